From an optimization exercise on the open Yosys and OpenROAD flow, aimed at small area; shortcuts taken in it are not production practice. In this exercise RTL edits were held to simulation tests only and were not proved equivalent to the original. Order is by start time. A run may have started before the one above it ended, and the first run may already hold edits. Not every run is shown, and edits may drop behaviour that the tests do not exercise. The flow treats the clock pin as an ideal source, which a real chip does not have. Power and IR drop assume default switching activity.

### flow/run.sh
#!/bin/bash
# synth_recipe.tcl (not shown) runs the flow's synth.tcl, then flattens the netlist and writes it again
# the make line also repeats each setting of config.mk as NAME=value (left out here)
make -C /OpenROAD-flow-scripts/flow DESIGN_CONFIG=/design/flow/config.mk WORK_HOME=/design/flow/orfs CLKGATE_MAP_FILE= SYNTH_SCRIPT=/design/flow/synth_recipe.tcl finish
### flow/config.mk
export PLATFORM = sky130hd
export DESIGN_NAME = poker_board
export DESIGN_NICKNAME = poker_board
export VERILOG_FILES = /design/flow/design.v
export SDC_FILE = /design/flow/constraint.sdc
export NUM_CORES = 4
export LEC_CHECK = 0
export CAP_MARGIN = 20
export CORE_MARGIN = 2
export CORE_UTILIZATION = 40
export SLEW_MARGIN = 20
### flow/constraint.sdc
create_clock -name core_clock -period 20.0 [get_ports {Clk}]
set_input_delay 4.0000 -clock core_clock [delete_from_list [all_inputs] [get_ports {Clk}]]
set_output_delay 4.0000 -clock core_clock [all_outputs]
set_load 0.01 [all_outputs]
### flow/design.v
module poker (	Switches, Ack,
					Check, Bet, Call, Fold,
					Clk, Reset,  SCEN,
					Card1, Card2, Card3, Card4, Card5,
					Player1card1, Player1card2, Player2card1, Player2card2,
					Player1balance, Player2balance,
					PlayerTurn, DispCards, Winner, Gameover,
					Player1state, Player2state, Betting);
input Ack, Clk, Reset, Check, Bet, Call, Fold;
input [7:0] Switches;
input SCEN;
output [3:0] Card1, Card2, Card3, Card4, Card5, Player1card1, Player1card2, Player2card1, Player2card2;
output [7:0] Player1balance, Player2balance;
output PlayerTurn;
output DispCards;
output Winner;
output Gameover;
output [5:0] Player1state;
output [5:0] Player2state;
output Betting;
reg [5:0] state;
reg [3:0] card1, card2, card3, card4, card5, player1card1, player1card2, player2card1, player2card2;
reg playerTurn;
reg dispCards;
reg gameover;
reg winner;
reg betting;
reg [7:0] player1balance, player2balance, betLimit, bet, pot;
reg [5:0] player1state;
reg [5:0] player2state;
reg flag;
reg [3:0] player1_data [0:6];
reg [3:0] player2_data [0:6];
reg [3:0] player1highcard;
reg [3:0] player2highcard;
reg [2:0] player1hand;
reg [2:0] player2hand;
reg player1sorted;
reg player2sorted;
reg player1High;
reg player2High;
reg [9:0] randomNum;
reg [9:0] rnd;
reg [3:0] srt [0:6];
reg [3:0] tmp;
reg [2:0] numpairs;
reg [2:0] hand_t;
reg [3:0] high_t;
integer i, j;
localparam
START   = 6'b000001,
HAND	= 6'b000010,
THREE	= 6'b000100,
FOUR    = 6'b001000,
FIVE    = 6'b010000,
WINNER  = 6'b100000,
NOMOVE  =   6'b000001,
CHECK   =   6'b000010,
BET	    =   6'b000100,
CALL    =   6'b001000,
FOLD    =   6'b010000,
IN 		=	6'b100000,
HIGHCARD    =   3'b000,
PAIR        =   3'b001,
TWOPAIR     =   3'b010,
TRIPLE      =   3'b011,
STRAIGHT    =   3'b100,
FULLHOUSE   =   3'b101,
QUAD        =   3'b110;
function [9:0] shift;
	input [9:0] v;
	shift = {v[8:0], v[9] ^ v[6]};
endfunction
function [3:0] draw;
	input [9:0] v;
	draw = v % 13 + 2;
endfunction
task rank;
	input [3:0] d0, d1, d2, d3, d4, d5, d6;
	output [2:0] hnd;
	output [3:0] hc;
	integer k;
	reg [3:0] d [0:6];
	begin
		d[0] = d0; d[1] = d1; d[2] = d2; d[3] = d3; d[4] = d4; d[5] = d5; d[6] = d6;
		if(d[0] == d[3] || d[1] == d[4] || d[2] == d[5] || d[3] == d[6])
		begin
			hnd = QUAD;
			hc = d[6];
		end
		else if((d[6] == d[4] && (d[3] == d[2] || d[2] == d[1] || d[1] == d[0]))
		|| (d[5] == d[3] && (d[2] == d[1] || d[1] == d[0])))
		begin
			hnd = FULLHOUSE;
			hc = d[6];
		end
		else if((d[4] == d[2] && (d[6] == d[5] || d[1] == d[0]))
		|| (d[3] == d[1] && (d[6] == d[5] || d[5] == d[4]))
		|| (d[2] == d[0] && (d[6] == d[5] || d[5] == d[4] || d[4] == d[3])))
		begin
			hnd = FULLHOUSE;
			if(d[6] == d[5])
				hc = d[6];
			else if(d[5] == d[4])
				hc = d[5];
			else
				hc = d[4];
		end
		else if(d[5] + 4'd1 == d[6] && d[4] + 4'd1 == d[5] && d[2] + 4'd1 == d[3] && d[3] + 4'd1 == d[4])
		begin
			hnd = STRAIGHT;
			hc = d[6];
		end
		else if(d[4] + 4'd1 == d[5] && d[1] + 4'd1 == d[2] && d[2] + 4'd1 == d[3] && d[3] + 4'd1 == d[4])
		begin
			hnd = STRAIGHT;
			hc = d[5];
		end
		else if(d[0] + 4'd1 == d[1] && d[1] + 4'd1 == d[2] && d[2] + 4'd1 == d[3] && d[3] + 4'd1 == d[4])
		begin
			hnd = STRAIGHT;
			hc = d[4];
		end
		else if(d[0] == d[2] || d[1] == d[3] || d[2] == d[4] || d[3] == d[5] || d[4] == d[6])
		begin
			hnd = TRIPLE;
			hc = d[6];
		end
		else if(d[0] == d[1] || d[1] == d[2] || d[2] == d[3] || d[3] == d[4] || d[4] == d[5] || d[6] == d[5])
		begin
			numpairs = 0;
			for (k = 1; k < 7; k = k + 1)
				if(d[k] == d[k-1])
					numpairs = numpairs + 1;
			hnd = (numpairs > 1) ? TWOPAIR : PAIR;
			hc = d[6];
		end
		else
		begin
			hnd = HIGHCARD;
			hc = d[6];
		end
	end
endtask
wire NEXT_TURN = player1state == CALL || player2state == CALL || (player1state == CHECK && player2state == CHECK);
wire END_GAME = player1state == FOLD || player2state == FOLD;
task betting_round;
	begin
		if(playerTurn == 0)
		begin
			if(player1state == BET)
			begin
				bet <= Switches;
				if(Bet && SCEN)
				begin
					player1state <= NOMOVE;	 
					betting <= 0;
				end
				else if(bet <= player1balance && bet > betLimit && Ack  && SCEN)  
				begin
					playerTurn <= 1;
					player1balance <= player1balance - bet;
					pot <= pot + bet;
					player1state <= IN;
					betLimit <= bet;
					betting <= 0;
				end
			end
			else
			begin
				if(Ack && SCEN)  
					dispCards <= !dispCards;
				if(player2state != NOMOVE && player2state != CHECK && Call && SCEN)
				begin
					playerTurn <= 1;
					dispCards <= 0;
					pot 			<= 	(player1balance > betLimit)	? pot + betLimit : pot + player1balance;
					player1balance 	<= 	(player1balance > betLimit)	? player1balance - betLimit : 0;
					player1state <= CALL;  
				end
				if(player1state != IN && Bet && SCEN)
				begin
					dispCards <= 0;
					player1state <= BET;  
					betting <= 1;
				end
				if((player2state == NOMOVE || player2state == CHECK) && player1state == NOMOVE && Check && SCEN)
				begin
					playerTurn <= 1;
					dispCards <= 0;
					player1state <= CHECK;  
				end
				if(Fold && SCEN)
				begin
					playerTurn <= 1;
					dispCards <= 0;
					player1state <= FOLD;  
				end
			end
		end
		else
		begin
			if(player2state == BET)
			begin
				bet <= Switches;
				if(Bet && SCEN)
				begin
					player2state <= NOMOVE;	 
					betting <= 0;
				end
				else if(bet <= player2balance && bet > betLimit && Ack && SCEN)  
				begin
					playerTurn <= 0;
					player2balance <= player2balance - bet;
					pot <= pot + bet;
					player2state <= IN;
					betLimit <= bet;
					betting <= 0;
				end
			end
			else
			begin
				if(Ack && SCEN)  
					dispCards <= !dispCards;
				if(player1state != NOMOVE && player1state != CHECK && Call && SCEN)  
				begin
					playerTurn <= 0;
					dispCards <= 0;
					pot 			<= 	(player2balance > betLimit)	? pot + betLimit : pot + player2balance;
					player2balance 	<= 	(player2balance > betLimit)	? player2balance - betLimit : 0;
					player2state <= CALL;  
				end
				if(player2state != IN && Bet && SCEN)  
				begin
					dispCards <= 0;
					player2state <= BET;  
					betting <= 1;
				end
				if((player1state == NOMOVE || player1state == CHECK) && player2state == NOMOVE && Check && SCEN)  
				begin
					playerTurn <= 0;
					dispCards <= 0;
					player2state <= CHECK;  
				end
				if(Fold && SCEN)  
				begin
					playerTurn <= 0;
					dispCards <= 0;
					player2state <= FOLD;  
				end
			end
		end
	end
endtask
always @(posedge Clk, posedge Reset)
  begin  : CU_n_DU
    if (Reset)
       begin
           state <= START;
           playerTurn <= 0;
           card1 <= 0;
           card2 <= 0;
           card3 <= 0;
           card4 <= 0;
           card5 <= 0;
           player1card1 <= 0;
           player1card2 <= 0;
           player2card1 <= 0;
           player2card2 <= 0;
           player1state <= NOMOVE;
           player2state <= NOMOVE;
           flag <= 0;
           dispCards <= 0;
           player1sorted <= 0;
           player2sorted <= 0;
           player1High <= 0;
           player2High <= 0;
           gameover <= 0;
           winner <= 0;
           betting <= 0;
           for (i = 0; i < 7; i = i + 1)
           begin
               player1_data[i] <= 0;
               player2_data[i] <= 0;
           end
           player1hand <= 0;
           player2hand <= 0;
           player1highcard <= 0;
           player2highcard <= 0;
			player1balance 		<= 		255;  
			player2balance 		<= 		255;
			betLimit 			<= 		8'b00000000;
			bet 				<= 		8'b00000000;
			pot 				<= 		8'b00000000;
            randomNum           <=      10'b1010110101;
       end
    else
       begin
         rnd = shift(randomNum);
         case (state)
            START :
              begin
                  rnd = shift(shift(rnd));
                  if (SCEN && Ack)
                     state <= HAND;
                    playerTurn <= 0;
                    card1 <= 0;
                    card2 <= 0;
                    card3 <= 0;
                    card4 <= 0;
                    card5 <= 0;
                    player1card1 <= 0;
                    player1card2 <= 0;
                    player2card1 <= 0;
                    player2card2 <= 0;
                    player1state <= NOMOVE;
                    player2state <= NOMOVE;
                    flag <= 0;
                    dispCards <= 0;
                    player1sorted <= 0;
                    player2sorted <= 0;
                    player1High <= 0;
                    player2High <= 0;
                    gameover <= 0;
                    betting <= 0;
                    for (i = 0; i < 7; i = i + 1)
                    begin
                        player1_data[i] <= 0;
                        player2_data[i] <= 0;
                    end
					pot 		<= 8'b00000000;
					betLimit 	<= 8'b00000000;
            end
            HAND, THREE, FOUR, FIVE :
            begin
			if(flag == 0)
			begin
				flag <= 1;
				if (state == HAND)
				begin
					player1card1 <= draw(rnd);
					rnd = shift(rnd);
					player1card2 <= draw(rnd);
					rnd = shift(rnd);
					player2card1 <= draw(rnd);
					rnd = shift(rnd);
					player2card2 <= draw(rnd);
				end
				else if (state == THREE)
				begin
					card1 <= draw(rnd);
					rnd = shift(rnd);
					card2 <= draw(rnd);
					rnd = shift(rnd);
					card3 <= draw(rnd);
					rnd = shift(rnd);
				end
				else if (state == FOUR)
				begin
					card4 <= draw(rnd);
					rnd = shift(rnd);
				end
				else
				begin
					card5 <= draw(rnd);
					rnd = shift(rnd);
				end
			end
			else if (NEXT_TURN)
			begin
				state <= (state == HAND) ? THREE : (state == THREE) ? FOUR : (state == FOUR) ? FIVE : WINNER;
				flag <= 0;
				player1state <= NOMOVE;
				player2state <= NOMOVE;
				betLimit <= 0;
				playerTurn <= 0;
			end
			else if(END_GAME)
			begin
				state <= WINNER;
				flag <= 0;
				betLimit <= 0;
				if (state == HAND)
					betting <= 0;
			end
			else
				betting_round;
            end
            WINNER :
            begin
                if(SCEN && Ack && gameover == 1)
                begin
					if(player1balance != 0 && player2balance != 0)	 
					begin
                        player1state <= NOMOVE;
                        player2state <= NOMOVE;
						state <= START;
					end
                end
                if(flag == 0)
                begin
                    flag <= 1;
                    player1_data[0] <= card1;
                    player1_data[1] <= card2;
                    player1_data[2] <= card3;
                    player1_data[3] <= card4;
                    player1_data[4] <= card5;
                    player1_data[5] <= player1card1;
                    player1_data[6] <= player1card2;
                    player2_data[0] <= card1;
                    player2_data[1] <= card2;
                    player2_data[2] <= card3;
                    player2_data[3] <= card4;
                    player2_data[4] <= card5;
                    player2_data[5] <= player2card1;
                    player2_data[6] <= player2card2;
                end
                if(player1state == FOLD)
                begin
					player2balance <= player2balance + pot;
					pot <= 0;
					winner <= 1;
					gameover <= 1;
                end
                else if(player2state == FOLD)
                begin
					player1balance <= player1balance + pot;
					pot <= 0;
					winner <= 0;
					gameover <= 1;
				end
                else if (player1sorted == 0)
                begin
                    srt[0] = card1; srt[1] = card2; srt[2] = card3; srt[3] = card4;
                    srt[4] = card5; srt[5] = player1card1; srt[6] = player1card2;
                    for (i = 0; i < 6; i = i + 1)
                        for (j = 0; j < 6 - i; j = j + 1)
                            if (srt[j] > srt[j + 1])
                            begin
                                tmp = srt[j];
                                srt[j] = srt[j + 1];
                                srt[j + 1] = tmp;
                            end
                    for (i = 0; i < 7; i = i + 1)
                        player1_data[i] <= srt[i];
                    player1sorted <= 1;
                end
                else if (player2sorted == 0)
                begin
                    for (i = 0; i < 7; i = i + 1)
                        srt[i] = player2_data[i];
                    for (i = 0; i < 6; i = i + 1)
                        for (j = 0; j < 6 - i; j = j + 1)
                            if (srt[j] > srt[j + 1])
                            begin
                                tmp = srt[j];
                                srt[j] = srt[j + 1];
                                srt[j + 1] = tmp;
                            end
                    for (i = 0; i < 7; i = i + 1)
                        player2_data[i] <= srt[i];
                    player2sorted <= 1;
                end
                else if(player1High == 0)
                begin
                    rank(player1_data[0], player1_data[1], player1_data[2], player1_data[3],
                         player1_data[4], player1_data[5], player1_data[6], hand_t, high_t);
                    player1hand <= hand_t;
                    player1highcard <= high_t;
                    player1High <= 1;
                end
                else if(player2High == 0)
                begin
                    rank(player2_data[0], player2_data[1], player2_data[2], player2_data[3],
                         player2_data[4], player2_data[5], player2_data[6], hand_t, high_t);
                    player2hand <= hand_t;
                    player2highcard <= high_t;
                    player2High <= 1;
                end
              else
              begin
                  gameover <= 1;
                  if(player1hand > player2hand || (player1hand == player2hand && player1highcard >= player2highcard))
                  begin
                    winner <= 0;  
					player1balance <= player1balance + pot;
					pot <= 0;
                  end
                  else
                  begin
                    winner <= 1;  
					player2balance <= player2balance + pot;
					pot <= 0;
                  end
              end
            end
            default : ;
        endcase
        randomNum <= rnd;
    end
  end
assign Card1 = card1;
assign Card2 = card2;
assign Card3 = card3;
assign Card4 = card4;
assign Card5 = card5;
assign Player1card1 = player1card1;
assign Player1card2 = player1card2;
assign Player2card1 = player2card1;
assign Player2card2 = player2card2;
assign Player1balance = player1balance;
assign Player2balance = player2balance;
assign PlayerTurn = playerTurn;
assign DispCards = dispCards;
assign Winner = winner;
assign Gameover = gameover;
assign Player1state = player1state;
assign Player2state = player2state;
assign Betting = betting;
endmodule   
module poker_board (
	input        Clk,
	input        Reset,
	input  [7:0] Switches,
	input        SCEN,
	input        Ack,
	input        Check,
	input        Bet,
	input        Call,
	input        Fold,
	output [3:0] Card1, Card2, Card3, Card4, Card5,
	output [3:0] Player1card1, Player1card2, Player2card1, Player2card2,
	output [7:0] Player1balance, Player2balance,
	output       PlayerTurn,
	output       DispCards,
	output       Winner,
	output       Gameover,
	output [5:0] Player1state,
	output [5:0] Player2state,
	output       Betting,
	output [31:0] Digits
);
	poker poker (   .Switches(Switches),
						.Ack(Ack),
						.Check(Check), .Bet(Bet), .Call(Call), .Fold(Fold),
						.Clk(Clk), .Reset(Reset), .SCEN(SCEN),
						.Card1(Card1), .Card2(Card2), .Card3(Card3), .Card4(Card4), .Card5(Card5),
						.Player1card1(Player1card1), .Player1card2(Player1card2), .Player2card1(Player2card1),
						.Player2card2(Player2card2), .Player1balance(Player1balance), .Player2balance(Player2balance),
						.PlayerTurn(PlayerTurn), .DispCards(DispCards), .Winner(Winner), .Gameover(Gameover),
						.Player1state(Player1state), .Player2state(Player2state), .Betting(Betting));
	function [3:0] dig;
		input [7:0] v;
		dig = (v % 10 == 0) ? 4'b1010 : v % 10;
	endfunction
	reg [3:0] SSD7, SSD6, SSD5, SSD4, SSD3, SSD2, SSD1, SSD0;
	reg [7:0] tempBal, tempSwitches;
	always @ *
	begin
		tempBal = 8'd0;
		tempSwitches = 8'd0;
		if(Betting == 0 && Gameover == 0 )
		begin
			SSD7 = (PlayerTurn == 0) ? 4'b0001 : 4'b0010;  
			SSD6 = Card5;
			SSD5 = Card4;
			SSD4 = Card3;
			SSD3 = Card2;
			SSD2 = Card1;
			SSD1 = (DispCards == 0) ? 4'b0000 : (PlayerTurn == 0) ? Player1card2 : Player2card2;  
			SSD0 = (DispCards == 0) ? 4'b0000 : (PlayerTurn == 0) ? Player1card1 : Player2card1;  
		end
		else if ( Betting == 1 )
		begin
			tempBal = (Player1state == 6'b000100)? Player1balance : Player2balance;
			tempSwitches = Switches;
			SSD4 = dig(tempBal);
			tempBal = tempBal / 10;
			SSD5 = dig(tempBal);
			tempBal = tempBal / 10;
			SSD6 = dig(tempBal);
			tempBal = tempBal / 10;
			SSD7 = dig(tempBal);
			SSD0 = dig(tempSwitches);
			tempSwitches = tempSwitches / 10;
			SSD1 = dig(tempSwitches);
			tempSwitches = tempSwitches / 10;
			SSD2 = dig(tempSwitches);
			tempSwitches = tempSwitches / 10;
			SSD3 = dig(tempSwitches);
		end
		else	 
		begin
			SSD7 = 4'b1111;
			SSD6 = (Winner == 0) ? 4'b0001 : 4'b0010;
			SSD5 = 4'b0000;
			SSD4 = 4'b0000;
			tempBal = (Winner == 0) ? Player1balance : Player2balance;
			SSD0 = dig(tempBal);
			tempBal = tempBal / 10;
			SSD1 = dig(tempBal);
			tempBal = tempBal / 10;
			SSD2 = dig(tempBal);
			tempBal = tempBal / 10;
			SSD3 = dig(tempBal);
		end
	end
	assign Digits = {SSD7, SSD6, SSD5, SSD4, SSD3, SSD2, SSD1, SSD0};
endmodule
==> results.toml, run 1 <==
[route]
vias_per_cell = 5.97
vias = 31700
wl_um = 106000
drtIter0Drc = 2803
ant_nets = 0
drc = 0
wl_per_cell_um = 20.0
firstDrtPassIters = 6

[clock_network]
cts.sinks = 184
htree_levels = 4
cts_hold_buffers = 0
root_buffer = "clkbuf_16"
clkTransAtPathRegs_ns = 0.08
insertion_delay_ns = 0.51
cts_buffers = 17
cts_tree = "done"
cts_buffer_depth = 2

[critical_path]
cp.required_ns = 20.34
crit_top_cell = "ha_1"
crit_fanout = 11
crit_buf_inv = 7
cp-end-kind = "flip-flop"
cp_top_family = "compound AO/OA/AOI/OAI gates"
cp.arrival_ns = 18.75
worstSetupPathType = "flip-flop to flip-flop"
start_kind = "flip-flop"
cp_slowest_cell = "dfrtp_1"
max_stage_delay_ns = 0.58

[power]
power_density_mw_per_mm2 = 23.9
netSwitchingPower_mw = 0.242
pwr-share-comb_pct = 9.6
pwr-share-clk_pct = 44.6
seqPwrFrac_pct = 45.8
peakVddDrop_uv = 70.0
switching_share_pct = 29.8
intPower_mw = 0.571
p_leak_nw = 15.0

[yosys]
synth_most_common_cell = "nand2_1"
synth_seq_area_share_pct = 14.8
yosys.cell_types.count = 115
yosysTopAreaCell = "dfrtp_1"
synth_area_per_cell_sq_um = 7.27
async_flop_share_pct = 100
synthesis.area_sq_mm = 0.0313
ys_ff_latch = 184
synth.net_count = 4631
synth_top_cell_area_share_pct = 12.7
synth.top_cells.by_count = "nand2_1 (452), a21oi_1 (367), o21ai_0 (352), nor2_1 (346), ha_1 (296)"
ys.flop_type = "dfrtp_1"
synth_edf_count = 0
synthTopCellsByArea = "dfrtp_1 (13%), ha_1 (12%), mux2i_1 (6.7%)"
synth_cells = 4311
synth.yosys.warnings = 7

[die]
rows = 102
die-area_sq_mm = 0.0806
ioPinCount = 117
die_w_um = 284
core_sq_mm = 0.0775
initial_core_util_pct = 40.4
fp.dieH_um = 284

[timing]
holdWs_ns = 0.492
min_period_over_period_pct = 92.1
hold_viol = 0
worst_pin_slew_ns = 1.02
setup_ws_ns = 1.59
fin_crit_ns = 18.41
setup_tns_ns = 0
setup_viol = 0
max_slew_margin_pct = 31.2
fin_skew_ns = 0.0270
max_freq_mhz = 54.3
drv_slew = 0

[global_route]
grt_max_degree = 66
grt_pass1_vias = 28400
grt_antenna_before_repair = 2
grt_usage_pct = 25.4
grt.overflow.total = 0
grt_pass1_wl_um = 165000

[layout]
drive_gt1_share_pct = 6.42
diodes = 0
seqCellArea_sq_mm = 0.00464
nets = 4578
area_growth_pct = 8.49
nFillCells = 7940
multi_input_area_sq_mm = 0.0247
final_util_pct = 43.9

[place]
port_buffers = 116
dp_slack_ns = 0.741
dp_hpwl_um = 82200
place_congestion = 0.939

[job]
cap_viol_max_count = 0

[status]
status = "complete, no violations"

[worst_hold_path]
holdCritPathClass = "flip-flop to flip-flop"
## repair_timing
action | CTS | global route
setup buffers | 0 | 0
endpoints found under the setup margin | 0 | 16
resized for setup | 0 | 14
## state kept, by name, summed over array words and instances, names as in the netlist, 6 cells and up
register	flops
poker.bet	8
poker.betLimit	8
poker.player1_data	28
poker.player1balance	8
poker.player1state	6
poker.player2_data	28
poker.player2balance	8
poker.player2state	6
poker.pot	8
poker.randomNum	10
poker.state	6
## metal layers
metal	track usage, %	vias up	routed length (um)
met1	36.0	15000	49500
met2	39.4	1024	46200
met3	4.05	140	7440
li1	-	15500	-
met4	7.53	4	2920
met5	0	-	27
## cell usage in the layout (no fill, tap or decap), types with 39 or more instances in the layout
master / netlist / routed
a21o_1: 54 / 54
a31oi_1: 46 / 45
a21oi_1: 367 / 366
o22ai_1: 42 / 42
o211ai_1: 46 / 46
buf_4: 2 / 58
nand4_1: 46 / 46
xnor2_1: 218 / 218
nand2_1: 452 / 452
nor2b_1: 68 / 68
mux2i_1: 211 / 211
ha_1: 296 / 296
nand3_1: 92 / 91
dfrtp_1: 159 / 157
nand2b_1: 60 / 60
nor2_1: 346 / 342
o31ai_1: 43 / 43
mux2_2: 60 / 60
inv_1: 279 / 278
xor2_1: 109 / 108
o21ai_0: 352 / 350
clkdlybuf4s50_1: 0 / 116
nor3_1: 64 / 63
a211oi_1: 39 / 39
## metrics by stage
step | power [mW] | instances | cell area [sq um]
global placement | 0.457 | 5279 | 33300
CTS | 0.824 | 5311 | 33900
global route | 0.845 | 5311 | 34000
floorplan | 0.438 | 4311 | 31300
finish | 0.814 | 5311 | 34000
detailed placement | 0.457 | 5279 | 33300
## logic make-up (layout without fill, tap and decap cells)
group	Yosys count	after routing	share of synthesized area, %
xor+xnor	327	327	9.14
mux	275	275	9.06
flops	184	184	14.8
buf+inv	536	496	6.52
fa+ha+maj	318	318	12.8
simple gates	1330	1330	20.2
compound gates	1341	1341	27.5
## power groups by stage
| stage | Clock [mW] | Combinational, mW | Sequential (mW) |
|---|---|---|---|
| final | 0.363 | 0.0781 | 0.372 |
| after floorplan | 0 | 0.0582 | 0.379 |
| after detailed placement | 0 | 0.0769 | 0.380 |
| after global placement | 0 | 0.0775 | 0.380 |
| after global routing | 0.386 | 0.0865 | 0.373 |
| after CTS | 0.375 | 0.0774 | 0.372 |
## cell type report
class	instances	area share (%)
Multi-Input combinational cell	3591	72.8
Clock inverter	15	0.563
Clock buffer	17	1.25
Inverter	290	3.23
Tap cell	1040	3.83
Timing Repair Buffer	174	4.70
Sequential cell	184	13.6
## tightest hold or removal path, stage by stage (launching register included)
cell and delay, ns:
dfrtp_1 0.35, nand2_1 0.04, o21ai_0 0.06
## final timing paths
path / from / depth (start not counted) / to / slack, ns
setup / recovery: poker.player2_data[0][1] / 83 / poker.player2_data[1][3] / 1.59
hold / removal: poker.player2highcard[1] / 2 / poker.player2highcard[1] / 0.49
setup reg to reg: poker.player2_data[0][1] / 83 / poker.player2_data[1][3] / 1.59
hold reg to reg: poker.player2highcard[1] / 2 / poker.player2highcard[1] / 0.49
max in group asynchronous: Reset / 3 / poker.flag / 14.77
min in group asynchronous: Reset / 2 / poker.player2_data[6][1] / 3.94
==> run 2, diff against run 1 <==
==> flow/design.v (replaced) <==
module poker (
	input            Clk,
	input            Reset,
	input      [7:0] Switches,
	input            SCEN,
	input            Ack,
	input            Check,
	input            Bet,
	input            Call,
	input            Fold,
	output reg [3:0] Card1, Card2, Card3, Card4, Card5,
	output reg [3:0] Player1card1, Player1card2, Player2card1, Player2card2,
	output reg [7:0] Player1balance, Player2balance,
	output reg       PlayerTurn,
	output reg       DispCards,
	output reg       Winner,
	output reg       Gameover,
	output reg [5:0] Player1state,
	output reg [5:0] Player2state,
	output reg       Betting
);
localparam
NOMOVE  = 6'b000001,
CHECK   = 6'b000010,
BET     = 6'b000100,
CALL    = 6'b001000,
FOLD    = 6'b010000,
IN      = 6'b100000;
localparam
S_START  = 3'b000,
S_WINNER = 3'b001,
S_HAND   = 3'b100,
S_THREE  = 3'b101,
S_FOUR   = 3'b110,
S_FIVE   = 3'b111;
reg [2:0] st;
reg [2:0] cnt;
reg [7:0] betLimit, bet;
reg [9:0] rnd;      
reg [3:0] rmod;     
reg [6:0] p1rank;   
function [9:0] shift;
	input [9:0] v;
	shift = {v[8:0], v[9] ^ v[6]};
endfunction
function [3:0] mstep;
	input [3:0] u;
	input b, f;
	reg [4:0] t;
	begin
		t = {u, 1'b0} + {3'b000, b, b} + {4'b0000, f} - 5'd2;   
		mstep = (t >= 5'd28) ? t - 5'd26 : (t >= 5'd15) ? t - 5'd13 : t;
	end
endfunction
wire [9:0] r1 = shift(rnd);
wire [9:0] r2 = shift(r1);
wire [9:0] r3 = shift(r2);
wire [9:0] r4 = shift(r3);
wire [3:0] u1 = mstep(rmod, rnd[9], r1[0]);
wire [3:0] u2 = mstep(u1, r1[9], r2[0]);
wire [3:0] u3 = mstep(u2, r2[9], r3[0]);
wire [3:0] u4 = mstep(u3, r3[9], r4[0]);
wire [6:0] rk;
poker_rank rank (.c0(Card1), .c1(Card2), .c2(Card3), .c3(Card4), .c4(Card5),
	.c5(cnt[2] ? Player2card1 : Player1card1),
	.c6(cnt[2] ? Player2card2 : Player1card2), .rk(rk));
wire p1wins = p1rank >= rk;
wire [5:0] meS = PlayerTurn ? Player2state : Player1state;
wire [5:0] otS = PlayerTurn ? Player1state : Player2state;
wire [7:0] meB = PlayerTurn ? Player2balance : Player1balance;
wire       inBet = meS == BET;
wire [7:0] subB = inBet ? bet : betLimit;
wire [8:0] diff = {1'b0, meB} - {1'b0, subB};
wire [7:0] newB = diff[8] ? 8'd0 : diff[7:0];
wire sAck = SCEN & Ack, sBet = SCEN & Bet, sCall = SCEN & Call, sCheck = SCEN & Check, sFold = SCEN & Fold;
wire NEXT_TURN = Player1state == CALL || Player2state == CALL || (Player1state == CHECK && Player2state == CHECK);
wire END_GAME = Player1state == FOLD || Player2state == FOLD;
wire act     = st[2] & cnt[0] & ~NEXT_TURN & ~END_GAME;
wire bCancel = inBet & sBet;
wire bSubmit = inBet & ~sBet & ~diff[8] & (bet > betLimit) & sAck;
wire mCall   = ~inBet & otS != NOMOVE & otS != CHECK & sCall;
wire mBet    = ~inBet & meS != IN & sBet;
wire mCheck  = ~inBet & (otS == NOMOVE || otS == CHECK) & meS == NOMOVE & sCheck;
wire mFold   = ~inBet & sFold;
wire mSwap   = bSubmit | mCall | mCheck | mFold;
wire newBal  = act & (bSubmit | mCall);
wire [5:0] newS = mFold ? FOLD : mCheck ? CHECK : mBet ? BET : mCall ? CALL :
                  bSubmit ? IN : bCancel ? NOMOVE : meS;
always @(posedge Clk, posedge Reset)
begin
	if (Reset)
	begin
		st <= S_START;
		cnt <= 0;
		PlayerTurn <= 0;
		Card1 <= 0; Card2 <= 0; Card3 <= 0; Card4 <= 0; Card5 <= 0;
		Player1card1 <= 0; Player1card2 <= 0; Player2card1 <= 0; Player2card2 <= 0;
		Player1state <= NOMOVE;
		Player2state <= NOMOVE;
		DispCards <= 0;
		Gameover <= 0;
		Winner <= 0;
		Betting <= 0;
		Player1balance <= 255;
		Player2balance <= 255;
		betLimit <= 0;
		bet <= 0;
		rnd <= 10'b1010110101;
		rmod <= 4'd6;    
	end
	else
	begin
		rnd <= r1;
		rmod <= u1;
		case (st)
		S_START:
		begin
			rnd <= r3;
			rmod <= u3;
			if (sAck)
				st <= S_HAND;
			cnt <= 0;
			PlayerTurn <= 0;
			Card1 <= 0; Card2 <= 0; Card3 <= 0; Card4 <= 0; Card5 <= 0;
			Player1card1 <= 0; Player1card2 <= 0; Player2card1 <= 0; Player2card2 <= 0;
			Player1state <= NOMOVE;
			Player2state <= NOMOVE;
			DispCards <= 0;
			Gameover <= 0;
			Betting <= 0;
			betLimit <= 0;
		end
		S_WINNER:
		begin
			if (sAck && Gameover && Player1balance != 0 && Player2balance != 0)
			begin
				Player1state <= NOMOVE;
				Player2state <= NOMOVE;
				st <= S_START;
			end
			if (!cnt[2])
				cnt <= cnt + 3'd1;
			if (Player1state == FOLD)
			begin
				Player2balance <= ~Player1balance - 8'd1;
				Winner <= 1;
				Gameover <= 1;
			end
			else if (Player2state == FOLD)
			begin
				Player1balance <= ~Player2balance - 8'd1;
				Winner <= 0;
				Gameover <= 1;
			end
			else if (cnt[2])
			begin
				Gameover <= 1;
				Winner <= !p1wins;
				if (p1wins)
					Player1balance <= ~Player2balance - 8'd1;
				else
					Player2balance <= ~Player1balance - 8'd1;
			end
		end
		default:	 
		begin
			if (!cnt[0])
			begin
				cnt <= 1;
				case (st[1:0])
				2'b00: begin
					Player1card1 <= u1; Player1card2 <= u2; Player2card1 <= u3; Player2card2 <= u4;
					rnd <= r4; rmod <= u4;
				end
				2'b01: begin
					Card1 <= u1; Card2 <= u2; Card3 <= u3;
					rnd <= r4; rmod <= u4;
				end
				2'b10: begin
					Card4 <= u1;
					rnd <= r2; rmod <= u2;
				end
				default: begin
					Card5 <= u1;
					rnd <= r2; rmod <= u2;
				end
				endcase
			end
			else if (NEXT_TURN)
			begin
				st <= (st == S_FIVE) ? S_WINNER : st + 3'd1;
				cnt <= 0;
				Player1state <= NOMOVE;
				Player2state <= NOMOVE;
				betLimit <= 0;
				PlayerTurn <= 0;
			end
			else if (END_GAME)
			begin
				st <= S_WINNER;
				cnt <= 0;
				betLimit <= 0;
				if (st == S_HAND)
					Betting <= 0;
			end
			else
			begin
				if (inBet)
				begin
					bet <= Switches;
					if (bCancel)
						Betting <= 0;
					else if (bSubmit)
					begin
						betLimit <= bet;
						Betting <= 0;
					end
				end
				else
				begin
					if (mBet)
						Betting <= 1;
					if (mCall | mBet | mCheck | mFold)
						DispCards <= 0;
					else if (sAck)
						DispCards <= !DispCards;
				end
				if (mSwap)
					PlayerTurn <= !PlayerTurn;
				if (PlayerTurn)
				begin
					Player2state <= newS;
					if (newBal)
						Player2balance <= newB;
				end
				else
				begin
					Player1state <= newS;
					if (newBal)
						Player1balance <= newB;
				end
			end
		end
		endcase
	end
end
always @(posedge Clk)
	if (!cnt[2])
		p1rank <= rk;
endmodule
module poker_rank (
	input  [3:0] c0, c1, c2, c3, c4, c5, c6,
	output reg [6:0] rk
);
function [7:0] cx;
	input [3:0] a, b;
	cx = (a > b) ? {b, a} : {a, b};
endfunction
reg [3:0] d0, d1, d2, d3, d4, d5, d6;
reg [2:0] hnd;
reg [3:0] hc;
always @*
begin
	d0 = c0; d1 = c1; d2 = c2; d3 = c3; d4 = c4; d5 = c5; d6 = c6;
	{d0, d6} = cx(d0, d6);
	{d2, d3} = cx(d2, d3);
	{d4, d5} = cx(d4, d5);
	{d0, d2} = cx(d0, d2);
	{d1, d4} = cx(d1, d4);
	{d3, d6} = cx(d3, d6);
	{d0, d1} = cx(d0, d1);
	{d2, d5} = cx(d2, d5);
	{d3, d4} = cx(d3, d4);
	{d1, d2} = cx(d1, d2);
	{d4, d6} = cx(d4, d6);
	{d2, d3} = cx(d2, d3);
	{d4, d5} = cx(d4, d5);
	{d1, d2} = cx(d1, d2);
	{d3, d4} = cx(d3, d4);
	{d5, d6} = cx(d5, d6);
	hc = d6;
	if (d0 == d3 || d1 == d4 || d2 == d5 || d3 == d6)
		hnd = 3'd6;
	else if ((d6 == d4 && (d3 == d2 || d2 == d1 || d1 == d0))
	      || (d5 == d3 && (d2 == d1 || d1 == d0)))
		hnd = 3'd5;
	else if ((d4 == d2 && (d6 == d5 || d1 == d0))
	      || (d3 == d1 && (d6 == d5 || d5 == d4))
	      || (d2 == d0 && (d6 == d5 || d5 == d4 || d4 == d3)))
	begin
		hnd = 3'd5;
		if (d6 == d5)
			hc = d6;
		else if (d5 == d4)
			hc = d5;
		else
			hc = d4;
	end
	else if (d5 + 4'd1 == d6 && d4 + 4'd1 == d5 && d2 + 4'd1 == d3 && d3 + 4'd1 == d4)
		hnd = 3'd4;
	else if (d4 + 4'd1 == d5 && d1 + 4'd1 == d2 && d2 + 4'd1 == d3 && d3 + 4'd1 == d4)
	begin
		hnd = 3'd4;
		hc = d5;
	end
	else if (d0 + 4'd1 == d1 && d1 + 4'd1 == d2 && d2 + 4'd1 == d3 && d3 + 4'd1 == d4)
	begin
		hnd = 3'd4;
		hc = d4;
	end
	else if (d0 == d2 || d1 == d3 || d2 == d4 || d3 == d5 || d4 == d6)
		hnd = 3'd3;
	else if ((d0 == d1) + (d1 == d2) + (d2 == d3) + (d3 == d4) + (d4 == d5) + (d5 == d6) > 1)
		hnd = 3'd2;
	else if (d0 == d1 || d1 == d2 || d2 == d3 || d3 == d4 || d4 == d5 || d5 == d6)
		hnd = 3'd1;
	else
		hnd = 3'd0;
	rk = {hnd, hc};
end
endmodule
module poker_board (
	input        Clk,
	input        Reset,
	input  [7:0] Switches,
	input        SCEN,
	input        Ack,
	input        Check,
	input        Bet,
	input        Call,
	input        Fold,
	output [3:0] Card1, Card2, Card3, Card4, Card5,
	output [3:0] Player1card1, Player1card2, Player2card1, Player2card2,
	output [7:0] Player1balance, Player2balance,
	output       PlayerTurn,
	output       DispCards,
	output       Winner,
	output       Gameover,
	output [5:0] Player1state,
	output [5:0] Player2state,
	output       Betting,
	output [31:0] Digits
);
	poker poker (.Switches(Switches), .Ack(Ack),
		.Check(Check), .Bet(Bet), .Call(Call), .Fold(Fold),
		.Clk(Clk), .Reset(Reset), .SCEN(SCEN),
		.Card1(Card1), .Card2(Card2), .Card3(Card3), .Card4(Card4), .Card5(Card5),
		.Player1card1(Player1card1), .Player1card2(Player1card2), .Player2card1(Player2card1),
		.Player2card2(Player2card2), .Player1balance(Player1balance), .Player2balance(Player2balance),
		.PlayerTurn(PlayerTurn), .DispCards(DispCards), .Winner(Winner), .Gameover(Gameover),
		.Player1state(Player1state), .Player2state(Player2state), .Betting(Betting));
	function [11:0] dec3;
		input [7:0] v;
		reg [7:0] h, t, o;
		begin
			h = v / 100;
			t = (v / 10) % 10;
			o = v % 10;
			dec3[11:8] = (h == 0) ? 4'd10 : h[3:0];
			dec3[7:4]  = (t == 0) ? 4'd10 : t[3:0];
			dec3[3:0]  = (o == 0) ? 4'd10 : o[3:0];
		end
	endfunction
	wire [7:0] balA = Betting ? ((Player1state == 6'b000100) ? Player1balance : Player2balance)
	                          : (Winner ? Player2balance : Player1balance);
	wire [11:0] decA = dec3(balA);
	wire [11:0] decS = dec3(Switches);
	reg [3:0] SSD7, SSD6, SSD5, SSD4, SSD3, SSD2, SSD1, SSD0;
	always @ *
	begin
		if (Betting)
		begin
			SSD7 = 4'd10;
			{SSD6, SSD5, SSD4} = decA;
			SSD3 = 4'd10;
			{SSD2, SSD1, SSD0} = decS;
		end
		else if (Gameover)
		begin
			SSD7 = 4'b1111;
			SSD6 = Winner ? 4'd2 : 4'd1;
			SSD5 = 4'd0;
			SSD4 = 4'd0;
			SSD3 = 4'd10;
			{SSD2, SSD1, SSD0} = decA;
		end
		else
		begin
			SSD7 = PlayerTurn ? 4'd2 : 4'd1;
			SSD6 = Card5;
			SSD5 = Card4;
			SSD4 = Card3;
			SSD3 = Card2;
			SSD2 = Card1;
			SSD1 = DispCards ? (PlayerTurn ? Player2card2 : Player1card2) : 4'd0;
			SSD0 = DispCards ? (PlayerTurn ? Player2card1 : Player1card1) : 4'd0;
		end
	end
	assign Digits = {SSD7, SSD6, SSD5, SSD4, SSD3, SSD2, SSD1, SSD0};
endmodule
--- a/flow/config.mk
+++ b/flow/config.mk
@@ -5,6 +5,7 @@
 export SDC_FILE = /design/flow/constraint.sdc
 export NUM_CORES = 4
 export LEC_CHECK = 0
+export ABC_AREA = 1
 export CAP_MARGIN = 20
 export CORE_MARGIN = 2
 export CORE_UTILIZATION = 40
==> run 2 against run 1 <==
Effect of this change: routed wire length fell by 54%; area after synthesis is 51% lower; first-iteration DRC count fell by 54%; setup slack gained 2.1 ns; critical path type unchanged; count of clock-buffer cells in the layout decreased by 8; flip-flop and latch count is 72 lower; cell count shrank 44%; maximum frequency up 13%; sequential share of layout area increased by 2.9 points; register-to-register slack better by 2.1 ns; critical path depth down 18; utilization is 2.0 points higher.
==> results.toml, run 2 <==
[status]
status = "complete, no violations"

[yosys]
synthTopCellsByArea = "nand2_1 (15%), ha_1 (13%), dfrtp_1 (13%)"
yosysTopAreaCell = "nand2_1"
synthSimpleGateAreaFrac_pct = 29.8
synth_seq_area_share_pct = 18.6
yosys.cell_types.count = 67
synth_most_common_cell = "nand2_1"
synth_edf_count = 7
synth_top_family_by_area = "simple AND/OR/NAND/NOR gates"
synth_top_cell_area_share_pct = 14.8
synth-compound-area-share_pct = 20.8
synthAdderAreaFrac_pct = 14.1
ys_ff_latch = 112
synth_area_per_cell_sq_um = 6.52
synth.area.mux_share_pct = 0.203
synth.yosys.warnings = 3
synthesis.area_sq_mm = 0.0154
synth.net_count = 2552
synth_xor_area_share_pct = 6.07
async_flop_share_pct = 93.8
synth_cells = 2367
ys.flop_type = "dfrtp_1"
synth.top_cells.by_count = "nand2_1 (608), inv_1 (328), o21ai_0 (232), ha_1 (161), nor2_1 (130)"

[die]
initial_core_util_pct = 40.8
rows = 71
die_w_um = 200
ioPinCount = 117
core_sq_mm = 0.0378
fp.dieH_um = 200
die-area_sq_mm = 0.0402

[layout]
drive_gt1_share_pct = 8.89
area_growth_pct = 12.5
nets = 2633
final_common_cell = "nand2_1"
most-common-layout-cells = "nand2_1 (608), inv_1 (327), o21ai_0 (232), ha_1 (161), nor2_1 (130)"
top_register = "poker.rnd"
largest_reg_flops = 10
diodes = 0

[place]
place_congestion = 0.909
dp_hpwl_um = 39600
port_buffers = 116

[global_route]
grt.overflow.total = 0
grt_max_degree = 59
grt_pass1_wl_um = 78500
grt_pass1_vias = 14700
grt_usage_pct = 23.9
grt_antenna_before_repair = 0

[worst_hold_path]
min_from = "poker.cnt[1]"
holdCritPathClass = "flip-flop to flip-flop"

[timing]
max_slew_margin_pct = 29.5
fin_skew_ns = 0.00963
setup_viol = 0
worst_pin_slew_ns = 1.03
setup_tns_ns = 0
max_freq_mhz = 61.2
rsz0062_at_grt = "false"
drv_slew = 0
hold_viol = 0
fin_crit_ns = 16.34
min_period_over_period_pct = 81.7

[critical_path]
cp-end-kind = "flip-flop"
crit_fanout = 16
max_stage_delay_ns = 0.88
cp.required_ns = 20.30
crit_top_cell = "nand2_1"
cp_slowest_cell = "a2111oi_0"
worstSetupPathType = "flip-flop to flip-flop"
cp.arrival_ns = 16.64
r2r_start = "poker.cnt[2]"
start_kind = "flip-flop"
cp-startpoint = "poker.cnt[2]"

[route]
wl_per_cell_um = 16.5
drtIter0Drc = 1276
vias = 15900
wl_um = 49000
vias_per_cell = 5.35
drc = 0
ant_nets = 0
firstDrtPassIters = 6

[job]
cap_viol_max_count = 0

[clock_network]
insertion_delay_ns = 0.37
cts_buffer_depth = 2
cts_setup_buffers = 0
cts_hold_buffers = 0
cts_tree = "done"
cts_buffers = 9
root_buffer = "clkbuf_16"
clkTransAtPathRegs_ns = 0.09
htree_levels = 3
cts.sinks = 112
cts-resized-gates = 0
run 2: cell count changes after synthesis, moves of 49 or more:
cell,before,now
a21oi_1,367,91
nor2_1,346,130
mux2i_1,211,2
xnor2_1,218,36
clkbuf_1,207,37
nand2_1,452,608
ha_1,296,161
o21ai_0,352,232
dfrtp_1,159,79
nor2b_1,68,0
nand2b_1,60,0
mux2_2,60,1
a21o_1,54,2
inv_1,279,328
run 2: area by class of cell:
class	count	area, sq um
tap	511	639
fill	3993	20500
sequential	112	2870
inverter	363	1370
timing repair buffer	126	1230
clock buffer	9	225
multi-input combinational	1836	10900
clock inverter	7	70.1
run 2: critical path, delay by kind of cell (launching register included):
family                   cells  cell delay, ns
buffers and inverters       14            2.46
XOR/XNOR                     1            0.15
flip-flops                   1            0.58
AO/OA/AOI/OAI               25            7.46
AND/OR/NAND/NOR             15            1.76
adder cells (fa/ha/maj)     10            3.83
run 2: path summary, 6_finish.rpt:
check,end,slack [ns],cells after the start
setup / recovery,poker.Player2balance[2],3.66,65
hold reg to reg,poker.cnt[1],0.51,1
setup reg to reg,poker.Player2balance[2],3.66,65
max in group asynchronous,poker.betLimit[5],14.72,3
min in group asynchronous,poker.rnd[3],4.04,2
hold / removal,poker.cnt[1],0.51,1
run 2: per-layer routing:
| layer | GRT usage [%] | routed length (um) |
|---|---|---|
| met2 | 40.1 | 22700 |
| met5 | 0 | 0 |
| met4 | 6.24 | 1100 |
| met1 | 32.9 | 22800 |
| met3 | 2.26 | 2410 |
run 2: stage by stage:
step | setup slack (ns) | area, sq um | hold WS, ns | util [%] | instances
global placement | 4.36 | 17000 | 0.479 | 45.0 | 2946
finish | 3.66 | 17400 | 0.512 | 45.9 | 2964
global route | 2.17 | 17400 | 0.552 | 45.9 | 2964
detailed placement | 3.67 | 17000 | 0.491 | 45.0 | 2946
floorplan | 6.88 | 15400 | 0.470 | - | 2367
CTS | 3.61 | 17300 | 0.511 | 45.8 | 2962
run 2: cell families (layout without fill, tap and decap cells):
group                      Yosys count  count (layout)
buffers and inverters              419             505
AOI/OAI and AO/OA                  539             539
xor gates and xnor gates           107             107
adders and majority gates          169             169
muxes                                3               3
DFF                                112             112
and+or+nand+nor                   1018            1018
Power of run 2 is not shown: default switching activity piles up to over one toggle a cycle in this logic, so the estimate is an artifact.
==> run 3, diff against run 2 <==
--- a/flow/design.v
+++ b/flow/design.v
@@ -250,15 +250,28 @@
 endmodule
 module poker_rank (
 	input  [3:0] c0, c1, c2, c3, c4, c5, c6,
-	output reg [6:0] rk
+	output [6:0] rk
 );
 function [7:0] cx;
 	input [3:0] a, b;
-	cx = (a > b) ? {b, a} : {a, b};
+	reg [3:0] gt, ge;
+	reg g;
+	begin
+		gt = a & ~b;
+		ge = a | ~b;
+		g = gt[3] | ge[3] & (gt[2] | ge[2] & (gt[1] | ge[1] & gt[0]));
+		cx = g ? {b, a} : {a, b};
+	end
+endfunction
+function succ;
+	input [3:0] a, b;
+	reg [3:0] a1;
+	begin
+		a1 = a + 4'd1;
+		succ = a1 == b;
+	end
 endfunction
 reg [3:0] d0, d1, d2, d3, d4, d5, d6;
-reg [2:0] hnd;
-reg [3:0] hc;
 always @*
 begin
 	d0 = c0; d1 = c1; d2 = c2; d3 = c3; d4 = c4; d5 = c5; d6 = c6;
@@ -278,46 +291,45 @@
 	{d1, d2} = cx(d1, d2);
 	{d3, d4} = cx(d3, d4);
 	{d5, d6} = cx(d5, d6);
-	hc = d6;
-	if (d0 == d3 || d1 == d4 || d2 == d5 || d3 == d6)
-		hnd = 3'd6;
-	else if ((d6 == d4 && (d3 == d2 || d2 == d1 || d1 == d0))
-	      || (d5 == d3 && (d2 == d1 || d1 == d0)))
-		hnd = 3'd5;
-	else if ((d4 == d2 && (d6 == d5 || d1 == d0))
-	      || (d3 == d1 && (d6 == d5 || d5 == d4))
-	      || (d2 == d0 && (d6 == d5 || d5 == d4 || d4 == d3)))
+end
+wire e0 = d0 == d1, e1 = d1 == d2, e2 = d2 == d3, e3 = d3 == d4, e4 = d4 == d5, e5 = d5 == d6;
+wire s0 = succ(d0, d1), s1 = succ(d1, d2), s2 = succ(d2, d3), s3 = succ(d3, d4), s4 = succ(d4, d5), s5 = succ(d5, d6);
+wire quad  = e0 & e1 & e2 | e1 & e2 & e3 | e2 & e3 & e4 | e3 & e4 & e5;
+wire full1 = e4 & e5 & (e2 | e1 | e0) | e3 & e4 & (e1 | e0);
+wire full2 = e2 & e3 & (e5 | e0) | e1 & e2 & (e5 | e4) | e0 & e1 & (e5 | e4 | e3);
+wire str1  = s2 & s3 & s4 & s5;
+wire str2  = s1 & s2 & s3 & s4;
+wire str3  = s0 & s1 & s2 & s3;
+wire trip  = e0 & e1 | e1 & e2 | e2 & e3 | e3 & e4 | e4 & e5;
+wire pair  = e0 | e1 | e2 | e3 | e4 | e5;
+wire pair2 = e0 & (e1 | e2 | e3 | e4 | e5) | e1 & (e2 | e3 | e4 | e5) | e2 & (e3 | e4 | e5) | e3 & (e4 | e5) | e4 & e5;
+reg [2:0] hnd;
+reg [1:0] hsel;   
+always @*
+begin
+	hsel = 2'd0;
+	if (quad | full1)
+		hnd = 3'd6 - {2'b00, ~quad};
+	else if (full2)
 	begin
 		hnd = 3'd5;
-		if (d6 == d5)
-			hc = d6;
-		else if (d5 == d4)
-			hc = d5;
-		else
-			hc = d4;
+		hsel = e5 ? 2'd0 : e4 ? 2'd1 : 2'd2;
 	end
-	else if (d5 + 4'd1 == d6 && d4 + 4'd1 == d5 && d2 + 4'd1 == d3 && d3 + 4'd1 == d4)
-		hnd = 3'd4;
-	else if (d4 + 4'd1 == d5 && d1 + 4'd1 == d2 && d2 + 4'd1 == d3 && d3 + 4'd1 == d4)
+	else if (str1 | str2 | str3)
 	begin
 		hnd = 3'd4;
-		hc = d5;
+		hsel = str1 ? 2'd0 : str2 ? 2'd1 : 2'd2;
 	end
-	else if (d0 + 4'd1 == d1 && d1 + 4'd1 == d2 && d2 + 4'd1 == d3 && d3 + 4'd1 == d4)
-	begin
-		hnd = 3'd4;
-		hc = d4;
-	end
-	else if (d0 == d2 || d1 == d3 || d2 == d4 || d3 == d5 || d4 == d6)
+	else if (trip)
 		hnd = 3'd3;
-	else if ((d0 == d1) + (d1 == d2) + (d2 == d3) + (d3 == d4) + (d4 == d5) + (d5 == d6) > 1)
+	else if (pair2)
 		hnd = 3'd2;
-	else if (d0 == d1 || d1 == d2 || d2 == d3 || d3 == d4 || d4 == d5 || d5 == d6)
+	else if (pair)
 		hnd = 3'd1;
 	else
 		hnd = 3'd0;
-	rk = {hnd, hc};
 end
+assign rk = {hnd, hsel[1] ? d4 : hsel[0] ? d5 : d6};
 endmodule
 module poker_board (
 	input        Clk,
@@ -349,16 +361,33 @@
 		.Player2card2(Player2card2), .Player1balance(Player1balance), .Player2balance(Player2balance),
 		.PlayerTurn(PlayerTurn), .DispCards(DispCards), .Winner(Winner), .Gameover(Gameover),
 		.Player1state(Player1state), .Player2state(Player2state), .Betting(Betting));
+	function [3:0] add3;
+		input [3:0] x;
+		begin
+			add3[3] = x[3] | x[2] & (x[1] | x[0]);
+			add3[2] = x[2] & ~x[1] & ~x[0] | x[3] & x[0];
+			add3[1] = ~x[2] & x[1] | x[1] & x[0] | x[3] & ~x[0];
+			add3[0] = ~x[3] & ~x[2] & x[0] | x[2] & x[1] & ~x[0] | x[3] & ~x[0];
+		end
+	endfunction
 	function [11:0] dec3;
 		input [7:0] v;
-		reg [7:0] h, t, o;
+		reg [3:0] c1, c2, c3, c4, c5, c6, c7;
+		reg [3:0] h, t, o;
 		begin
-			h = v / 100;
-			t = (v / 10) % 10;
-			o = v % 10;
-			dec3[11:8] = (h == 0) ? 4'd10 : h[3:0];
-			dec3[7:4]  = (t == 0) ? 4'd10 : t[3:0];
-			dec3[3:0]  = (o == 0) ? 4'd10 : o[3:0];
+			c1 = add3({1'b0, v[7:5]});
+			c2 = add3({c1[2:0], v[4]});
+			c3 = add3({c2[2:0], v[3]});
+			c4 = add3({1'b0, c1[3], c2[3], c3[3]});
+			c5 = add3({c3[2:0], v[2]});
+			c6 = add3({c4[2:0], c5[3]});
+			c7 = add3({c5[2:0], v[1]});
+			h = {2'b00, c4[3], c6[3]};
+			t = {c6[2:0], c7[3]};
+			o = {c7[2:0], v[0]};
+			dec3[11:8] = (h == 0) ? 4'd10 : h;
+			dec3[7:4]  = (t == 0) ? 4'd10 : t;
+			dec3[3:0]  = (o == 0) ? 4'd10 : o;
 		end
 	endfunction
 	wire [7:0] balA = Betting ? ((Player1state == 6'b000100) ? Player1balance : Player2balance)
==> run 3 against run 2 <==
Effect of this change: cell count down 0.34%; synthesized cell count increased by 1.2%; maximum frequency up 39%; area after synthesis is 5.4% lower; count of clock-buffer cells in the layout increased by 1; highest routed layer unchanged.
==> results.toml, run 3 <==
[route]
ant_nets = 0
vias_per_cell = 5.33
wl_per_cell_um = 16.3
drtIter0Drc = 1305
vias = 15800
firstDrtPassIters = 5
wl_um = 48100
drc = 0

[critical_path]
crit_top_cell = "inv_1"
worst-r2r-cell-count = 72
start_kind = "input pin"
max_stage_delay_ns = 0.59
crit_buf_inv = 8
r2r_start = "poker.cnt[2]"
cp-startpoint = "Switches[7]"
cp_slowest_cell = "clkdlybuf4s50_1"
path_cells = "clkdlybuf4s50_1 -> inv_1 -> nor2_1 -> inv_1 -> nor2_1 -> inv_1 -> nor2_1 -> inv_1 -> o21ai_0 -> nor3_1 -> nor3_1 -> inv_1 -> o21ai_0 -> nand2_1 -> nor2_1 -> inv_1 -> o21ai_0 -> nand4_1 -> o221ai_1 -> clkdlybuf4s50_1"
r2r-end = "poker.Player1balance[2]"
crit_fanout = 5
cp-end-kind = "primary output"
cp.required_ns = 16.00
cp_top_family = "buffers and inverters"
reg2reg_slack_ns = 9.77
worstSetupPathType = "input pin to primary output"
cp.arrival_ns = 7.74

[die]
core_sq_mm = 0.0357
initial_core_util_pct = 40.9
fp.dieH_um = 195
die_w_um = 195
ioPinCount = 117
rows = 69
die-area_sq_mm = 0.0380

[yosys]
ys_ff_latch = 112
synth_seq_area_share_pct = 19.7
synthesis.area_sq_mm = 0.0146
synth_cells = 2395
synth.top_cells.by_count = "nand2_1 (636), inv_1 (405), nand3_1 (239), o21ai_0 (217), nor2_1 (172)"
yosysTopAreaCell = "nand2_1"
synth.yosys.warnings = 3
synth_most_common_cell = "nand2_1"
synth_edf_count = 7
ys.flop_type = "dfrtp_1"
synth_top_cell_area_share_pct = 16.3
synth.net_count = 2521
yosys.cell_types.count = 61
synthTopCellsByArea = "nand2_1 (16%), dfrtp_1 (14%), inv_1 (10%)"
async_flop_share_pct = 93.8
synth_area_per_cell_sq_um = 6.10

[global_route]
grt.overflow.total = 0
grt_pass1_vias = 14700
grt_max_degree = 66
grt_pass1_wl_um = 77300
grt_usage_pct = 25.1
grt_antenna_before_repair = 0

[timing]
hold_viol = 0
drv_slew = 0
worst_pin_slew_ns = 0.947
max_freq_mhz = 85.2
setup_tns_ns = 0
rsz0062_at_grt = "false"
holdWs_ns = 0.517
fin_skew_ns = 0.0213
setup_viol = 0
max_slew_margin_pct = 36.7
min_period_over_period_pct = 58.7
fin_crit_ns = 11.74

[layout]
largest_reg_flops = 10
nets = 2614
diodes = 0
final_area_sq_mm = 0.0165
area_growth_pct = 13.0
drive_gt1_share_pct = 8.74
seqCellArea_sq_mm = 0.00287
final_common_cell = "nand2_1"
most-common-layout-cells = "nand2_1 (636), inv_1 (404), nand3_1 (239), o21ai_0 (217), nor2_1 (172)"
nFillCells = 3804
top_register = "poker.rnd"
multi_input_area_sq_mm = 0.00986

[status]
status = "complete, no violations"

[place]
port_buffers = 116
place_congestion = 0.940
postPlaceCellArea_sq_mm = 0.0162
dp_hpwl_um = 38800

[clock_network]
cts-resized-gates = 0
cts_buffer_depth = 2
clkTransAtPathRegs_ns = 0.10
htree_levels = 3
cts_buffers = 9
cts.sinks = 112
cts_setup_buffers = 0
root_buffer = "clkbuf_16"
insertion_delay_ns = 0.38
cts_tree = "done"
cts_hold_buffers = 0

[worst_hold_path]
holdCritPathClass = "flip-flop to flip-flop"
hold_end = "poker.Player1state[0]"
hold_path_depth = 2
min_from = "poker.Player1state[0]"

[job]
cap_viol_max_count = 0
==> run 3: layout make-up <==
type | count | area share [%]
Tap cell | 461 | 3.50
Timing Repair Buffer | 128 | 7.59
Clock inverter | 6 | 0.372
Inverter | 431 | 9.88
Multi-Input combinational cell | 1806 | 59.8
Clock buffer | 10 | 1.45
Sequential cell | 112 | 17.4
==> run 3: metrics by stage <==
step	cells	worst slack [ns]	utilization, %
global route	2954	7.91	46.1
floorplan	2395	9.78	-
CTS	2952	8.32	46.1
global placement	2936	8.49	45.3
detailed placement	2936	8.33	45.3
finish	2954	8.26	46.1
==> run 3: kinds of logic after synthesis <==
family / Yosys count / synth area share, %
compound gates: 406 / 15.8
xor+xnor: 40 / 2.40
fa+ha+maj: 110 / 9.68
buf+inv: 477 / 12.8
flops: 112 / 19.7
mux: 1 / 0.0686
simple gates: 1249 / 39.6
==> run 3: per-layer routing <==
layer | global-route usage [%] | routed length, um
met5 | 0 | 0
met2 | 39.6 | 20800
met3 | 2.59 | 2580
met1 | 36.3 | 23600
met4 | 6.79 | 1130
==> run 3: how the worst max path moves through the flow <==
stage                             to  slack (ns)  cells after the start
after floorplan            Digits[3]        9.78                     22
after global placement     Digits[3]        8.49                     24
after detailed placement  Digits[11]        8.33                     20
after CTS                 Digits[11]        8.32                     20
after global routing       Digits[7]        7.91                     20
final                     Digits[11]        8.26                     20
==> run 3: worst register-to-register path: cells and delay by family, from the launching register on <==
family	cells	cell delay, ns
adder cells (fa/ha/maj)	3	0.68
buffers and inverters	8	1.44
flip-flops	1	0.86
AO/OA/AOI/OAI	6	1.42
AND/OR/NAND/NOR	55	5.73
Power of run 3 is left out for the same reason.
==> run 4, diff against run 3 <==
==> flow/flow/run.sh (new file) <==
#!/bin/bash
# Own layout flow: the standard synthesis, then its combinational logic
# re-mapped by ABC for area (every register instance is kept as it is), then
# the standard layout from floorplan to finish.
set -euo pipefail
W=$(pwd)
R=$W/orfs/results/$FLOW_PLATFORM/poker_board/base
LIB=$FLOW_HOME/platforms/$FLOW_PLATFORM/lib/sky130_fd_sc_hd__tt_025C_1v80.lib

bash standard.sh synth > $W/log_1_synth.txt 2>&1
cp $R/1_2_yosys.v $W/std_1_2_yosys.v

DONT_USE=$(sed -n '/^export DONT_USE_CELLS += /,/^$/p' $FLOW_HOME/platforms/$FLOW_PLATFORM/config.mk \
	| grep -o 'sky130_fd_sc_hd__[a-z0-9_]*' | sed 's/^/-dont_use /' | tr '\n' ' ')

yosys -p "
read_liberty -ignore_miss_func $LIB
read_verilog $W/std_1_2_yosys.v
hierarchy -check -top $FLOW_TOP
setattr -mod -set keep_hierarchy 1 sky130_fd_sc_hd__df* sky130_fd_sc_hd__edf* sky130_fd_sc_hd__conb_1
flatten
rename -hide w:*.*
opt -purge
abc -liberty $LIB -script $W/flow/area.abc $DONT_USE $FLOW_TOP
opt_clean -purge
select $FLOW_TOP
write_verilog -noattr -nohex -nodec -selected $W/abc_1_2_yosys.v
" > $W/log_2_resyn.txt 2>&1

yosys -p "
read_liberty -lib $LIB
read_verilog $W/abc_1_2_yosys.v
hierarchy -check -top $FLOW_TOP
hilomap -singleton -hicell sky130_fd_sc_hd__conb_1 HI -locell sky130_fd_sc_hd__conb_1 LO
splitnets
opt_clean -purge
insbuf -buf sky130_fd_sc_hd__buf_4 A X
check -assert
tee -o $W/resyn_stat.txt stat -liberty $LIB
write_verilog -noattr -nohex -nodec $W/resyn_1_2_yosys.v
" > $W/log_3_resyn_check.txt 2>&1

cp $W/resyn_1_2_yosys.v $R/1_2_yosys.v
rm -f $R/1_synth.odb
bash standard.sh BUFFER_PORTS_ARGS="-buffer_cell sky130_fd_sc_hd__buf_1" finish > $W/log_4_layout.txt 2>&1
==> flow/flow/area.abc (new file) <==
strash
&get -n
&dch -f
&nf -R 1000
&put
==> flow/standard.sh (new file) <==
#!/bin/bash
# synth_recipe.tcl (not shown) runs the flow's synth.tcl, then flattens the netlist and writes it again
# the make line also repeats each setting of config.mk as NAME=value (left out here)
make -C /OpenROAD-flow-scripts/flow DESIGN_CONFIG=/design/flow/config.mk WORK_HOME=/design/flow/orfs CLKGATE_MAP_FILE= SYNTH_SCRIPT=/design/flow/synth_recipe.tcl "${@:-finish}"
removed: flow/run.sh
==> run 4 against run 3 <==
Effect of this change: sequential share of layout area is 7.2 points higher; critical path depth up 35; worst hold slack worse by 0.0058 ns; count of clock-buffer cells in the layout up 1; first-iteration DRC count is 30% lower; cell count shrank 36%; die area shrank 28%; maximum frequency shrank 13%; register-to-register slack got worse by 3.3 ns; final area is 29% lower; area after synthesis fell by 28%; global-route usage fell by 0.22 points; critical path type is now flip-flop to flip-flop.
==> results.toml, run 4 <==
[clock_network]
insertion_delay_ns = 0.37
clkTransAtPathRegs_ns = 0.08
htree_levels = 3
cts_hold_buffers = 0
cts_buffer_depth = 2
cts-resized-gates = 0
cts_buffers = 9
cts_setup_buffers = 0
cts.sinks = 112
root_buffer = "clkbuf_16"
cts_tree = "done"

[job]
cap_viol_max_count = 0

[layout]
area_growth_pct = 11.8
seqCellArea_sq_mm = 0.00287
largest_reg_flops = 10
top_register = "poker.rnd"
nFillCells = 2656
nets = 1573
final_util_pct = 45.2
diodes = 0
most-common-layout-cells = "nand2_1 (225), o21ai_0 (176), nor2_1 (173), a21oi_1 (138), buf_1 (116)"
multi_input_area_sq_mm = 0.00734
final_common_cell = "nand2_1"
drive_gt1_share_pct = 3.46

[critical_path]
cp-end-kind = "flip-flop"
max_stage_delay_ns = 0.83
start_kind = "flip-flop"
crit_top_cell = "a21oi_1"
cp.arrival_ns = 13.80
crit_fanout = 16
cp_slowest_cell = "dfrtp_1"
reg2reg_slack_ns = 6.48
cp.required_ns = 20.29
worstSetupPathType = "flip-flop to flip-flop"

[timing]
rsz0062_at_grt = "false"
hold_viol = 0
drv_slew = 0
holdWs_ns = 0.511
min_period_over_period_pct = 67.6
worst_pin_slew_ns = 1.11
max_freq_mhz = 74.0
max_slew_margin_pct = 25.1
setup_tns_ns = 0
fin_crit_ns = 13.52
setup_viol = 0
fin_skew_ns = 0.0155

[die]
die_w_um = 166
initial_core_util_pct = 40.4
die-area_sq_mm = 0.0274
rows = 59
fp.dieH_um = 166
ioPinCount = 117
core_sq_mm = 0.0258

[status]
status = "complete, no violations"

[global_route]
grt_pass1_vias = 10300
grt_usage_pct = 24.9
grt_max_degree = 57
grt.overflow.total = 0
grt_pass1_wl_um = 55900
grt_antenna_before_repair = 0

[place]
place_congestion = 0.950
dp_hpwl_um = 27200
port_buffers = 116

[route]
vias_per_cell = 5.91
firstDrtPassIters = 6
drtIter0Drc = 918
ant_nets = 0
drc = 0
vias = 11200
wl_um = 35100
wl_per_cell_um = 18.5

[worst_hold_path]
holdCritPathClass = "flip-flop to flip-flop"

[yosys]
synth_area_per_cell_sq_um = 7.36
synth.net_count = 1436
synth_cells = 1420
synth.yosys.warnings = 3
synthesis.area_sq_mm = 0.0104
## run 4: cell type report
class	instances	share of cell area, %
Inverter	62	2.01
Sequential cell	112	24.6
Timing Repair Buffer	128	4.50
Multi-Input combinational cell	1244	62.8
Clock inverter	5	0.546
Clock buffer	11	1.99
Tap cell	335	3.59
## run 4: path summary, 6_finish.rpt
check                             start                      end  cells past startpoint
max in group asynchronous         Reset           poker.Card1[0]                      3
min in group asynchronous         Reset    poker.Player2state[4]                      2
min reg2reg                poker.cnt[1]             poker.cnt[1]                      2
min                        poker.cnt[1]             poker.cnt[1]                      2
max                        poker.cnt[2]  poker.Player1balance[1]                     55
max reg2reg                poker.cnt[2]  poker.Player1balance[1]                     55
## run 4: metrics by stage
stage | cells | setup slack (ns) | cell area [sq um]
finish | 1897 | 6.48 | 11700
global route | 1897 | 5.04 | 11700
CTS | 1897 | 6.63 | 11700
detailed placement | 1881 | 6.71 | 11400
global placement | 1881 | 7.20 | 11400
floorplan | 1420 | 8.30 | 10400
## run 4: metal layers
layer  vias to the layer above  global-route usage [%]  part of all wire, %
li1                       5459                       -                    -
met2                       370                    39.8                   45
met4                         0                    6.81                  2.2
met1                      5332                    35.4                   46
met3                        43                    3.23                  6.3
met5                         -                       0                    0
## run 4: worst max-delay path, delay by kind of cell (launching register included)
| kind | cells | cell delay (ns) |
|---|---|---|
| AOI/OAI and AO/OA | 29 | 6.68 |
| buffers and inverters | 2 | 0.34 |
| and+or+nand+nor | 15 | 2.46 |
| xor gates and xnor gates | 1 | 0.15 |
| DFF | 1 | 0.83 |
| muxes | 6 | 2.12 |
| adders and majority gates | 2 | 0.84 |
Power of run 4 is left out for the same reason.
==> run 5, diff against run 4 <==
--- a/flow/design.v
+++ b/flow/design.v
@@ -39,6 +39,58 @@
 reg [9:0] rnd;      
 reg [3:0] rmod;     
 reg [6:0] p1rank;   
+function gt8;
+	input [7:0] a, b;
+	integer i;
+	reg g;
+	begin
+		g = 1'b0;
+		for (i = 0; i < 8; i = i + 1)
+			g = a[i] & ~b[i] | (a[i] | ~b[i]) & g;
+		gt8 = g;
+	end
+endfunction
+function [8:0] sub8;
+	input [7:0] a, b;
+	integer i;
+	reg br;
+	reg [7:0] d;
+	begin
+		br = 1'b0;
+		for (i = 0; i < 8; i = i + 1)
+		begin
+			d[i] = a[i] ^ b[i] ^ br;
+			br = ~a[i] & b[i] | ~(a[i] ^ b[i]) & br;
+		end
+		sub8 = {br, d};
+	end
+endfunction
+function [7:0] pay;
+	input [7:0] v;
+	integer i;
+	reg br;
+	reg [7:0] d;
+	begin
+		br = 1'b1;
+		for (i = 0; i < 8; i = i + 1)
+		begin
+			d[i] = ~v[i] ^ br;
+			br = v[i] & br;
+		end
+		pay = d;
+	end
+endfunction
+function ge7;
+	input [6:0] a, b;
+	integer i;
+	reg g;
+	begin
+		g = 1'b1;
+		for (i = 0; i < 7; i = i + 1)
+			g = a[i] & ~b[i] | (a[i] | ~b[i]) & g;
+		ge7 = g;
+	end
+endfunction
 function [9:0] shift;
 	input [9:0] v;
 	shift = {v[8:0], v[9] ^ v[6]};
@@ -64,20 +116,20 @@
 poker_rank rank (.c0(Card1), .c1(Card2), .c2(Card3), .c3(Card4), .c4(Card5),
 	.c5(cnt[2] ? Player2card1 : Player1card1),
 	.c6(cnt[2] ? Player2card2 : Player1card2), .rk(rk));
-wire p1wins = p1rank >= rk;
+wire p1wins = ge7(p1rank, rk);
 wire [5:0] meS = PlayerTurn ? Player2state : Player1state;
 wire [5:0] otS = PlayerTurn ? Player1state : Player2state;
 wire [7:0] meB = PlayerTurn ? Player2balance : Player1balance;
 wire       inBet = meS == BET;
 wire [7:0] subB = inBet ? bet : betLimit;
-wire [8:0] diff = {1'b0, meB} - {1'b0, subB};
+wire [8:0] diff = sub8(meB, subB);
 wire [7:0] newB = diff[8] ? 8'd0 : diff[7:0];
 wire sAck = SCEN & Ack, sBet = SCEN & Bet, sCall = SCEN & Call, sCheck = SCEN & Check, sFold = SCEN & Fold;
 wire NEXT_TURN = Player1state == CALL || Player2state == CALL || (Player1state == CHECK && Player2state == CHECK);
 wire END_GAME = Player1state == FOLD || Player2state == FOLD;
 wire act     = st[2] & cnt[0] & ~NEXT_TURN & ~END_GAME;
 wire bCancel = inBet & sBet;
-wire bSubmit = inBet & ~sBet & ~diff[8] & (bet > betLimit) & sAck;
+wire bSubmit = inBet & ~sBet & ~diff[8] & gt8(bet, betLimit) & sAck;
 wire mCall   = ~inBet & otS != NOMOVE & otS != CHECK & sCall;
 wire mBet    = ~inBet & meS != IN & sBet;
 wire mCheck  = ~inBet & (otS == NOMOVE || otS == CHECK) & meS == NOMOVE & sCheck;
@@ -142,13 +194,13 @@
 				cnt <= cnt + 3'd1;
 			if (Player1state == FOLD)
 			begin
-				Player2balance <= ~Player1balance - 8'd1;
+				Player2balance <= pay(Player1balance);
 				Winner <= 1;
 				Gameover <= 1;
 			end
 			else if (Player2state == FOLD)
 			begin
-				Player1balance <= ~Player2balance - 8'd1;
+				Player1balance <= pay(Player2balance);
 				Winner <= 0;
 				Gameover <= 1;
 			end
@@ -157,9 +209,9 @@
 				Gameover <= 1;
 				Winner <= !p1wins;
 				if (p1wins)
-					Player1balance <= ~Player2balance - 8'd1;
+					Player1balance <= pay(Player2balance);
 				else
-					Player2balance <= ~Player1balance - 8'd1;
+					Player2balance <= pay(Player1balance);
 			end
 		end
 		default:	 
@@ -263,13 +315,9 @@
 		cx = g ? {b, a} : {a, b};
 	end
 endfunction
-function succ;
+function plus4;
 	input [3:0] a, b;
-	reg [3:0] a1;
-	begin
-		a1 = a + 4'd1;
-		succ = a1 == b;
-	end
+	plus4 = b[1:0] == a[1:0] && b[3:2] == a[3:2] + 2'd1;
 endfunction
 reg [3:0] d0, d1, d2, d3, d4, d5, d6;
 always @*
@@ -293,13 +341,12 @@
 	{d5, d6} = cx(d5, d6);
 end
 wire e0 = d0 == d1, e1 = d1 == d2, e2 = d2 == d3, e3 = d3 == d4, e4 = d4 == d5, e5 = d5 == d6;
-wire s0 = succ(d0, d1), s1 = succ(d1, d2), s2 = succ(d2, d3), s3 = succ(d3, d4), s4 = succ(d4, d5), s5 = succ(d5, d6);
 wire quad  = e0 & e1 & e2 | e1 & e2 & e3 | e2 & e3 & e4 | e3 & e4 & e5;
 wire full1 = e4 & e5 & (e2 | e1 | e0) | e3 & e4 & (e1 | e0);
 wire full2 = e2 & e3 & (e5 | e0) | e1 & e2 & (e5 | e4) | e0 & e1 & (e5 | e4 | e3);
-wire str1  = s2 & s3 & s4 & s5;
-wire str2  = s1 & s2 & s3 & s4;
-wire str3  = s0 & s1 & s2 & s3;
+wire str1  = ~(e2 | e3 | e4 | e5) & plus4(d2, d6);
+wire str2  = ~(e1 | e2 | e3 | e4) & plus4(d1, d5);
+wire str3  = ~(e0 | e1 | e2 | e3) & plus4(d0, d4);
 wire trip  = e0 & e1 | e1 & e2 | e2 & e3 | e3 & e4 | e4 & e5;
 wire pair  = e0 | e1 | e2 | e3 | e4 | e5;
 wire pair2 = e0 & (e1 | e2 | e3 | e4 | e5) | e1 & (e2 | e3 | e4 | e5) | e2 & (e3 | e4 | e5) | e3 & (e4 | e5) | e4 & e5;
==> run 5 against run 4 <==
Effect of this change: still clean; final area down 1.6%; die area shrank 2.0%; global-route usage is 0.78 points higher; via count is 0.20% lower; flip-flop and latch count did not move; synthesized cell count shrank 0.77%; critical path depth down 3; non-clock buffer count up 1; cell count is 0.69% lower; maximum frequency increased by 2.4%; largest cell class unchanged; highest routed layer unchanged.
==> results.toml, run 5 <==
[yosys]
synth_area_per_cell_sq_um = 7.27
synth_cells = 1409
synth.yosys.warnings = 3
synth.net_count = 1425
synthesis.area_sq_mm = 0.0102

[layout]
nets = 1565
drive_gt1_share_pct = 3.80
diodes = 0
final_common_cell = "nand2_1"
final_util_pct = 45.6
area_growth_pct = 12.3
top_register = "poker.rnd"
nFillCells = 2596
most-common-layout-cells = "nand2_1 (225), nor2_1 (183), o21ai_0 (169), a21oi_1 (150), buf_1 (116)"
largest_reg_flops = 10

[clock_network]
cts-resized-gates = 0
root_buffer = "clkbuf_16"
cts_buffer_depth = 2
cts_tree = "done"
cts_buffers = 9
htree_levels = 3
cts.sinks = 112
cts_setup_buffers = 0
clkTransAtPathRegs_ns = 0.08
cts_hold_buffers = 0
insertion_delay_ns = 0.37

[global_route]
grt_usage_pct = 25.6
grt_antenna_before_repair = 0
grt_max_degree = 61
grt.overflow.total = 0
grt_pass1_vias = 10000
grt_pass1_wl_um = 54400

[place]
place_congestion = 0.946
dp_hpwl_um = 26600
port_buffers = 116

[critical_path]
crit_fanout = 16
cp_slowest_cell = "o21ai_0"
worst-r2r-cell-count = 52
worstSetupPathType = "flip-flop to flip-flop"
cp.required_ns = 20.30
max_stage_delay_ns = 0.80
start_kind = "flip-flop"
cp-end-kind = "flip-flop"
crit_top_cell = "a21oi_1"
cp.arrival_ns = 13.50

[status]
status = "complete, no violations"

[die]
die-area_sq_mm = 0.0269
ioPinCount = 117
core_sq_mm = 0.0252
rows = 58
initial_core_util_pct = 40.7
fp.dieH_um = 164
die_w_um = 164

[timing]
rsz0062_at_grt = "false"
setup_viol = 0
fin_crit_ns = 13.20
max_slew_margin_pct = 29.1
worst_pin_slew_ns = 1.05
max_freq_mhz = 75.7
min_period_over_period_pct = 66.0
hold_viol = 0
fin_skew_ns = 0.0154
drv_slew = 0
setup_tns_ns = 0

[job]
cap_viol_max_count = 0

[route]
vias_per_cell = 5.94
wl_um = 34800
drc = 0
vias = 11200
drtIter0Drc = 963
ant_nets = 0
wl_per_cell_um = 18.5
firstDrtPassIters = 6

[worst_hold_path]
hold_path_depth = 2
holdCritPathClass = "flip-flop to flip-flop"
[run 5: critical path, delay by kind of cell (launching register included)]
kind                     cells  cell delay, ns
AND/OR/NAND/NOR              7            0.82
XOR/XNOR                     1            0.16
buffers and inverters        2            0.36
multiplexers                 5            1.78
adder cells (fa/ha/maj)      1            0.35
AO/OA/AOI/OAI               36            8.91
flip-flops                   1            0.79
[run 5: metal layers]
metal	part of all wire (%)	wire [um]	global-route usage, %	up-vias
met4	2.3	786	7.22	0
met3	6.9	2390	4.52	51
met5	0	0	0	-
met1	47	16200	36.6	5304
met2	44	15300	39.7	401
li1	-	-	-	5426
[run 5: final timing paths]
| check | from | end | slack (ns) |
|---|---|---|---|
| setup / recovery | poker.cnt[2] | poker.Player2balance[0] | 6.80 |
| hold / removal | poker.betLimit[4] | poker.betLimit[4] | 0.50 |
| min in group asynchronous | Reset | poker.rnd[1] | 3.70 |
| max in group asynchronous | Reset | poker.bet[3] | 15.06 |
| setup reg to reg | poker.cnt[2] | poker.Player2balance[0] | 6.80 |
| hold reg to reg | poker.betLimit[4] | poker.betLimit[4] | 0.50 |
[run 5: per-stage QoR]
| stage | std cells | hold WS (ns) | worst slack (ns) | instance area, sq um |
|---|---|---|---|---|
| after floorplan | 1409 | 0.458 | 7.97 | 10200 |
| after global placement | 1868 | 0.481 | 7.45 | 11200 |
| after detailed placement | 1868 | 0.494 | 7.00 | 11200 |
| after CTS | 1884 | 0.513 | 6.98 | 11500 |
| after global routing | 1884 | 0.535 | 5.05 | 11500 |
| final | 1884 | 0.504 | 6.80 | 11500 |
[run 5: cell type report]
type	instances	area (sq um)	area share [%]
timing repair buffer	129	533	4.64
multi-input combinational	1231	7150	62.2
sequential	112	2870	25.0
tap	330	413	3.59
inverter	66	250	2.18
clock inverter	7	55.1	0.479
clock buffer	9	225	1.96
Power of run 5 is not shown: the default activity estimate is doubtful for this run.
==> run 6, diff against run 5 <==
--- a/flow/flow/run.sh
+++ b/flow/flow/run.sh
@@ -1,7 +1,8 @@
 #!/bin/bash
 # Own layout flow: the standard synthesis, then its combinational logic
 # re-mapped by ABC for area (every register instance is kept as it is), then
-# the standard layout from floorplan to finish.
+# the standard layout from floorplan to finish, with the smallest buffer
+# on the ports and no dummy loads in the clock tree.
 set -euo pipefail
 W=$(pwd)
 R=$W/orfs/results/$FLOW_PLATFORM/poker_board/base
@@ -42,4 +43,5 @@
 
 cp $W/resyn_1_2_yosys.v $R/1_2_yosys.v
 rm -f $R/1_synth.odb
-bash standard.sh BUFFER_PORTS_ARGS="-buffer_cell sky130_fd_sc_hd__buf_1" finish > $W/log_4_layout.txt 2>&1
+bash standard.sh BUFFER_PORTS_ARGS="-buffer_cell sky130_fd_sc_hd__buf_1" \
+	CTS_ARGS="-sink_clustering_enable -repair_clock_nets -dont_use_dummy_load" finish > $W/log_4_layout.txt 2>&1
==> flow/flow/area.abc (replaced) <==
strash
&get -n
&dch -f
&nf -R 1000
&put
mfs2 -a
strash
&get -n
&dch -f
&nf -R 1000
&put
mfs2 -a
strash
&get -n
&dch -f
&nf -R 1000
&put
mfs2 -a
strash
&get -n
&dch -f
&nf -R 1000
&put
mfs2 -a
strash
&get -n
&dch -f
&nf -R 1000
&put
mfs2 -a
strash
&get -n
&dch -f
&nf -R 1000
&put
mfs2 -a
strash
&get -n
&dch -f
&nf -R 1000
&put
mfs2 -a
strash
&get -n
&dch -f
&nf -R 1000
&put
mfs2 -a
strash
&get -n
&dch -f
&nf -R 1000
&put
mfs2 -a
strash
&get -n
&dch -f
&nf -R 1000
&put
mfs2 -a
strash
&get -n
&dch -f
&nf -R 1000
&put
mfs2 -a
strash
&get -n
&dch -f
&nf -R 1000
&put
mfs2 -a
strash
&get -n
&dch -f
&nf -R 1000
&put
mfs2 -a
strash
&get -n
&dch -f
&nf -R 1000
&put
mfs2 -a
strash
&get -n
&dch -f
&nf -R 1000
&put
mfs2 -a
strash
&get -n
&dch -f
&nf -R 1000
&put
mfs2 -a
strash
&get -n
&dch -f
&nf -R 1000
&put
mfs2 -a
strash
&get -n
&dch -f
&nf -R 1000
&put
mfs2 -a
strash
&get -n
&dch -f
&nf -R 1000
&put
mfs2 -a
strash
&get -n
&dch -f
&nf -R 1000
&put
mfs2 -a
strash
&get -n
&dch -f
&nf -R 1000
&put
mfs2 -a
strash
&get -n
&dch -f
&nf -R 1000
&put
mfs2 -a
strash
&get -n
&dch -f
&nf -R 1000
&put
mfs2 -a
strash
&get -n
&dch -f
&nf -R 1000
&put
mfs2 -a
strash
&get -n
&dch -f
&nf -R 1000
&put
mfs2 -a
strash
&get -n
&dch -f
&nf -R 1000
&put
mfs2 -a
strash
&get -n
&dch -f
&nf -R 1000
&put
mfs2 -a
strash
&get -n
&dch -f
&nf -R 1000
&put
mfs2 -a
strash
&get -n
&dch -f
&nf -R 1000
&put
mfs2 -a
strash
&get -n
&dch -f
&nf -R 1000
&put
mfs2 -a
strash
&get -n
&dch -f
&nf -R 1000
&put
mfs2 -a
strash
&get -n
&dch -f
&nf -R 1000
&put
mfs2 -a
strash
&get -n
&dch -f
&nf -R 1000
&put
mfs2 -a
strash
&get -n
&dch -f
&nf -R 1000
&put
mfs2 -a
strash
&get -n
&dch -f
&nf -R 1000
&put
mfs2 -a
strash
&get -n
&dch -f
&nf -R 1000
&put
mfs2 -a
strash
&get -n
&dch -f
&nf -R 1000
&put
mfs2 -a
strash
&get -n
&dch -f
&nf -R 1000
&put
mfs2 -a
strash
&get -n
&dch -f
&nf -R 1000
&put
mfs2 -a
strash
&get -n
&dch -f
&nf -R 1000
&put
mfs2 -a
strash
&get -n
&dch -f
&nf -R 1000
&put
==> run 6 against run 5 <==
Effect of this change: synthesized cell count decreased by 6.3%; die area decreased by 3.6%; global-route usage increased by 0.57 points; flip-flop and latch count unchanged.
==> results.toml, run 6 <==
[layout]
diodes = 0
drive_gt1_share_pct = 3.43
largest_reg_flops = 10
most-common-layout-cells = "nand2_1 (184), nor2_1 (168), o21ai_0 (158), a21oi_1 (126), buf_1 (116)"
nets = 1476
top_register = "poker.rnd"
area_growth_pct = 11.9
final_common_cell = "nand2_1"

[global_route]
grt.overflow.total = 0
grt_usage_pct = 26.2
grt_antenna_before_repair = 0
grt_max_degree = 63
grt_pass1_wl_um = 54200
grt_pass1_vias = 9608

[clock_network]
cts-resized-gates = 0
htree_levels = 3
cts_buffer_depth = 2
cts_tree = "done"
cts_hold_buffers = 0
root_buffer = "clkbuf_16"
insertion_delay_ns = 0.36
cts.sinks = 112
cts_setup_buffers = 0
clkTransAtPathRegs_ns = 0.07
cts_buffers = 9

[place]
dp_hpwl_um = 26300
port_buffers = 116
place_congestion = 0.932

[timing]
setup_viol = 0
hold_viol = 0
max_freq_mhz = 73.9
worst_pin_slew_ns = 1.04
setup_tns_ns = 0
min_period_over_period_pct = 67.7
fin_crit_ns = 13.53
max_slew_margin_pct = 29.9
fin_skew_ns = 0.0333
rsz0062_at_grt = "false"
drv_slew = 0

[route]
vias = 10500
ant_nets = 0
wl_per_cell_um = 19.1
vias_per_cell = 5.88
drtIter0Drc = 1096
drc = 0
wl_um = 34000
firstDrtPassIters = 5

[critical_path]
crit_top_cell = "o21ai_0"
cp_slowest_cell = "dfrtp_1"
crit_buf_inv = 3
worstSetupPathType = "flip-flop to flip-flop"
cp-end-kind = "flip-flop"
reg2reg_slack_ns = 6.47
cp_top_family = "compound AO/OA/AOI/OAI gates"
start_kind = "flip-flop"
cp.arrival_ns = 13.81
max_stage_delay_ns = 0.67
cp.required_ns = 20.28
crit_fanout = 16

[status]
status = "complete, no violations"

[yosys]
synth.yosys.warnings = 3
synthesis.area_sq_mm = 0.00986
synth_area_per_cell_sq_um = 7.47
synth_cells = 1320
synth.net_count = 1336

[die]
die-area_sq_mm = 0.0259
initial_core_util_pct = 40.7
ioPinCount = 117
rows = 57
fp.dieH_um = 161
die_w_um = 161
core_sq_mm = 0.0242

[worst_hold_path]
holdCritPathClass = "flip-flop to flip-flop"

[job]
cap_viol_max_count = 0
run 6: layout make-up:
cell class | count | area (sq um)
clock buffers | 9 | 225
flip-flops and latches | 112 | 2870
well taps | 324 | 405
fillers | 2480 | 13200
repair buffers | 129 | 533
inverters | 53 | 201
multi-input cells | 1155 | 6790
run 6: metal layers:
metal  GRT usage (%)  share of wire, %  up-vias
met3            4.60               6.7       45
met2            38.0                42      383
met5               0                 0        -
met4            7.10               2.4        0
li1                -                 -     5118
met1            39.9                49     4939
run 6: path summary, 6_finish.rpt:
check / from / endpoint / depth (start not counted)
max: poker.cnt[2] / poker.Player2balance[4] / 53
min: poker.betLimit[4] / poker.betLimit[4] / 2
max reg2reg: poker.cnt[2] / poker.Player2balance[4] / 53
min reg2reg: poker.betLimit[4] / poker.betLimit[4] / 2
max in group asynchronous: Reset / poker.cnt[0] / 3
min in group asynchronous: Reset / poker.DispCards / 2
run 6: tightest hold or removal path: cells and delay by family (launching register included):
kind / cells / cell delay (ns)
flip-flops: 1 / 0.37
AND/OR/NAND/NOR: 1 / 0.05
AO/OA/AOI/OAI: 1 / 0.06
run 6: metrics by stage:
step,hold WS [ns],util (%),setup slack [ns],area (sq um),instances
after global routing,0.529,45.5,5.04,11000,1782
after floorplan,0.462,-,8.04,9860,1320
after global placement,0.491,44.5,6.50,10800,1773
after CTS,0.518,45.5,6.35,11000,1782
final,0.512,45.5,6.47,11000,1782
after detailed placement,0.503,44.5,6.37,10800,1773
Power of run 6 is left out: the tool's default activity adds up to more than one toggle a clock period on the data nets, which glitch-free logic cannot reach.
==> run 7, diff against run 6 <==
--- a/flow/design.v
+++ b/flow/design.v
@@ -15,17 +15,21 @@
 	output reg       DispCards,
 	output reg       Winner,
 	output reg       Gameover,
-	output reg [5:0] Player1state,
-	output reg [5:0] Player2state,
+	output     [5:0] Player1state,
+	output     [5:0] Player2state,
 	output reg       Betting
 );
 localparam
-NOMOVE  = 6'b000001,
-CHECK   = 6'b000010,
-BET     = 6'b000100,
-CALL    = 6'b001000,
-FOLD    = 6'b010000,
-IN      = 6'b100000;
+NOMOVE  = 3'b000,
+CHECK   = 3'b001,
+BET     = 3'b010,
+IN      = 3'b110,
+CALL    = 3'b100,
+FOLD    = 3'b101;
+function [5:0] onehot;
+	input [2:0] e;
+	onehot = {e == IN, e == FOLD, e == CALL, e == BET, e == CHECK, e == NOMOVE};
+endfunction
 localparam
 S_START  = 3'b000,
 S_WINNER = 3'b001,
@@ -39,6 +43,9 @@
 reg [9:0] rnd;      
 reg [3:0] rmod;     
 reg [6:0] p1rank;   
+reg [2:0] p1e, p2e;   
+assign Player1state = onehot(p1e);
+assign Player2state = onehot(p2e);
 function gt8;
 	input [7:0] a, b;
 	integer i;
@@ -117,16 +124,16 @@
 	.c5(cnt[2] ? Player2card1 : Player1card1),
 	.c6(cnt[2] ? Player2card2 : Player1card2), .rk(rk));
 wire p1wins = ge7(p1rank, rk);
-wire [5:0] meS = PlayerTurn ? Player2state : Player1state;
-wire [5:0] otS = PlayerTurn ? Player1state : Player2state;
+wire [2:0] meS = PlayerTurn ? p2e : p1e;
+wire [2:0] otS = PlayerTurn ? p1e : p2e;
 wire [7:0] meB = PlayerTurn ? Player2balance : Player1balance;
 wire       inBet = meS == BET;
 wire [7:0] subB = inBet ? bet : betLimit;
 wire [8:0] diff = sub8(meB, subB);
 wire [7:0] newB = diff[8] ? 8'd0 : diff[7:0];
 wire sAck = SCEN & Ack, sBet = SCEN & Bet, sCall = SCEN & Call, sCheck = SCEN & Check, sFold = SCEN & Fold;
-wire NEXT_TURN = Player1state == CALL || Player2state == CALL || (Player1state == CHECK && Player2state == CHECK);
-wire END_GAME = Player1state == FOLD || Player2state == FOLD;
+wire NEXT_TURN = p1e == CALL || p2e == CALL || (p1e == CHECK && p2e == CHECK);
+wire END_GAME = p1e == FOLD || p2e == FOLD;
 wire act     = st[2] & cnt[0] & ~NEXT_TURN & ~END_GAME;
 wire bCancel = inBet & sBet;
 wire bSubmit = inBet & ~sBet & ~diff[8] & gt8(bet, betLimit) & sAck;
@@ -136,7 +143,7 @@
 wire mFold   = ~inBet & sFold;
 wire mSwap   = bSubmit | mCall | mCheck | mFold;
 wire newBal  = act & (bSubmit | mCall);
-wire [5:0] newS = mFold ? FOLD : mCheck ? CHECK : mBet ? BET : mCall ? CALL :
+wire [2:0] newS = mFold ? FOLD : mCheck ? CHECK : mBet ? BET : mCall ? CALL :
                   bSubmit ? IN : bCancel ? NOMOVE : meS;
 always @(posedge Clk, posedge Reset)
 begin
@@ -147,8 +154,8 @@
 		PlayerTurn <= 0;
 		Card1 <= 0; Card2 <= 0; Card3 <= 0; Card4 <= 0; Card5 <= 0;
 		Player1card1 <= 0; Player1card2 <= 0; Player2card1 <= 0; Player2card2 <= 0;
-		Player1state <= NOMOVE;
-		Player2state <= NOMOVE;
+		p1e <= NOMOVE;
+		p2e <= NOMOVE;
 		DispCards <= 0;
 		Gameover <= 0;
 		Winner <= 0;
@@ -175,8 +182,8 @@
 			PlayerTurn <= 0;
 			Card1 <= 0; Card2 <= 0; Card3 <= 0; Card4 <= 0; Card5 <= 0;
 			Player1card1 <= 0; Player1card2 <= 0; Player2card1 <= 0; Player2card2 <= 0;
-			Player1state <= NOMOVE;
-			Player2state <= NOMOVE;
+			p1e <= NOMOVE;
+			p2e <= NOMOVE;
 			DispCards <= 0;
 			Gameover <= 0;
 			Betting <= 0;
@@ -186,25 +193,25 @@
 		begin
 			if (sAck && Gameover && Player1balance != 0 && Player2balance != 0)
 			begin
-				Player1state <= NOMOVE;
-				Player2state <= NOMOVE;
+				p1e <= NOMOVE;
+				p2e <= NOMOVE;
 				st <= S_START;
 			end
-			if (!cnt[2])
+			if (!(cnt[2] & cnt[0]))
 				cnt <= cnt + 3'd1;
-			if (Player1state == FOLD)
+			if (p1e == FOLD)
 			begin
 				Player2balance <= pay(Player1balance);
 				Winner <= 1;
 				Gameover <= 1;
 			end
-			else if (Player2state == FOLD)
+			else if (p2e == FOLD)
 			begin
 				Player1balance <= pay(Player2balance);
 				Winner <= 0;
 				Gameover <= 1;
 			end
-			else if (cnt[2])
+			else if (cnt[2] & ~cnt[0])
 			begin
 				Gameover <= 1;
 				Winner <= !p1wins;
@@ -242,8 +249,8 @@
 			begin
 				st <= (st == S_FIVE) ? S_WINNER : st + 3'd1;
 				cnt <= 0;
-				Player1state <= NOMOVE;
-				Player2state <= NOMOVE;
+				p1e <= NOMOVE;
+				p2e <= NOMOVE;
 				betLimit <= 0;
 				PlayerTurn <= 0;
 			end
@@ -281,13 +288,13 @@
 					PlayerTurn <= !PlayerTurn;
 				if (PlayerTurn)
 				begin
-					Player2state <= newS;
+					p2e <= newS;
 					if (newBal)
 						Player2balance <= newB;
 				end
 				else
 				begin
-					Player1state <= newS;
+					p1e <= newS;
 					if (newBal)
 						Player1balance <= newB;
 				end
@@ -297,8 +304,7 @@
 	end
 end
 always @(posedge Clk)
-	if (!cnt[2])
-		p1rank <= rk;
+	p1rank <= rk;
 endmodule
 module poker_rank (
 	input  [3:0] c0, c1, c2, c3, c4, c5, c6,
@@ -437,28 +443,29 @@
 			dec3[3:0]  = (o == 0) ? 4'd10 : o;
 		end
 	endfunction
-	wire [7:0] balA = Betting ? ((Player1state == 6'b000100) ? Player1balance : Player2balance)
-	                          : (Winner ? Player2balance : Player1balance);
-	wire [11:0] decA = dec3(balA);
-	wire [11:0] decS = dec3(Switches);
+	wire [7:0] balB = (Player1state == 6'b000100) ? Player1balance : Player2balance;
+	wire [7:0] balL = Betting ? Switches : Winner ? Player2balance : Player1balance;
+	wire [11:0] decA = dec3(balB);
+	wire [11:0] decL = dec3(balL);
 	reg [3:0] SSD7, SSD6, SSD5, SSD4, SSD3, SSD2, SSD1, SSD0;
 	always @ *
 	begin
-		if (Betting)
+		if (Betting | Gameover)
 		begin
-			SSD7 = 4'd10;
-			{SSD6, SSD5, SSD4} = decA;
 			SSD3 = 4'd10;
-			{SSD2, SSD1, SSD0} = decS;
-		end
-		else if (Gameover)
-		begin
-			SSD7 = 4'b1111;
-			SSD6 = Winner ? 4'd2 : 4'd1;
-			SSD5 = 4'd0;
-			SSD4 = 4'd0;
-			SSD3 = 4'd10;
-			{SSD2, SSD1, SSD0} = decA;
+			{SSD2, SSD1, SSD0} = decL;
+			if (Betting)
+			begin
+				SSD7 = 4'd10;
+				{SSD6, SSD5, SSD4} = decA;
+			end
+			else
+			begin
+				SSD7 = 4'b1111;
+				SSD6 = Winner ? 4'd2 : 4'd1;
+				SSD5 = 4'd0;
+				SSD4 = 4'd0;
+			end
 		end
 		else
 		begin
==> run 7 against run 6 <==
Effect of this change: flip-flop and latch count down 6; sequential share of layout area down 0.66 points; still clean on timing, DRC and antenna; setup slack better by 0.55 ns; maximum frequency up 4.2%; count of clock-buffer cells in the layout unchanged; first-iteration DRC count down 9.9%.
==> results.toml, run 7 <==
[die]
rows = 55
ioPinCount = 117
core_sq_mm = 0.0227
fp.dieH_um = 156
initial_core_util_pct = 41.0
die_w_um = 156
die-area_sq_mm = 0.0245

[critical_path]
start_kind = "flip-flop"
crit_top_cell = "o21ai_0"
r2r_start = "poker.cnt[2]"
cp.arrival_ns = 13.27
r2r-end = "poker.Player2balance[5]"
worstSetupPathType = "flip-flop to flip-flop"
worst-r2r-cell-count = 55
max_stage_delay_ns = 0.68
cp_slowest_cell = "dfrtp_1"
cp-end-kind = "flip-flop"
cp.required_ns = 20.28
crit_fanout = 16
reg2reg_slack_ns = 7.01

[layout]
nets = 1407
diodes = 0
most-common-layout-cells = "nand2_1 (201), nor2_1 (162), a21oi_1 (119), buf_1 (116), o21ai_0 (110)"
final_common_cell = "nand2_1"
final_area_sq_mm = 0.0104
drive_gt1_share_pct = 3.67
top_register = "poker.rnd"
largest_reg_flops = 10
area_growth_pct = 12.2

[route]
drtIter0Drc = 988
drc = 0
wl_um = 31200
firstDrtPassIters = 5
wl_per_cell_um = 18.7
vias_per_cell = 5.95
vias = 9959
ant_nets = 0

[clock_network]
cts_buffers = 9
cts_setup_buffers = 0
cts_buffer_depth = 2
cts_hold_buffers = 0
insertion_delay_ns = 0.36
clkTransAtPathRegs_ns = 0.07
cts-resized-gates = 0
cts_tree = "done"
root_buffer = "clkbuf_16"
htree_levels = 3
cts.sinks = 106

[worst_hold_path]
hold_end = "poker.rnd[4]"
min_from = "poker.rnd[0]"
holdCritPathClass = "flip-flop to flip-flop"
hold_path_depth = 2

[job]
cap_viol_max_count = 0

[place]
dp_hpwl_um = 24000
place_congestion = 0.912
port_buffers = 116
postPlaceCellArea_sq_mm = 0.0102

[yosys]
synthesis.area_sq_mm = 0.00930
synth.yosys.warnings = 3
synth_cells = 1251
synth_area_per_cell_sq_um = 7.44
synth.net_count = 1267

[status]
status = "complete, no violations"

[timing]
min_period_over_period_pct = 64.9
max_slew_margin_pct = 30.8
fin_skew_ns = 0.0184
fin_crit_ns = 12.99
drv_slew = 0
worst_pin_slew_ns = 1.03
setup_tns_ns = 0
max_freq_mhz = 77.0
hold_viol = 0
holdWs_ns = 0.489
rsz0062_at_grt = "false"
setup_viol = 0

[global_route]
grt_antenna_before_repair = 0
grt.overflow.total = 0
grt_pass1_wl_um = 49300
grt_pass1_vias = 8999
grt_max_degree = 63
grt_usage_pct = 25.5
## run 7: cell types whose count changed in the layout (fill, tap and decap cells not counted), sizes merged, moves of 8 or more
cell / previous run / this run
nand3: 31 / 23
a22oi: 33 / 22
o22ai: 23 / 31
o21ai: 161 / 111
nand2: 184 / 201
xnor2: 38 / 30
xor2: 18 / 29
a222oi: 3 / 12
## run 7: worst max-delay path: cells and delay by family (launching register included)
family / cells / cell delay [ns]
fa+ha+maj: 2 / 0.85
flops: 1 / 0.68
simple gates: 13 / 1.63
buf+inv: 3 / 0.54
mux: 4 / 1.17
compound gates: 33 / 8.04
## run 7: per-layer routing
metal	GRT usage, %	wire (um)	vias to the layer above	share of wire, %
li1	-	-	4879	-
met1	35.9	14400	4760	46
met5	0	0	-	0
met3	3.05	1520	46	4.9
met2	41.2	14500	274	47
met4	7.43	758	0	2.4
## run 7: how the worst max path moves through the flow
| stage | from | end | slack, ns | depth (start not counted) |
|---|---|---|---|---|
| after global placement | poker.cnt[2] | poker.Player2balance[3] | 7.42 | 49 |
| after detailed placement | poker.cnt[2] | poker.Player2balance[2] | 7.29 | 55 |
| after global routing | poker.cnt[2] | poker.Player2balance[5] | 5.45 | 57 |
| after CTS | poker.cnt[2] | poker.Player2balance[5] | 7.23 | 55 |
| final | poker.cnt[2] | poker.Player2balance[5] | 7.01 | 55 |
| after floorplan | Switches[7] | Digits[7] | 8.30 | 18 |
## run 7: area by class of cell
class | instances | area, sq um
fillers | 2361 | 12300
flip-flops and latches | 106 | 2650
repair buffers | 129 | 533
inverters | 47 | 179
multi-input cells | 1098 | 6500
clock buffers | 9 | 225
well taps | 285 | 357
## run 7: stage by stage
step                setup slack [ns]  util (%)  std cells
finish                          7.01      46.0       1674
CTS                             7.23      45.9       1674
global placement                7.42      44.9       1665
global route                    5.45      46.0       1674
detailed placement              7.29      44.9       1665
floorplan                       8.30         -       1251
Power of run 7 is left out for the same reason.
==> run 8, diff against run 7 <==
==> flow/design.v: back to that of run 5 <==
--- a/flow/flow/run.sh
+++ b/flow/flow/run.sh
@@ -44,4 +44,4 @@
 cp $W/resyn_1_2_yosys.v $R/1_2_yosys.v
 rm -f $R/1_synth.odb
 bash standard.sh BUFFER_PORTS_ARGS="-buffer_cell sky130_fd_sc_hd__buf_1" \
-	CTS_ARGS="-sink_clustering_enable -repair_clock_nets -dont_use_dummy_load" finish > $W/log_4_layout.txt 2>&1
+	CTS_ARGS="-sink_clustering_enable -repair_clock_nets -dont_use_dummy_load -buf_list sky130_fd_sc_hd__clkbuf_8 -sink_clustering_size 10" finish > $W/log_4_layout.txt 2>&1
==> run 8 against run 7 <==
Effect of this change: still clean; global-route usage up 0.64 points; maximum frequency decreased by 4.3%; first-iteration DRC count grew 9.3%; synthesized cell count is 5.5% higher; count of clock-buffer cells in the layout is the same; flip-flop and latch count grew 6; largest cell class unchanged.
==> results.toml, run 8 <==
[route]
wl_met1_um = 16300
wl_um = 34000
firstDrtPassIters = 6
vias_per_cell = 5.97
met3_length_um = 2430
top_layer = "met4"
wl_met2_um = 14300
wl_per_cell_um = 19.1
drtIter0Drc = 1080
vias = 10600
drc = 0
ant_nets = 0

[timing]
fin_skew_ns = 0.0517
rsz0062_at_grt = "false"
setup_tns_ns = 0
max_slew_margin_pct = 32.4
fin_crit_ns = 13.57
max_freq_mhz = 73.7
worst_pin_slew_ns = 1.00
drv_slew = 0
hold_viol = 0
min_period_over_period_pct = 67.8
setup_viol = 0

[clock_network]
root_buffer = "clkbuf_8"
htree_levels = 3
cts_buffers = 9
cts_hold_buffers = 0
cts_setup_buffers = 0
clkTransAtPathRegs_ns = 0.10
cts_buffer_depth = 2
cts-resized-gates = 0
insertion_delay_ns = 0.40
cts_tree = "done"
cts.sinks = 112

[critical_path]
crit_buf_inv = 3
cp.arrival_ns = 13.88
max_stage_delay_ns = 0.67
cp-end-kind = "flip-flop"
start_kind = "flip-flop"
cp.required_ns = 20.31
worstSetupPathType = "flip-flop to flip-flop"
cp_slowest_cell = "dfrtp_1"
crit_fanout = 16
cp_top_family = "compound AO/OA/AOI/OAI gates"
crit_top_cell = "o21ai_0"

[global_route]
grt_pass1_wl_um = 54100
grt_max_degree = 63
grt.overflow.total = 0
grt_pass1_vias = 9586
grt_usage_pct = 26.1
grt_antenna_before_repair = 0

[yosys]
synth.net_count = 1336
synth.yosys.warnings = 3
synth_area_per_cell_sq_um = 7.47
synthesis.area_sq_mm = 0.00986
synth_cells = 1320

[place]
port_buffers = 116
place_congestion = 0.932
dp_hpwl_um = 26300

[layout]
top_register = "poker.rnd"
final_common_cell = "nand2_1"
drive_gt1_share_pct = 3.43
nets = 1476
most-common-layout-cells = "nand2_1 (184), nor2_1 (168), o21ai_0 (158), a21oi_1 (126), buf_1 (116)"
diodes = 0
largest_reg_flops = 10
nFillCells = 2496
area_growth_pct = 10.8

[worst_hold_path]
holdCritPathClass = "flip-flop to flip-flop"

[die]
rows = 57
die_w_um = 161
die-area_sq_mm = 0.0259
initial_core_util_pct = 40.7
fp.dieH_um = 161
core_sq_mm = 0.0242
ioPinCount = 117

[job]
cap_viol_max_count = 0

[status]
status = "complete, no violations"
==> run 8: worst paths after layout <==
check / startpoint / cells after the start / end / slack (ns)
hold reg to reg: poker.betLimit[4] / 2 / poker.betLimit[4] / 0.52
min in group asynchronous: Reset / 2 / poker.DispCards / 3.67
hold / removal: poker.betLimit[4] / 2 / poker.betLimit[4] / 0.52
max in group asynchronous: Reset / 3 / poker.cnt[0] / 15.10
setup reg to reg: poker.cnt[2] / 53 / poker.Player2balance[4] / 6.43
setup / recovery: poker.cnt[2] / 53 / poker.Player2balance[4] / 6.43
==> run 8: tightest hold or removal path: cells and delay by family (launching register included) <==
family | cells | cell delay, ns
flip-flops | 1 | 0.38
AO/OA/AOI/OAI | 1 | 0.06
AND/OR/NAND/NOR | 1 | 0.05
==> run 8: cell type report <==
class / instances / area (sq um) / share of cell area, %
Sequential cell: 112 / 2870 / 26.3
Clock buffer: 9 / 124 / 1.13
Timing Repair Buffer: 129 / 533 / 4.88
Multi-Input combinational cell: 1155 / 6790 / 62.2
Tap cell: 324 / 405 / 3.71
Inverter: 53 / 201 / 1.84
==> run 8: metal layers <==
metal / vias to the layer above / GRT usage [%]
met5: - / 0
li1: 5107 / -
met3: 53 / 4.52
met4: 0 / 7.26
met1: 5052 / 39.9
met2: 418 / 37.7
==> run 8: through the flow <==
stage / cells / utilization, % / cell area (sq um) / worst slack (ns) / hold slack, ns
2_1_floorplan: 1320 / - / 9860 / 8.04 / 0.462
5_1_grt: 1782 / 45.1 / 10900 / 5.04 / 0.535
3_5_place_dp: 1773 / 44.5 / 10800 / 6.37 / 0.503
4_1_cts: 1782 / 45.1 / 10900 / 6.36 / 0.523
6_report: 1782 / 45.1 / 10900 / 6.43 / 0.518
3_3_place_gp: 1773 / 44.5 / 10800 / 6.50 / 0.491
Power of run 8 is left out for the same reason.
==> run 9, diff against run 8 <==
--- a/flow/flow/run.sh
+++ b/flow/flow/run.sh
@@ -44,4 +44,4 @@
 cp $W/resyn_1_2_yosys.v $R/1_2_yosys.v
 rm -f $R/1_synth.odb
 bash standard.sh BUFFER_PORTS_ARGS="-buffer_cell sky130_fd_sc_hd__buf_1" \
-	CTS_ARGS="-sink_clustering_enable -repair_clock_nets -dont_use_dummy_load -buf_list sky130_fd_sc_hd__clkbuf_8 -sink_clustering_size 10" finish > $W/log_4_layout.txt 2>&1
+	CTS_ARGS="-sink_clustering_enable -repair_clock_nets -dont_use_dummy_load -buf_list sky130_fd_sc_hd__clkbuf_8 -sink_clustering_size 8" finish > $W/log_4_layout.txt 2>&1
==> run 9 against run 8 <==
Effect of this change: still clean; critical path depth unchanged; global-route usage unchanged; worst hold slack unchanged; maximum frequency unchanged; clock skew unchanged; critical endpoint unchanged; largest cell class unchanged.
==> results.toml, run 9 <==
[die]
core_sq_mm = 0.0242
initial_core_util_pct = 40.7
fp.dieH_um = 161
die-area_sq_mm = 0.0259
rows = 57
ioPinCount = 117
die_w_um = 161

[clock_network]
cts_buffers = 9
cts_tree = "done"
insertion_delay_ns = 0.40
cts_hold_buffers = 0
root_buffer = "clkbuf_8"
cts-resized-gates = 0
htree_levels = 3
cts.sinks = 112
clkTransAtPathRegs_ns = 0.10
cts_setup_buffers = 0
cts_buffer_depth = 2

[timing]
fin_skew_ns = 0.0517
setup_viol = 0
min_period_over_period_pct = 67.8
rsz0062_at_grt = "false"
fin_crit_ns = 13.57
setup_tns_ns = 0
max_slew_margin_pct = 32.4
worst_pin_slew_ns = 1.00
hold_viol = 0
drv_slew = 0
max_freq_mhz = 73.7

[layout]
multi_input_area_sq_mm = 0.00679
largest_reg_flops = 10
final_common_cell = "nand2_1"
top_register = "poker.rnd"
diodes = 0
area_growth_pct = 10.8
drive_gt1_share_pct = 3.43
most-common-layout-cells = "nand2_1 (184), nor2_1 (168), o21ai_0 (158), a21oi_1 (126), buf_1 (116)"
nets = 1476
nFillCells = 2496
seqCellArea_sq_mm = 0.00287

[yosys]
synthesis.area_sq_mm = 0.00986
synth.net_count = 1336
synth_cells = 1320
synth_area_per_cell_sq_um = 7.47
synth.yosys.warnings = 3

[global_route]
grt_pass1_wl_um = 54100
grt.overflow.total = 0
grt_usage_pct = 26.1
grt_max_degree = 63
grt_antenna_before_repair = 0
grt_pass1_vias = 9586

[critical_path]
crit_buf_inv = 3
cp_top_family = "compound AO/OA/AOI/OAI gates"
crit_fanout = 16
worstSetupPathType = "flip-flop to flip-flop"
cp_slowest_cell = "dfrtp_1"
crit_top_cell = "o21ai_0"
cp.arrival_ns = 13.88
max_stage_delay_ns = 0.67
cp-end-kind = "flip-flop"
start_kind = "flip-flop"
cp.required_ns = 20.31

[worst_hold_path]
holdCritPathClass = "flip-flop to flip-flop"

[route]
wl_um = 34000
drc = 0
wl_per_cell_um = 19.1
drtIter0Drc = 1080
firstDrtPassIters = 6
ant_nets = 0
vias = 10600
vias_per_cell = 5.97

[status]
status = "complete, no violations"

[place]
dp_hpwl_um = 26300
place_congestion = 0.932
port_buffers = 116

[job]
cap_viol_max_count = 0
==> run 9: worst register-to-register path: cells and delay by family (launching register included) <==
kind / cells / cell delay (ns)
AOI/OAI and AO/OA: 31 / 8.04
muxes: 5 / 1.84
and+or+nand+nor: 12 / 1.77
adders and majority gates: 2 / 0.70
DFF: 1 / 0.67
buffers and inverters: 3 / 0.51
==> run 9: path summary, 6_finish.rpt <==
| check | slack [ns] | end | startpoint | depth (start not counted) |
|---|---|---|---|---|
| min in group asynchronous | 3.67 | poker.DispCards | Reset | 2 |
| worst min-delay path | 0.52 | poker.betLimit[4] | poker.betLimit[4] | 2 |
| max in group asynchronous | 15.10 | poker.cnt[0] | Reset | 3 |
| worst max register to register | 6.43 | poker.Player2balance[4] | poker.cnt[2] | 53 |
| worst min register to register | 0.52 | poker.betLimit[4] | poker.betLimit[4] | 2 |
| worst max-delay path | 6.43 | poker.Player2balance[4] | poker.cnt[2] | 53 |
==> run 9: layout make-up <==
type	count	share of cell area (%)
tap	324	3.71
multi-input combinational	1155	62.2
inverter	53	1.84
timing repair buffer	129	4.88
clock buffer	9	1.13
sequential	112	26.3
==> run 9: metrics by stage <==
stage / setup slack [ns] / hold WS, ns / instances / utilization [%] / instance area (sq um)
after global routing: 5.04 / 0.535 / 1782 / 45.1 / 10900
after CTS: 6.36 / 0.523 / 1782 / 45.1 / 10900
after global placement: 6.50 / 0.491 / 1773 / 44.5 / 10800
after detailed placement: 6.37 / 0.503 / 1773 / 44.5 / 10800
after floorplan: 8.04 / 0.462 / 1320 / - / 9860
final: 6.43 / 0.518 / 1782 / 45.1 / 10900
==> run 9: layer usage <==
| layer | track usage [%] | share of wire (%) |
|---|---|---|
| met1 | 39.9 | 48 |
| met2 | 37.7 | 42 |
| met3 | 4.52 | 7.2 |
| met4 | 7.26 | 2.6 |
| met5 | 0 | 0 |
Power of run 9 is left out for the same reason.
==> run 10, diff against run 9 <==
--- a/flow/design.v
+++ b/flow/design.v
@@ -15,17 +15,21 @@
 	output reg       DispCards,
 	output reg       Winner,
 	output reg       Gameover,
-	output reg [5:0] Player1state,
-	output reg [5:0] Player2state,
+	output     [5:0] Player1state,
+	output     [5:0] Player2state,
 	output reg       Betting
 );
 localparam
-NOMOVE  = 6'b000001,
-CHECK   = 6'b000010,
-BET     = 6'b000100,
-CALL    = 6'b001000,
-FOLD    = 6'b010000,
-IN      = 6'b100000;
+NOMOVE  = 3'b000,
+CHECK   = 3'b001,
+BET     = 3'b010,
+IN      = 3'b110,
+CALL    = 3'b100,
+FOLD    = 3'b101;
+function [5:0] onehot;
+	input [2:0] e;
+	onehot = {e == IN, e == FOLD, e == CALL, e == BET, e == CHECK, e == NOMOVE};
+endfunction
 localparam
 S_START  = 3'b000,
 S_WINNER = 3'b001,
@@ -39,6 +43,9 @@
 reg [9:0] rnd;      
 reg [3:0] rmod;     
 reg [6:0] p1rank;   
+reg [2:0] p1e, p2e;   
+assign Player1state = onehot(p1e);
+assign Player2state = onehot(p2e);
 function gt8;
 	input [7:0] a, b;
 	integer i;
@@ -65,21 +72,6 @@
 		sub8 = {br, d};
 	end
 endfunction
-function [7:0] pay;
-	input [7:0] v;
-	integer i;
-	reg br;
-	reg [7:0] d;
-	begin
-		br = 1'b1;
-		for (i = 0; i < 8; i = i + 1)
-		begin
-			d[i] = ~v[i] ^ br;
-			br = v[i] & br;
-		end
-		pay = d;
-	end
-endfunction
 function ge7;
 	input [6:0] a, b;
 	integer i;
@@ -117,16 +109,20 @@
 	.c5(cnt[2] ? Player2card1 : Player1card1),
 	.c6(cnt[2] ? Player2card2 : Player1card2), .rk(rk));
 wire p1wins = ge7(p1rank, rk);
-wire [5:0] meS = PlayerTurn ? Player2state : Player1state;
-wire [5:0] otS = PlayerTurn ? Player1state : Player2state;
-wire [7:0] meB = PlayerTurn ? Player2balance : Player1balance;
+wire [2:0] meS = PlayerTurn ? p2e : p1e;
+wire [2:0] otS = PlayerTurn ? p1e : p2e;
+wire inWin   = st == S_WINNER;
+wire p1Fold  = p1e == FOLD;
+wire p2Fold  = p2e == FOLD;
+wire payNow  = inWin & (p1Fold | p2Fold | cnt[2] & ~cnt[0]);
+wire lose2   = p1Fold ? 1'b0 : p2Fold ? 1'b1 : p1wins;
+wire [7:0] meB = (inWin ? lose2 : PlayerTurn) ? Player2balance : Player1balance;
 wire       inBet = meS == BET;
-wire [7:0] subB = inBet ? bet : betLimit;
-wire [8:0] diff = sub8(meB, subB);
-wire [7:0] newB = diff[8] ? 8'd0 : diff[7:0];
+wire [8:0] diff = sub8(payNow ? 8'd254 : meB, payNow ? meB : inBet ? bet : betLimit);
+wire [7:0] newB = (diff[8] & ~payNow) ? 8'd0 : diff[7:0];
 wire sAck = SCEN & Ack, sBet = SCEN & Bet, sCall = SCEN & Call, sCheck = SCEN & Check, sFold = SCEN & Fold;
-wire NEXT_TURN = Player1state == CALL || Player2state == CALL || (Player1state == CHECK && Player2state == CHECK);
-wire END_GAME = Player1state == FOLD || Player2state == FOLD;
+wire NEXT_TURN = p1e == CALL || p2e == CALL || (p1e == CHECK && p2e == CHECK);
+wire END_GAME = p1e == FOLD || p2e == FOLD;
 wire act     = st[2] & cnt[0] & ~NEXT_TURN & ~END_GAME;
 wire bCancel = inBet & sBet;
 wire bSubmit = inBet & ~sBet & ~diff[8] & gt8(bet, betLimit) & sAck;
@@ -136,7 +132,7 @@
 wire mFold   = ~inBet & sFold;
 wire mSwap   = bSubmit | mCall | mCheck | mFold;
 wire newBal  = act & (bSubmit | mCall);
-wire [5:0] newS = mFold ? FOLD : mCheck ? CHECK : mBet ? BET : mCall ? CALL :
+wire [2:0] newS = mFold ? FOLD : mCheck ? CHECK : mBet ? BET : mCall ? CALL :
                   bSubmit ? IN : bCancel ? NOMOVE : meS;
 always @(posedge Clk, posedge Reset)
 begin
@@ -147,8 +143,8 @@
 		PlayerTurn <= 0;
 		Card1 <= 0; Card2 <= 0; Card3 <= 0; Card4 <= 0; Card5 <= 0;
 		Player1card1 <= 0; Player1card2 <= 0; Player2card1 <= 0; Player2card2 <= 0;
-		Player1state <= NOMOVE;
-		Player2state <= NOMOVE;
+		p1e <= NOMOVE;
+		p2e <= NOMOVE;
 		DispCards <= 0;
 		Gameover <= 0;
 		Winner <= 0;
@@ -175,8 +171,8 @@
 			PlayerTurn <= 0;
 			Card1 <= 0; Card2 <= 0; Card3 <= 0; Card4 <= 0; Card5 <= 0;
 			Player1card1 <= 0; Player1card2 <= 0; Player2card1 <= 0; Player2card2 <= 0;
-			Player1state <= NOMOVE;
-			Player2state <= NOMOVE;
+			p1e <= NOMOVE;
+			p2e <= NOMOVE;
 			DispCards <= 0;
 			Gameover <= 0;
 			Betting <= 0;
@@ -186,32 +182,32 @@
 		begin
 			if (sAck && Gameover && Player1balance != 0 && Player2balance != 0)
 			begin
-				Player1state <= NOMOVE;
-				Player2state <= NOMOVE;
+				p1e <= NOMOVE;
+				p2e <= NOMOVE;
 				st <= S_START;
 			end
-			if (!cnt[2])
+			if (!(cnt[2] & cnt[0]))
 				cnt <= cnt + 3'd1;
-			if (Player1state == FOLD)
+			if (p1e == FOLD)
 			begin
-				Player2balance <= pay(Player1balance);
+				Player2balance <= newB;
 				Winner <= 1;
 				Gameover <= 1;
 			end
-			else if (Player2state == FOLD)
+			else if (p2e == FOLD)
 			begin
-				Player1balance <= pay(Player2balance);
+				Player1balance <= newB;
 				Winner <= 0;
 				Gameover <= 1;
 			end
-			else if (cnt[2])
+			else if (cnt[2] & ~cnt[0])
 			begin
 				Gameover <= 1;
 				Winner <= !p1wins;
 				if (p1wins)
-					Player1balance <= pay(Player2balance);
+					Player1balance <= newB;
 				else
-					Player2balance <= pay(Player1balance);
+					Player2balance <= newB;
 			end
 		end
 		default:	 
@@ -242,8 +238,8 @@
 			begin
 				st <= (st == S_FIVE) ? S_WINNER : st + 3'd1;
 				cnt <= 0;
-				Player1state <= NOMOVE;
-				Player2state <= NOMOVE;
+				p1e <= NOMOVE;
+				p2e <= NOMOVE;
 				betLimit <= 0;
 				PlayerTurn <= 0;
 			end
@@ -281,13 +277,13 @@
 					PlayerTurn <= !PlayerTurn;
 				if (PlayerTurn)
 				begin
-					Player2state <= newS;
+					p2e <= newS;
 					if (newBal)
 						Player2balance <= newB;
 				end
 				else
 				begin
-					Player1state <= newS;
+					p1e <= newS;
 					if (newBal)
 						Player1balance <= newB;
 				end
@@ -297,8 +293,7 @@
 	end
 end
 always @(posedge Clk)
-	if (!cnt[2])
-		p1rank <= rk;
+	p1rank <= rk;
 endmodule
 module poker_rank (
 	input  [3:0] c0, c1, c2, c3, c4, c5, c6,
@@ -437,28 +432,29 @@
 			dec3[3:0]  = (o == 0) ? 4'd10 : o;
 		end
 	endfunction
-	wire [7:0] balA = Betting ? ((Player1state == 6'b000100) ? Player1balance : Player2balance)
-	                          : (Winner ? Player2balance : Player1balance);
-	wire [11:0] decA = dec3(balA);
-	wire [11:0] decS = dec3(Switches);
+	wire [7:0] balB = (Player1state == 6'b000100) ? Player1balance : Player2balance;
+	wire [7:0] balL = Betting ? Switches : Winner ? Player2balance : Player1balance;
+	wire [11:0] decA = dec3(balB);
+	wire [11:0] decL = dec3(balL);
 	reg [3:0] SSD7, SSD6, SSD5, SSD4, SSD3, SSD2, SSD1, SSD0;
 	always @ *
 	begin
-		if (Betting)
+		if (Betting | Gameover)
 		begin
-			SSD7 = 4'd10;
-			{SSD6, SSD5, SSD4} = decA;
 			SSD3 = 4'd10;
-			{SSD2, SSD1, SSD0} = decS;
-		end
-		else if (Gameover)
-		begin
-			SSD7 = 4'b1111;
-			SSD6 = Winner ? 4'd2 : 4'd1;
-			SSD5 = 4'd0;
-			SSD4 = 4'd0;
-			SSD3 = 4'd10;
-			{SSD2, SSD1, SSD0} = decA;
+			{SSD2, SSD1, SSD0} = decL;
+			if (Betting)
+			begin
+				SSD7 = 4'd10;
+				{SSD6, SSD5, SSD4} = decA;
+			end
+			else
+			begin
+				SSD7 = 4'b1111;
+				SSD6 = Winner ? 4'd2 : 4'd1;
+				SSD5 = 4'd0;
+				SSD4 = 4'd0;
+			end
 		end
 		else
 		begin
--- a/flow/flow/run.sh
+++ b/flow/flow/run.sh
@@ -44,4 +44,4 @@
 cp $W/resyn_1_2_yosys.v $R/1_2_yosys.v
 rm -f $R/1_synth.odb
 bash standard.sh BUFFER_PORTS_ARGS="-buffer_cell sky130_fd_sc_hd__buf_1" \
-	CTS_ARGS="-sink_clustering_enable -repair_clock_nets -dont_use_dummy_load -buf_list sky130_fd_sc_hd__clkbuf_8 -sink_clustering_size 8" finish > $W/log_4_layout.txt 2>&1
+	CTS_ARGS="-sink_clustering_enable -repair_clock_nets -dont_use_dummy_load" finish > $W/log_4_layout.txt 2>&1
==> run 10 against run 9 <==
Effect of this change: critical path type unchanged; register-to-register slack got worse by 2.7 ns; count of clock-buffer cells in the layout did not move; largest cell class unchanged; maximum frequency fell by 17%; still clean; first-iteration DRC count fell by 34%; via count fell by 6.3%; critical path depth rose by 15; final area fell by 4.2%; utilization rose by 0.88 points; non-clock buffer count fell by 4; critical endpoint is now poker.Player1balance[1]; global-route usage fell by 0.37 points.
==> results.toml, run 10 <==
[timing]
fin_crit_ns = 16.31
rsz0062_at_grt = "false"
max_slew_margin_pct = 29.1
setup_viol = 0
fin_skew_ns = 0.0347
drv_slew = 0
min_period_over_period_pct = 81.6
setup_tns_ns = 0
max_freq_mhz = 61.3
hold_viol = 0
worst_pin_slew_ns = 1.05

[clock_network]
cts_hold_buffers = 0
root_buffer = "clkbuf_16"
htree_levels = 3
cts_buffer_depth = 2
clkTransAtPathRegs_ns = 0.07
insertion_delay_ns = 0.37
cts_tree = "done"
cts_buffers = 9
cts-resized-gates = 0
cts.sinks = 106
cts_setup_buffers = 0

[critical_path]
cp_top_family = "compound AO/OA/AOI/OAI gates"
crit_buf_inv = 2
worstSetupPathType = "flip-flop to flip-flop"
cp.arrival_ns = 16.57
cp.required_ns = 20.26
cp_slowest_cell = "o21ai_0"
start_kind = "flip-flop"
crit_fanout = 12
crit_top_cell = "a21oi_1"
max_stage_delay_ns = 0.82
cp-end-kind = "flip-flop"

[worst_hold_path]
holdCritPathClass = "flip-flop to flip-flop"

[route]
vias_per_cell = 5.81
ant_nets = 0
vias = 9957
wl_um = 31700
drc = 0
drtIter0Drc = 710
wl_per_cell_um = 18.5
firstDrtPassIters = 5

[die]
ioPinCount = 117
rows = 55
die_w_um = 157
initial_core_util_pct = 41.0
core_sq_mm = 0.0228
fp.dieH_um = 157
die-area_sq_mm = 0.0246

[yosys]
synthesis.area_sq_mm = 0.00933
synth_cells = 1267
synth.net_count = 1283
synth.yosys.warnings = 3
synth_area_per_cell_sq_um = 7.36

[job]
cap_viol_max_count = 0

[layout]
nets = 1419
drive_gt1_share_pct = 3.28
final_util_pct = 45.9
area_growth_pct = 12.2
most-common-layout-cells = "nand2_1 (196), nor2_1 (161), a21oi_1 (149), o21ai_0 (141), buf_1 (116)"
final_common_cell = "nand2_1"
top_register = "poker.rnd"
diodes = 0
largest_reg_flops = 10

[global_route]
grt_pass1_wl_um = 49800
grt.overflow.total = 0
grt_antenna_before_repair = 0
grt_usage_pct = 25.8
grt_max_degree = 62
grt_pass1_vias = 9003

[place]
place_congestion = 0.944
port_buffers = 116
dp_hpwl_um = 24700

[status]
status = "complete, no violations"
[run 10: per-layer routing]
layer | share of wire, % | vias up | track usage (%) | wire (um)
met2 | 44 | 372 | 40.0 | 13900
met1 | 47 | 4670 | 37.2 | 14900
met3 | 6.9 | 48 | 3.93 | 2190
met5 | 0 | - | 0 | 0
met4 | 2.4 | 0 | 6.95 | 760
li1 | - | 4867 | - | -
[run 10: final timing paths]
path	from	endpoint	slack, ns	cells past startpoint
hold / removal	poker.rnd[2]	poker.rnd[5]	0.53	2
setup reg to reg	poker.cnt[2]	poker.Player1balance[1]	3.69	68
hold reg to reg	poker.rnd[2]	poker.rnd[5]	0.53	2
setup / recovery	poker.cnt[2]	poker.Player1balance[1]	3.69	68
max in group asynchronous	Reset	poker.betLimit[0]	15.13	3
min in group asynchronous	Reset	poker.rnd[6]	3.66	2
[run 10: final cells by class]
class                           instances  area [sq um]
Fill cell                            2363         12300
Tap cell                              313           392
Inverter                               55           209
Clock buffer                            9           225
Timing Repair Buffer                  125           503
Multi-Input combinational cell       1106          6490
Sequential cell                       106          2650
[run 10: stage by stage]
stage	std cells	setup WS, ns	instance area [sq um]	hold WS (ns)
after global placement	1705	4.68	10200	0.512
after CTS	1714	4.04	10500	0.533
after floorplan	1267	6.06	9330	0.477
after detailed placement	1705	4.12	10200	0.519
after global routing	1714	2.10	10500	0.558
final	1714	3.69	10500	0.533
[run 10: worst min-delay path: stages (launching register included)]
cell and delay (ns):
dfstp_2 0.39, clkinv_1 0.05, o21ai_0 0.09
Power of run 10 is left out for the same reason.
==> run 11, diff against run 10 <==
--- a/flow/design.v
+++ b/flow/design.v
@@ -31,14 +31,15 @@
 	onehot = {e == IN, e == FOLD, e == CALL, e == BET, e == CHECK, e == NOMOVE};
 endfunction
 localparam
-S_START  = 3'b000,
-S_WINNER = 3'b001,
-S_HAND   = 3'b100,
-S_THREE  = 3'b101,
-S_FOUR   = 3'b110,
-S_FIVE   = 3'b111;
-reg [2:0] st;
-reg [2:0] cnt;
+G_START  = 4'b0000,
+G_WIN0   = 4'b0001,
+G_PAY    = 4'b0101,
+G_HELD   = 4'b0110,
+G_HAND   = 4'b1000;
+reg [3:0] gs;
+wire inStage = gs[3];
+wire dealt   = gs[0];
+wire inWin   = ~gs[3] & (gs[2:0] != 3'b000);
 reg [7:0] betLimit, bet;
 reg [9:0] rnd;      
 reg [3:0] rmod;     
@@ -105,16 +106,16 @@
 wire [3:0] u3 = mstep(u2, r2[9], r3[0]);
 wire [3:0] u4 = mstep(u3, r3[9], r4[0]);
 wire [6:0] rk;
+wire rankP2 = gs == G_PAY || gs == G_HELD;
 poker_rank rank (.c0(Card1), .c1(Card2), .c2(Card3), .c3(Card4), .c4(Card5),
-	.c5(cnt[2] ? Player2card1 : Player1card1),
-	.c6(cnt[2] ? Player2card2 : Player1card2), .rk(rk));
+	.c5(rankP2 ? Player2card1 : Player1card1),
+	.c6(rankP2 ? Player2card2 : Player1card2), .rk(rk));
 wire p1wins = ge7(p1rank, rk);
 wire [2:0] meS = PlayerTurn ? p2e : p1e;
 wire [2:0] otS = PlayerTurn ? p1e : p2e;
-wire inWin   = st == S_WINNER;
 wire p1Fold  = p1e == FOLD;
 wire p2Fold  = p2e == FOLD;
-wire payNow  = inWin & (p1Fold | p2Fold | cnt[2] & ~cnt[0]);
+wire payNow  = inWin & (p1Fold | p2Fold) | gs == G_PAY;
 wire lose2   = p1Fold ? 1'b0 : p2Fold ? 1'b1 : p1wins;
 wire [7:0] meB = (inWin ? lose2 : PlayerTurn) ? Player2balance : Player1balance;
 wire       inBet = meS == BET;
@@ -123,7 +124,7 @@
 wire sAck = SCEN & Ack, sBet = SCEN & Bet, sCall = SCEN & Call, sCheck = SCEN & Check, sFold = SCEN & Fold;
 wire NEXT_TURN = p1e == CALL || p2e == CALL || (p1e == CHECK && p2e == CHECK);
 wire END_GAME = p1e == FOLD || p2e == FOLD;
-wire act     = st[2] & cnt[0] & ~NEXT_TURN & ~END_GAME;
+wire act     = inStage & dealt & ~NEXT_TURN & ~END_GAME;
 wire bCancel = inBet & sBet;
 wire bSubmit = inBet & ~sBet & ~diff[8] & gt8(bet, betLimit) & sAck;
 wire mCall   = ~inBet & otS != NOMOVE & otS != CHECK & sCall;
@@ -138,8 +139,7 @@
 begin
 	if (Reset)
 	begin
-		st <= S_START;
-		cnt <= 0;
+		gs <= G_START;
 		PlayerTurn <= 0;
 		Card1 <= 0; Card2 <= 0; Card3 <= 0; Card4 <= 0; Card5 <= 0;
 		Player1card1 <= 0; Player1card2 <= 0; Player2card1 <= 0; Player2card2 <= 0;
@@ -160,14 +160,12 @@
 	begin
 		rnd <= r1;
 		rmod <= u1;
-		case (st)
-		S_START:
+		if (gs == G_START)
 		begin
 			rnd <= r3;
 			rmod <= u3;
 			if (sAck)
-				st <= S_HAND;
-			cnt <= 0;
+				gs <= G_HAND;
 			PlayerTurn <= 0;
 			Card1 <= 0; Card2 <= 0; Card3 <= 0; Card4 <= 0; Card5 <= 0;
 			Player1card1 <= 0; Player1card2 <= 0; Player2card1 <= 0; Player2card2 <= 0;
@@ -178,16 +176,16 @@
 			Betting <= 0;
 			betLimit <= 0;
 		end
-		S_WINNER:
+		else if (!inStage)	 
 		begin
 			if (sAck && Gameover && Player1balance != 0 && Player2balance != 0)
 			begin
 				p1e <= NOMOVE;
 				p2e <= NOMOVE;
-				st <= S_START;
+				gs <= G_START;
 			end
-			if (!(cnt[2] & cnt[0]))
-				cnt <= cnt + 3'd1;
+			else if (gs != G_HELD)
+				gs <= gs + 4'd1;
 			if (p1e == FOLD)
 			begin
 				Player2balance <= newB;
@@ -200,7 +198,7 @@
 				Winner <= 0;
 				Gameover <= 1;
 			end
-			else if (cnt[2] & ~cnt[0])
+			else if (gs == G_PAY)
 			begin
 				Gameover <= 1;
 				Winner <= !p1wins;
@@ -210,12 +208,12 @@
 					Player2balance <= newB;
 			end
 		end
-		default:	 
+		else	 
 		begin
-			if (!cnt[0])
+			if (!dealt)
 			begin
-				cnt <= 1;
-				case (st[1:0])
+				gs[0] <= 1'b1;
+				case (gs[2:1])
 				2'b00: begin
 					Player1card1 <= u1; Player1card2 <= u2; Player2card1 <= u3; Player2card2 <= u4;
 					rnd <= r4; rmod <= u4;
@@ -236,8 +234,7 @@
 			end
 			else if (NEXT_TURN)
 			begin
-				st <= (st == S_FIVE) ? S_WINNER : st + 3'd1;
-				cnt <= 0;
+				gs <= (gs[2:1] == 2'b11) ? G_WIN0 : {1'b1, gs[2:1] + 2'd1, 1'b0};
 				p1e <= NOMOVE;
 				p2e <= NOMOVE;
 				betLimit <= 0;
@@ -245,10 +242,9 @@
 			end
 			else if (END_GAME)
 			begin
-				st <= S_WINNER;
-				cnt <= 0;
+				gs <= G_WIN0;
 				betLimit <= 0;
-				if (st == S_HAND)
+				if (gs[2:1] == 2'b00)
 					Betting <= 0;
 			end
 			else
@@ -289,7 +285,6 @@
 				end
 			end
 		end
-		endcase
 	end
 end
 always @(posedge Clk)
--- a/flow/flow/run.sh
+++ b/flow/flow/run.sh
@@ -1,8 +1,9 @@
 #!/bin/bash
 # Own layout flow: the standard synthesis, then its combinational logic
-# re-mapped by ABC for area (every register instance is kept as it is), then
-# the standard layout from floorplan to finish, with the smallest buffer
-# on the ports and no dummy loads in the clock tree.
+# re-mapped by ABC for area (every register instance is kept as it is; of a
+# few ABC scripts the one giving the smallest area is used), then the standard flow's
+# standard layout from floorplan to finish, with the smallest buffer on the
+# ports and no dummy loads in the clock tree.
 set -euo pipefail
 W=$(pwd)
 R=$W/orfs/results/$FLOW_PLATFORM/poker_board/base
@@ -14,7 +15,11 @@
 DONT_USE=$(sed -n '/^export DONT_USE_CELLS += /,/^$/p' $FLOW_HOME/platforms/$FLOW_PLATFORM/config.mk \
 	| grep -o 'sky130_fd_sc_hd__[a-z0-9_]*' | sed 's/^/-dont_use /' | tr '\n' ' ')
 
-yosys -p "
+best=""
+best_area=""
+for S in $W/flow/area*.abc; do
+	n=$(basename $S .abc)
+	yosys -p "
 read_liberty -ignore_miss_func $LIB
 read_verilog $W/std_1_2_yosys.v
 hierarchy -check -top $FLOW_TOP
@@ -22,15 +27,24 @@
 flatten
 rename -hide w:*.*
 opt -purge
-abc -liberty $LIB -script $W/flow/area.abc $DONT_USE $FLOW_TOP
+abc -liberty $LIB -script $S $DONT_USE $FLOW_TOP
 opt_clean -purge
 select $FLOW_TOP
-write_verilog -noattr -nohex -nodec -selected $W/abc_1_2_yosys.v
-" > $W/log_2_resyn.txt 2>&1
+tee -o $W/abc_$n.stat stat -liberty $LIB
+write_verilog -noattr -nohex -nodec -selected $W/abc_$n.v
+" > $W/log_2_resyn_$n.txt 2>&1
+	a=$(grep "Chip area" $W/abc_$n.stat | awk '{print $NF}')
+	echo "$n $a" >> $W/resyn_areas.txt
+	if [[ -z "$best" ]] || awk "BEGIN{exit !($a < $best_area)}"; then
+		best=$n
+		best_area=$a
+	fi
+done
+echo "chosen $best $best_area" >> $W/resyn_areas.txt
 
 yosys -p "
 read_liberty -lib $LIB
-read_verilog $W/abc_1_2_yosys.v
+read_verilog $W/abc_$best.v
 hierarchy -check -top $FLOW_TOP
 hilomap -singleton -hicell sky130_fd_sc_hd__conb_1 HI -locell sky130_fd_sc_hd__conb_1 LO
 splitnets
==> flow/flow/area1.abc (new file) <==
strash
&get -n
&dch -f
&nf -R 1000
&put
mfs2 -a
strash
&get -n
&dch -f
&nf -R 1000
&put
mfs2 -a
strash
&get -n
&dch -f
&nf -R 1000
&put
mfs2 -a
strash
&get -n
&dch -f
&nf -R 1000
&put
mfs2 -a
strash
&get -n
&dch -f
&nf -R 1000
&put
mfs2 -a
strash
&get -n
&dch -f
&nf -R 1000
&put
mfs2 -a
strash
&get -n
&dch -f
&nf -R 1000
&put
mfs2 -a
strash
&get -n
&dch -f
&nf -R 1000
&put
mfs2 -a
strash
&get -n
&dch -f
&nf -R 1000
&put
mfs2 -a
strash
&get -n
&dch -f
&nf -R 1000
&put
mfs2 -a
strash
&get -n
&dch -f
&nf -R 1000
&put
mfs2 -a
strash
&get -n
&dch -f
&nf -R 1000
&put
mfs2 -a
strash
&get -n
&dch -f
&nf -R 1000
&put
mfs2 -a
strash
&get -n
&dch -f
&nf -R 1000
&put
mfs2 -a
strash
&get -n
&dch -f
&nf -R 1000
&put
mfs2 -a
strash
&get -n
&dch -f
&nf -R 1000
&put
mfs2 -a
strash
&get -n
&dch -f
&nf -R 1000
&put
mfs2 -a
strash
&get -n
&dch -f
&nf -R 1000
&put
mfs2 -a
strash
&get -n
&dch -f
&nf -R 1000
&put
mfs2 -a
strash
&get -n
&dch -f
&nf -R 1000
&put
mfs2 -a
strash
&get -n
&dch -f
&nf -R 1000
&put
mfs2 -a
strash
&get -n
&dch -f
&nf -R 1000
&put
mfs2 -a
strash
&get -n
&dch -f
&nf -R 1000
&put
mfs2 -a
strash
&get -n
&dch -f
&nf -R 1000
&put
mfs2 -a
strash
&get -n
&dch -f
&nf -R 1000
&put
mfs2 -a
strash
&get -n
&dch -f
&nf -R 1000
&put
mfs2 -a
strash
&get -n
&dch -f
&nf -R 1000
&put
mfs2 -a
strash
&get -n
&dch -f
&nf -R 1000
&put
mfs2 -a
strash
&get -n
&dch -f
&nf -R 1000
&put
mfs2 -a
strash
&get -n
&dch -f
&nf -R 1000
&put
mfs2 -a
strash
&get -n
&dch -f
&nf -R 1000
&put
mfs2 -a
strash
&get -n
&dch -f
&nf -R 1000
&put
mfs2 -a
strash
&get -n
&dch -f
&nf -R 1000
&put
mfs2 -a
strash
&get -n
&dch -f
&nf -R 1000
&put
mfs2 -a
strash
&get -n
&dch -f
&nf -R 1000
&put
mfs2 -a
strash
&get -n
&dch -f
&nf -R 1000
&put
mfs2 -a
strash
&get -n
&dch -f
&nf -R 1000
&put
mfs2 -a
strash
&get -n
&dch -f
&nf -R 1000
&put
mfs2 -a
strash
&get -n
&dch -f
&nf -R 1000
&put
mfs2 -a
strash
&get -n
&dch -f
&nf -R 1000
&put
mfs2 -a
strash
&get -n
&dch -f
&nf -R 1000
&put
==> flow/flow/area2.abc (new file) <==
strash
&get -n
&dch -f
&nf -R 1000
&put
mfs2 -a -W 8 -D 30 -M 10000
strash
&get -n
&dch -f
&nf -R 1000
&put
mfs2 -a -W 8 -D 30 -M 10000
strash
&get -n
&dch -f
&nf -R 1000
&put
mfs2 -a -W 8 -D 30 -M 10000
strash
&get -n
&dch -f
&nf -R 1000
&put
mfs2 -a -W 8 -D 30 -M 10000
strash
&get -n
&dch -f
&nf -R 1000
&put
mfs2 -a -W 8 -D 30 -M 10000
strash
&get -n
&dch -f
&nf -R 1000
&put
mfs2 -a -W 8 -D 30 -M 10000
strash
&get -n
&dch -f
&nf -R 1000
&put
mfs2 -a -W 8 -D 30 -M 10000
strash
&get -n
&dch -f
&nf -R 1000
&put
mfs2 -a -W 8 -D 30 -M 10000
strash
&get -n
&dch -f
&nf -R 1000
&put
mfs2 -a -W 8 -D 30 -M 10000
strash
&get -n
&dch -f
&nf -R 1000
&put
mfs2 -a -W 8 -D 30 -M 10000
strash
&get -n
&dch -f
&nf -R 1000
&put
mfs2 -a -W 8 -D 30 -M 10000
strash
&get -n
&dch -f
&nf -R 1000
&put
mfs2 -a -W 8 -D 30 -M 10000
strash
&get -n
&dch -f
&nf -R 1000
&put
mfs2 -a -W 8 -D 30 -M 10000
strash
&get -n
&dch -f
&nf -R 1000
&put
mfs2 -a -W 8 -D 30 -M 10000
strash
&get -n
&dch -f
&nf -R 1000
&put
mfs2 -a -W 8 -D 30 -M 10000
strash
&get -n
&dch -f
&nf -R 1000
&put
mfs2 -a -W 8 -D 30 -M 10000
strash
&get -n
&dch -f
&nf -R 1000
&put
mfs2 -a -W 8 -D 30 -M 10000
strash
&get -n
&dch -f
&nf -R 1000
&put
mfs2 -a -W 8 -D 30 -M 10000
strash
&get -n
&dch -f
&nf -R 1000
&put
mfs2 -a -W 8 -D 30 -M 10000
strash
&get -n
&dch -f
&nf -R 1000
&put
mfs2 -a -W 8 -D 30 -M 10000
strash
&get -n
&dch -f
&nf -R 1000
&put
mfs2 -a -W 8 -D 30 -M 10000
strash
&get -n
&dch -f
&nf -R 1000
&put
mfs2 -a -W 8 -D 30 -M 10000
strash
&get -n
&dch -f
&nf -R 1000
&put
mfs2 -a -W 8 -D 30 -M 10000
strash
&get -n
&dch -f
&nf -R 1000
&put
mfs2 -a -W 8 -D 30 -M 10000
strash
&get -n
&dch -f
&nf -R 1000
&put
mfs2 -a -W 8 -D 30 -M 10000
strash
&get -n
&dch -f
&nf -R 1000
&put
mfs2 -a -W 8 -D 30 -M 10000
strash
&get -n
&dch -f
&nf -R 1000
&put
mfs2 -a -W 8 -D 30 -M 10000
strash
&get -n
&dch -f
&nf -R 1000
&put
mfs2 -a -W 8 -D 30 -M 10000
strash
&get -n
&dch -f
&nf -R 1000
&put
mfs2 -a -W 8 -D 30 -M 10000
strash
&get -n
&dch -f
&nf -R 1000
&put
mfs2 -a -W 8 -D 30 -M 10000
strash
&get -n
&dch -f
&nf -R 1000
&put
mfs2 -a -W 8 -D 30 -M 10000
strash
&get -n
&dch -f
&nf -R 1000
&put
mfs2 -a -W 8 -D 30 -M 10000
strash
&get -n
&dch -f
&nf -R 1000
&put
mfs2 -a -W 8 -D 30 -M 10000
strash
&get -n
&dch -f
&nf -R 1000
&put
mfs2 -a -W 8 -D 30 -M 10000
strash
&get -n
&dch -f
&nf -R 1000
&put
mfs2 -a -W 8 -D 30 -M 10000
strash
&get -n
&dch -f
&nf -R 1000
&put
mfs2 -a -W 8 -D 30 -M 10000
strash
&get -n
&dch -f
&nf -R 1000
&put
mfs2 -a -W 8 -D 30 -M 10000
strash
&get -n
&dch -f
&nf -R 1000
&put
mfs2 -a -W 8 -D 30 -M 10000
strash
&get -n
&dch -f
&nf -R 1000
&put
mfs2 -a -W 8 -D 30 -M 10000
strash
&get -n
&dch -f
&nf -R 1000
&put
mfs2 -a -W 8 -D 30 -M 10000
strash
&get -n
&dch -f
&nf -R 1000
&put
==> flow/flow/area3.abc (new file) <==
strash
&get -n
&dch -f
&nf -R 1000
&put
mfs2 -a
strash
&get -n
&dch -f
&nf -R 1000
&put
mfs2 -a
strash
&get -n
&dch -f
&nf -R 1000
&put
mfs2 -a
strash
&get -n
&dch -f
&nf -R 1000
&put
mfs2 -a
strash
&get -n
&dch -f
&nf -R 1000
&put
mfs2 -a
strash
&get -n
&dch -f
&nf -R 1000
&put
mfs2 -a
strash
&get -n
&dch -f
&nf -R 1000
&put
mfs2 -a
strash
&get -n
&dch -f
&nf -R 1000
&put
mfs2 -a
strash
&get -n
&dch -f
&nf -R 1000
&put
mfs2 -a
strash
&get -n
&dch -f
&nf -R 1000
&put
mfs2 -a
strash
&get -n
&dch -f
&nf -R 1000
&put
mfs2 -a
strash
&get -n
&dch -f
&nf -R 1000
&put
mfs2 -a
strash
&get -n
&dch -f
&nf -R 1000
&put
mfs2 -a
strash
&get -n
&dch -f
&nf -R 1000
&put
mfs2 -a
strash
&get -n
&dch -f
&nf -R 1000
&put
mfs2 -a
strash
&get -n
&dch -f
&nf -R 1000
&put
mfs2 -a
strash
&get -n
&dch -f
&nf -R 1000
&put
mfs2 -a
strash
&get -n
&dch -f
&nf -R 1000
&put
mfs2 -a
strash
&get -n
&dch -f
&nf -R 1000
&put
mfs2 -a
strash
&get -n
&dch -f
&nf -R 1000
&put
mfs2 -a
strash
&get -n
&dch -f
&nf -R 1000
&put
mfs2 -a
strash
&get -n
&dch -f
&nf -R 1000
&put
mfs2 -a
strash
&get -n
&dch -f
&nf -R 1000
&put
mfs2 -a
strash
&get -n
&dch -f
&nf -R 1000
&put
mfs2 -a
strash
&get -n
&dch -f
&nf -R 1000
&put
mfs2 -a
strash
&get -n
&dch -f
&nf -R 1000
&put
==> flow/flow/area4.abc (new file) <==
strash
&get -n
&dch -f
&nf -R 1000
&put
mfs2 -a
strash
&get -n
&dch -f
&nf -R 1000
&put
mfs2 -a
strash
&get -n
&dch -f
&nf -R 1000
&put
mfs2 -a
strash
&get -n
&dch -f
&nf -R 1000
&put
mfs2 -a
strash
&get -n
&dch -f
&nf -R 1000
&put
mfs2 -a
strash
&get -n
&dch -f
&nf -R 1000
&put
mfs2 -a
strash
&get -n
&dch -f
&nf -R 1000
&put
mfs2 -a
strash
&get -n
&dch -f
&nf -R 1000
&put
mfs2 -a
strash
&get -n
&dch -f
&nf -R 1000
&put
mfs2 -a
strash
&get -n
&dch -f
&nf -R 1000
&put
mfs2 -a
strash
&get -n
&dch -f
&nf -R 1000
&put
mfs2 -a
strash
&get -n
&dch -f
&nf -R 1000
&put
mfs2 -a
strash
&get -n
&dch -f
&nf -R 1000
&put
mfs2 -a
strash
&get -n
&dch -f
&nf -R 1000
&put
mfs2 -a
strash
&get -n
&dch -f
&nf -R 1000
&put
mfs2 -a
strash
&get -n
&dch -f
&nf -R 1000
&put
mfs2 -a
strash
&get -n
&dch -f
&nf -R 1000
&put
mfs2 -a
strash
&get -n
&dch -f
&nf -R 1000
&put
mfs2 -a
strash
&get -n
&dch -f
&nf -R 1000
&put
mfs2 -a
strash
&get -n
&dch -f
&nf -R 1000
&put
mfs2 -a
strash
&get -n
&dch -f
&nf -R 1000
&put
mfs2 -a
strash
&get -n
&dch -f
&nf -R 1000
&put
mfs2 -a
strash
&get -n
&dch -f
&nf -R 1000
&put
mfs2 -a
strash
&get -n
&dch -f
&nf -R 1000
&put
mfs2 -a
strash
&get -n
&dch -f
&nf -R 1000
&put
mfs2 -a
strash
&get -n
&dch -f
&nf -R 1000
&put
mfs2 -a
strash
&get -n
&dch -f
&nf -R 1000
&put
mfs2 -a
strash
&get -n
&dch -f
&nf -R 1000
&put
mfs2 -a
strash
&get -n
&dch -f
&nf -R 1000
&put
mfs2 -a
strash
&get -n
&dch -f
&nf -R 1000
&put
mfs2 -a
strash
&get -n
&dch -f
&nf -R 1000
&put
mfs2 -a
strash
&get -n
&dch -f
&nf -R 1000
&put
mfs2 -a
strash
&get -n
&dch -f
&nf -R 1000
&put
mfs2 -a
strash
&get -n
&dch -f
&nf -R 1000
&put
mfs2 -a
strash
&get -n
&dch -f
&nf -R 1000
&put
mfs2 -a
strash
&get -n
&dch -f
&nf -R 1000
&put
mfs2 -a
strash
&get -n
&dch -f
&nf -R 1000
&put
mfs2 -a
strash
&get -n
&dch -f
&nf -R 1000
&put
mfs2 -a
strash
&get -n
&dch -f
&nf -R 1000
&put
mfs2 -a
strash
&get -n
&dch -f
&nf -R 1000
&put
mfs2 -a
strash
&get -n
&dch -f
&nf -R 1000
&put
mfs2 -a
strash
&get -n
&dch -f
&nf -R 1000
&put
mfs2 -a
strash
&get -n
&dch -f
&nf -R 1000
&put
mfs2 -a
strash
&get -n
&dch -f
&nf -R 1000
&put
mfs2 -a
strash
&get -n
&dch -f
&nf -R 1000
&put
mfs2 -a
strash
&get -n
&dch -f
&nf -R 1000
&put
mfs2 -a
strash
&get -n
&dch -f
&nf -R 1000
&put
mfs2 -a
strash
&get -n
&dch -f
&nf -R 1000
&put
mfs2 -a
strash
&get -n
&dch -f
&nf -R 1000
&put
mfs2 -a
strash
&get -n
&dch -f
&nf -R 1000
&put
mfs2 -a
strash
&get -n
&dch -f
&nf -R 1000
&put
mfs2 -a
strash
&get -n
&dch -f
&nf -R 1000
&put
mfs2 -a
strash
&get -n
&dch -f
&nf -R 1000
&put
mfs2 -a
strash
&get -n
&dch -f
&nf -R 1000
&put
mfs2 -a
strash
&get -n
&dch -f
&nf -R 1000
&put
mfs2 -a
strash
&get -n
&dch -f
&nf -R 1000
&put
mfs2 -a
strash
&get -n
&dch -f
&nf -R 1000
&put
mfs2 -a
strash
&get -n
&dch -f
&nf -R 1000
&put
mfs2 -a
strash
&get -n
&dch -f
&nf -R 1000
&put
mfs2 -a
strash
&get -n
&dch -f
&nf -R 1000
&put
mfs2 -a
strash
&get -n
&dch -f
&nf -R 1000
&put
--- a/flow/config.mk
+++ b/flow/config.mk
@@ -9,4 +9,5 @@
 export CAP_MARGIN = 20
 export CORE_MARGIN = 2
 export CORE_UTILIZATION = 40
+export GPL_TIMING_DRIVEN = 0
 export SLEW_MARGIN = 20
removed: flow/flow/area.abc
==> run 11 against run 10 <==
Effect of this change: setup slack lost 1.2 ns; synthesized cell count shrank 1.3%; first-iteration DRC count grew 2.8%; worst hold slack lost 0.048 ns; clock skew shrank 0.017 ns; routed wire length shrank 3.2%; critical path type unchanged; highest routed layer unchanged; register-to-register slack lost 1.2 ns; utilization shrank 0.61 points; non-clock buffer count shrank 6; sequential share of layout area grew 0.16 points; via count shrank 1.5%.
==> results.toml, run 11 <==
[route]
ant_nets = 0
vias_per_cell = 5.89
wl_um = 30700
firstDrtPassIters = 7
wl_per_cell_um = 18.5
drtIter0Drc = 730
drc = 0
vias = 9808

[timing]
hold_viol = 0
max_freq_mhz = 57.1
fin_skew_ns = 0.0181
drv_slew = 0
max_slew_margin_pct = 26.5
setup_tns_ns = 0
rsz0062_at_grt = "false"
fin_crit_ns = 17.50
setup_viol = 0
min_period_over_period_pct = 87.5
worst_pin_slew_ns = 1.09

[clock_network]
cts_buffers = 9
cts_setup_buffers = 0
root_buffer = "clkbuf_16"
cts_buffer_depth = 2
cts_tree = "done"
cts-resized-gates = 0
htree_levels = 3
cts_hold_buffers = 0
insertion_delay_ns = 0.36
clkTransAtPathRegs_ns = 0.07
cts.sinks = 104

[critical_path]
cp-end-kind = "flip-flop"
start_kind = "flip-flop"
cp.arrival_ns = 17.78
max_stage_delay_ns = 0.66
cp_slowest_cell = "a21oi_2"
crit_fanout = 15
cp.required_ns = 20.27
worstSetupPathType = "flip-flop to flip-flop"

[worst_hold_path]
holdCritPathClass = "flip-flop to flip-flop"

[layout]
largest_reg_flops = 10
final_area_sq_mm = 0.0102
top_register = "poker.rnd"
area_growth_pct = 11.9
nets = 1397
nFillCells = 2300
diodes = 0
multi_input_area_sq_mm = 0.00631
final_common_cell = "nand2_1"
most-common-layout-cells = "nand2_1 (201), nor2_1 (169), a21oi_1 (152), o21ai_0 (121), buf_1 (116)"
drive_gt1_share_pct = 3.05
seqCellArea_sq_mm = 0.00260

[die]
ioPinCount = 117
rows = 55
die-area_sq_mm = 0.0240
fp.dieH_um = 155
initial_core_util_pct = 40.5
die_w_um = 155
core_sq_mm = 0.0225

[yosys]
synth.net_count = 1267
synthesis.area_sq_mm = 0.00912
synth.yosys.warnings = 3
synth_cells = 1251
synth_area_per_cell_sq_um = 7.29

[global_route]
grt_antenna_before_repair = 0
grt_max_degree = 55
grt_pass1_vias = 8786
grt_pass1_wl_um = 48000
grt.overflow.total = 0
grt_usage_pct = 25.1

[place]
port_buffers = 116
dp_hpwl_um = 23800
postPlaceCellArea_sq_mm = 0.00998
place_congestion = 0.905

[status]
status = "complete, no violations"

[job]
cap_viol_max_count = 0
[run 11: critical path, delay by kind of cell (launching register included)]
| family | cells | cell delay (ns) |
|---|---|---|
| adder cells (fa/ha/maj) | 6 | 2.36 |
| XOR/XNOR | 1 | 0.29 |
| flip-flops | 1 | 0.64 |
| buffers and inverters | 1 | 0.17 |
| multiplexers | 5 | 2.17 |
| AND/OR/NAND/NOR | 23 | 3.36 |
| AO/OA/AOI/OAI | 36 | 8.40 |
[run 11: layout make-up]
class,count,share of cell area (%)
timing repair buffer,119,4.69
inverter,62,2.33
multi-input combinational,1085,61.8
tap,285,3.50
sequential,104,25.5
clock buffer,9,2.21
[run 11: worst paths after layout]
check                        startpoint                      end  slack (ns)  depth (start not counted)
setup / recovery            poker.gs[1]  poker.Player1balance[7]        2.50                         72
min in group asynchronous         Reset             poker.p2e[2]        3.64                          2
max in group asynchronous         Reset             poker.rnd[9]       15.69                          3
setup reg to reg            poker.gs[1]  poker.Player1balance[7]        2.50                         72
hold reg to reg            poker.rnd[0]             poker.rnd[2]        0.48                          2
hold / removal             poker.rnd[0]             poker.rnd[2]        0.48                          2
[run 11: per-layer routing]
layer | global-route usage, % | wire [um]
met4 | 9.30 | 838
met1 | 33.8 | 13800
met2 | 40.6 | 14100
met5 | 0 | 0
met3 | 4.37 | 1970
[run 11: stage by stage]
| step | std cells | hold WS (ns) | util, % | worst slack [ns] |
|---|---|---|---|---|
| floorplan | 1251 | 0.448 | - | 5.58 |
| global placement | 1652 | 0.467 | 44.0 | 2.65 |
| detailed placement | 1655 | 0.468 | 44.3 | 2.83 |
| CTS | 1664 | 0.479 | 45.3 | 2.77 |
| global route | 1664 | 0.495 | 45.3 | 0.811 |
| finish | 1664 | 0.485 | 45.3 | 2.50 |
Power of run 11 is left out for the same reason.
==> run 12, diff against run 11 <==
--- a/flow/design.v
+++ b/flow/design.v
@@ -17,7 +17,9 @@
 	output reg       Gameover,
 	output     [5:0] Player1state,
 	output     [5:0] Player2state,
-	output reg       Betting
+	output reg       Betting,
+	output     [3:0] Hole1,
+	output     [3:0] Hole2
 );
 localparam
 NOMOVE  = 3'b000,
@@ -107,9 +109,11 @@
 wire [3:0] u4 = mstep(u3, r3[9], r4[0]);
 wire [6:0] rk;
 wire rankP2 = gs == G_PAY || gs == G_HELD;
+wire holeP2 = inWin ? rankP2 : PlayerTurn;
+assign Hole1 = holeP2 ? Player2card1 : Player1card1;
+assign Hole2 = holeP2 ? Player2card2 : Player1card2;
 poker_rank rank (.c0(Card1), .c1(Card2), .c2(Card3), .c3(Card4), .c4(Card5),
-	.c5(rankP2 ? Player2card1 : Player1card1),
-	.c6(rankP2 ? Player2card2 : Player1card2), .rk(rk));
+	.c5(Hole1), .c6(Hole2), .rk(rk));
 wire p1wins = ge7(p1rank, rk);
 wire [2:0] meS = PlayerTurn ? p2e : p1e;
 wire [2:0] otS = PlayerTurn ? p1e : p2e;
@@ -390,6 +394,7 @@
 	output       Betting,
 	output [31:0] Digits
 );
+	wire [3:0] Hole1, Hole2;
 	poker poker (.Switches(Switches), .Ack(Ack),
 		.Check(Check), .Bet(Bet), .Call(Call), .Fold(Fold),
 		.Clk(Clk), .Reset(Reset), .SCEN(SCEN),
@@ -397,7 +402,8 @@
 		.Player1card1(Player1card1), .Player1card2(Player1card2), .Player2card1(Player2card1),
 		.Player2card2(Player2card2), .Player1balance(Player1balance), .Player2balance(Player2balance),
 		.PlayerTurn(PlayerTurn), .DispCards(DispCards), .Winner(Winner), .Gameover(Gameover),
-		.Player1state(Player1state), .Player2state(Player2state), .Betting(Betting));
+		.Player1state(Player1state), .Player2state(Player2state), .Betting(Betting),
+		.Hole1(Hole1), .Hole2(Hole2));
 	function [3:0] add3;
 		input [3:0] x;
 		begin
@@ -459,8 +465,8 @@
 			SSD4 = Card3;
 			SSD3 = Card2;
 			SSD2 = Card1;
-			SSD1 = DispCards ? (PlayerTurn ? Player2card2 : Player1card2) : 4'd0;
-			SSD0 = DispCards ? (PlayerTurn ? Player2card1 : Player1card1) : 4'd0;
+			SSD1 = DispCards ? Hole2 : 4'd0;
+			SSD0 = DispCards ? Hole1 : 4'd0;
 		end
 	end
 	assign Digits = {SSD7, SSD6, SSD5, SSD4, SSD3, SSD2, SSD1, SSD0};
==> run 12 against run 11 <==
Effect of this change: final area is 0.98% lower; largest cell class unchanged; utilization is 0.67 points higher; area after synthesis is 1.2% lower; still clean; highest routed layer unchanged; register-to-register slack worse by 0.86 ns.
==> results.toml, run 12 <==
[clock_network]
cts_tree = "done"
htree_levels = 3
cts_buffer_depth = 2
cts-resized-gates = 0
cts_buffers = 9
clkTransAtPathRegs_ns = 0.06
cts.sinks = 104
cts_hold_buffers = 0
insertion_delay_ns = 0.36
cts_setup_buffers = 0
root_buffer = "clkbuf_16"

[critical_path]
cp.required_ns = 20.27
r2r_start = "poker.gs[1]"
start_kind = "flip-flop"
cp_slowest_cell = "a21oi_1"
crit_top_cell = "o21ai_0"
crit_buf_inv = 3
cp.arrival_ns = 18.64
r2r-end = "poker.Player1balance[2]"
worstSetupPathType = "flip-flop to flip-flop"
worst-r2r-cell-count = 69
max_stage_delay_ns = 0.67
reg2reg_slack_ns = 1.63
cp_top_family = "compound AO/OA/AOI/OAI gates"
cp-end-kind = "flip-flop"
crit_fanout = 14

[place]
port_buffers = 116
dp_hpwl_um = 22700
place_congestion = 0.901

[die]
die_w_um = 154
core_sq_mm = 0.0220
rows = 54
initial_core_util_pct = 41.0
fp.dieH_um = 154
die-area_sq_mm = 0.0237
ioPinCount = 117

[route]
drc = 0
ant_nets = 0
wl_per_cell_um = 17.7
vias = 9619
firstDrtPassIters = 5
vias_per_cell = 5.82
drtIter0Drc = 770
wl_um = 29300

[timing]
max_slew_margin_pct = 26.3
worst_pin_slew_ns = 1.09
rsz0062_at_grt = "false"
setup_tns_ns = 0
setup_viol = 0
max_freq_mhz = 54.4
hold_viol = 0
fin_crit_ns = 18.37
fin_skew_ns = 0.0188
drv_slew = 0
min_period_over_period_pct = 91.8

[layout]
seqCellArea_sq_mm = 0.00260
nFillCells = 2253
diodes = 0
multi_input_area_sq_mm = 0.00626
most-common-layout-cells = "nand2_1 (225), nor2_1 (177), o21ai_0 (137), buf_1 (116), a21oi_1 (106)"
nets = 1391
final_common_cell = "nand2_1"
largest_reg_flops = 10
top_register = "poker.rnd"
area_growth_pct = 12.1
drive_gt1_share_pct = 3.13

[global_route]
grt_pass1_wl_um = 46800
grt_pass1_vias = 8559
grt_max_degree = 73
grt.overflow.total = 0
grt_antenna_before_repair = 0
grt_usage_pct = 24.6

[status]
status = "complete, no violations"

[yosys]
synth_area_per_cell_sq_um = 7.25
synth.net_count = 1259
synthesis.area_sq_mm = 0.00901
synth.yosys.warnings = 3
synth_cells = 1243

[worst_hold_path]
holdCritPathClass = "flip-flop to flip-flop"
hold_end = "poker.Player1card1[3]"
hold_path_depth = 2
min_from = "poker.Player1card1[3]"

[job]
cap_viol_max_count = 0
## run 12: changes by cell type in the layout (fill, tap and decap cells not counted), sizes merged, moves of 8 or more
cell / previous run / this run
a21oi: 153 / 106
nand2: 201 / 225
clkinv: 62 / 44
o21ai: 122 / 140
o22ai: 32 / 44
nand3: 17 / 28
and3: 3 / 12
a222oi: 14 / 6
## run 12: worst min-delay path, cell delays in order, from the launching register on
cell	delay [ns]
dfrtp_1	0.36
nand2_1	0.05
o21ai_0	0.06
## run 12: per-layer routing
layer  global-route usage [%]  part of all wire (%)
met5                        0                     0
met4                     6.01                   1.5
met2                     37.2                    44
met1                     37.1                    49
met3                     2.96                   6.3
## run 12: how the worst max path moves through the flow
stage | start | to | slack, ns | cells after the start
3_5_place_dp | poker.gs[1] | poker.Player1balance[7] | 1.97 | 71
6_report | poker.gs[1] | poker.Player1balance[2] | 1.63 | 69
3_3_place_gp | poker.gs[3] | poker.betLimit[2] | 1.12 | 64
5_1_grt | poker.gs[1] | poker.Player1balance[2] | 0.01 | 66
2_1_floorplan | poker.gs[1] | poker.betLimit[0] | 4.83 | 67
4_1_cts | poker.gs[1] | poker.Player1balance[2] | 1.86 | 71
## run 12: metrics by stage
step | hold slack (ns) | util (%) | instance area, sq um | worst slack [ns] | instances
3_3_place_gp | 0.488 | 44.6 | 9790 | 1.12 | 1639
2_1_floorplan | 0.471 | - | 9010 | 4.83 | 1243
3_5_place_dp | 0.491 | 44.9 | 9870 | 1.97 | 1644
4_1_cts | 0.506 | 46.0 | 10100 | 1.86 | 1653
5_1_grt | 0.528 | 46.0 | 10100 | 0.0135 | 1653
6_report | 0.500 | 46.0 | 10100 | 1.63 | 1653
## run 12: area by class of cell
cell class,count,share of cell area (%)
clock buffer,9,2.23
tap,280,3.47
sequential,104,25.7
timing repair buffer,121,4.88
multi-input combinational,1095,62.0
inverter,44,1.68
Power of run 12 is left out for the same reason.
==> run 13, diff against run 12 <==
--- a/flow/design.v
+++ b/flow/design.v
@@ -37,6 +37,7 @@
 G_WIN0   = 4'b0001,
 G_PAY    = 4'b0101,
 G_HELD   = 4'b0110,
+G_RANK2  = 4'b0100,
 G_HAND   = 4'b1000;
 reg [3:0] gs;
 wire inStage = gs[3];
@@ -46,6 +47,7 @@
 reg [9:0] rnd;      
 reg [3:0] rmod;     
 reg [6:0] p1rank;   
+reg       p1wins;   
 reg [2:0] p1e, p2e;   
 assign Player1state = onehot(p1e);
 assign Player2state = onehot(p2e);
@@ -108,13 +110,11 @@
 wire [3:0] u3 = mstep(u2, r2[9], r3[0]);
 wire [3:0] u4 = mstep(u3, r3[9], r4[0]);
 wire [6:0] rk;
-wire rankP2 = gs == G_PAY || gs == G_HELD;
-wire holeP2 = inWin ? rankP2 : PlayerTurn;
+wire holeP2 = inWin ? gs == G_RANK2 : PlayerTurn;
 assign Hole1 = holeP2 ? Player2card1 : Player1card1;
 assign Hole2 = holeP2 ? Player2card2 : Player1card2;
 poker_rank rank (.c0(Card1), .c1(Card2), .c2(Card3), .c3(Card4), .c4(Card5),
 	.c5(Hole1), .c6(Hole2), .rk(rk));
-wire p1wins = ge7(p1rank, rk);
 wire [2:0] meS = PlayerTurn ? p2e : p1e;
 wire [2:0] otS = PlayerTurn ? p1e : p2e;
 wire p1Fold  = p1e == FOLD;
@@ -292,7 +292,10 @@
 	end
 end
 always @(posedge Clk)
+begin
 	p1rank <= rk;
+	p1wins <= ge7(p1rank, rk);
+end
 endmodule
 module poker_rank (
 	input  [3:0] c0, c1, c2, c3, c4, c5, c6,
--- a/flow/flow/run.sh
+++ b/flow/flow/run.sh
@@ -15,10 +15,10 @@
 DONT_USE=$(sed -n '/^export DONT_USE_CELLS += /,/^$/p' $FLOW_HOME/platforms/$FLOW_PLATFORM/config.mk \
 	| grep -o 'sky130_fd_sc_hd__[a-z0-9_]*' | sed 's/^/-dont_use /' | tr '\n' ' ')
 
-best=""
-best_area=""
-for S in $W/flow/area*.abc; do
-	n=$(basename $S .abc)
+# candidate ABC scripts, run in parallel
+resyn() {
+	local S=$1
+	local n=$(basename $S .abc)
 	yosys -p "
 read_liberty -ignore_miss_func $LIB
 read_verilog $W/std_1_2_yosys.v
@@ -33,8 +33,21 @@
 tee -o $W/abc_$n.stat stat -liberty $LIB
 write_verilog -noattr -nohex -nodec -selected $W/abc_$n.v
 " > $W/log_2_resyn_$n.txt 2>&1
-	a=$(grep "Chip area" $W/abc_$n.stat | awk '{print $NF}')
+}
+jobs_max=${NUM_CORES:-4}
+for S in $W/flow/area*.abc; do
+	while (( $(jobs -rp | wc -l) >= jobs_max )); do sleep 1; done
+	resyn $S &
+done
+wait
+
+best=""
+best_area=""
+for S in $W/flow/area*.abc; do
+	n=$(basename $S .abc)
+	a=$(grep "Chip area" $W/abc_$n.stat 2>/dev/null | awk '{print $NF}' || true)
 	echo "$n $a" >> $W/resyn_areas.txt
+	[[ -n "$a" ]] || continue
 	if [[ -z "$best" ]] || awk "BEGIN{exit !($a < $best_area)}"; then
 		best=$n
 		best_area=$a
@@ -49,7 +62,7 @@
 hilomap -singleton -hicell sky130_fd_sc_hd__conb_1 HI -locell sky130_fd_sc_hd__conb_1 LO
 splitnets
 opt_clean -purge
-insbuf -buf sky130_fd_sc_hd__buf_4 A X
+insbuf -buf sky130_fd_sc_hd__buf_1 A X
 check -assert
 tee -o $W/resyn_stat.txt stat -liberty $LIB
 write_verilog -noattr -nohex -nodec $W/resyn_1_2_yosys.v
==> flow/flow/area3.abc (replaced) <==
strash
&get -n
&dch -f
&nf -R 1000
&put
mfs2 -a -W 12 -D 50 -M 20000
strash
&get -n
&dch -f
&nf -R 1000
&put
mfs2 -a -W 12 -D 50 -M 20000
strash
&get -n
&dch -f
&nf -R 1000
&put
mfs2 -a -W 12 -D 50 -M 20000
strash
&get -n
&dch -f
&nf -R 1000
&put
mfs2 -a -W 12 -D 50 -M 20000
strash
&get -n
&dch -f
&nf -R 1000
&put
mfs2 -a -W 12 -D 50 -M 20000
strash
&get -n
&dch -f
&nf -R 1000
&put
mfs2 -a -W 12 -D 50 -M 20000
strash
&get -n
&dch -f
&nf -R 1000
&put
mfs2 -a -W 12 -D 50 -M 20000
strash
&get -n
&dch -f
&nf -R 1000
&put
mfs2 -a -W 12 -D 50 -M 20000
strash
&get -n
&dch -f
&nf -R 1000
&put
mfs2 -a -W 12 -D 50 -M 20000
strash
&get -n
&dch -f
&nf -R 1000
&put
mfs2 -a -W 12 -D 50 -M 20000
strash
&get -n
&dch -f
&nf -R 1000
&put
mfs2 -a -W 12 -D 50 -M 20000
strash
&get -n
&dch -f
&nf -R 1000
&put
mfs2 -a -W 12 -D 50 -M 20000
strash
&get -n
&dch -f
&nf -R 1000
&put
mfs2 -a -W 12 -D 50 -M 20000
strash
&get -n
&dch -f
&nf -R 1000
&put
mfs2 -a -W 12 -D 50 -M 20000
strash
&get -n
&dch -f
&nf -R 1000
&put
mfs2 -a -W 12 -D 50 -M 20000
strash
&get -n
&dch -f
&nf -R 1000
&put
mfs2 -a -W 12 -D 50 -M 20000
strash
&get -n
&dch -f
&nf -R 1000
&put
mfs2 -a -W 12 -D 50 -M 20000
strash
&get -n
&dch -f
&nf -R 1000
&put
mfs2 -a -W 12 -D 50 -M 20000
strash
&get -n
&dch -f
&nf -R 1000
&put
mfs2 -a -W 12 -D 50 -M 20000
strash
&get -n
&dch -f
&nf -R 1000
&put
mfs2 -a -W 12 -D 50 -M 20000
strash
&get -n
&dch -f
&nf -R 1000
&put
mfs2 -a -W 12 -D 50 -M 20000
strash
&get -n
&dch -f
&nf -R 1000
&put
mfs2 -a -W 12 -D 50 -M 20000
strash
&get -n
&dch -f
&nf -R 1000
&put
mfs2 -a -W 12 -D 50 -M 20000
strash
&get -n
&dch -f
&nf -R 1000
&put
mfs2 -a -W 12 -D 50 -M 20000
strash
&get -n
&dch -f
&nf -R 1000
&put
mfs2 -a -W 12 -D 50 -M 20000
strash
&get -n
&dch -f
&nf -R 1000
&put
mfs2 -a -W 12 -D 50 -M 20000
strash
&get -n
&dch -f
&nf -R 1000
&put
mfs2 -a -W 12 -D 50 -M 20000
strash
&get -n
&dch -f
&nf -R 1000
&put
mfs2 -a -W 12 -D 50 -M 20000
strash
&get -n
&dch -f
&nf -R 1000
&put
mfs2 -a -W 12 -D 50 -M 20000
strash
&get -n
&dch -f
&nf -R 1000
&put
mfs2 -a -W 12 -D 50 -M 20000
strash
&get -n
&dch -f
&nf -R 1000
&put
mfs2 -a -W 12 -D 50 -M 20000
strash
&get -n
&dch -f
&nf -R 1000
&put
mfs2 -a -W 12 -D 50 -M 20000
strash
&get -n
&dch -f
&nf -R 1000
&put
mfs2 -a -W 12 -D 50 -M 20000
strash
&get -n
&dch -f
&nf -R 1000
&put
mfs2 -a -W 12 -D 50 -M 20000
strash
&get -n
&dch -f
&nf -R 1000
&put
mfs2 -a -W 12 -D 50 -M 20000
strash
&get -n
&dch -f
&nf -R 1000
&put
mfs2 -a -W 12 -D 50 -M 20000
strash
&get -n
&dch -f
&nf -R 1000
&put
mfs2 -a -W 12 -D 50 -M 20000
strash
&get -n
&dch -f
&nf -R 1000
&put
mfs2 -a -W 12 -D 50 -M 20000
strash
&get -n
&dch -f
&nf -R 1000
&put
mfs2 -a -W 12 -D 50 -M 20000
strash
&get -n
&dch -f
&nf -R 1000
&put
mfs2 -a -W 12 -D 50 -M 20000
strash
&get -n
&dch -f
&nf -R 1000
&put
mfs2 -a -W 12 -D 50 -M 20000
strash
&get -n
&dch -f
&nf -R 1000
&put
mfs2 -a -W 12 -D 50 -M 20000
strash
&get -n
&dch -f
&nf -R 1000
&put
mfs2 -a -W 12 -D 50 -M 20000
strash
&get -n
&dch -f
&nf -R 1000
&put
mfs2 -a -W 12 -D 50 -M 20000
strash
&get -n
&dch -f
&nf -R 1000
&put
mfs2 -a -W 12 -D 50 -M 20000
strash
&get -n
&dch -f
&nf -R 1000
&put
mfs2 -a -W 12 -D 50 -M 20000
strash
&get -n
&dch -f
&nf -R 1000
&put
mfs2 -a -W 12 -D 50 -M 20000
strash
&get -n
&dch -f
&nf -R 1000
&put
mfs2 -a -W 12 -D 50 -M 20000
strash
&get -n
&dch -f
&nf -R 1000
&put
mfs2 -a -W 12 -D 50 -M 20000
strash
&get -n
&dch -f
&nf -R 1000
&put
mfs2 -a -W 12 -D 50 -M 20000
strash
&get -n
&dch -f
&nf -R 1000
&put
mfs2 -a -W 12 -D 50 -M 20000
strash
&get -n
&dch -f
&nf -R 1000
&put
mfs2 -a -W 12 -D 50 -M 20000
strash
&get -n
&dch -f
&nf -R 1000
&put
mfs2 -a -W 12 -D 50 -M 20000
strash
&get -n
&dch -f
&nf -R 1000
&put
mfs2 -a -W 12 -D 50 -M 20000
strash
&get -n
&dch -f
&nf -R 1000
&put
mfs2 -a -W 12 -D 50 -M 20000
strash
&get -n
&dch -f
&nf -R 1000
&put
mfs2 -a -W 12 -D 50 -M 20000
strash
&get -n
&dch -f
&nf -R 1000
&put
mfs2 -a -W 12 -D 50 -M 20000
strash
&get -n
&dch -f
&nf -R 1000
&put
mfs2 -a -W 12 -D 50 -M 20000
strash
&get -n
&dch -f
&nf -R 1000
&put
mfs2 -a -W 12 -D 50 -M 20000
strash
&get -n
&dch -f
&nf -R 1000
&put
mfs2 -a -W 12 -D 50 -M 20000
strash
&get -n
&dch -f
&nf -R 1000
&put
==> flow/flow/area4.abc (replaced) <==
strash
&get -n
&dch -f
&nf -R 1000
&put
mfs2 -a -W 16 -D 100 -M 50000
strash
&get -n
&dch -f
&nf -R 1000
&put
mfs2 -a -W 16 -D 100 -M 50000
strash
&get -n
&dch -f
&nf -R 1000
&put
mfs2 -a -W 16 -D 100 -M 50000
strash
&get -n
&dch -f
&nf -R 1000
&put
mfs2 -a -W 16 -D 100 -M 50000
strash
&get -n
&dch -f
&nf -R 1000
&put
mfs2 -a -W 16 -D 100 -M 50000
strash
&get -n
&dch -f
&nf -R 1000
&put
mfs2 -a -W 16 -D 100 -M 50000
strash
&get -n
&dch -f
&nf -R 1000
&put
mfs2 -a -W 16 -D 100 -M 50000
strash
&get -n
&dch -f
&nf -R 1000
&put
mfs2 -a -W 16 -D 100 -M 50000
strash
&get -n
&dch -f
&nf -R 1000
&put
mfs2 -a -W 16 -D 100 -M 50000
strash
&get -n
&dch -f
&nf -R 1000
&put
mfs2 -a -W 16 -D 100 -M 50000
strash
&get -n
&dch -f
&nf -R 1000
&put
mfs2 -a -W 16 -D 100 -M 50000
strash
&get -n
&dch -f
&nf -R 1000
&put
mfs2 -a -W 16 -D 100 -M 50000
strash
&get -n
&dch -f
&nf -R 1000
&put
mfs2 -a -W 16 -D 100 -M 50000
strash
&get -n
&dch -f
&nf -R 1000
&put
mfs2 -a -W 16 -D 100 -M 50000
strash
&get -n
&dch -f
&nf -R 1000
&put
mfs2 -a -W 16 -D 100 -M 50000
strash
&get -n
&dch -f
&nf -R 1000
&put
mfs2 -a -W 16 -D 100 -M 50000
strash
&get -n
&dch -f
&nf -R 1000
&put
mfs2 -a -W 16 -D 100 -M 50000
strash
&get -n
&dch -f
&nf -R 1000
&put
mfs2 -a -W 16 -D 100 -M 50000
strash
&get -n
&dch -f
&nf -R 1000
&put
mfs2 -a -W 16 -D 100 -M 50000
strash
&get -n
&dch -f
&nf -R 1000
&put
mfs2 -a -W 16 -D 100 -M 50000
strash
&get -n
&dch -f
&nf -R 1000
&put
mfs2 -a -W 16 -D 100 -M 50000
strash
&get -n
&dch -f
&nf -R 1000
&put
mfs2 -a -W 16 -D 100 -M 50000
strash
&get -n
&dch -f
&nf -R 1000
&put
mfs2 -a -W 16 -D 100 -M 50000
strash
&get -n
&dch -f
&nf -R 1000
&put
mfs2 -a -W 16 -D 100 -M 50000
strash
&get -n
&dch -f
&nf -R 1000
&put
mfs2 -a -W 16 -D 100 -M 50000
strash
&get -n
&dch -f
&nf -R 1000
&put
mfs2 -a -W 16 -D 100 -M 50000
strash
&get -n
&dch -f
&nf -R 1000
&put
mfs2 -a -W 16 -D 100 -M 50000
strash
&get -n
&dch -f
&nf -R 1000
&put
mfs2 -a -W 16 -D 100 -M 50000
strash
&get -n
&dch -f
&nf -R 1000
&put
mfs2 -a -W 16 -D 100 -M 50000
strash
&get -n
&dch -f
&nf -R 1000
&put
mfs2 -a -W 16 -D 100 -M 50000
strash
&get -n
&dch -f
&nf -R 1000
&put
mfs2 -a -W 16 -D 100 -M 50000
strash
&get -n
&dch -f
&nf -R 1000
&put
mfs2 -a -W 16 -D 100 -M 50000
strash
&get -n
&dch -f
&nf -R 1000
&put
mfs2 -a -W 16 -D 100 -M 50000
strash
&get -n
&dch -f
&nf -R 1000
&put
mfs2 -a -W 16 -D 100 -M 50000
strash
&get -n
&dch -f
&nf -R 1000
&put
mfs2 -a -W 16 -D 100 -M 50000
strash
&get -n
&dch -f
&nf -R 1000
&put
mfs2 -a -W 16 -D 100 -M 50000
strash
&get -n
&dch -f
&nf -R 1000
&put
mfs2 -a -W 16 -D 100 -M 50000
strash
&get -n
&dch -f
&nf -R 1000
&put
mfs2 -a -W 16 -D 100 -M 50000
strash
&get -n
&dch -f
&nf -R 1000
&put
mfs2 -a -W 16 -D 100 -M 50000
strash
&get -n
&dch -f
&nf -R 1000
&put
mfs2 -a -W 16 -D 100 -M 50000
strash
&get -n
&dch -f
&nf -R 1000
&put
mfs2 -a -W 16 -D 100 -M 50000
strash
&get -n
&dch -f
&nf -R 1000
&put
mfs2 -a -W 16 -D 100 -M 50000
strash
&get -n
&dch -f
&nf -R 1000
&put
mfs2 -a -W 16 -D 100 -M 50000
strash
&get -n
&dch -f
&nf -R 1000
&put
mfs2 -a -W 16 -D 100 -M 50000
strash
&get -n
&dch -f
&nf -R 1000
&put
mfs2 -a -W 16 -D 100 -M 50000
strash
&get -n
&dch -f
&nf -R 1000
&put
mfs2 -a -W 16 -D 100 -M 50000
strash
&get -n
&dch -f
&nf -R 1000
&put
mfs2 -a -W 16 -D 100 -M 50000
strash
&get -n
&dch -f
&nf -R 1000
&put
mfs2 -a -W 16 -D 100 -M 50000
strash
&get -n
&dch -f
&nf -R 1000
&put
mfs2 -a -W 16 -D 100 -M 50000
strash
&get -n
&dch -f
&nf -R 1000
&put
mfs2 -a -W 16 -D 100 -M 50000
strash
&get -n
&dch -f
&nf -R 1000
&put
mfs2 -a -W 16 -D 100 -M 50000
strash
&get -n
&dch -f
&nf -R 1000
&put
mfs2 -a -W 16 -D 100 -M 50000
strash
&get -n
&dch -f
&nf -R 1000
&put
mfs2 -a -W 16 -D 100 -M 50000
strash
&get -n
&dch -f
&nf -R 1000
&put
mfs2 -a -W 16 -D 100 -M 50000
strash
&get -n
&dch -f
&nf -R 1000
&put
mfs2 -a -W 16 -D 100 -M 50000
strash
&get -n
&dch -f
&nf -R 1000
&put
mfs2 -a -W 16 -D 100 -M 50000
strash
&get -n
&dch -f
&nf -R 1000
&put
mfs2 -a -W 16 -D 100 -M 50000
strash
&get -n
&dch -f
&nf -R 1000
&put
mfs2 -a -W 16 -D 100 -M 50000
strash
&get -n
&dch -f
&nf -R 1000
&put
mfs2 -a -W 16 -D 100 -M 50000
strash
&get -n
&dch -f
&nf -R 1000
&put
mfs2 -a -W 16 -D 100 -M 50000
strash
&get -n
&dch -f
&nf -R 1000
&put
mfs2 -a -W 16 -D 100 -M 50000
strash
&get -n
&dch -f
&nf -R 1000
&put
mfs2 -a -W 16 -D 100 -M 50000
strash
&get -n
&dch -f
&nf -R 1000
&put
mfs2 -a -W 16 -D 100 -M 50000
strash
&get -n
&dch -f
&nf -R 1000
&put
mfs2 -a -W 16 -D 100 -M 50000
strash
&get -n
&dch -f
&nf -R 1000
&put
mfs2 -a -W 16 -D 100 -M 50000
strash
&get -n
&dch -f
&nf -R 1000
&put
mfs2 -a -W 16 -D 100 -M 50000
strash
&get -n
&dch -f
&nf -R 1000
&put
mfs2 -a -W 16 -D 100 -M 50000
strash
&get -n
&dch -f
&nf -R 1000
&put
mfs2 -a -W 16 -D 100 -M 50000
strash
&get -n
&dch -f
&nf -R 1000
&put
mfs2 -a -W 16 -D 100 -M 50000
strash
&get -n
&dch -f
&nf -R 1000
&put
mfs2 -a -W 16 -D 100 -M 50000
strash
&get -n
&dch -f
&nf -R 1000
&put
mfs2 -a -W 16 -D 100 -M 50000
strash
&get -n
&dch -f
&nf -R 1000
&put
mfs2 -a -W 16 -D 100 -M 50000
strash
&get -n
&dch -f
&nf -R 1000
&put
mfs2 -a -W 16 -D 100 -M 50000
strash
&get -n
&dch -f
&nf -R 1000
&put
mfs2 -a -W 16 -D 100 -M 50000
strash
&get -n
&dch -f
&nf -R 1000
&put
mfs2 -a -W 16 -D 100 -M 50000
strash
&get -n
&dch -f
&nf -R 1000
&put
mfs2 -a -W 16 -D 100 -M 50000
strash
&get -n
&dch -f
&nf -R 1000
&put
mfs2 -a -W 16 -D 100 -M 50000
strash
&get -n
&dch -f
&nf -R 1000
&put
mfs2 -a -W 16 -D 100 -M 50000
strash
&get -n
&dch -f
&nf -R 1000
&put
mfs2 -a -W 16 -D 100 -M 50000
strash
&get -n
&dch -f
&nf -R 1000
&put
mfs2 -a -W 16 -D 100 -M 50000
strash
&get -n
&dch -f
&nf -R 1000
&put
==> flow/flow/area5.abc (new file) <==
strash
&get -n
&dch -f
&nf -R 1000
&put
mfs2 -a -W 16 -D 100 -M 50000
strash
&get -n
&dch -f
&nf -R 1000
&put
mfs2 -a -W 16 -D 100 -M 50000
strash
&get -n
&dch -f
&nf -R 1000
&put
mfs2 -a -W 16 -D 100 -M 50000
strash
&get -n
&dch -f
&nf -R 1000
&put
mfs2 -a -W 16 -D 100 -M 50000
strash
&get -n
&dch -f
&nf -R 1000
&put
mfs2 -a -W 16 -D 100 -M 50000
strash
&get -n
&dch -f
&nf -R 1000
&put
mfs2 -a -W 16 -D 100 -M 50000
strash
&get -n
&dch -f
&nf -R 1000
&put
mfs2 -a -W 16 -D 100 -M 50000
strash
&get -n
&dch -f
&nf -R 1000
&put
mfs2 -a -W 16 -D 100 -M 50000
strash
&get -n
&dch -f
&nf -R 1000
&put
mfs2 -a -W 16 -D 100 -M 50000
strash
&get -n
&dch -f
&nf -R 1000
&put
mfs2 -a -W 16 -D 100 -M 50000
strash
&get -n
&dch -f
&nf -R 1000
&put
mfs2 -a -W 16 -D 100 -M 50000
strash
&get -n
&dch -f
&nf -R 1000
&put
mfs2 -a -W 16 -D 100 -M 50000
strash
&get -n
&dch -f
&nf -R 1000
&put
mfs2 -a -W 16 -D 100 -M 50000
strash
&get -n
&dch -f
&nf -R 1000
&put
mfs2 -a -W 16 -D 100 -M 50000
strash
&get -n
&dch -f
&nf -R 1000
&put
mfs2 -a -W 16 -D 100 -M 50000
strash
&get -n
&dch -f
&nf -R 1000
&put
mfs2 -a -W 16 -D 100 -M 50000
strash
&get -n
&dch -f
&nf -R 1000
&put
mfs2 -a -W 16 -D 100 -M 50000
strash
&get -n
&dch -f
&nf -R 1000
&put
mfs2 -a -W 16 -D 100 -M 50000
strash
&get -n
&dch -f
&nf -R 1000
&put
mfs2 -a -W 16 -D 100 -M 50000
strash
&get -n
&dch -f
&nf -R 1000
&put
mfs2 -a -W 16 -D 100 -M 50000
strash
&get -n
&dch -f
&nf -R 1000
&put
mfs2 -a -W 16 -D 100 -M 50000
strash
&get -n
&dch -f
&nf -R 1000
&put
mfs2 -a -W 16 -D 100 -M 50000
strash
&get -n
&dch -f
&nf -R 1000
&put
mfs2 -a -W 16 -D 100 -M 50000
strash
&get -n
&dch -f
&nf -R 1000
&put
mfs2 -a -W 16 -D 100 -M 50000
strash
&get -n
&dch -f
&nf -R 1000
&put
mfs2 -a -W 16 -D 100 -M 50000
strash
&get -n
&dch -f
&nf -R 1000
&put
mfs2 -a -W 16 -D 100 -M 50000
strash
&get -n
&dch -f
&nf -R 1000
&put
mfs2 -a -W 16 -D 100 -M 50000
strash
&get -n
&dch -f
&nf -R 1000
&put
mfs2 -a -W 16 -D 100 -M 50000
strash
&get -n
&dch -f
&nf -R 1000
&put
mfs2 -a -W 16 -D 100 -M 50000
strash
&get -n
&dch -f
&nf -R 1000
&put
mfs2 -a -W 16 -D 100 -M 50000
strash
&get -n
&dch -f
&nf -R 1000
&put
mfs2 -a -W 16 -D 100 -M 50000
strash
&get -n
&dch -f
&nf -R 1000
&put
mfs2 -a -W 16 -D 100 -M 50000
strash
&get -n
&dch -f
&nf -R 1000
&put
mfs2 -a -W 16 -D 100 -M 50000
strash
&get -n
&dch -f
&nf -R 1000
&put
mfs2 -a -W 16 -D 100 -M 50000
strash
&get -n
&dch -f
&nf -R 1000
&put
mfs2 -a -W 16 -D 100 -M 50000
strash
&get -n
&dch -f
&nf -R 1000
&put
mfs2 -a -W 16 -D 100 -M 50000
strash
&get -n
&dch -f
&nf -R 1000
&put
mfs2 -a -W 16 -D 100 -M 50000
strash
&get -n
&dch -f
&nf -R 1000
&put
mfs2 -a -W 16 -D 100 -M 50000
strash
&get -n
&dch -f
&nf -R 1000
&put
mfs2 -a -W 16 -D 100 -M 50000
strash
&get -n
&dch -f
&nf -R 1000
&put
mfs2 -a -W 16 -D 100 -M 50000
strash
&get -n
&dch -f
&nf -R 1000
&put
==> flow/flow/area6.abc (new file) <==
strash
&get -n
&dch -f
&nf -R 1000
&put
mfs2 -a -W 12 -D 50 -M 20000
strash
&get -n
&dch -f
&nf -R 1000
&put
mfs2 -a -W 12 -D 50 -M 20000
strash
&get -n
&dch -f
&nf -R 1000
&put
mfs2 -a -W 12 -D 50 -M 20000
strash
&get -n
&dch -f
&nf -R 1000
&put
mfs2 -a -W 12 -D 50 -M 20000
strash
&get -n
&dch -f
&nf -R 1000
&put
mfs2 -a -W 12 -D 50 -M 20000
strash
&get -n
&dch -f
&nf -R 1000
&put
mfs2 -a -W 12 -D 50 -M 20000
strash
&get -n
&dch -f
&nf -R 1000
&put
mfs2 -a -W 12 -D 50 -M 20000
strash
&get -n
&dch -f
&nf -R 1000
&put
mfs2 -a -W 12 -D 50 -M 20000
strash
&get -n
&dch -f
&nf -R 1000
&put
mfs2 -a -W 12 -D 50 -M 20000
strash
&get -n
&dch -f
&nf -R 1000
&put
mfs2 -a -W 12 -D 50 -M 20000
strash
&get -n
&dch -f
&nf -R 1000
&put
mfs2 -a -W 12 -D 50 -M 20000
strash
&get -n
&dch -f
&nf -R 1000
&put
mfs2 -a -W 12 -D 50 -M 20000
strash
&get -n
&dch -f
&nf -R 1000
&put
mfs2 -a -W 12 -D 50 -M 20000
strash
&get -n
&dch -f
&nf -R 1000
&put
mfs2 -a -W 12 -D 50 -M 20000
strash
&get -n
&dch -f
&nf -R 1000
&put
mfs2 -a -W 12 -D 50 -M 20000
strash
&get -n
&dch -f
&nf -R 1000
&put
mfs2 -a -W 12 -D 50 -M 20000
strash
&get -n
&dch -f
&nf -R 1000
&put
mfs2 -a -W 12 -D 50 -M 20000
strash
&get -n
&dch -f
&nf -R 1000
&put
mfs2 -a -W 12 -D 50 -M 20000
strash
&get -n
&dch -f
&nf -R 1000
&put
mfs2 -a -W 12 -D 50 -M 20000
strash
&get -n
&dch -f
&nf -R 1000
&put
mfs2 -a -W 12 -D 50 -M 20000
strash
&get -n
&dch -f
&nf -R 1000
&put
mfs2 -a -W 12 -D 50 -M 20000
strash
&get -n
&dch -f
&nf -R 1000
&put
mfs2 -a -W 12 -D 50 -M 20000
strash
&get -n
&dch -f
&nf -R 1000
&put
mfs2 -a -W 12 -D 50 -M 20000
strash
&get -n
&dch -f
&nf -R 1000
&put
mfs2 -a -W 12 -D 50 -M 20000
strash
&get -n
&dch -f
&nf -R 1000
&put
mfs2 -a -W 12 -D 50 -M 20000
strash
&get -n
&dch -f
&nf -R 1000
&put
mfs2 -a -W 12 -D 50 -M 20000
strash
&get -n
&dch -f
&nf -R 1000
&put
mfs2 -a -W 12 -D 50 -M 20000
strash
&get -n
&dch -f
&nf -R 1000
&put
mfs2 -a -W 12 -D 50 -M 20000
strash
&get -n
&dch -f
&nf -R 1000
&put
mfs2 -a -W 12 -D 50 -M 20000
strash
&get -n
&dch -f
&nf -R 1000
&put
mfs2 -a -W 12 -D 50 -M 20000
strash
&get -n
&dch -f
&nf -R 1000
&put
mfs2 -a -W 12 -D 50 -M 20000
strash
&get -n
&dch -f
&nf -R 1000
&put
mfs2 -a -W 12 -D 50 -M 20000
strash
&get -n
&dch -f
&nf -R 1000
&put
mfs2 -a -W 12 -D 50 -M 20000
strash
&get -n
&dch -f
&nf -R 1000
&put
mfs2 -a -W 12 -D 50 -M 20000
strash
&get -n
&dch -f
&nf -R 1000
&put
mfs2 -a -W 12 -D 50 -M 20000
strash
&get -n
&dch -f
&nf -R 1000
&put
mfs2 -a -W 12 -D 50 -M 20000
strash
&get -n
&dch -f
&nf -R 1000
&put
mfs2 -a -W 12 -D 50 -M 20000
strash
&get -n
&dch -f
&nf -R 1000
&put
mfs2 -a -W 12 -D 50 -M 20000
strash
&get -n
&dch -f
&nf -R 1000
&put
mfs2 -a -W 12 -D 50 -M 20000
strash
&get -n
&dch -f
&nf -R 1000
&put
mfs2 -a -W 12 -D 50 -M 20000
strash
&get -n
&dch -f
&nf -R 1000
&put
==> run 13 against run 12 <==
Effect of this change: still clean on timing, DRC and antenna; register-to-register slack improved by 5.6 ns; maximum frequency rose by 44%; sequential share of layout area rose by 0.57 points; cell count fell by 4.8%; clock skew rose by 0.012 ns; count of clock-buffer cells in the layout did not move; via count fell by 5.8%; critical path type unchanged; critical endpoint is now poker.p1wins; largest cell class unchanged.
==> results.toml, run 13 <==
[clock_network]
root_buffer = "clkbuf_16"
cts_buffer_depth = 2
htree_levels = 3
cts_hold_buffers = 0
cts.sinks = 105
cts_tree = "done"
insertion_delay_ns = 0.36
cts_setup_buffers = 0
cts_buffers = 9
cts-resized-gates = 0
clkTransAtPathRegs_ns = 0.06

[die]
core_sq_mm = 0.0218
die-area_sq_mm = 0.0234
die_w_um = 153
fp.dieH_um = 153
ioPinCount = 117
rows = 54
initial_core_util_pct = 40.7

[layout]
top_register = "poker.rnd"
nets = 1312
final_common_cell = "nand2_1"
drive_gt1_share_pct = 3.32
fin_cells = 1574
diodes = 0
largest_reg_flops = 10
nFillCells = 2259
area_growth_pct = 12.4
final_util_pct = 45.8
most-common-layout-cells = "nand2_1 (195), nor2_1 (148), o21ai_0 (116), buf_1 (116), a21oi_1 (92)"

[critical_path]
cp_slowest_cell = "o21ai_0"
worstSetupPathType = "flip-flop to flip-flop"
cp.required_ns = 20.26
worst-r2r-cell-count = 45
reg2reg_slack_ns = 7.22
start_kind = "flip-flop"
crit_fanout = 14
cp.arrival_ns = 13.04
r2r_start = "poker.gs[3]"
cp-end-kind = "flip-flop"
max_stage_delay_ns = 0.81
r2r-end = "poker.p1wins"
crit_top_cell = "a21oi_1"

[route]
wl_per_cell_um = 18.0
ant_nets = 0
firstDrtPassIters = 5
drc = 0
drtIter0Drc = 529
vias_per_cell = 5.75
vias = 9057
wl_um = 28300

[timing]
hold_viol = 0
max_slew_margin_pct = 30.5
min_period_over_period_pct = 63.9
worst_pin_slew_ns = 1.04
rsz0062_at_grt = "false"
setup_viol = 0
drv_slew = 0
fin_crit_ns = 12.78
fin_skew_ns = 0.0309
setup_ws_ns = 7.22
setup_tns_ns = 0
max_freq_mhz = 78.2

[place]
place_congestion = 0.922
dp_slack_ns = 7.27
dp_hpwl_um = 22200
dpl.cell_count = 1565
port_buffers = 116

[global_route]
grt_max_degree = 81
grt.overflow.total = 0
grt_usage_pct = 23.9
grt_pass1_wl_um = 45100
grt_antenna_before_repair = 0
grt_pass1_vias = 8487

[status]
status = "complete, no violations"

[worst_hold_path]
hold_path_depth = 2
min_from = "poker.p1rank[6]"
holdCritPathClass = "flip-flop to flip-flop"
hold_end = "poker.p1wins"

[yosys]
synth_area_per_cell_sq_um = 7.60
synth.net_count = 1181
synth_cells = 1165
synth.yosys.warnings = 3
synthesis.area_sq_mm = 0.00886

[job]
cap_viol_max_count = 0
[run 13: metal layers]
layer  part of all wire, %  global-route usage (%)  up-vias
li1                      -                       -     4513
met1                    48                    33.4     4262
met2                    44                    37.4      234
met3                   4.2                    3.12       48
met4                   3.4                    9.52        0
met5                     0                       0        -
[run 13: metrics by stage]
step / hold slack (ns) / cell area (sq um)
floorplan: 0.466 / 8860
global placement: 0.483 / 9650
detailed placement: 0.494 / 9730
CTS: 0.510 / 9950
global route: 0.532 / 9960
finish: 0.501 / 9960
[run 13: final cells by class]
cell class	instances	area (sq um)	area share (%)
Tap cell	280	350	3.52
Clock buffer	9	225	2.26
Sequential cell	105	2620	26.3
Timing Repair Buffer	120	493	4.95
Inverter	39	151	1.52
Multi-Input combinational cell	1021	6120	61.5
[run 13: worst max-delay path, delay by kind of cell (launching register included)]
family,cells,cell delay (ns)
AO/OA/AOI/OAI,27,7.96
adder cells (fa/ha/maj),2,0.80
buffers and inverters,1,0.21
flip-flops,1,0.70
multiplexers,3,1.29
AND/OR/NAND/NOR,12,1.71
[run 13: worst max-delay path by stage]
| stage | from | to | slack (ns) | depth (start not counted) |
|---|---|---|---|---|
| after floorplan | poker.gs[3] | poker.p1wins | 9.07 | 44 |
| after global routing | poker.gs[3] | poker.p1wins | 5.99 | 47 |
| final | poker.gs[3] | poker.p1wins | 7.22 | 45 |
| after detailed placement | poker.gs[1] | poker.p1wins | 7.27 | 45 |
| after global placement | poker.gs[3] | poker.p1wins | 6.72 | 43 |
| after CTS | poker.gs[1] | poker.p1wins | 7.17 | 45 |
Power of run 13 is left out for the same reason.
==> run 14, diff against run 13 <==
--- a/flow/design.v
+++ b/flow/design.v
@@ -320,19 +320,19 @@
 always @*
 begin
 	d0 = c0; d1 = c1; d2 = c2; d3 = c3; d4 = c4; d5 = c5; d6 = c6;
-	{d0, d6} = cx(d0, d6);
+	{d0, d1} = cx(d0, d1);
 	{d2, d3} = cx(d2, d3);
 	{d4, d5} = cx(d4, d5);
 	{d0, d2} = cx(d0, d2);
-	{d1, d4} = cx(d1, d4);
-	{d3, d6} = cx(d3, d6);
-	{d0, d1} = cx(d0, d1);
-	{d2, d5} = cx(d2, d5);
-	{d3, d4} = cx(d3, d4);
-	{d1, d2} = cx(d1, d2);
+	{d1, d3} = cx(d1, d3);
 	{d4, d6} = cx(d4, d6);
-	{d2, d3} = cx(d2, d3);
-	{d4, d5} = cx(d4, d5);
+	{d1, d2} = cx(d1, d2);
+	{d5, d6} = cx(d5, d6);
+	{d0, d4} = cx(d0, d4);
+	{d1, d5} = cx(d1, d5);
+	{d2, d6} = cx(d2, d6);
+	{d2, d4} = cx(d2, d4);
+	{d3, d5} = cx(d3, d5);
 	{d1, d2} = cx(d1, d2);
 	{d3, d4} = cx(d3, d4);
 	{d5, d6} = cx(d5, d6);
==> run 14 against run 13 <==
Effect of this change: first-iteration DRC count grew 20%; flip-flop and latch count did not move; die area fell by 0.69%; non-clock buffer count decreased by 2; global-route usage increased by 0.75 points; count of clock-buffer cells in the layout did not move; register-to-register slack improved by 0.34 ns; via count increased by 2.2%; still clean; maximum frequency up 2.7%.
==> results.toml, run 14 <==
[layout]
area_growth_pct = 12.2
diodes = 0
nets = 1308
drive_gt1_share_pct = 3.26
final_area_sq_mm = 0.00987
top_register = "poker.rnd"
largest_reg_flops = 10
most-common-layout-cells = "nand2_1 (174), nor2_1 (162), o21ai_0 (116), buf_1 (116), a21oi_1 (102)"
final_common_cell = "nand2_1"

[global_route]
grt.overflow.total = 0
grt_pass1_wl_um = 46200
grt_pass1_vias = 8492
grt.met3_usage_pct = 2.70
grt.met2_usage_pct = 38.6
grt_antenna_before_repair = 0
grt_max_degree = 79
grt_usage_pct = 24.6
grt-busiest-layer = "met2"
met1_usage_pct = 35.2

[job]
cap_viol_max_count = 0

[yosys]
synth.yosys.warnings = 3
synth_cells = 1163
synth.net_count = 1179
synth_area_per_cell_sq_um = 7.56
synthesis.area_sq_mm = 0.00880

[critical_path]
crit_buf_inv = 3
cp.required_ns = 20.24
start_kind = "flip-flop"
cp.arrival_ns = 12.68
reg2reg_slack_ns = 7.56
r2r-end = "poker.p1wins"
cp_slowest_cell = "o21ai_0"
crit_fanout = 15
worst-r2r-cell-count = 50
max_stage_delay_ns = 0.73
crit_top_cell = "o21ai_0"
cp-end-kind = "flip-flop"
worstSetupPathType = "flip-flop to flip-flop"
cp_top_family = "compound AO/OA/AOI/OAI gates"
cp.depth = 50
r2r_start = "poker.gs[3]"

[timing]
hold_viol = 0
holdWs_ns = 0.508
setup_tns_ns = 0
min_period_over_period_pct = 62.2
rsz0062_at_grt = "false"
drv_slew = 0
worst_pin_slew_ns = 1.02
fin_crit_ns = 12.44
max_freq_mhz = 80.4
setup_viol = 0
fin_skew_ns = 0.0121
max_slew_margin_pct = 31.0

[clock_network]
cts.sinks = 105
cts_buffer_depth = 2
cts-resized-gates = 0
htree_levels = 3
cts_setup_buffers = 0
clkTransAtPathRegs_ns = 0.07
insertion_delay_ns = 0.35
cts_tree = "done"
root_buffer = "clkbuf_16"
cts_hold_buffers = 0
cts_buffers = 9

[die]
die_w_um = 152
rows = 54
core_sq_mm = 0.0217
die-area_sq_mm = 0.0232
fp.dieH_um = 152
initial_core_util_pct = 40.6
ioPinCount = 117

[status]
status = "complete, no violations"

[route]
drc = 0
vias_per_cell = 5.89
vias = 9253
wl_um = 28700
firstDrtPassIters = 5
drtIter0Drc = 633
wl_per_cell_um = 18.3
ant_nets = 0

[place]
dp_hpwl_um = 22200
port_buffers = 116
place_congestion = 0.915
postPlaceCellArea_sq_mm = 0.00964

[worst_hold_path]
holdCritPathClass = "flip-flop to flip-flop"
hold_path_depth = 2
min_from = "poker.p1rank[6]"
hold_end = "poker.p1wins"
[run 14: worst max-delay path by stage]
stage	startpoint	to	slack, ns
after floorplan	Switches[7]	Digits[5]	9.12
after global placement	poker.gs[3]	poker.p1wins	6.93
after detailed placement	poker.gs[3]	poker.p1wins	7.62
after CTS	poker.gs[3]	poker.p1wins	7.59
after global routing	poker.gs[3]	poker.p1wins	6.06
final	poker.gs[3]	poker.p1wins	7.56
[run 14: worst register-to-register path, delay by kind of cell (launching register included)]
family	cells	cell delay, ns
flip-flops	1	0.66
adder cells (fa/ha/maj)	3	0.64
AND/OR/NAND/NOR	11	1.70
buffers and inverters	3	0.61
multiplexers	1	0.55
AO/OA/AOI/OAI	32	8.16
[run 14: stage by stage]
step	cells	utilization, %	worst slack, ns
after floorplan	1163	-	9.12
after global placement	1559	44.2	6.93
after detailed placement	1561	44.4	7.62
after CTS	1570	45.5	7.59
after global routing	1570	45.5	6.06
final	1570	45.5	7.56
[run 14: area by class of cell]
class / instances / area, sq um
Fill cell: 2247 / 11800
Sequential cell: 105 / 2620
Timing Repair Buffer: 118 / 470
Clock buffer: 9 / 225
Inverter: 53 / 204
Tap cell: 280 / 350
Multi-Input combinational cell: 1005 / 6000
[run 14: routing by layer]
| metal | part of all wire, % | vias up |
|---|---|---|
| li1 | - | 4518 |
| met1 | 46 | 4378 |
| met2 | 44 | 319 |
| met3 | 6.4 | 38 |
| met4 | 2.9 | 0 |
| met5 | 0 | - |
Power of run 14 is left out for the same reason.
==> run 15, diff against run 14 <==
--- a/flow/flow/run.sh
+++ b/flow/flow/run.sh
@@ -71,4 +71,4 @@
 cp $W/resyn_1_2_yosys.v $R/1_2_yosys.v
 rm -f $R/1_synth.odb
 bash standard.sh BUFFER_PORTS_ARGS="-buffer_cell sky130_fd_sc_hd__buf_1" \
-	CTS_ARGS="-sink_clustering_enable -repair_clock_nets -dont_use_dummy_load" finish > $W/log_4_layout.txt 2>&1
+	CTS_ARGS="-sink_clustering_enable -repair_clock_nets -dont_use_dummy_load -buf_list {sky130_fd_sc_hd__clkbuf_8 sky130_fd_sc_hd__clkbuf_16}" finish > $W/log_4_layout.txt 2>&1
==> run 15 against run 14 <==
Effect of this change: still clean on timing, DRC and antenna; cell count did not move; sequential share of layout area did not move; synthesized cell count did not move; routed wire length did not move; global-route usage did not move; area after synthesis did not move; utilization did not move; count of clock-buffer cells in the layout did not move; first-iteration DRC count did not move; critical path type unchanged; critical endpoint unchanged.
==> results.toml, run 15 <==
[critical_path]
crit_top_cell = "o21ai_0"
reg2reg_slack_ns = 7.56
crit_fanout = 15
cp_slowest_cell = "o21ai_0"
cp.required_ns = 20.24
endpoint = "poker.p1wins"
worstSetupPathType = "flip-flop to flip-flop"
r2r-end = "poker.p1wins"
cp-startpoint = "poker.gs[3]"
cp.arrival_ns = 12.68
max_stage_delay_ns = 0.73
worst-r2r-cell-count = 50
start_kind = "flip-flop"
cp-end-kind = "flip-flop"
r2r_start = "poker.gs[3]"

[layout]
drive_gt1_share_pct = 3.26
final_area_sq_mm = 0.00987
area_growth_pct = 12.2
largest_reg_flops = 10
most-common-layout-cells = "nand2_1 (174), nor2_1 (162), o21ai_0 (116), buf_1 (116), a21oi_1 (102)"
nFillCells = 2247
diodes = 0
top_register = "poker.rnd"
final_common_cell = "nand2_1"
final_util_pct = 45.5
nets = 1308

[route]
wl_um = 28700
top_layer = "met4"
vias = 9253
drc = 0
drtIter0Drc = 633
wl_met2_um = 12700
ant_nets = 0
vias_per_cell = 5.89
wl_per_cell_um = 18.3
wl_met1_um = 13300
firstDrtPassIters = 5
met3_length_um = 1830

[die]
initial_core_util_pct = 40.6
die-area_sq_mm = 0.0232
core_sq_mm = 0.0217
die_w_um = 152
fp.dieH_um = 152
rows = 54
ioPinCount = 117

[yosys]
synthesis.area_sq_mm = 0.00880
synth.yosys.warnings = 3
synth_area_per_cell_sq_um = 7.56
synth.net_count = 1179
synth_cells = 1163

[timing]
hold_viol = 0
worst_pin_slew_ns = 1.02
holdWs_ns = 0.508
fin_crit_ns = 12.44
drv_slew = 0
setup_viol = 0
fin_skew_ns = 0.0121
rsz0062_at_grt = "false"
setup_tns_ns = 0
max_freq_mhz = 80.4
max_slew_margin_pct = 31.0
min_period_over_period_pct = 62.2

[status]
status = "complete, no violations"

[global_route]
grt_pass1_wl_um = 46200
grt.overflow.total = 0
grt_pass1_vias = 8492
grt_usage_pct = 24.6
grt_antenna_before_repair = 0
grt_max_degree = 79

[place]
dp_hpwl_um = 22200
port_buffers = 116
place_congestion = 0.915
postPlaceCellArea_sq_mm = 0.00964

[clock_network]
cts-resized-gates = 0
insertion_delay_ns = 0.35
cts.sinks = 105
cts_hold_buffers = 0
clkTransAtPathRegs_ns = 0.07
cts_setup_buffers = 0
htree_levels = 3
cts_buffer_depth = 2
root_buffer = "clkbuf_16"
cts_tree = "done"
cts_buffers = 9

[worst_hold_path]
min_from = "poker.p1rank[6]"
holdCritPathClass = "flip-flop to flip-flop"

[job]
cap_viol_max_count = 0
[run 15: worst min path at each step]
stage                            endpoint  slack, ns  cells past startpoint
detailed placement           poker.p1wins       0.48                      2
finish                       poker.p1wins       0.51                      2
global placement    poker.Player1card1[0]       0.49                      2
global route                 poker.p1wins       0.55                      2
CTS                          poker.p1wins       0.51                      2
floorplan                    poker.p1wins       0.44                      2
[run 15: routing by layer]
| metal | track usage [%] | vias up |
|---|---|---|
| met3 | 2.70 | 38 |
| met2 | 38.6 | 319 |
| met5 | 0 | - |
| met4 | 8.86 | 0 |
| met1 | 35.2 | 4378 |
| li1 | - | 4518 |
[run 15: final cells by class]
cell class / count / area, sq um / share of cell area [%]
multi-input cells: 1005 / 6000 / 60.8
flip-flops and latches: 105 / 2620 / 26.5
repair buffers: 118 / 470 / 4.77
well taps: 280 / 350 / 3.55
clock buffers: 9 / 225 / 2.28
inverters: 53 / 204 / 2.07
[run 15: worst max-delay path: cells and delay by family, from the launching register on]
family / cells / cell delay [ns]
multiplexers: 1 / 0.54
flip-flops: 1 / 0.66
buffers and inverters: 3 / 0.61
adder cells (fa/ha/maj): 3 / 0.64
AO/OA/AOI/OAI: 32 / 8.15
AND/OR/NAND/NOR: 11 / 1.69
[run 15: metrics by stage]
step / worst slack, ns / cells
after floorplan: 9.12 / 1163
after global placement: 6.93 / 1559
after detailed placement: 7.62 / 1561
after CTS: 7.59 / 1570
after global routing: 6.06 / 1570
final: 7.56 / 1570
Power of run 15 is left out for the same reason.
==> run 16, diff against run 15 <==
--- a/flow/flow/run.sh
+++ b/flow/flow/run.sh
@@ -71,4 +71,4 @@
 cp $W/resyn_1_2_yosys.v $R/1_2_yosys.v
 rm -f $R/1_synth.odb
 bash standard.sh BUFFER_PORTS_ARGS="-buffer_cell sky130_fd_sc_hd__buf_1" \
-	CTS_ARGS="-sink_clustering_enable -repair_clock_nets -dont_use_dummy_load -buf_list {sky130_fd_sc_hd__clkbuf_8 sky130_fd_sc_hd__clkbuf_16}" finish > $W/log_4_layout.txt 2>&1
+	PRE_CTS_TCL=$W/flow/pre_cts.tcl CTS_ARGS="-sink_clustering_enable -repair_clock_nets -dont_use_dummy_load -buf_list sky130_fd_sc_hd__clkbuf_8" finish > $W/log_4_layout.txt 2>&1
==> flow/flow/pre_cts.tcl (new file) <==
configure_cts_characterization -max_slew 1.0e-10
==> run 16 against run 15 <==
Effect of this change: highest routed layer unchanged; synthesized cell count unchanged; still clean on timing, DRC and antenna; routed wire length decreased by 0.56%; cell count unchanged; sequential share of layout area increased by 0.28 points; flip-flop and latch count unchanged.
==> results.toml, run 16 <==
[clock_network]
cts.sinks = 105
cts-resized-gates = 0
cts_hold_buffers = 0
cts_tree = "done"
insertion_delay_ns = 0.39
cts_setup_buffers = 0
cts_buffers = 9
clkTransAtPathRegs_ns = 0.09

[route]
ant_nets = 0
drc = 0
vias = 9166
wl_per_cell_um = 18.1
drtIter0Drc = 690
vias_per_cell = 5.84
wl_um = 28500
firstDrtPassIters = 6

[job]
cap_viol_max_count = 0

[die]
core_sq_mm = 0.0217
initial_core_util_pct = 40.6
rows = 54
die_w_um = 152
fp.dieH_um = 152
ioPinCount = 117
die-area_sq_mm = 0.0232

[timing]
rsz0062_at_grt = "false"
drv_slew = 0
worst_pin_slew_ns = 1.02
setup_tns_ns = 0
hold_viol = 0
fin_skew_ns = 0.0188
max_slew_margin_pct = 31.5
max_freq_mhz = 80.7
setup_viol = 0
min_period_over_period_pct = 62.0
fin_crit_ns = 12.39

[critical_path]
max_stage_delay_ns = 0.73
worst-r2r-cell-count = 50
reg2reg_slack_ns = 7.61
cp-end-kind = "flip-flop"
cp.required_ns = 20.28
start_kind = "flip-flop"
r2r_start = "poker.gs[3]"
worstSetupPathType = "flip-flop to flip-flop"
crit_top_cell = "o21ai_0"
cp_slowest_cell = "o21ai_0"
cp.arrival_ns = 12.67
r2r-end = "poker.p1wins"
crit_fanout = 15

[layout]
area_growth_pct = 11.0
final_common_cell = "nand2_1"
most-common-layout-cells = "nand2_1 (174), nor2_1 (162), o21ai_0 (116), buf_1 (116), a21oi_1 (102)"
drive_gt1_share_pct = 3.26
nets = 1308
fin_cells = 1570
largest_reg_flops = 10
diodes = 0
top_register = "poker.rnd"

[place]
place_congestion = 0.915
dpl.cell_count = 1561
dp_hpwl_um = 22200
port_buffers = 116

[yosys]
synth.net_count = 1179
synthesis.area_sq_mm = 0.00880
synth_area_per_cell_sq_um = 7.56
synth.yosys.warnings = 3
synth_cells = 1163

[global_route]
grt_pass1_wl_um = 46100
grt_usage_pct = 24.6
grt_max_degree = 79
grt.overflow.total = 0
grt_antenna_before_repair = 0
grt_pass1_vias = 8458

[status]
status = "complete, no violations"

[worst_hold_path]
hold_end = "poker.p1wins"
hold_path_depth = 2
min_from = "poker.p1rank[6]"
holdCritPathClass = "flip-flop to flip-flop"
## run 16: changes by cell type in the layout (fill, tap and decap cells not counted)
cell / change
clkbuf_16: -9
clkbuf_8: +9
## run 16: layout make-up
cell class	count	area [sq um]
multi-input combinational	1005	6000
sequential	105	2620
fill	2258	11900
tap	280	350
inverter	53	204
clock buffer	9	124
timing repair buffer	118	470
## run 16: worst max path at each step
stage	end	startpoint	slack, ns
finish	poker.p1wins	poker.gs[3]	7.61
global placement	poker.p1wins	poker.gs[3]	6.93
global route	poker.p1wins	poker.gs[3]	6.06
detailed placement	poker.p1wins	poker.gs[3]	7.62
floorplan	Digits[5]	Switches[7]	9.12
CTS	poker.p1wins	poker.gs[3]	7.60
## run 16: routing by layer
metal / GRT usage, % / wire [um] / vias to the layer above
met5: 0 / 0 / -
met4: 9.12 / 837 / 0
met1: 35.0 / 13500 / 4305
met2: 38.4 / 12400 / 304
met3: 2.90 / 1740 / 37
li1: - / - / 4520
## run 16: critical path, delay by kind of cell (launching register included)
kind,cells,cell delay [ns]
AOI/OAI and AO/OA,32,8.10
adders and majority gates,3,0.64
muxes,1,0.56
and+or+nand+nor,11,1.69
DFF,1,0.66
buffers and inverters,3,0.61
## run 16: per-stage QoR
stage / hold slack (ns) / setup slack [ns] / util (%) / area (sq um)
6_report: 0.512 / 7.61 / 45.0 / 9770
5_1_grt: 0.552 / 6.06 / 45.0 / 9770
4_1_cts: 0.510 / 7.60 / 45.0 / 9760
3_5_place_dp: 0.482 / 7.62 / 44.4 / 9640
3_3_place_gp: 0.493 / 6.93 / 44.2 / 9580
2_1_floorplan: 0.440 / 9.12 / - / 8800
Power of run 16 is left out for the same reason.
==> run 17, diff against run 16 <==
--- a/flow/flow/run.sh
+++ b/flow/flow/run.sh
@@ -71,4 +71,4 @@
 cp $W/resyn_1_2_yosys.v $R/1_2_yosys.v
 rm -f $R/1_synth.odb
 bash standard.sh BUFFER_PORTS_ARGS="-buffer_cell sky130_fd_sc_hd__buf_1" \
-	PRE_CTS_TCL=$W/flow/pre_cts.tcl CTS_ARGS="-sink_clustering_enable -repair_clock_nets -dont_use_dummy_load -buf_list sky130_fd_sc_hd__clkbuf_8" finish > $W/log_4_layout.txt 2>&1
+	CTS_ARGS="-sink_clustering_enable -repair_clock_nets -dont_use_dummy_load" finish > $W/log_4_layout.txt 2>&1
--- a/flow/config.mk
+++ b/flow/config.mk
@@ -6,8 +6,8 @@
 export NUM_CORES = 4
 export LEC_CHECK = 0
 export ABC_AREA = 1
-export CAP_MARGIN = 20
+export CAP_MARGIN = 0
 export CORE_MARGIN = 2
 export CORE_UTILIZATION = 40
 export GPL_TIMING_DRIVEN = 0
-export SLEW_MARGIN = 20
+export SLEW_MARGIN = 0
removed: flow/flow/pre_cts.tcl
==> run 17 against run 16 <==
Effect of this change: still clean on timing, DRC and antenna; cell count barely moved; area after synthesis unchanged; non-clock buffer count grew 1; global-route usage decreased by 0.15 points; final area up 0.90%; count of clock-buffer cells in the layout is the same; synthesized cell count did not move; critical path type unchanged; critical endpoint unchanged.
==> results.toml, run 17 <==
[timing]
rsz0062_at_grt = "false"
fin_skew_ns = 0.0144
max_freq_mhz = 78.6
holdWs_ns = 0.511
setup_viol = 0
setup_ws_ns = 7.27
worst_pin_slew_ns = 1.15
drv_slew = 0
min_period_over_period_pct = 63.6
max_slew_margin_pct = 23.0
hold_viol = 0
setup_tns_ns = 0
fin_crit_ns = 12.73

[layout]
most-common-layout-cells = "nand2_1 (174), nor2_1 (162), o21ai_0 (118), buf_1 (116), a21oi_1 (103)"
largest_reg_flops = 10
seqCellArea_sq_mm = 0.00262
final_common_cell = "nand2_1"
area_growth_pct = 12.0
multi_input_area_sq_mm = 0.00599
diodes = 0
nFillCells = 2252
nets = 1309
top_register = "poker.rnd"
drive_gt1_share_pct = 3.10
final_area_sq_mm = 0.00986

[clock_network]
cts_buffers = 9
cts_buffer_depth = 2
cts.sinks = 105
cts-resized-gates = 0
cts_hold_buffers = 0
cts_setup_buffers = 0
root_buffer = "clkbuf_16"
cts_tree = "done"
htree_levels = 3
insertion_delay_ns = 0.35
clkTransAtPathRegs_ns = 0.07

[critical_path]
cp.required_ns = 20.24
cp_slowest_cell = "o21ai_0"
reg2reg_slack_ns = 7.27
crit_fanout = 15
start_kind = "flip-flop"
r2r-end = "poker.p1wins"
endpoint = "poker.p1wins"
cp-startpoint = "poker.gs[3]"
r2r_start = "poker.gs[3]"
worst-r2r-cell-count = 51
worstSetupPathType = "flip-flop to flip-flop"
cp.arrival_ns = 12.96
cp-end-kind = "flip-flop"
crit_top_cell = "o21ai_0"
max_stage_delay_ns = 0.74

[yosys]
synth.net_count = 1179
synth_cells = 1163
synth_area_per_cell_sq_um = 7.56
synthesis.area_sq_mm = 0.00880
synth.yosys.warnings = 3

[die]
rows = 54
core_sq_mm = 0.0217
initial_core_util_pct = 40.6
die-area_sq_mm = 0.0232
ioPinCount = 117
fp.dieH_um = 152
die_w_um = 152

[global_route]
grt_pass1_wl_um = 45900
grt.overflow.total = 0
grt_antenna_before_repair = 0
grt_max_degree = 98
grt_usage_pct = 24.4
grt_pass1_vias = 8407

[route]
wl_per_cell_um = 18.0
vias_per_cell = 5.82
firstDrtPassIters = 5
wl_um = 28300
ant_nets = 0
drtIter0Drc = 663
drc = 0
vias = 9138

[worst_hold_path]
holdCritPathClass = "flip-flop to flip-flop"

[place]
place_congestion = 0.915
dp_slack_ns = 7.49
dp_hpwl_um = 22100
port_buffers = 116
postPlaceCellArea_sq_mm = 0.00962

[job]
cap_viol_max_count = 0

[status]
status = "complete, no violations"
run 17: final cells by class:
class | instances | area share [%]
Timing Repair Buffer | 119 | 4.72
Sequential cell | 105 | 26.6
Multi-Input combinational cell | 1005 | 60.8
Tap cell | 280 | 3.55
Inverter | 53 | 2.07
Clock buffer | 9 | 2.29
run 17: critical path: cells and delay by family (launching register included):
kind | cells | cell delay, ns
mux | 1 | 0.44
flops | 1 | 0.63
compound gates | 32 | 8.33
buf+inv | 4 | 0.84
simple gates | 11 | 1.73
fa+ha+maj | 3 | 0.64
run 17: worst min path at each step:
stage / from / endpoint / slack (ns) / cells past startpoint
global route: poker.Player1balance[0] / poker.Player1balance[0] / 0.55 / 2
detailed placement: poker.p1rank[6] / poker.p1wins / 0.49 / 2
CTS: poker.p1rank[6] / poker.p1wins / 0.51 / 2
floorplan: poker.p1rank[6] / poker.p1wins / 0.44 / 2
global placement: poker.Player1card1[0] / poker.Player1card1[0] / 0.49 / 2
finish: poker.p1rank[6] / poker.p1wins / 0.51 / 2
run 17: layer usage:
layer,wire [um],up-vias,global-route usage (%)
met5,0,-,0
met4,658,0,7.61
li1,-,4518,-
met3,1750,34,2.65
met1,13300,4300,34.9
met2,12600,286,38.8
run 17: metrics by stage:
stage          utilization, %  cells
6_report                 45.4   1571
5_1_grt                  45.4   1571
4_1_cts                  45.4   1571
3_5_place_dp             44.4   1562
3_3_place_gp             44.2   1559
2_1_floorplan               -   1163
Power of run 17 is left out for the same reason.
==> run 18, diff against run 17 <==
--- a/flow/flow/run.sh
+++ b/flow/flow/run.sh
@@ -3,7 +3,8 @@
 # re-mapped by ABC for area (every register instance is kept as it is; of a
 # few ABC scripts the one giving the smallest area is used), then the standard flow's
 # standard layout from floorplan to finish, with the smallest buffer on the
-# ports and no dummy loads in the clock tree.
+# ports and a clock tree of clkbuf_8 (characterized for at most 100 ps slew)
+# with no dummy loads.
 set -euo pipefail
 W=$(pwd)
 R=$W/orfs/results/$FLOW_PLATFORM/poker_board/base
@@ -70,5 +71,5 @@
 
 cp $W/resyn_1_2_yosys.v $R/1_2_yosys.v
 rm -f $R/1_synth.odb
-bash standard.sh BUFFER_PORTS_ARGS="-buffer_cell sky130_fd_sc_hd__buf_1" \
-	CTS_ARGS="-sink_clustering_enable -repair_clock_nets -dont_use_dummy_load" finish > $W/log_4_layout.txt 2>&1
+bash standard.sh BUFFER_PORTS_ARGS="-buffer_cell sky130_fd_sc_hd__buf_1" PRE_CTS_TCL=$W/flow/pre_cts.tcl \
+	CTS_ARGS="-sink_clustering_enable -repair_clock_nets -dont_use_dummy_load -buf_list sky130_fd_sc_hd__clkbuf_8" finish > $W/log_4_layout.txt 2>&1
==> flow/flow/pre_cts.tcl (new file) <==
configure_cts_characterization -max_slew 1.0e-10
--- a/flow/config.mk
+++ b/flow/config.mk
@@ -6,8 +6,8 @@
 export NUM_CORES = 4
 export LEC_CHECK = 0
 export ABC_AREA = 1
-export CAP_MARGIN = 0
+export CAP_MARGIN = 20
 export CORE_MARGIN = 2
 export CORE_UTILIZATION = 40
 export GPL_TIMING_DRIVEN = 0
-export SLEW_MARGIN = 0
+export SLEW_MARGIN = 20
==> run 18 against run 17 <==
Effect of this change: utilization is 0.40 points lower; synthesized cell count stayed put; routed wire length increased by 0.65%; register-to-register slack improved by 0.33 ns; sequential share of layout area up 0.25 points; setup slack improved by 0.33 ns; global-route usage rose by 0.15 points; count of clock-buffer cells in the layout did not move; maximum frequency is 2.7% higher; die area unchanged; critical endpoint unchanged.
==> results.toml, run 18 <==
[route]
wl_per_cell_um = 18.1
wl_um = 28500
drc = 0
drtIter0Drc = 690
firstDrtPassIters = 6
vias_per_cell = 5.84
vias = 9166
ant_nets = 0

[layout]
most-common-layout-cells = "nand2_1 (174), nor2_1 (162), o21ai_0 (116), buf_1 (116), a21oi_1 (102)"
largest_reg_flops = 10
area_growth_pct = 11.0
nFillCells = 2258
seqCellArea_sq_mm = 0.00262
drive_gt1_share_pct = 3.26
final_common_cell = "nand2_1"
top_register = "poker.rnd"
diodes = 0
multi_input_area_sq_mm = 0.00600
nets = 1308

[place]
place_congestion = 0.915
port_buffers = 116
dp_slack_ns = 7.62
dp_hpwl_um = 22200

[die]
ioPinCount = 117
die-area_sq_mm = 0.0232
initial_core_util_pct = 40.6
die_w_um = 152
rows = 54
core_sq_mm = 0.0217
fp.dieH_um = 152

[clock_network]
cts_setup_buffers = 0
cts_buffers = 9
cts-resized-gates = 0
cts_tree = "done"
cts.sinks = 105
insertion_delay_ns = 0.39
cts_hold_buffers = 0
clkTransAtPathRegs_ns = 0.09

[critical_path]
crit_fanout = 15
worstSetupPathType = "flip-flop to flip-flop"
cp.required_ns = 20.28
cp.arrival_ns = 12.67
cp-end-kind = "flip-flop"
crit_top_cell = "o21ai_0"
reg2reg_slack_ns = 7.61
start_kind = "flip-flop"
cp_slowest_cell = "o21ai_0"
max_stage_delay_ns = 0.73

[global_route]
grt_usage_pct = 24.6
grt.overflow.total = 0
grt_pass1_wl_um = 46100
grt_antenna_before_repair = 0
grt_max_degree = 79
grt_pass1_vias = 8458

[yosys]
synth.net_count = 1179
synthesis.area_sq_mm = 0.00880
synth_cells = 1163
synth_area_per_cell_sq_um = 7.56
synth.yosys.warnings = 3

[status]
status = "complete, no violations"

[job]
cap_viol_max_count = 0

[timing]
min_period_over_period_pct = 62.0
setup_viol = 0
setup_ws_ns = 7.61
worst_pin_slew_ns = 1.02
rsz0062_at_grt = "false"
fin_skew_ns = 0.0188
setup_tns_ns = 0
max_slew_margin_pct = 31.5
max_freq_mhz = 80.7
drv_slew = 0
fin_crit_ns = 12.39
hold_viol = 0

[worst_hold_path]
holdCritPathClass = "flip-flop to flip-flop"
## run 18: cell count changes in the layout (fill, tap and decap cells not counted), sizes merged
cell  delta
buf      -1
## run 18: metal layers
layer  vias up  global-route usage [%]  part of all wire (%)
li1       4520                       -                     -
met1      4305                    35.0                    47
met2       304                    38.4                    44
met3        37                    2.90                   6.1
met4         0                    9.12                   2.9
met5         -                       0                     0
## run 18: worst paths after layout
path | start | endpoint | depth (start not counted)
min in group asynchronous | Reset | poker.Card2[1] | 2
max reg2reg | poker.gs[3] | poker.p1wins | 50
max | poker.gs[3] | poker.p1wins | 50
min | poker.p1rank[6] | poker.p1wins | 2
min reg2reg | poker.p1rank[6] | poker.p1wins | 2
max in group asynchronous | Reset | poker.rmod[1] | 3
## run 18: layout make-up
class                           count  share of cell area [%]
Clock buffer                        9                    1.27
Inverter                           53                    2.09
Tap cell                          280                    3.59
Sequential cell                   105                    26.8
Timing Repair Buffer              118                    4.82
Multi-Input combinational cell   1005                    61.4
## run 18: critical path: cells and delay by family, from the launching register on
kind	cells	cell delay, ns
fa+ha+maj	3	0.64
compound gates	32	8.10
buf+inv	3	0.61
flops	1	0.66
simple gates	11	1.69
mux	1	0.56
## run 18: stage by stage
| stage | util, % | area (sq um) | std cells | hold slack, ns |
|---|---|---|---|---|
| 2_1_floorplan | - | 8800 | 1163 | 0.440 |
| 3_5_place_dp | 44.4 | 9640 | 1561 | 0.482 |
| 5_1_grt | 45.0 | 9770 | 1570 | 0.552 |
| 3_3_place_gp | 44.2 | 9580 | 1559 | 0.493 |
| 4_1_cts | 45.0 | 9760 | 1570 | 0.510 |
| 6_report | 45.0 | 9770 | 1570 | 0.512 |
Power of run 18 is left out for the same reason.
==> run 19, diff against run 18 <==
--- a/flow/config.mk
+++ b/flow/config.mk
@@ -8,6 +8,6 @@
 export ABC_AREA = 1
 export CAP_MARGIN = 20
 export CORE_MARGIN = 2
-export CORE_UTILIZATION = 40
+export CORE_UTILIZATION = 60
 export GPL_TIMING_DRIVEN = 0
 export SLEW_MARGIN = 20
==> run 19 against run 18 <==
Effect of this change: non-clock buffer count grew 2; first-iteration DRC count grew 26%; critical path depth grew 2; critical endpoint unchanged; highest routed layer unchanged.
==> results.toml, run 19 <==
[critical_path]
worst-r2r-cell-count = 52
r2r_start = "poker.gs[3]"
max_stage_delay_ns = 0.73
cp.arrival_ns = 13.21
r2r-end = "poker.p1wins"
crit_top_cell = "o21ai_0"
reg2reg_slack_ns = 7.05
cp.required_ns = 20.26
crit_fanout = 15
cp-end-kind = "flip-flop"
cp_slowest_cell = "o21ai_0"
worstSetupPathType = "flip-flop to flip-flop"
start_kind = "flip-flop"

[timing]
setup_viol = 0
max_slew_margin_pct = 29.6
setup_tns_ns = 0
drv_slew = 0
worst_pin_slew_ns = 1.06
fin_crit_ns = 12.95
min_period_over_period_pct = 64.8
rsz0062_at_grt = "false"
hold_viol = 0
max_freq_mhz = 77.2
fin_skew_ns = 0.0305

[clock_network]
cts-resized-gates = 0
cts_tree = "done"
cts_hold_buffers = 0
clkTransAtPathRegs_ns = 0.10
cts_buffers = 9
insertion_delay_ns = 0.39
cts.sinks = 105
cts_setup_buffers = 0

[route]
firstDrtPassIters = 7
ant_nets = 0
vias = 9389
wl_per_cell_um = 17.9
drtIter0Drc = 872
vias_per_cell = 6.36
drc = 0
wl_um = 26400

[layout]
top_register = "poker.rnd"
diodes = 0
drive_gt1_share_pct = 3.25
seqCellArea_sq_mm = 0.00262
multi_input_area_sq_mm = 0.00600
area_growth_pct = 9.83
largest_reg_flops = 10
nFillCells = 1302
most-common-layout-cells = "nand2_1 (174), nor2_1 (162), o21ai_0 (117), buf_1 (116), a21oi_1 (102)"
nets = 1310
final_common_cell = "nand2_1"

[global_route]
grt_pass1_wl_um = 42800
grt_max_degree = 76
grt_usage_pct = 33.5
grt.overflow.total = 0
grt_antenna_before_repair = 0
grt_pass1_vias = 8242

[job]
cap_viol_max_count = 0

[yosys]
synthesis.area_sq_mm = 0.00880
synth.net_count = 1179
synth_cells = 1163
synth_area_per_cell_sq_um = 7.56
synth.yosys.warnings = 3

[worst_hold_path]
min_from = "poker.p1rank[6]"
hold_end = "poker.p1wins"
hold_path_depth = 2
holdCritPathClass = "flip-flop to flip-flop"

[die]
die-area_sq_mm = 0.0156
core_sq_mm = 0.0144
rows = 44
initial_core_util_pct = 61.0
fp.dieH_um = 125
die_w_um = 125
ioPinCount = 117

[place]
dp_hpwl_um = 20300
place_congestion = 0.949
port_buffers = 116

[status]
status = "complete, no violations"
[run 19: per-stage QoR]
| stage | worst slack (ns) | cells | util [%] | instance area [sq um] | hold slack, ns |
|---|---|---|---|---|---|
| 2_1_floorplan | 9.12 | 1163 | - | 8800 | 0.440 |
| 3_3_place_gp | 7.11 | 1463 | 65.6 | 9460 | 0.498 |
| 3_5_place_dp | 7.50 | 1467 | 66.1 | 9530 | 0.506 |
| 4_1_cts | 7.41 | 1476 | 67.0 | 9660 | 0.498 |
| 5_1_grt | 5.51 | 1476 | 67.0 | 9660 | 0.517 |
| 6_report | 7.05 | 1476 | 67.0 | 9660 | 0.497 |
[run 19: worst max-delay path: cells and delay by family, from the launching register on]
family / cells / cell delay [ns]
AOI/OAI and AO/OA: 31 / 7.74
adders and majority gates: 3 / 0.62
buffers and inverters: 4 / 0.91
DFF: 1 / 0.69
muxes: 2 / 1.02
and+or+nand+nor: 12 / 1.85
[run 19: layout make-up]
cell class | count | share of cell area, %
Timing Repair Buffer | 120 | 5.06
Clock buffer | 9 | 1.28
Tap cell | 184 | 2.38
Multi-Input combinational cell | 1005 | 62.1
Sequential cell | 105 | 27.1
Inverter | 53 | 2.11
[run 19: worst max path at each step]
stage / startpoint / endpoint / slack, ns / depth (start not counted)
finish: poker.gs[3] / poker.p1wins / 7.05 / 52
global route: poker.gs[3] / poker.p1wins / 5.51 / 52
CTS: poker.gs[3] / poker.p1wins / 7.41 / 52
detailed placement: poker.gs[3] / poker.p1wins / 7.50 / 52
global placement: poker.gs[3] / poker.p1wins / 7.11 / 50
floorplan: Switches[7] / Digits[5] / 9.12 / 15
[run 19: metal layers]
| layer | share of wire [%] | vias to the layer above | wire length (um) | track usage [%] |
|---|---|---|---|---|
| li1 | - | 4534 | - | - |
| met2 | 45 | 437 | 11700 | 51.9 |
| met1 | 45 | 4389 | 11800 | 49.4 |
| met4 | 1.5 | 0 | 387 | 7.52 |
| met3 | 9.0 | 29 | 2380 | 5.69 |
| met5 | 0 | - | 0 | 0 |
Power of run 19 is left out for the same reason.

static timing again, ports no longer ideal:
How much do the figures lean on ideal ports? The routed layouts below were timed once more, with nothing changed but the port constraints. Step 1: set_driving_cell puts a clkbuf_16 on Clk and a buf_2 on each other input, an assumption about the parent block. Step 2 moves the port delays by t, midway between the first and last clock arrival at a register: inputs arrive t later, outputs are due t later. That takes back most of the time a late clock gives input paths. Three values: ideal ports, drivers, drivers and shift; two values: the first two.
| run | t, ns | setup slack, ns | clock arrival spread, ns | worst data-port slew with drivers (ns) | pins driven straight from the clock port |
|---|---|---|---|---|---|
| run 1 | 0.556 | 1.587 / 1.587 / 1.587 | 0.027 / 0.027 | 0.04 | 1 |
| run 2 | 0.417 | 3.656 / 3.656 / 3.656 | 0.009 / 0.009 | 0.05 | 1 |
| run 3 | 0.413 | 8.261 / 8.238 / 8.238 | 0.027 / 0.027 | 0.05 | 1 |
| run 4 | 0.407 | 6.483 / 6.483 / 6.483 | 0.015 / 0.015 | 0.03 | 1 |
| run 5 | 0.406 | 6.798 / 6.798 / 6.798 | 0.015 / 0.015 | 0.04 | 1 |
| run 6 | 0.395 | 6.466 / 6.466 / 6.466 | 0.033 / 0.034 | 0.03 | 1 |
| run 7 | 0.401 | 7.011 / 7.011 / 7.011 | 0.018 / 0.019 | 0.03 | 1 |
| run 8 | 0.419 | 6.430 / 6.430 / 6.430 | 0.051 / 0.052 | 0.03 | 1 |
| run 9 | 0.419 | 6.430 / 6.430 / 6.430 | 0.051 / 0.052 | 0.03 | 1 |
| run 10 | 0.400 | 3.689 / 3.689 / 3.689 | 0.034 / 0.035 | 0.03 | 1 |
| run 11 | 0.401 | 2.497 / 2.497 / 2.497 | 0.020 / 0.021 | 0.03 | 1 |
| run 12 | 0.389 | 1.632 / 1.632 / 1.632 | 0.019 / 0.019 | 0.03 | 1 |
| run 13 | 0.388 | 7.218 / 7.218 / 7.218 | 0.031 / 0.031 | 0.03 | 1 |
| run 14 | 0.393 | 7.559 / 7.559 / 7.559 | 0.016 / 0.017 | 0.03 | 1 |
| run 15 | 0.393 | 7.559 / 7.559 / 7.559 | 0.016 / 0.017 | 0.03 | 1 |
| run 16 | 0.417 | 7.606 / 7.606 / 7.606 | 0.021 / 0.021 | 0.03 | 1 |
| run 17 | 0.389 | 7.274 / 7.274 / 7.274 | 0.017 / 0.017 | 0.03 | 1 |
| run 18 | 0.417 | 7.606 / 7.606 / 7.606 | 0.021 / 0.021 | 0.03 | 1 |
| run 19 | 0.413 | 7.050 / 7.050 / 7.050 | 0.032 / 0.032 | 0.03 | 1 |
After both steps setup and hold are still met in every run listed. The setup slack of run 3, which loses most, moves by -0.023 ns with the drivers and by -0.023 ns with both steps.
